From an optimization exercise on the open Yosys and OpenROAD flow, aimed at small area; shortcuts taken in it are not production practice.
RTL that was checked went through simulation tests only; none was proved equivalent to the original.
Order is by start time. A run may have started before the one above it ended, and the first run may already hold edits.
The series may have gaps, and a smaller design here may also do less where the tests do not look.
For runs 3 to 6, only the layout was checked, not whether the RTL still works.
No driver is modelled on the clock port, so clocking that relies on it looks cheaper here than on a real chip.
Power figures rest on the tool's default switching activity, not on a simulated workload.

<file path="flow/run.sh">
#!/bin/bash
# synth_recipe.tcl (not shown) runs the flow's synth.tcl, then flattens the netlist and writes it again
# the make line also repeats each setting of config.mk as NAME=value (left out here)
make -C /OpenROAD-flow-scripts/flow DESIGN_CONFIG=/design/flow/config.mk WORK_HOME=/design/flow/orfs CLKGATE_MAP_FILE= SYNTH_SCRIPT=/design/flow/synth_recipe.tcl finish
</file>
<file path="flow/config.mk">
export PLATFORM = sky130hd
export DESIGN_NAME = udma_i2c_control
export DESIGN_NICKNAME = udma_i2c_control
export VERILOG_FILES = /design/flow/design.v
export SDC_FILE = /design/flow/constraint.sdc
export NUM_CORES = 4
export LEC_CHECK = 0
export CAP_MARGIN = 20
export CORE_MARGIN = 2
export CORE_UTILIZATION = 40
export SLEW_MARGIN = 20
</file>
<file path="flow/constraint.sdc">
create_clock -name core_clock -period 5.0 [get_ports {clk_i}]
set_input_delay 1.0000 -clock core_clock [delete_from_list [all_inputs] [get_ports {clk_i}]]
set_output_delay 1.0000 -clock core_clock [all_outputs]
set_load 0.01 [all_outputs]
</file>
<file path="flow/design.v">
module udma_i2c_bus_ctrl
(
    input  logic            clk_i,       
    input  logic            rstn_i,      
    input  logic            ena_i,       
    input  logic            sw_rst_i,    
    input  logic     [15:0] clk_cnt_i,   
    input  logic     [ 2:0] cmd_i,       
    input  logic            cmd_valid_i, 
    output logic            cmd_ack_o,   
    output logic            busy_o,      
    output logic            al_o,        
    input  logic            din_i,
    output logic            dout_o,
    input  logic            scl_i,       
    output logic            scl_o,       
    output logic            scl_oen,      
    input  logic            sda_i,       
    output logic            sda_o,       
    output logic            sda_oen       
);
    typedef logic [13:0] logic_14;
    logic [ 1:0] r_sync_scl;       
    logic [ 1:0] r_sync_sda;       
    logic [ 2:0] r_filter_scl, r_filter_sda;       
    logic        sSCL, sSDA;       
    logic        dSCL, dSDA;       
    logic        dscl_oen;         
    logic        sda_chk;          
    logic        clk_en;           
    logic        slave_wait;       
    logic [15:0] cnt;              
    logic [13:0] r_filter_cnt;     
    logic        scl_sync;
    logic r_start;
    logic r_stop;
    logic r_cmd_stop;
    enum logic [4:0] {S_IDLE,
                      S_START_PHASE1,
                      S_START_PHASE2,
                      S_START_PHASE3,
                      S_START_PHASE4,
                      S_STOP_PHASE1,
                      S_STOP_PHASE2,
                      S_STOP_PHASE3,
                      S_STOP_PHASE4,
                      S_RD_PHASE1,
                      S_RD_PHASE2,
                      S_RD_PHASE3,
                      S_RD_PHASE4,
                      S_WAIT_PHASE1,
                      S_WAIT_PHASE2,
                      S_WAIT_PHASE3,
                      S_WAIT_PHASE4,
                      S_WR_PHASE1,
                      S_WR_PHASE2,
                      S_WR_PHASE3,
                      S_WR_PHASE4} CS;
    assign scl_o = 1'b0;
    assign sda_o = 1'b0;
    always @(posedge clk_i, negedge rstn_i)
    begin
      if(rstn_i == 1'b0)
        dscl_oen <= 1'b1;   
      else
        dscl_oen <= scl_oen;
    end
    always @(posedge clk_i or negedge rstn_i)
      if (!rstn_i)
        slave_wait <= 1'b0;
      else
        if (sw_rst_i)
          slave_wait <= 1'b0;
        else
          slave_wait <= (scl_oen & ~dscl_oen & ~sSCL) | (slave_wait & ~sSCL);
    assign scl_sync   = dSCL & ~sSCL & scl_oen;
    always @(posedge clk_i or negedge rstn_i)
      if (~rstn_i)
      begin
          cnt    <= 16'h0;
          clk_en <= 1'b1;
      end
        else if (sw_rst_i)
        begin
            cnt    <= 16'h0;
            clk_en <= 1'b1;
        end
        else if (~|cnt || !ena_i || scl_sync)
        begin
            cnt    <= clk_cnt_i;
            clk_en <= 1'b1;
        end
        else if (slave_wait)
        begin
            cnt    <= cnt;
            clk_en <= 1'b0;
        end
        else
        begin
            cnt    <= cnt - 16'h1;
            clk_en <= 1'b0;
        end
    always @(posedge clk_i or negedge rstn_i)
      if (!rstn_i)
      begin
          r_sync_scl <= 2'b00;
          r_sync_sda <= 2'b00;
      end
      else
      begin
        if (sw_rst_i)
        begin
          r_sync_scl <= 2'b00;
          r_sync_sda <= 2'b00;
        end
        else
        begin
          r_sync_scl <= {r_sync_scl[0],scl_i};
          r_sync_sda <= {r_sync_sda[0],sda_i};
        end
      end
    always @(posedge clk_i or negedge rstn_i)
      if (!rstn_i)
        r_filter_cnt <= 'h0;
      else if (!ena_i || sw_rst_i)
        r_filter_cnt <= 'h0;
      else if (r_filter_cnt == 'h0)
        r_filter_cnt <= logic_14'(clk_cnt_i >> 2);  
      else
        r_filter_cnt <= r_filter_cnt -1;
    always @(posedge clk_i or negedge rstn_i)
      if (!rstn_i)
      begin
          r_filter_scl <= 3'b111;
          r_filter_sda <= 3'b111;
      end
      else
      if (sw_rst_i)
      begin
          r_filter_scl <= 3'b111;
          r_filter_sda <= 3'b111;
      end
      else if (r_filter_cnt == 'h0)
      begin
          r_filter_scl <= {r_filter_scl[1:0],r_sync_scl[1]};
          r_filter_sda <= {r_filter_sda[1:0],r_sync_sda[1]};
      end
    always @(posedge clk_i or negedge rstn_i)
      if (~rstn_i)
      begin
          sSCL <= 1'b1;
          sSDA <= 1'b1;
          dSCL <= 1'b1;
          dSDA <= 1'b1;
      end
      else
      begin
        if (sw_rst_i)
        begin
          sSCL <= 1'b1;
          sSDA <= 1'b1;
          dSCL <= 1'b1;
          dSDA <= 1'b1;
        end
        else
        begin
          sSCL <= &r_filter_scl[2:1] | &r_filter_scl[1:0] | (r_filter_scl[2] & r_filter_scl[0]);
          sSDA <= &r_filter_sda[2:1] | &r_filter_sda[1:0] | (r_filter_sda[2] & r_filter_sda[0]);
          dSCL <= sSCL;
          dSDA <= sSDA;
        end
      end
    always @(posedge clk_i or negedge rstn_i)
      if (~rstn_i)
      begin
        r_start <= 1'b0;
        r_stop  <= 1'b0;
      end
      else
      begin
        if (sw_rst_i)
        begin
          r_start <= 1'b0;
          r_stop  <= 1'b0;
        end
        else
        begin
          r_start <= ~sSDA &  dSDA & sSCL;  
          r_stop  <=  sSDA & ~dSDA & sSCL;  
        end
      end
    always @(posedge clk_i or negedge rstn_i)
      if      (!rstn_i)
        busy_o <= 1'b0;
      else
        if (sw_rst_i)
          busy_o <= 1'b0;
        else
          busy_o <= (r_start | busy_o) & ~r_stop;
    always @(posedge clk_i or negedge rstn_i)
      if (~rstn_i)
          r_cmd_stop <= 1'b0;
      else
      begin
        if (sw_rst_i)
          r_cmd_stop <= 1'b0;
        else if (cmd_valid_i)
          r_cmd_stop <= cmd_i == 3'b010;
      end
    always @(posedge clk_i or negedge rstn_i)
      if (~rstn_i)
          al_o <= 1'b0;
      else
      begin
        if (sw_rst_i)
          al_o <= 1'b0;
        else
          al_o <= (sda_chk & ~sSDA & sda_oen) | ((CS != S_IDLE) & r_stop & ~r_cmd_stop);
      end
    always @(posedge clk_i, negedge rstn_i)
    begin
      if(rstn_i == 1'b0)
      begin
        dout_o <= 1'b1;
      end
      else
      begin
        if (sSCL & ~dSCL)
          dout_o <= sSDA;
      end
    end
    always @(posedge clk_i or negedge rstn_i)
      if (!rstn_i)
      begin
          CS <= S_IDLE;
          cmd_ack_o <= 1'b0;
          scl_oen   <= 1'b1;
          sda_oen   <= 1'b1;
          sda_chk   <= 1'b0;
      end
      else if (al_o || sw_rst_i)
      begin
          CS <= S_IDLE;
          cmd_ack_o <= 1'b0;
          scl_oen   <= 1'b1;
          sda_oen   <= 1'b1;
          sda_chk   <= 1'b0;
      end
      else
      begin
              case (CS)
                    S_IDLE:
                    begin
                      if (cmd_valid_i)
                      begin
                        case (cmd_i)
                             3'b001: CS <= S_START_PHASE1;
                             3'b010:  CS <= S_STOP_PHASE1;
                             3'b011: CS <= S_WR_PHASE1;
                             3'b100:  CS <= S_RD_PHASE1;
                             3'b101:  CS <= S_WAIT_PHASE1;
                             default:        CS <= S_IDLE;
                        endcase
                      end
                      scl_oen <= scl_oen;  
                      sda_oen <= sda_oen;  
                      sda_chk <= 1'b0;     
                      cmd_ack_o <= 1'b0;     
                    end
                    S_WAIT_PHASE1:
                    begin
                      if (clk_en)
                        CS <= S_WAIT_PHASE2;
                      scl_oen <= 1'b1;     
                      sda_oen <= 1'b1;     
                      sda_chk <= 1'b0;     
                      cmd_ack_o <= 1'b0;   
                    end
                    S_WAIT_PHASE2:
                    begin
                      if (clk_en)
                        CS <= S_WAIT_PHASE3;
                      scl_oen <= 1'b1;     
                      sda_oen <= 1'b1;     
                      sda_chk <= 1'b0;     
                      cmd_ack_o <= 1'b0;   
                    end
                    S_WAIT_PHASE3:
                    begin
                      if (clk_en)
                        CS <= S_WAIT_PHASE4;
                      scl_oen <= 1'b1;     
                      sda_oen <= 1'b1;     
                      sda_chk <= 1'b0;     
                      cmd_ack_o <= 1'b0;   
                    end
                    S_WAIT_PHASE4:
                    begin
                      if (clk_en)
                      begin
                        CS <= S_IDLE;
                        cmd_ack_o <= 1'b1;
                      end
                      else
                        cmd_ack_o <= 1'b0;     
                      scl_oen <= 1'b1;     
                      sda_oen <= 1'b1;     
                      sda_chk <= 1'b0;     
                    end
                    S_START_PHASE1:
                    begin
                      if (clk_en)
                        CS <= S_START_PHASE2;
                      scl_oen <= scl_oen;  
                      sda_oen <= 1'b1;     
                      sda_chk <= 1'b0;     
                      cmd_ack_o <= 1'b0;     
                    end
                    S_START_PHASE2:
                    begin
                      if (clk_en)
                        CS <= S_START_PHASE3;
                      scl_oen <= 1'b1;  
                      sda_oen <= 1'b1;  
                      sda_chk <= 1'b0;  
                      cmd_ack_o <= 1'b0;     
                    end
                    S_START_PHASE3:
                    begin
                      if (clk_en)
                        CS <= S_START_PHASE4;
                      scl_oen <= 1'b1;  
                      sda_oen <= 1'b0;  
                      sda_chk <= 1'b0;  
                      cmd_ack_o <= 1'b0;     
                    end
                    S_START_PHASE4:
                    begin
                      if (clk_en)
                      begin
                        CS <= S_IDLE;
                        cmd_ack_o <= 1'b1;
                      end
                      else
                        cmd_ack_o <= 1'b0;     
                      scl_oen <= 1'b0;  
                      sda_oen <= 1'b0;  
                      sda_chk <= 1'b0;  
                    end
                    S_STOP_PHASE1:
                    begin
                      if (clk_en)
                        CS <= S_STOP_PHASE2;
                      scl_oen <= 1'b0;  
                      sda_oen <= 1'b0;  
                      sda_chk <= 1'b0;  
                      cmd_ack_o <= 1'b0;     
                    end
                    S_STOP_PHASE2:
                    begin
                      if (clk_en)
                        CS <= S_STOP_PHASE3;
                      scl_oen <= 1'b1;  
                      sda_oen <= 1'b0;  
                      sda_chk <= 1'b0;  
                      cmd_ack_o <= 1'b0;     
                    end
                    S_STOP_PHASE3:
                    begin
                      if (clk_en)
                        CS <= S_STOP_PHASE4;
                      scl_oen <= 1'b1;  
                      sda_oen <= 1'b0;  
                      sda_chk <= 1'b0;  
                      cmd_ack_o <= 1'b0;     
                    end
                    S_STOP_PHASE4:
                    begin
                      if (clk_en)
                      begin
                        CS <= S_IDLE;
                        cmd_ack_o <= 1'b1;
                      end
                      else
                        cmd_ack_o <= 1'b0;     
                      scl_oen <= 1'b1;  
                      sda_oen <= 1'b1;  
                      sda_chk <= 1'b0;  
                    end
                    S_RD_PHASE1:
                    begin
                      if (clk_en)
                        CS <= S_RD_PHASE2;
                      scl_oen <= 1'b0;  
                      sda_oen <= 1'b1;  
                      sda_chk <= 1'b0;  
                      cmd_ack_o <= 1'b0;     
                    end
                    S_RD_PHASE2:
                    begin
                      if (clk_en)
                        CS <= S_RD_PHASE3;
                        scl_oen <= 1'b1;  
                        sda_oen <= 1'b1;  
                        sda_chk <= 1'b0;  
                      cmd_ack_o <= 1'b0;     
                    end
                    S_RD_PHASE3:
                    begin
                      if (clk_en)
                        CS <= S_RD_PHASE4;
                      scl_oen <= 1'b1;  
                      sda_oen <= 1'b1;  
                      sda_chk <= 1'b0;  
                      cmd_ack_o <= 1'b0;     
                    end
                    S_RD_PHASE4:
                    begin
                      if (clk_en)
                      begin
                        CS <= S_IDLE;
                        cmd_ack_o <= 1'b1;
                      end
                      else
                        cmd_ack_o <= 1'b0;
                      scl_oen <= 1'b0;  
                      sda_oen <= 1'b1;  
                      sda_chk <= 1'b0;  
                    end
                    S_WR_PHASE1:
                    begin
                      if (clk_en)
                        CS <= S_WR_PHASE2;
                      scl_oen <= 1'b0;  
                      sda_oen <= din_i;   
                      sda_chk <= 1'b0;  
                      cmd_ack_o <= 1'b0;
                    end
                    S_WR_PHASE2:
                    begin
                      if (clk_en)
                        CS <= S_WR_PHASE3;
                      scl_oen <= 1'b1;  
                      sda_oen <= din_i;   
                      sda_chk <= 1'b0;  
                      cmd_ack_o <= 1'b0;
                    end
                    S_WR_PHASE3:
                    begin
                      if (clk_en)
                        CS <= S_WR_PHASE4;
                      scl_oen <= 1'b1;  
                      sda_oen <= din_i;
                      sda_chk <= 1'b1;  
                      cmd_ack_o <= 1'b0;
                    end
                    S_WR_PHASE4:
                    begin
                      if (clk_en)
                      begin
                        CS <= S_IDLE;
                        cmd_ack_o <= 1'b1;
                      end
                      else
                        cmd_ack_o <= 1'b0;
                      scl_oen <= 1'b0;  
                      sda_oen <= din_i;
                      sda_chk <= 1'b0;  
                    end
                    default:
                    begin
                      CS <= S_IDLE;
                      cmd_ack_o <= 1'b0;
                      scl_oen   <= 1'b1;  
                      sda_oen   <= 1'b1;
                      sda_chk   <= 1'b0;  
                    end
              endcase
      end
endmodule
module udma_i2c_control
(
	input  logic                      clk_i,           
	input  logic                      rstn_i,          
	input  logic                [3:0] ext_events_i,
	input  logic                [7:0] data_tx_i,
	input  logic                      data_tx_valid_i,
	output logic                      data_tx_ready_o,
	output logic                [7:0] data_rx_o,
	output logic                      data_rx_valid_o,
	input  logic                      data_rx_ready_i,
	input  logic                      sw_rst_i,
	output logic                      busy_o,
	output logic                      al_o,
	output logic                      eot_o,
	output logic                      ack_no,
	output logic                      err_o,
	input  logic                      scl_i,
	output logic                      scl_o,
	output logic                      scl_oe,
	input  logic                      sda_i,
	output logic                      sda_o,
	output logic                      sda_oe,
    input  logic [31:0] udma_cmd_i,
    input  logic udma_cmd_valid_i,
    output logic udma_cmd_ready_o
);
    enum logic [3:0]    {
                            ST_WAIT_IN_CMD,
                            ST_WAIT_EV,
                            ST_CMD_DONE,
                            ST_READ,
                            ST_WRITE,
                            ST_WRITE_BYTE,
                            ST_STORE_DATA,
                            ST_SKIP_CMD,
                            ST_GET_DATA,
                            ST_GET_WAIT,
                            ST_GET_WAIT_EV,
                            ST_GET_RPT,
                            ST_GET_CFG
                        } CS,NS;
    logic s_cmd_start;
    logic s_cmd_stop;
    logic s_cmd_rd_ack;
    logic s_cmd_rd_nack;
    logic s_cmd_wr;
    logic s_cmd_wait;
    logic s_cmd_wait_ev;
    logic s_cmd_rpt;
    logic s_cmd_cfg;
    logic s_cmd_wrb;
    logic s_cmd_eot;
    logic s_en_decode;
    logic s_sample_div;
    logic s_sample_rpt;
    logic s_sample_ev;
    logic [24:0] s_cmd_arg;
    logic [24:0] r_cmd_arg;
    logic [15:0] s_div_num;
    logic [15:0] r_div_num;
    logic [15:0] s_rpt_num;
    logic [15:0] r_rpt_num;
    logic [7:0] s_data;
    logic [7:0] r_data;
    logic [7:0] s_bits;
    logic [7:0] r_bits;
    logic s_core_txd;
    logic s_core_rxd;
    logic r_sample_wd;
    logic s_sample_wd;
	logic s_sample_arg;
	logic s_ack_valid;
    logic r_rd_ack;
    logic s_rd_ack;
    logic [2:0] s_bus_if_cmd;
    logic       s_bus_if_cmd_valid;
    logic s_en_bus_ctrl;
	logic s_scl_oen;
	logic s_sda_oen;
	logic s_cmd_done;
	logic s_busy;
	logic s_busy_rise;
	logic r_busy;
	logic s_al;
	logic s_al_rise;
	logic r_al;
	logic s_do_rst;
	logic s_data_tx_ready;
	logic s_data_rx_valid;
	logic [1:0] s_ev_sel;
	logic [1:0] r_ev_sel;
	logic       s_event;
	assign s_busy_rise = ~r_busy & s_busy;
	assign s_al_rise   = ~r_al   & s_al;
        assign busy_o = s_busy_rise;
        assign al_o = s_al_rise;
	assign err_o       = s_busy_rise | s_al_rise;
	assign ack_no      = s_ack_valid & s_core_rxd;
	assign s_do_rst    = sw_rst_i;
    assign s_cmd_start   = s_en_decode ? (udma_cmd_i[31:28] == 4'b0000)   : 1'b0;
    assign s_cmd_stop    = s_en_decode ? (udma_cmd_i[31:28] == 4'b0010)    : 1'b0;
    assign s_cmd_rd_ack  = s_en_decode ? (udma_cmd_i[31:28] == 4'b0100)  : 1'b0;
    assign s_cmd_rd_nack = s_en_decode ? (udma_cmd_i[31:28] == 4'b0110) : 1'b0;
    assign s_cmd_wr      = s_en_decode ? (udma_cmd_i[31:28] == 4'b1000)      : 1'b0;
    assign s_cmd_wait    = s_en_decode ? (udma_cmd_i[31:28] == 4'b1010)    : 1'b0;
    assign s_cmd_wait_ev = s_en_decode ? (udma_cmd_i[31:28] == 4'b0001) : 1'b0;
    assign s_cmd_rpt     = s_en_decode ? (udma_cmd_i[31:28] == 4'b1100)     : 1'b0;
    assign s_cmd_cfg     = s_en_decode ? (udma_cmd_i[31:28] == 4'b1110)     : 1'b0;
    assign s_cmd_wrb     = s_en_decode ? (udma_cmd_i[31:28] == 4'b0111)     : 1'b0;
    assign s_cmd_eot     = s_en_decode ? (udma_cmd_i[31:28] == 4'b1001)     : 1'b0;
    assign s_cmd_arg     = s_en_decode ? udma_cmd_i[24:0]                        : 'h0;
    assign s_ev_sel      = udma_cmd_i[25:24];
    assign s_core_txd = (CS == ST_READ) ? r_rd_ack : s_data[7];
    assign data_rx_o       = r_data;
    assign data_rx_valid_o = s_do_rst ? 1'b1 : s_data_rx_valid;
    assign data_tx_ready_o = s_do_rst ? 1'b1 : s_data_tx_ready;
	assign scl_oe = ~s_scl_oen;
	assign sda_oe = ~s_sda_oen;
    always_comb begin : proc_s_event
        s_event = 1'b0;
        for(int i=0;i<4;i++)
            if(r_ev_sel == i)
                s_event = ext_events_i[i];
    end
	udma_i2c_bus_ctrl bus_controller (
		.clk_i      ( clk_i              ),
		.rstn_i     ( rstn_i             ),
		.sw_rst_i   ( s_do_rst           ),
		.ena_i      ( s_en_bus_ctrl      ),
		.clk_cnt_i  ( r_div_num          ),
		.cmd_i      ( s_bus_if_cmd       ),
		.cmd_valid_i( s_bus_if_cmd_valid ),
		.cmd_ack_o  ( s_cmd_done         ),
		.busy_o     ( s_busy             ),
		.al_o       ( s_al               ),
		.din_i      ( s_core_txd         ),
		.dout_o     ( s_core_rxd         ),
		.scl_i      ( scl_i              ),
		.scl_o      ( scl_o              ),
		.scl_oen    ( s_scl_oen          ),
		.sda_i      ( sda_i              ),
		.sda_o      ( sda_o              ),
		.sda_oen    ( s_sda_oen          )
	);
	always_comb
	begin
		NS  = CS;
		s_data_tx_ready     = 1'b0;
		s_data_rx_valid     = 1'b0;
		udma_cmd_ready_o    = 1'b0;
		s_bus_if_cmd        = 3'b000;
		s_bus_if_cmd_valid  = 1'b0;
		s_rd_ack            = r_rd_ack;
		s_sample_wd         = r_sample_wd;
		s_rpt_num           = r_rpt_num;
		s_bits              = r_bits;
		s_data              = r_data;
		s_en_bus_ctrl       = 1'b1;
		s_en_decode         = 1'b0;
		s_div_num           = r_div_num;
		s_sample_div        = 1'b0;
		s_sample_rpt        = 1'b0;
		s_sample_ev         = 1'b0;
		s_sample_arg        = 1'b0;
		s_ack_valid         = 1'b0;
                eot_o               = 1'b0;
		case(CS)
			ST_WAIT_IN_CMD:
			begin
				s_en_bus_ctrl   = 1'b0;
				s_data_tx_ready	= 1'b0;
				s_en_bus_ctrl   = 1'b1;
                udma_cmd_ready_o    = 1'b1;
				if (udma_cmd_valid_i)
				begin
					s_en_decode     = 1'b1;
					s_sample_arg    = 1'b1;
					if(s_cmd_start)
					begin
						s_bus_if_cmd       = 3'b001;
						s_bus_if_cmd_valid = 1'b1;
						NS = ST_CMD_DONE;
					end
					else if(s_cmd_stop)
					begin
						s_bus_if_cmd       = 3'b010;
						s_bus_if_cmd_valid = 1'b1;
						NS = ST_CMD_DONE;
					end
					else if(s_cmd_wait)
					begin
						NS = ST_GET_WAIT;
					end
					else if(s_cmd_wait_ev)
					begin
						s_sample_ev = 1'b1;
						NS = ST_WAIT_EV;
					end
					else if(s_cmd_rd_ack)
					begin
                        s_bus_if_cmd       = 3'b100;
						s_bus_if_cmd_valid = 1'b1;
						s_rd_ack = 1'b0;
						s_bits = 8'h8;
						NS = ST_READ;
					end
					else if(s_cmd_rd_nack)
					begin
                        s_bus_if_cmd       = 3'b100;
						s_bus_if_cmd_valid = 1'b1;
						s_rd_ack = 1'b1;
						s_bits = 8'h8;
						NS = ST_READ;
					end
					else if(s_cmd_wr)
					begin
						NS = ST_GET_DATA;
					end
					else if(s_cmd_wrb)
					begin
                        NS = ST_WRITE_BYTE;
					end
					else if(s_cmd_eot)
					begin
                        eot_o = 1'b1;
					end
					else if(s_cmd_rpt)
					begin
						NS = ST_GET_RPT;
					end
					else if(s_cmd_cfg)
					begin
						NS = ST_GET_CFG;
					end
				end
			end
			ST_CMD_DONE:
			begin
				if (s_cmd_done && (r_bits == 'h0))
					NS = ST_WAIT_IN_CMD;
				else if (s_cmd_done && !(r_bits == 'h0))
				begin
                    s_bus_if_cmd       = 3'b101;
					s_bus_if_cmd_valid = 1'b1;
					s_bits             = r_bits - 1;
					NS = ST_CMD_DONE;
				end
			end
			ST_WAIT_EV:
			begin
				if (s_event && (r_bits == 'h0))
					NS = ST_WAIT_IN_CMD;
				else if (s_event && !(r_bits == 'h0))
				begin
					s_bits             = r_bits - 1;
					NS = ST_WAIT_EV;
				end
			end
			ST_READ:
				if (s_cmd_done && (r_bits == 'h1))
				begin
                    s_bus_if_cmd       = 3'b011;
					s_bus_if_cmd_valid = 1'b1;
					s_bits = r_bits - 1;
					s_data = {r_data[6:0],s_core_rxd};
					NS = ST_READ;
				end
				else if (s_cmd_done && !(r_bits == 'h0))
				begin
                    s_bus_if_cmd       = 3'b100;
					s_bus_if_cmd_valid = 1'b1;
					s_bits = r_bits - 1;
					s_data = {r_data[6:0],s_core_rxd};
					NS = ST_READ;
				end
				else if(s_cmd_done && (r_bits == 'h0))
				begin
					NS = ST_STORE_DATA;
				end
			ST_STORE_DATA:
			begin
                s_data_rx_valid = 1'b1;
				if (data_rx_ready_i)
				begin
					if(r_rpt_num == 'h0)
						NS = ST_WAIT_IN_CMD;
					else
					begin
                        s_bus_if_cmd       = 3'b100;
						s_bus_if_cmd_valid = 1'b1;
						s_bits = 'h8;
						s_sample_rpt = 1'b1;
						s_rpt_num = r_rpt_num - 1;
						NS = ST_READ;
					end
				end
			end
			ST_GET_DATA:
			begin
                s_data_tx_ready	= 1'b1;
                if (data_tx_valid_i)
                begin
                    s_bus_if_cmd       = 3'b011;
                    s_bus_if_cmd_valid = 1'b1;
                    s_data = data_tx_i;
                    s_bits = 8'h8;
                    NS = ST_WRITE;
                end
			end
			ST_SKIP_CMD:
			begin
				s_data_tx_ready	= 1'b1;
				begin
					NS = ST_WAIT_IN_CMD;
				end
			end
            ST_GET_RPT:
            begin
                s_sample_rpt    = 1'b1;
                if (r_cmd_arg[7:0] == 'h0)
                begin
                    s_rpt_num = 'h0;
                    NS = ST_SKIP_CMD;
                end
                else
                begin
                    s_rpt_num = r_cmd_arg[15:0] - 1;
                    NS = ST_WAIT_IN_CMD;
                end
            end
			ST_GET_CFG:
            begin
                s_sample_div = 1'b1;
                s_div_num[15:0] = r_cmd_arg[15:0];
                NS = ST_WAIT_IN_CMD;
            end
			ST_GET_WAIT:
            begin
                s_bus_if_cmd       = 3'b101;
                s_bus_if_cmd_valid = 1'b1;
                s_bits = r_cmd_arg[7:0];
                NS = ST_CMD_DONE;
            end
			ST_WRITE:
            begin
				if (s_cmd_done && (r_bits == 'h1))
				begin
                    s_bus_if_cmd       = 3'b100;
					s_bus_if_cmd_valid = 1'b1;
					s_data = {r_data[6:0],1'b0};
					s_bits = r_bits - 1;
					NS = ST_WRITE;
				end
				else if (s_cmd_done && !(r_bits == 'h0))
				begin
                    s_bus_if_cmd       = 3'b011;
					s_bus_if_cmd_valid = 1'b1;
					s_data = {r_data[6:0],1'b0};
					s_bits = r_bits - 1;
					NS = ST_WRITE;
				end
				else if(s_cmd_done && (r_bits == 'h0) && !(r_rpt_num == 'h0))
				begin
					s_bits = 'h8;
					s_sample_rpt = 1'b1;
					s_rpt_num = r_rpt_num - 1;
				        s_ack_valid = 1'b1;
                                        NS = ST_GET_DATA;
				end
				else if (s_cmd_done && (r_bits == 'h0) && (r_rpt_num == 'h0))
				begin
				        s_ack_valid = 1'b1;
                                        NS = ST_WAIT_IN_CMD;
				end
            end
            ST_WRITE_BYTE:
            begin
                s_bus_if_cmd       = 3'b011;
                s_bus_if_cmd_valid = 1'b1;
                s_data = r_cmd_arg[7:0];
                s_bits = 8'h8;
                NS = ST_WRITE;
            end
			default:
			begin
				NS  = ST_WAIT_IN_CMD;
				s_en_bus_ctrl       = 1'b0;
				s_data_tx_ready     = 1'b0;
				s_bus_if_cmd        = 3'b000;
				s_bus_if_cmd_valid  = 1'b0;
				s_rd_ack            = r_rd_ack;
				s_sample_wd         = r_sample_wd;
				s_rpt_num           = r_rpt_num;
				s_bits              = r_bits;
				s_data              = r_data;
			end
		endcase  
	end
	always @(posedge clk_i or negedge rstn_i)
      if (!rstn_i)
	  begin
	    CS          <= ST_WAIT_IN_CMD;
        r_cmd_arg   <= 'h0;
	    r_sample_wd <= 1'b0;
	    r_rpt_num   <= 'h0;
	    r_data      <= 'h0;
	    r_bits      <= 'h0;
	    r_rd_ack    <= 1'b0;
	    r_div_num   <= 16'h100;
	    r_busy      <= 1'b0;
	    r_al        <= 1'b0;
	    r_ev_sel    <=  'h0;
	  end
	  else
	  begin
	  	if (s_do_rst)
	  	begin
		    CS          <= ST_WAIT_IN_CMD;
            r_cmd_arg   <= 'h0;
		    r_sample_wd <= 1'b0;
		    r_rpt_num   <= 'h0;
	    	r_data      <= 'h0;
		    r_bits      <= 'h0;
	    	r_rd_ack    <= 1'b0;
		    r_div_num   <= 16'h100;
	    	r_busy      <= 1'b0;
	    	r_al        <= 1'b0;
     	    r_ev_sel    <=  'h0;
	  	end
	  	else
	  	begin
		  	CS  <= NS;
		  	if (s_sample_arg)
            	r_cmd_arg   <= s_cmd_arg;
		  	r_sample_wd <= s_sample_wd;
	  		r_data      <= s_data;
		  	r_bits      <= s_bits;
		    r_rd_ack    <= s_rd_ack;
		    r_busy      <= s_busy;
		    r_al        <= s_al;
            if (s_sample_rpt)
		  		r_rpt_num <= s_rpt_num;
		    if (s_sample_div)
	    		r_div_num <= s_div_num;
	    	if (s_sample_ev)
	    		r_ev_sel  <= s_ev_sel;
	  	end
	  end
endmodule
</file>
==> summary.md, run 1 <==
| Metric | Value |
|---|---|
| Die width | `~150 um` |
| DR iter-0 viols | `706` |
| Most frequent cell after synthesis | `nand2_1` |
| Pre-CTS setup slack | `approximately 1.3 ns` |
| Comb pwr share | `0.405` |
| Synth area leader | `dfrtp_1` |
| Crit path DAT | `between 2 and 3 ns` |
| Fin worst setup slack | `1.02 ns` |
| R2R Path Start | `r_bits[0]` |
| Placed inst area | `between 8000 and 9000 um2` |
| Worst Path Required | `approximately 4.0 ns` |
| CTS tree | `built` |
| # diodes | `0` |
| Mux cell area share after synthesis | `0.0180` |
| Initial antenna violation count | `0` |
| Adder-cell share of the synthesized area | `0.0156` |
| Buffers plus inverters on the worst setup path | `1` |
| Psw | `around 1.9 mW` |
| Synth Area in Compound Gates | `0.214` |
| Clock Path Buffers | `2` |
| Hold Slack | `between 0.3 and 0.4 ns` |
| Mapped Cells | `938` |
| Largest net degree at the start of global routing | `56` |
| Post-placement cell count | `~1,200` |
| Unrepaired setup endpoints after global routing | `no` |
| Final Critical Period | `approximately 4.0 ns` |
| CTS Buf Count | `17` |
| Synthesized area | `between 8000 and 9000 um2` |
| CP Capture Type | `output port` |
| Met3 usage in global routing | `0.0411` |
| Row cnt | `51` |
| Vias per inst | `approximately 5.7` |
| Max_slew headroom | `0.326` |
| Wirelength per Cell | `17.6 um` |
| Final nets | `1,038` |
| Slew @ Worst Pin | `approximately 1.0 ns` |
| Max Clk Rate | `about 0.25 GHz` |
| Global-route wire length before repair | `~36,000 um` |
| Top Usage Layer GRT | `met2` |
| DP Wirelength | `approximately 15,000 um` |
| Clock latency (worst-skew pair) | `roughly 0.43 ns` |
| WL final | `roughly 22,000 um` |
| Cts repair resizes | `0` |
| CP top delay family | `simple AND/OR/NAND/NOR gates` |
| Routability cong. | `between 0.9 and 1` |
| Met2 Use GR | `0.329` |
| Crit-path max FO | `30` |
| Finished Cell Area | `between 9000 and 10,000 um2` |
| Worst IR Drop VDD | `275 uV` |
| Io pins | `between 70 and 80` |
| Vias | `7,204` |
| Setup Viol. Count Final | `0` |
| Port-buffer cells | `59` |
| Fill cells | `about 2,000` |
| Reg clk slew, reported paths | `~0.06 ns` |
| CTS Root Cell | `clkbuf_16` |
| Synth top area share | `0.372` |
| DRC | `0` |
| Fin crit share | `0.796` |
| Yosys warns | `2` |
| Asr flop ratio synth | `1.00` |
| GRT Residual Overflow | `0` |
| Area of the multi-input gates | `roughly 4300 um2` |
| P_leak | `around 3.9 nW` |
| Reg area | `approximately 3400 um2` |
| Postcts setup bufs | `0` |
| Synth Register Bits | `approximately 140` |
| Largest family of logic cells by synthesized area | `simple AND/OR/NAND/NOR gates` |
| CTS HTree Levels | `4` |
| CTS hold repair buffers | `0` |
| Final Util | `0.479` |
| Die H | `roughly 150 um` |
| Clock Skew | `approximately 0.011 ns` |
| CTS sink cnt | `~140` |
| Ys flop type | `dfrtp_1` |
| Initial Util | `0.410` |
| Syn avg cell area | `around 8.5 um2` |
| ANT nets after route | `0` |
| Clock network power share | `0.261` |
| Synthesis-to-layout area growth | `16.9%` |
| Post-route insts no fill | `approximately 1,300` |
| Worst Setup Start Kind | `register` |
| Pre-Repair DR Iteration Count | `7` |
| Hold Crit Class | `reg -> reg` |
| Post-synth EDFFs | `0` |
| Hold Vio Cnt, Final | `0` |
| Synth top area cells | `dfrtp_1, nand2_1, dfstp_2` |
| Max-Cap Viols | `0` |
| Switching portion of total power | `0.409` |
| Hold path start | `bus_controller.scl_oen` |
| Simple-gate portion of the synthesized area | `0.241` |
| Total GRT Usage | `0.211` |
| Core Area | `just under 20,000 um2` |
| Outcome | `timing/DRC/antenna clean` |
| Internal power | `between 2 and 3 mW` |
| Crit-path slowest cell | `dfrtp_1` |
| Crit. Startpoint | `CS[2]` |
| CP cell instances | `or4b_2 -> nor2_1 -> and3_1 -> clkdlybuf4s50_1` |
| Seq pwr share | `0.334` |
| Synth Area in XOR/XNOR | `0.0427` |
| Slew Limit Fails | `0` |
| Die ar. | `roughly 21,000 um2` |
| Sequential fraction of the synthesis area | `0.425` |
| Synth unique cells | `77` |
| Power per cell area | `501 nW/um2` |
| Vias in the first global route | `about 7,000` |
| Setup TNS | `0 ns` |
| Synth cell count leaders | `nand2_1, dfrtp_1, nor2_1` |
| Final total power | `4.69 mW` |
| Routing usage on met1 | `0.298` |
| Crit Path Class | `reg -> out` |
| Share of post-route cells with drive strength above 1 | `0.0839` |
| Delay of the slowest cell on the worst path | `0.88 ns` |
-- flip-flops by register name (all words and copies together) (netlist names), 2 cells and up --
| signal | cells |
|---|---|
| bus_controller.CS | 5 |
| bus_controller.r_sync_sda | 2 |
| bus_controller.r_filter_scl | 3 |
| r_ev_sel | 2 |
| r_bits | 8 |
| bus_controller.r_sync_scl | 2 |
| r_div_num | 16 |
| r_cmd_arg | 16 |
| bus_controller.cnt | 16 |
| r_rpt_num | 16 |
| bus_controller.r_filter_sda | 3 |
| CS | 4 |
| bus_controller.r_filter_cnt | 14 |
| r_data | 8 |
-- power groups by stage --
stage	Sequential (mW)	Combinational (mW)	Clock, mW
finish	1.57	1.90	1.22
global route	1.60	2.13	1.28
CTS	1.56	1.89	1.23
detailed placement	1.58	1.87	0
global placement	1.58	1.85	0
floorplan	1.44	1.49	0
-- per-layer routing --
layer  wire [um]  vias to the layer above
met2       10100                      230
met3        1270                       40
met4         490                        0
met1       10200                     3451
li1            -                     3483
met5           0                        -
-- layout make-up --
type / instances / share of cell area
tap: 265 / 0.0354
multi-input combinational: 721 / 0.456
sequential: 135 / 0.363
clock buffer: 18 / 0.0469
timing repair buffer: 73 / 0.0737
inverter: 28 / 0.0112
clock inverter: 14 / 0.0135
-- cell usage in the layout, fill, tap and decap left out, drive strengths merged, types with 18 or more instances in the layout --
cell type      count
clkdlybuf4s50     57
nand2            140
o21ai             59
a211oi            24
a21oi             75
nand3             18
inv               31
clkbuf            18
xnor2             29
dfrtp            119
nor2              96
nor4              20
nor3              29
-- cell families (layout without fill, tap and decap cells) --
| family | Yosys count | after routing |
|---|---|---|
| simple gates | 396 | 396 |
| compound gates | 261 | 261 |
| flops | 135 | 135 |
| buf+inv | 83 | 133 |
| xor+xnor | 39 | 39 |
| mux | 13 | 13 |
| fa+ha+maj | 10 | 10 |
| other cells | 1 | 2 |
-- path summary, 6_finish.rpt --
path                       cells past startpoint  slack [ns]                       to
max in group asynchronous                      2        3.49   bus_controller.cnt[12]
max                                            4        1.02                   ack_no
max reg2reg                                   10        1.58   bus_controller.sda_oen
min                                            0        0.40  bus_controller.dscl_oen
min in group asynchronous                      1        0.50              r_ev_sel[0]
min reg2reg                                    0        0.40  bus_controller.dscl_oen
==> run 2: changes to the inputs <==
==> flow/design.v (replaced) <==
module udma_i2c_bus_ctrl
(
    input  logic            clk_i,
    input  logic            rstn_i,
    input  logic            sw_rst_i,
    input  logic     [15:0] clk_cnt_i,
    input  logic     [ 2:0] cmd_i,
    input  logic            cmd_valid_i,
    output logic            cmd_ack_o,
    output logic            busy_o,
    output logic            al_o,
    input  logic            din_i,
    output logic            dout_o,
    input  logic            scl_i,
    output logic            scl_oe,
    input  logic            sda_i,
    output logic            sda_oe
);
    logic [ 1:0] r_sync_scl;
    logic [ 1:0] r_sync_sda;
    logic [ 2:0] r_filter_scl, r_filter_sda;
    logic        sSCL, sSDA;
    logic        dSCL, dSDA;
    logic        dscl_oe;
    logic        sda_chk;
    logic        clk_en;
    logic        slave_wait;
    logic [15:0] cnt;
    logic [13:0] r_filter_cnt;
    logic        scl_sync;
    logic        r_start;
    logic        r_stop;
    logic [ 2:0] r_type;
    logic [ 1:0] r_phase;
    logic        s_idle;
    logic        s_fz;
    assign s_idle    = (r_type == 3'd0);
    assign cmd_ack_o = s_idle & (r_phase == 2'd1);
    always_ff @(posedge clk_i, negedge rstn_i)
      if (!rstn_i)
        dscl_oe <= 1'b0;
      else
        dscl_oe <= scl_oe;
    always_ff @(posedge clk_i or negedge rstn_i)
      if (!rstn_i)
        slave_wait <= 1'b0;
      else if (sw_rst_i)
        slave_wait <= 1'b0;
      else
        slave_wait <= (~scl_oe & dscl_oe & ~sSCL) | (slave_wait & ~sSCL);
    assign scl_sync = dSCL & ~sSCL & ~scl_oe;
    always_ff @(posedge clk_i or negedge rstn_i)
      if (!rstn_i)
      begin
          cnt    <= 16'h0;
          clk_en <= 1'b1;
      end
      else if (sw_rst_i)
      begin
          cnt    <= 16'h0;
          clk_en <= 1'b1;
      end
      else if (~|cnt || scl_sync)
      begin
          cnt    <= clk_cnt_i;
          clk_en <= 1'b1;
      end
      else
      begin
          if (!slave_wait)
            cnt  <= cnt - 16'h1;
          clk_en <= 1'b0;
      end
    always_ff @(posedge clk_i or negedge rstn_i)
      if (!rstn_i)
      begin
          r_sync_scl <= 2'b00;
          r_sync_sda <= 2'b00;
      end
      else if (sw_rst_i)
      begin
          r_sync_scl <= 2'b00;
          r_sync_sda <= 2'b00;
      end
      else
      begin
          r_sync_scl <= {r_sync_scl[0],scl_i};
          r_sync_sda <= {r_sync_sda[0],sda_i};
      end
    assign s_fz = ~|r_filter_cnt;
    always_ff @(posedge clk_i or negedge rstn_i)
      if (!rstn_i)
        r_filter_cnt <= 14'h0;
      else if (sw_rst_i)
        r_filter_cnt <= 14'h0;
      else if (s_fz)
        r_filter_cnt <= clk_cnt_i[15:2];
      else
        r_filter_cnt <= r_filter_cnt - 14'h1;
    always_ff @(posedge clk_i or negedge rstn_i)
      if (!rstn_i)
      begin
          r_filter_scl <= 3'b111;
          r_filter_sda <= 3'b111;
      end
      else if (sw_rst_i)
      begin
          r_filter_scl <= 3'b111;
          r_filter_sda <= 3'b111;
      end
      else if (s_fz)
      begin
          r_filter_scl <= {r_filter_scl[1:0],r_sync_scl[1]};
          r_filter_sda <= {r_filter_sda[1:0],r_sync_sda[1]};
      end
    always_ff @(posedge clk_i or negedge rstn_i)
      if (!rstn_i)
      begin
          sSCL <= 1'b1;
          sSDA <= 1'b1;
          dSCL <= 1'b1;
          dSDA <= 1'b1;
      end
      else if (sw_rst_i)
      begin
          sSCL <= 1'b1;
          sSDA <= 1'b1;
          dSCL <= 1'b1;
          dSDA <= 1'b1;
      end
      else
      begin
          sSCL <= (r_filter_scl[2] & r_filter_scl[1]) | (r_filter_scl[1] & r_filter_scl[0]) | (r_filter_scl[2] & r_filter_scl[0]);
          sSDA <= (r_filter_sda[2] & r_filter_sda[1]) | (r_filter_sda[1] & r_filter_sda[0]) | (r_filter_sda[2] & r_filter_sda[0]);
          dSCL <= sSCL;
          dSDA <= sSDA;
      end
    always_ff @(posedge clk_i or negedge rstn_i)
      if (!rstn_i)
      begin
        r_start <= 1'b0;
        r_stop  <= 1'b0;
      end
      else if (sw_rst_i)
      begin
        r_start <= 1'b0;
        r_stop  <= 1'b0;
      end
      else
      begin
        r_start <= ~sSDA &  dSDA & sSCL;
        r_stop  <=  sSDA & ~dSDA & sSCL;
      end
    always_ff @(posedge clk_i or negedge rstn_i)
      if (!rstn_i)
        busy_o <= 1'b0;
      else if (sw_rst_i)
        busy_o <= 1'b0;
      else
        busy_o <= (r_start | busy_o) & ~r_stop;
    always_ff @(posedge clk_i or negedge rstn_i)
      if (!rstn_i)
        al_o <= 1'b0;
      else if (sw_rst_i)
        al_o <= 1'b0;
      else
        al_o <= (sda_chk & ~sSDA & ~sda_oe) |
                (~s_idle & (r_type != 3'b010) & r_stop);
    always_ff @(posedge clk_i, negedge rstn_i)
      if (!rstn_i)
        dout_o <= 1'b1;
      else if (sSCL & ~dSCL)
        dout_o <= sSDA;
    always_ff @(posedge clk_i or negedge rstn_i)
      if (!rstn_i)
      begin
          r_type  <= 3'd0;
          r_phase <= 2'd0;
          scl_oe  <= 1'b0;
          sda_oe  <= 1'b0;
          sda_chk <= 1'b0;
      end
      else if (al_o || sw_rst_i)
      begin
          r_type  <= 3'd0;
          r_phase <= 2'd0;
          scl_oe  <= 1'b0;
          sda_oe  <= 1'b0;
          sda_chk <= 1'b0;
      end
      else if (s_idle)
      begin
          if (cmd_valid_i)
            r_type <= cmd_i;
          r_phase <= 2'd0;
          sda_chk <= 1'b0;
      end
      else
      begin
          if (clk_en)
          begin
            if (r_phase == 2'd3)
            begin
              r_type  <= 3'd0;
              r_phase <= 2'd1;
            end
            else
              r_phase <= r_phase + 2'd1;
          end
          sda_chk <= 1'b0;
          case (r_type)
            3'b001:
            begin
              if (r_phase != 2'd0)
                scl_oe <= (r_phase == 2'd3);
              sda_oe <= r_phase[1];
            end
            3'b010:
            begin
              scl_oe <= (r_phase == 2'd0);
              sda_oe <= (r_phase != 2'd3);
            end
            3'b011:
            begin
              scl_oe  <= (r_phase == 2'd0) || (r_phase == 2'd3);
              sda_oe  <= ~din_i;
              sda_chk <= (r_phase == 2'd2);
            end
            3'b100:
            begin
              scl_oe <= (r_phase == 2'd0) || (r_phase == 2'd3);
              sda_oe <= 1'b0;
            end
            default:
            begin
              scl_oe <= 1'b0;
              sda_oe <= 1'b0;
            end
          endcase
      end
endmodule
module udma_i2c_control
(
	input  logic                      clk_i,
	input  logic                      rstn_i,
	input  logic                [3:0] ext_events_i,
	input  logic                [7:0] data_tx_i,
	input  logic                      data_tx_valid_i,
	output logic                      data_tx_ready_o,
	output logic                [7:0] data_rx_o,
	output logic                      data_rx_valid_o,
	input  logic                      data_rx_ready_i,
	input  logic                      sw_rst_i,
	output logic                      busy_o,
	output logic                      al_o,
	output logic                      eot_o,
	output logic                      ack_no,
	output logic                      err_o,
	input  logic                      scl_i,
	output logic                      scl_o,
	output logic                      scl_oe,
	input  logic                      sda_i,
	output logic                      sda_o,
	output logic                      sda_oe,
    input  logic [31:0] udma_cmd_i,
    input  logic udma_cmd_valid_i,
    output logic udma_cmd_ready_o
);
    typedef enum logic [3:0] {
        ST_WAIT_IN_CMD = 4'd0,
        ST_WAIT_EV     = 4'd1,
        ST_DONE_SS     = 4'd2,
        ST_DONE_WAIT   = 4'd3,
        ST_READ        = 4'd4,
        ST_WRITE       = 4'd5,
        ST_WRITE_BYTE  = 4'd6,
        ST_STORE_DATA  = 4'd7,
        ST_SKIP_CMD    = 4'd8,
        ST_GET_DATA    = 4'd9,
        ST_GET_WAIT    = 4'd10,
        ST_GET_RPT     = 4'd11,
        ST_GET_CFG     = 4'd12
    } state_t;
    state_t CS, NS;
    logic [15:0] r_arg;
    logic [15:0] r_rpt_num;
    logic [15:0] r_div_num;
    logic  [7:0] r_data;
    logic        r_busy;
    logic        r_al;
    logic        s_busy;
    logic        s_al;
    logic        s_done;
    logic        s_dout;
    logic        s_din;
    logic  [2:0] s_bus_cmd;
    logic        s_bus_cmd_valid;
    logic  [3:0] s_op;
    logic        s_take;
    logic        s_is_rd;
    logic        s_arg_load;
    logic        s_arg_dec;
    logic        s_arg_bits;
    logic        s_shift;
    logic        s_data_tx;
    logic        s_data_wrb;
    logic        s_rpt_load;
    logic        s_rpt_dec;
    logic        s_rpt_clr;
    logic        s_div_load;
    logic        s_bits_z;
    logic        s_bits_one;
    logic        s_wait_z;
    logic        s_rpt_z;
    logic        s_rpt_lo_z;
    logic        s_event;
    assign s_op    = udma_cmd_i[31:28];
    assign s_take  = udma_cmd_valid_i & (CS == ST_WAIT_IN_CMD);
    assign s_is_rd = (s_op == 4'b0100) | (s_op == 4'b0110);
    assign s_bits_z   = (r_arg[3:0] == 4'd0);
    assign s_bits_one = (r_arg[3:0] == 4'd1);
    assign s_wait_z   = s_bits_z & (r_arg[7:4] == 4'd0);
    assign s_rpt_lo_z = (r_rpt_num[7:0] == 8'd0);
    assign s_rpt_z    = s_rpt_lo_z & (r_rpt_num[15:8] == 8'd0);
    assign s_event = ext_events_i[r_arg[1:0]];
    assign busy_o = ~r_busy & s_busy;
    assign al_o   = ~r_al & s_al;
    assign err_o  = busy_o | al_o;
    assign ack_no = (CS == ST_WRITE) & s_done & s_bits_z & s_dout;
    assign data_rx_o       = r_data;
    assign data_rx_valid_o = sw_rst_i | (CS == ST_STORE_DATA);
    assign data_tx_ready_o = sw_rst_i | (CS == ST_GET_DATA) | (CS == ST_SKIP_CMD);
    assign udma_cmd_ready_o = (CS == ST_WAIT_IN_CMD);
    assign eot_o = s_take & (s_op == 4'b1001);
    assign scl_o = 1'b0;
    assign sda_o = 1'b0;
    assign s_din = (CS == ST_READ) ? r_arg[4] : r_data[7];
    udma_i2c_bus_ctrl bus_controller (
        .clk_i      ( clk_i           ),
        .rstn_i     ( rstn_i          ),
        .sw_rst_i   ( sw_rst_i        ),
        .clk_cnt_i  ( r_div_num       ),
        .cmd_i      ( s_bus_cmd       ),
        .cmd_valid_i( s_bus_cmd_valid ),
        .cmd_ack_o  ( s_done          ),
        .busy_o     ( s_busy          ),
        .al_o       ( s_al            ),
        .din_i      ( s_din           ),
        .dout_o     ( s_dout          ),
        .scl_i      ( scl_i           ),
        .scl_oe     ( scl_oe          ),
        .sda_i      ( sda_i           ),
        .sda_oe     ( sda_oe          )
    );
    always_comb
    begin
        NS              = CS;
        s_bus_cmd       = 3'b011;
        s_bus_cmd_valid = 1'b0;
        s_arg_load      = 1'b0;
        s_arg_dec       = 1'b0;
        s_arg_bits      = 1'b0;
        s_shift         = 1'b0;
        s_data_tx       = 1'b0;
        s_data_wrb      = 1'b0;
        s_rpt_load      = 1'b0;
        s_rpt_dec       = 1'b0;
        s_rpt_clr       = 1'b0;
        s_div_load      = 1'b0;
        case (CS)
            ST_WAIT_IN_CMD:
            begin
                if (udma_cmd_valid_i)
                begin
                    s_arg_load = 1'b1;
                    case (s_op)
                        4'b0000:
                        begin
                            s_bus_cmd       = 3'b001;
                            s_bus_cmd_valid = 1'b1;
                            NS = ST_DONE_SS;
                        end
                        4'b0010:
                        begin
                            s_bus_cmd       = 3'b010;
                            s_bus_cmd_valid = 1'b1;
                            NS = ST_DONE_SS;
                        end
                        4'b1010:    NS = ST_GET_WAIT;
                        4'b0001: NS = ST_WAIT_EV;
                        4'b0100, 4'b0110:
                        begin
                            s_bus_cmd       = 3'b100;
                            s_bus_cmd_valid = 1'b1;
                            NS = ST_READ;
                        end
                        4'b1000:      NS = ST_GET_DATA;
                        4'b0111:     NS = ST_WRITE_BYTE;
                        4'b1100:
                        begin
                            s_rpt_load = 1'b1;
                            NS = ST_GET_RPT;
                        end
                        4'b1110:     NS = ST_GET_CFG;
                        default:          ;
                    endcase
                end
            end
            ST_DONE_SS:
            begin
                if (s_done)
                    NS = ST_WAIT_IN_CMD;
            end
            ST_DONE_WAIT:
            begin
                if (s_done)
                begin
                    if (s_wait_z)
                        NS = ST_WAIT_IN_CMD;
                    else
                    begin
                        s_bus_cmd       = 3'b101;
                        s_bus_cmd_valid = 1'b1;
                        s_arg_dec       = 1'b1;
                    end
                end
            end
            ST_WAIT_EV:
            begin
                if (s_event)
                    NS = ST_WAIT_IN_CMD;
            end
            ST_READ:
            begin
                if (s_done)
                begin
                    if (s_bits_z)
                        NS = ST_STORE_DATA;
                    else
                    begin
                        s_bus_cmd       = s_bits_one ? 3'b011 : 3'b100;
                        s_bus_cmd_valid = 1'b1;
                        s_arg_dec       = 1'b1;
                        s_shift         = 1'b1;
                    end
                end
            end
            ST_STORE_DATA:
            begin
                if (data_rx_ready_i)
                begin
                    if (s_rpt_z)
                        NS = ST_WAIT_IN_CMD;
                    else
                    begin
                        s_bus_cmd       = 3'b100;
                        s_bus_cmd_valid = 1'b1;
                        s_arg_bits      = 1'b1;
                        s_rpt_dec       = 1'b1;
                        NS = ST_READ;
                    end
                end
            end
            ST_GET_DATA:
            begin
                if (data_tx_valid_i)
                begin
                    s_bus_cmd       = 3'b011;
                    s_bus_cmd_valid = 1'b1;
                    s_data_tx       = 1'b1;
                    s_arg_bits      = 1'b1;
                    NS = ST_WRITE;
                end
            end
            ST_SKIP_CMD:
            begin
                NS = ST_WAIT_IN_CMD;
            end
            ST_GET_RPT:
            begin
                if (s_rpt_lo_z)
                begin
                    s_rpt_clr = 1'b1;
                    NS = ST_SKIP_CMD;
                end
                else
                begin
                    s_rpt_dec = 1'b1;
                    NS = ST_WAIT_IN_CMD;
                end
            end
            ST_GET_CFG:
            begin
                s_div_load = 1'b1;
                NS = ST_WAIT_IN_CMD;
            end
            ST_GET_WAIT:
            begin
                s_bus_cmd       = 3'b101;
                s_bus_cmd_valid = 1'b1;
                NS = ST_DONE_WAIT;
            end
            ST_WRITE:
            begin
                if (s_done)
                begin
                    if (s_bits_z)
                    begin
                        if (s_rpt_z)
                            NS = ST_WAIT_IN_CMD;
                        else
                        begin
                            s_rpt_dec = 1'b1;
                            NS = ST_GET_DATA;
                        end
                    end
                    else
                    begin
                        s_bus_cmd       = s_bits_one ? 3'b100 : 3'b011;
                        s_bus_cmd_valid = 1'b1;
                        s_arg_dec       = 1'b1;
                        s_shift         = 1'b1;
                    end
                end
            end
            ST_WRITE_BYTE:
            begin
                s_bus_cmd       = 3'b011;
                s_bus_cmd_valid = 1'b1;
                s_data_wrb      = 1'b1;
                s_arg_bits      = 1'b1;
                NS = ST_WRITE;
            end
            default:
            begin
                NS = ST_WAIT_IN_CMD;
            end
        endcase
    end
    always_ff @(posedge clk_i)
    begin
        if (s_arg_load)
        begin
            r_arg[15:5] <= udma_cmd_i[15:5];
            r_arg[4]    <= s_is_rd ? udma_cmd_i[29] : udma_cmd_i[4];
            r_arg[3]    <= s_is_rd | udma_cmd_i[3];
            r_arg[2]    <= ~s_is_rd & udma_cmd_i[2];
            r_arg[1:0]  <= s_is_rd ? 2'b00 :
                           (s_op == 4'b0001) ? udma_cmd_i[25:24] : udma_cmd_i[1:0];
        end
        else if (s_arg_bits)
            r_arg[3:0] <= 4'd8;
        else if (s_arg_dec)
            r_arg[7:0] <= r_arg[7:0] - 8'd1;
    end
    always_ff @(posedge clk_i or negedge rstn_i)
    begin
        if (!rstn_i)
        begin
            CS        <= ST_WAIT_IN_CMD;
            r_rpt_num <= 16'h0;
            r_data    <= 8'h0;
            r_div_num <= 16'h100;
            r_busy    <= 1'b0;
            r_al      <= 1'b0;
        end
        else if (sw_rst_i)
        begin
            CS        <= ST_WAIT_IN_CMD;
            r_rpt_num <= 16'h0;
            r_data    <= 8'h0;
            r_div_num <= 16'h100;
            r_busy    <= 1'b0;
            r_al      <= 1'b0;
        end
        else
        begin
            CS     <= NS;
            r_busy <= s_busy;
            r_al   <= s_al;
            if (s_rpt_clr)
                r_rpt_num <= 16'h0;
            else if (s_rpt_load)
                r_rpt_num <= udma_cmd_i[15:0];
            else if (s_rpt_dec)
                r_rpt_num <= r_rpt_num - 16'h1;
            if (s_data_tx)
                r_data <= data_tx_i;
            else if (s_data_wrb)
                r_data <= r_arg[7:0];
            else if (s_shift)
                r_data <= {r_data[6:0], s_dout & (CS == ST_READ)};
            if (s_div_load)
                r_div_num <= r_arg;
        end
    end
endmodule
==> summary.md, run 2 <==
| Metric | Value |
|---|---|
| Outcome | `timing/DRC/antenna clean` |
| CTS tree | `built` |
| Fin crit share | `0.795` |
| GRT Residual Overflow | `0` |
| Global-route wire length before repair | `between 20,000 and 30,000 um` |
| Crit-path max FO | `20` |
| CTS Buf Count | `17` |
| Reg area | `3150 um2` |
| Final total power | `4.36 mW` |
| Buffers plus inverters on the worst setup path | `2` |
| Vias in the first global route | `5,665` |
| Crit. Startpoint | `CS[0]` |
| Max Clk Rate | `between 0.2 and 0.3 GHz` |
| DP Wirelength | `roughly 12,000 um` |
| Worst Setup Start Kind | `register` |
| Pre-Repair DR Iteration Count | `6` |
| DR iter-0 viols | `between 400 and 500` |
| Setup TNS | `0 ns` |
| CP Capture Type | `output port` |
| DRC | `0` |
| Synth top area share | `0.333` |
| Slew Limit Fails | `0` |
| Die ar. | `18,500 um2` |
| Postcts setup bufs | `0` |
| Largest net degree at the start of global routing | `between 50 and 60` |
| Syn avg cell area | `9.22 um2` |
| Vias per inst | `between 5 and 6` |
| Unrepaired setup endpoints after global routing | `no` |
| WL final | `~17,000 um` |
| Io pins | `72` |
| Initial antenna violation count | `0` |
| Ys flop type | `dfrtp_1` |
| Sequential fraction of the synthesis area | `0.451` |
| CP top delay family | `simple AND/OR/NAND/NOR gates` |
| R2R Path Start | `CS[0]` |
| CP cell instances | `nor2_1 -> nand2_2 -> inv_1 -> nand2_1 -> nor4_1 -> clkdlybuf4s50_1` |
| Vias | `between 5,000 and 6,000` |
| Most frequent cell after synthesis | `nor2_1` |
| Worst Path Required | `approximately 4.0 ns` |
| Final Critical Period | `just under 4 ns` |
| Synth top area cells | `dfrtp_1, edfxtp_1, nor2_1` |
| Crit path DAT | `2.97 ns` |
| Synthesis-to-layout area growth | `18.2%` |
| CTS Root Cell | `clkbuf_16` |
| Hold Vio Cnt, Final | `0` |
| Row cnt | `48` |
| Post-synth EDFFs | `16` |
| Reg clk slew, reported paths | `0.06 ns` |
| Core Area | `between 15,000 and 20,000 um2` |
| Cts repair resizes | `0` |
| Final Util | `0.480` |
| Mapped Cells | `roughly 760` |
| Asr flop ratio synth | `0.869` |
| CTS HTree Levels | `4` |
| Synth cell count leaders | `nor2_1, dfrtp_1, nand2_1` |
| Synth unique cells | `80` |
| Initial Util | `0.406` |
| CTS hold repair buffers | `0` |
| Worst IR Drop VDD | `roughly 260 uV` |
| Share of post-route cells with drive strength above 1 | `0.0902` |
| Area of the multi-input gates | `~3500 um2` |
| Fill cells | `between 1,500 and 2,000` |
| # diodes | `0` |
| Clock latency (worst-skew pair) | `around 0.42 ns` |
| Wirelength per Cell | `roughly 17 um` |
| Routability cong. | `0.891` |
| Port-buffer cells | `a little under 60` |
| Clock Path Buffers | `2` |
| Yosys warns | `2` |
| Crit Path Class | `reg -> out` |
| Synth area leader | `dfrtp_1` |
| Commonest non-fill, non-tap cell in the layout | `nor2_1` |
| Total GRT Usage | `0.200` |
| ANT nets after route | `0` |
| Max-Cap Viols | `0` |
| Power per cell area | `between 500 and 600 nW/um2` |
| CTS sink cnt | `~120` |
| Setup Viol. Count Final | `0` |
| Commonest non-fill, non-tap cells in the layout | `nor2_1, dfrtp_1, nand2_1` |
| Clock Skew | `approximately 0.01 ns` |
| P_leak | `about 3.3 nW` |
| Final nets | `860` |
| Synthesized area | `between 6000 and 7000 um2` |
| Die H | `around 140 um` |
| Delay of the slowest cell on the worst path | `slightly above 0.6 ns` |
| Slew @ Worst Pin | `between 0.8 and 0.9 ns` |
| Die width | `around 140 um` |
| Crit-path slowest cell | `dfrtp_1` |
| Max_slew headroom | `0.417` |
| Hold Crit Class | `in -> async` |
| Synth Register Bits | `approximately 120` |
## run 2: cell count changes after synthesis, sizes merged, moves of 14 or more
cell / before / now
o21ai: 59 / 26
nand2: 140 / 84
edfxtp: 0 / 16
nor2: 96 / 111
a21oi: 75 / 61
dfrtp: 119 / 93
## run 2: path summary, 6_finish.rpt
| check | endpoint | slack (ns) | cells past startpoint |
|---|---|---|---|
| worst max-delay path | eot_o | 1.03 | 6 |
| worst min-delay path | bus_controller.r_filter_cnt[6] | 0.40 | 1 |
| worst max register to register | r_rpt_num[5] | 1.90 | 10 |
| worst min register to register | bus_controller.busy_o | 0.43 | 1 |
| max in group asynchronous | bus_controller.r_sync_scl[1] | 3.67 | 2 |
| min in group core_clock | bus_controller.busy_o | 0.43 | 1 |
## run 2: worst reg2reg max path, stage by stage (launching register included)
cell and delay (ns):
dfrtp_1 0.61, nor2_1 0.50, nand2_2 0.12, inv_1 0.23
nand2_1 0.23, inv_1 0.53, nand4b_1 0.19, buf_4 0.27
inv_1 0.12, a22oi_1 0.09, a21oi_1 0.13
## run 2: area by class of cell
| cell class | instances | area share |
|---|---|---|
| Multi-Input combinational cell | 565 | 0.423 |
| Sequential cell | 122 | 0.382 |
| Timing Repair Buffer | 65 | 0.0766 |
| Clock buffer | 25 | 0.0564 |
| Tap cell | 225 | 0.0341 |
| Clock inverter | 7 | 0.0171 |
| Inverter | 25 | 0.0114 |
## run 2: layer usage
layer	vias up	part of all wire	global-route usage
met5	-	0	0
met4	0	0.027	0.0828
met3	36	0.043	0.0347
met2	176	0.48	0.322
met1	2734	0.45	0.267
li1	2771	-	-
## run 2: power breakdown
part | internal [mW] | leakage, nW | switching [mW]
Clock | 0.847 | 0.290 | 0.427
Combinational | 0.663 | 1.49 | 0.890
Sequential | 1.26 | 1.56 | 0.270
## run 2: cells by family after synthesis
kind of cell,count (synthesis),synth area share
compound gates,167,0.161
xor+xnor,43,0.0539
fa+ha+maj,12,0.0215
buf+inv,71,0.0522
flops,122,0.451
mux,13,0.0229
other cells,1,0.000537
simple gates,328,0.237
## run 2: metrics by stage
step | worst slack [ns] | hold slack [ns] | area, um2 | cells
after floorplan | 2.37 | 0.402 | 6990 | 758
after global placement | 1.38 | 0.434 | 7630 | 1001
after detailed placement | 1.38 | 0.432 | 7630 | 1001
after CTS | 1.05 | 0.386 | 8240 | 1033
after global routing | 0.838 | 0.392 | 8250 | 1034
final | 1.03 | 0.396 | 8250 | 1034
==> run 3: changes to the inputs <==
--- a/flow/design.v
+++ b/flow/design.v
@@ -10,4 +10,5 @@
     output logic            busy_o,
     output logic            al_o,
+    output logic            al_rise_o,
     input  logic            din_i,
     output logic            dout_o,
@@ -29,4 +30,5 @@
     logic [13:0] r_filter_cnt;
     logic        scl_sync;
+    logic        ddSDA;
     logic        r_start;
     logic        r_stop;
@@ -37,4 +39,5 @@
     assign s_idle    = (r_type == 3'd0);
     assign cmd_ack_o = s_idle & (r_phase == 2'd1);
+    assign al_rise_o = al_o & ~(s_idle & (r_phase == 2'd0));
     always_ff @(posedge clk_i, negedge rstn_i)
       if (!rstn_i)
@@ -68,6 +71,5 @@
       else
       begin
-          if (!slave_wait)
-            cnt  <= cnt - 16'h1;
+          cnt    <= cnt - {15'h0, ~slave_wait};
           clk_en <= 1'b0;
       end
@@ -117,15 +119,17 @@
       if (!rstn_i)
       begin
-          sSCL <= 1'b1;
-          sSDA <= 1'b1;
-          dSCL <= 1'b1;
-          dSDA <= 1'b1;
+          sSCL  <= 1'b1;
+          sSDA  <= 1'b1;
+          dSCL  <= 1'b1;
+          dSDA  <= 1'b1;
+          ddSDA <= 1'b1;
       end
       else if (sw_rst_i)
       begin
-          sSCL <= 1'b1;
-          sSDA <= 1'b1;
-          dSCL <= 1'b1;
-          dSDA <= 1'b1;
+          sSCL  <= 1'b1;
+          sSDA  <= 1'b1;
+          dSCL  <= 1'b1;
+          dSDA  <= 1'b1;
+          ddSDA <= 1'b1;
       end
       else
@@ -135,21 +139,8 @@
           dSCL <= sSCL;
           dSDA <= sSDA;
+          ddSDA <= dSDA;
       end
-    always_ff @(posedge clk_i or negedge rstn_i)
-      if (!rstn_i)
-      begin
-        r_start <= 1'b0;
-        r_stop  <= 1'b0;
-      end
-      else if (sw_rst_i)
-      begin
-        r_start <= 1'b0;
-        r_stop  <= 1'b0;
-      end
-      else
-      begin
-        r_start <= ~sSDA &  dSDA & sSCL;
-        r_stop  <=  sSDA & ~dSDA & sSCL;
-      end
+    assign r_start = ~dSDA &  ddSDA & dSCL;
+    assign r_stop  =  dSDA & ~ddSDA & dSCL;
     always_ff @(posedge clk_i or negedge rstn_i)
       if (!rstn_i)
@@ -288,7 +279,7 @@
     logic  [7:0] r_data;
     logic        r_busy;
-    logic        r_al;
     logic        s_busy;
     logic        s_al;
+    logic        s_al_rise;
     logic        s_done;
     logic        s_dout;
@@ -325,5 +316,5 @@
     assign s_event = ext_events_i[r_arg[1:0]];
     assign busy_o = ~r_busy & s_busy;
-    assign al_o   = ~r_al & s_al;
+    assign al_o   = s_al_rise;
     assign err_o  = busy_o | al_o;
     assign ack_no = (CS == ST_WRITE) & s_done & s_bits_z & s_dout;
@@ -346,4 +337,5 @@
         .busy_o     ( s_busy          ),
         .al_o       ( s_al            ),
+        .al_rise_o  ( s_al_rise       ),
         .din_i      ( s_din           ),
         .dout_o     ( s_dout          ),
@@ -551,6 +543,6 @@
         else if (s_arg_bits)
             r_arg[3:0] <= 4'd8;
-        else if (s_arg_dec)
-            r_arg[7:0] <= r_arg[7:0] - 8'd1;
+        else
+            r_arg[7:0] <= r_arg[7:0] - {7'd0, s_arg_dec};
     end
     always_ff @(posedge clk_i or negedge rstn_i)
@@ -563,5 +555,4 @@
             r_div_num <= 16'h100;
             r_busy    <= 1'b0;
-            r_al      <= 1'b0;
         end
         else if (sw_rst_i)
@@ -572,5 +563,4 @@
             r_div_num <= 16'h100;
             r_busy    <= 1'b0;
-            r_al      <= 1'b0;
         end
         else
@@ -578,11 +568,10 @@
             CS     <= NS;
             r_busy <= s_busy;
-            r_al   <= s_al;
             if (s_rpt_clr)
                 r_rpt_num <= 16'h0;
             else if (s_rpt_load)
                 r_rpt_num <= udma_cmd_i[15:0];
-            else if (s_rpt_dec)
-                r_rpt_num <= r_rpt_num - 16'h1;
+            else
+                r_rpt_num <= r_rpt_num - {15'h0, s_rpt_dec};
             if (s_data_tx)
                 r_data <= data_tx_i;
==> flow/flow/run.sh (new file) <==
#!/bin/bash
# Layout flow: the standard ORFS flow (standard.sh), with
#  - port buffers of the smallest buffer cell instead of clkdlybuf4s50_1,
#  - clock tree synthesis without dummy loads and with small clock buffers.
# Each tool's output goes to the ORFS logs under orfs/logs; make's own output
# goes to flow_make.log in this folder.
set -euo pipefail
export BUFFER_PORTS_ARGS="-buffer_cell sky130_fd_sc_hd__buf_1"
export CTS_ARGS="-sink_clustering_enable -repair_clock_nets -dont_use_dummy_load -buf_list sky130_fd_sc_hd__clkbuf_8"
bash standard.sh > flow_make.log 2>&1
==> flow/standard.sh (new file) <==
#!/bin/bash
# synth_recipe.tcl (not shown) runs the flow's synth.tcl, then flattens the netlist and writes it again
# the make line also repeats each setting of config.mk as NAME=value (left out here)
make -C /OpenROAD-flow-scripts/flow DESIGN_CONFIG=/design/flow/config.mk WORK_HOME=/design/flow/orfs CLKGATE_MAP_FILE= SYNTH_SCRIPT=/design/flow/synth_recipe.tcl "${@:-finish}"
removed: flow/run.sh
==> summary.md, run 3 <==
| Metric | Value |
|---|---|
| Die ar. | `about 18,000 um2` |
| Synthesized area | `approximately 6600 um2` |
| Global-route wire length before repair | `around 26,000 um` |
| CTS HTree Levels | `4` |
| Commonest non-fill, non-tap cell in the layout | `nor2_1` |
| CTS tree | `built` |
| Met2 Use GR | `0.304` |
| Synth unique cells | `69` |
| Top Usage Layer GRT | `met2` |
| Worst Path Required | `4.00 ns` |
| Reg area | `between 3000 and 4000 um2` |
| Synth top area cells | `dfrtp_1, nor2_1, dfstp_2` |
| Synth area leader | `dfrtp_1` |
| Routability cong. | `~0.86` |
| Syn avg cell area | `9.13 um2` |
| Vias per inst | `roughly 5.4` |
| Initial Util | `0.412` |
| Post-synth EDFFs | `12` |
| Fin worst setup slack | `between 1 and 1.5 ns` |
| Postcts setup bufs | `0` |
| Setup TNS | `0 ns` |
| Synth Register Bits | `120` |
| Initial antenna violation count | `0` |
| R2R Setup Slk | `roughly 1.6 ns` |
| Final Util | `0.448` |
| Io pins | `72` |
| Power per cell area | `approximately 460 nW/um2` |
| Wirelength per Cell | `~16 um` |
| Finished Cell Area | `around 7200 um2` |
| Cts repair resizes | `0` |
| Hold endpoint | `bus_controller.dscl_oe` |
| Area of the multi-input gates | `roughly 3300 um2` |
| Setup Viol. Count Final | `0` |
| Mapped Cells | `around 720` |
| Yosys warns | `2` |
| Pre-Repair DR Iteration Count | `4` |
| Worst Setup Start Kind | `register` |
| Max Clk Rate | `approximately 0.27 GHz` |
| WL final | `~16,000 um` |
| # diodes | `0` |
| Vias | `5,294` |
| Clock Skew | `about 0.019 ns` |
| Commonest non-fill, non-tap cells in the layout | `nor2_1, nand2_1, dfrtp_1` |
| Crit Path Class | `reg -> out` |
| Hold path depth | `0` |
| Crit path DAT | `2.65 ns` |
| DP Wirelength | `around 11,000 um` |
| Reg2Reg Depth | `11` |
| Final nets | `a little over 800` |
| Hold Slack | `0.448 ns` |
| ANT nets after route | `0` |
| CTS hold repair buffers | `0` |
| Hold Crit Class | `reg -> reg` |
| Sequential fraction of the synthesis area | `0.464` |
| Clock Path Buffers | `2` |
| Synth cell count leaders | `nor2_1, nand2_1, dfrtp_1` |
| Clock latency (worst-skew pair) | `between 0.4 and 0.5 ns` |
| CP Capture Type | `output port` |
| Placed inst area | `6930 um2` |
| Ys flop type | `dfrtp_1` |
| Row cnt | `46` |
| Core Area | `16,000 um2` |
| Routing usage on met1 | `0.248` |
| Terminus of the critical flop-to-flop path | `r_rpt_num[10]` |
| Port-buffer cells | `between 50 and 60` |
| DRC | `0` |
| Outcome | `timing/DRC/antenna clean` |
| Die width | `about 130 um` |
| Share of post-route cells with drive strength above 1 | `0.0923` |
| Synthesis-to-layout area growth | `8.65%` |
| Fin crit share | `0.731` |
| Unrepaired setup endpoints after global routing | `no` |
| Final total power | `approximately 3.3 mW` |
| Reg clk slew, reported paths | `roughly 0.060 ns` |
| CTS sink cnt | `120` |
| Max_slew headroom | `0.318` |
| CTS Root Cell | `clkbuf_8` |
| Synth top area share | `0.341` |
| Most frequent cell after synthesis | `nor2_1` |
| Slew @ Worst Pin | `between 1 and 1.5 ns` |
| R2R Path Start | `CS[3]` |
| Hold Vio Cnt, Final | `0` |
| Post-placement cell count | `between 900 and 1,000` |
| Crit-path max FO | `26` |
| Worst IR Drop VDD | `about 210 uV` |
| Asr flop ratio synth | `0.867` |
| Hold path start | `bus_controller.scl_oe` |
| Met3 usage in global routing | `0.0475` |
| Vias in the first global route | `between 5,000 and 6,000` |
| GRT Residual Overflow | `0` |
| Fill cells | `1,611` |
| P_leak | `2.99 nW` |
| Largest net degree at the start of global routing | `71` |
| Die H | `between 100 and 150 um` |
| Final Critical Period | `3.65 ns` |
| Total GRT Usage | `0.188` |
| Max-Cap Viols | `0` |
| Pre-CTS setup slack | `approximately 1.6 ns` |
| Slew Limit Fails | `0` |
| CTS Buf Count | `17` |
| Post-route insts no fill | `974` |
| DR iter-0 viols | `just over 300` |
run 3: kinds of logic (layout without fill, tap and decap cells):
logic type / Yosys count / in the layout / share of synthesized area
AO/OA/AOI/OAI: 142 / 142 / 0.145
XOR/XNOR: 41 / 41 / 0.0544
adder cells (fa/ha/maj): 13 / 13 / 0.0247
buffers and inverters: 70 / 104 / 0.0444
flip-flops: 120 / 120 / 0.464
multiplexers: 27 / 27 / 0.0432
other: 1 / 2 / 0.000568
AND/OR/NAND/NOR: 309 / 309 / 0.224
run 3: layout make-up:
| class | count | area share |
|---|---|---|
| inverter | 25 | 0.0131 |
| timing repair buffer | 62 | 0.0347 |
| clock buffer | 17 | 0.0326 |
| multi-input combinational | 534 | 0.455 |
| sequential | 120 | 0.427 |
| tap | 216 | 0.0377 |
run 3: metal layers:
| metal | share of wire | wire length [um] | vias up |
|---|---|---|---|
| li1 | - | - | 2585 |
| met1 | 0.46 | 7190 | 2590 |
| met2 | 0.48 | 7530 | 100 |
| met3 | 0.039 | 605 | 19 |
| met4 | 0.015 | 230 | 0 |
| met5 | 0 | 0 | - |
run 3: worst max-delay path by stage:
stage / from / slack, ns / cells past startpoint / end
after global placement: CS[3] / 1.66 / 11 / r_rpt_num[10]
final: CS[0] / 1.35 / 6 / eot_o
after global routing: CS[0] / 1.12 / 6 / eot_o
after detailed placement: CS[3] / 1.58 / 11 / r_rpt_num[10]
after CTS: CS[0] / 1.34 / 6 / eot_o
after floorplan: r_rpt_num[9] / 2.21 / 11 / r_rpt_num[10]
run 3: critical path, stage by stage, from the launching register on:
cell	delay, ns
dfrtp_1	0.66
nor2_2	0.45
nand2_1	0.16
inv_1	0.10
nand2_1	0.31
nor4_1	0.35
buf_1	0.18
run 3: power breakdown:
| group | total [mW] | leakage [nW] | switching, mW | internal, mW |
|---|---|---|---|---|
| clock network | 0.623 | 0.122 | 0.325 | 0.298 |
| logic | 1.22 | 1.34 | 0.697 | 0.525 |
| registers | 1.47 | 1.53 | 0.256 | 1.22 |
==> run 4: changes to the inputs <==
--- a/flow/flow/run.sh
+++ b/flow/flow/run.sh
@@ -7,4 +7,4 @@
 set -euo pipefail
 export BUFFER_PORTS_ARGS="-buffer_cell sky130_fd_sc_hd__buf_1"
-export CTS_ARGS="-sink_clustering_enable -repair_clock_nets -dont_use_dummy_load -buf_list sky130_fd_sc_hd__clkbuf_8"
+export CTS_ARGS="-sink_clustering_enable -repair_clock_nets -dont_use_dummy_load -buf_list {sky130_fd_sc_hd__clkbuf_4 sky130_fd_sc_hd__clkbuf_8}"
 bash standard.sh > flow_make.log 2>&1
==> summary.md, run 4 <==
| Metric | Value |
|---|---|
| Unrepaired setup endpoints after global routing | `no` |
| Worst Setup Start Kind | `register` |
| Cts repair resizes | `0` |
| R2R Path Start | `CS[3]` |
| Slew @ Worst Pin | `~1.0 ns` |
| Buffers plus inverters on the worst setup path | `2` |
| Total stage count of the critical path | `6` |
| Worst IR Drop VDD | `208 uV` |
| GRT Residual Overflow | `0` |
| CTS HTree Levels | `4` |
| Total GRT Usage | `0.188` |
| Crit Path Class | `reg -> out` |
| Max Clk Rate | `about 0.27 GHz` |
| Clock Path Buffers | `2` |
| Ys flop type | `dfrtp_1` |
| Synthesized area | `about 6600 um2` |
| CP Capture Type | `output port` |
| Synth cell count leaders | `nor2_1, nand2_1, dfrtp_1` |
| Final total power | `3.32 mW` |
| Synth top area cells | `dfrtp_1, nor2_1, dfstp_2` |
| Clock latency (worst-skew pair) | `~0.44 ns` |
| Reg clk slew, reported paths | `0.06 ns` |
| Commonest non-fill, non-tap cell in the layout | `nor2_1` |
| Hold Crit Class | `reg -> reg` |
| Wirelength per Cell | `approximately 16 um` |
| Max-Cap Viols | `0` |
| DRC | `0` |
| Fin crit share | `0.731` |
| Slew Limit Fails | `0` |
| Die H | `~130 um` |
| Crit-path slowest cell | `dfrtp_1` |
| Worst Path Required | `about 4.0 ns` |
| Mapped Cells | `723` |
| Finished Cell Area | `between 7000 and 8000 um2` |
| Placed inst area | `6930 um2` |
| Synth area leader | `dfrtp_1` |
| Hold endpoint | `bus_controller.dscl_oe` |
| CP dominant cell by count | `nand2_1` |
| Synth unique cells | `69` |
| Vias in the first global route | `5,281` |
| Global-route wire length before repair | `~26,000 um` |
| Postcts setup bufs | `0` |
| Commonest non-fill, non-tap cells in the layout | `nor2_1, nand2_1, dfrtp_1` |
| CTS hold repair buffers | `0` |
| Share of post-route cells with drive strength above 1 | `0.0923` |
| Top Usage Layer GRT | `met2` |
| WL final | `between 15,000 and 20,000 um` |
| Row cnt | `46` |
| Routing usage on met1 | `0.248` |
| Most frequent cell after synthesis | `nor2_1` |
| Syn avg cell area | `approximately 9 um2` |
| CTS Root Cell | `clkbuf_8` |
| Vias per inst | `5.44` |
| Synth Register Bits | `120` |
| Core Area | `16,000 um2` |
| Reg2Reg Depth | `11` |
| Synthesis-to-layout area growth | `8.65%` |
| Yosys warns | `2` |
| Met2 Use GR | `0.304` |
| Initial antenna violation count | `0` |
| Hold path depth | `0` |
| Synth top area share | `0.341` |
| Crit-path max FO | `26` |
| Routability cong. | `~0.86` |
| Setup TNS | `0 ns` |
| CP top delay family | `simple AND/OR/NAND/NOR gates` |
| Setup Viol. Count Final | `0` |
| CTS Buf Count | `17` |
| Final nets | `between 800 and 900` |
| Max_slew headroom | `0.318` |
| Hold Vio Cnt, Final | `0` |
| CTS sink cnt | `between 100 and 150` |
| Crit path DAT | `2.65 ns` |
| CTS tree | `built` |
| Vias | `5,294` |
| Outcome | `timing/DRC/antenna clean` |
| Initial Util | `0.412` |
| Die width | `132 um` |
| Pre-Repair DR Iteration Count | `4` |
| Clock Skew | `0.0188 ns` |
| Hold path start | `bus_controller.scl_oe` |
| Port-buffer cells | `59` |
| Largest net degree at the start of global routing | `71` |
| DP Wirelength | `around 11,000 um` |
| Delay of the slowest cell on the worst path | `0.66 ns` |
| Power per cell area | `around 460 nW/um2` |
| # diodes | `0` |
| R2R Setup Slk | `approximately 1.6 ns` |
| Terminus of the critical flop-to-flop path | `r_rpt_num[10]` |
| CP cell instances | `nor2_2 -> nand2_1 -> inv_1 -> nand2_1 -> nor4_1 -> buf_1` |
| Post-synth EDFFs | `12` |
| Asr flop ratio synth | `0.867` |
| Sequential fraction of the synthesis area | `0.464` |
| P_leak | `2.99 nW` |
| Met3 usage in global routing | `0.0475` |
| Die ar. | `17,500 um2` |
| Io pins | `between 70 and 80` |
| ANT nets after route | `0` |
| Final Critical Period | `approximately 3.7 ns` |
| DR iter-0 viols | `310` |
[run 4: per-stage QoR]
step / util / hold slack (ns) / cells / setup slack (ns)
5_1_grt: 0.448 / 0.468 / 974 / 1.12
6_report: 0.448 / 0.448 / 974 / 1.35
2_1_floorplan: - / 0.439 / 724 / 2.21
4_1_cts: 0.448 / 0.459 / 974 / 1.34
3_5_place_dp: 0.433 / 0.454 / 957 / 1.58
3_3_place_gp: 0.433 / 0.451 / 957 / 1.66
[run 4: how the worst max path moves through the flow]
stage                            start             to
after floorplan           r_rpt_num[9]  r_rpt_num[10]
after global placement           CS[3]  r_rpt_num[10]
after detailed placement         CS[3]  r_rpt_num[10]
after CTS                        CS[0]          eot_o
after global routing             CS[0]          eot_o
final                            CS[0]          eot_o
[run 4: kinds of logic after synthesis]
family	Yosys count	share of synthesized area
DFF	120	0.464
other	1	0.000568
buffers and inverters	70	0.0444
AOI/OAI and AO/OA	142	0.145
adders and majority gates	13	0.0247
and+or+nand+nor	309	0.224
muxes	27	0.0432
xor gates and xnor gates	41	0.0544
[run 4: per-layer routing]
layer  part of all wire  wire length [um]
met1               0.46              7190
met2               0.48              7530
met3              0.039               605
met4              0.015               230
met5                  0                 0
[run 4: area by class of cell]
type	count	area, um2
Clock buffer	17	234
Sequential cell	120	3060
Tap cell	216	270
Timing Repair Buffer	62	249
Multi-Input combinational cell	534	3260
Fill cell	1611	8830
Inverter	25	93.8
[run 4: power breakdown]
| group | switching, mW | internal, mW |
|---|---|---|
| Sequential | 0.256 | 1.22 |
| Combinational | 0.697 | 0.525 |
| Clock | 0.325 | 0.298 |
| Total | 1.28 | 2.04 |
==> run 5: changes to the inputs <==
--- a/flow/flow/run.sh
+++ b/flow/flow/run.sh
@@ -7,4 +7,4 @@
 set -euo pipefail
 export BUFFER_PORTS_ARGS="-buffer_cell sky130_fd_sc_hd__buf_1"
-export CTS_ARGS="-sink_clustering_enable -repair_clock_nets -dont_use_dummy_load -buf_list {sky130_fd_sc_hd__clkbuf_4 sky130_fd_sc_hd__clkbuf_8}"
+export CTS_ARGS="-sink_clustering_enable -repair_clock_nets -dont_use_dummy_load -buf_list sky130_fd_sc_hd__clkbuf_8 -sink_clustering_size 40 -sink_clustering_max_diameter 300"
 bash standard.sh > flow_make.log 2>&1
==> summary.md, run 5 <==
| Metric | Value |
|---|---|
| Internal power | `2.04 mW` |
| Vias in the first global route | `roughly 5,300` |
| Reg2Reg Depth | `11` |
| Final nets | `between 800 and 900` |
| Wirelength per Cell | `about 16 um` |
| DRC | `0` |
| Initial Util | `0.412` |
| Setup Viol. Count Final | `0` |
| Hold path depth | `0` |
| Worst Setup Start Kind | `register` |
| Outcome | `timing/DRC/antenna clean` |
| DR iter-0 viols | `310` |
| # diodes | `0` |
| Most frequent cell after synthesis | `nor2_1` |
| P_leak | `between 2 and 3 nW` |
| Yosys warns | `2` |
| Row cnt | `46` |
| Unrepaired setup endpoints after global routing | `no` |
| Mapped Cells | `approximately 720` |
| Synthesized area | `between 6000 and 7000 um2` |
| Largest net degree at the start of global routing | `between 70 and 80` |
| Post-synth EDFFs | `12` |
| CTS Buf Count | `17` |
| WL final | `15,600 um` |
| Synth Register Bits | `120` |
| CP top delay family | `simple AND/OR/NAND/NOR gates` |
| CTS tree | `built` |
| Setup TNS | `0 ns` |
| Max Clk Rate | `0.274 GHz` |
| Worst Path Required | `around 4.0 ns` |
| Seq pwr share | `0.444` |
| Sequential fraction of the synthesis area | `0.464` |
| Slew @ Worst Pin | `around 1.0 ns` |
| Synth area leader | `dfrtp_1` |
| Clock network power share | `0.188` |
| Hold Vio Cnt, Final | `0` |
| CTS HTree Levels | `4` |
| Final Critical Period | `3.65 ns` |
| Initial antenna violation count | `0` |
| CTS hold repair buffers | `0` |
| Synth cell count leaders | `nor2_1, nand2_1, dfrtp_1` |
| Post-placement cell count | `about 960` |
| Max_slew headroom | `0.318` |
| Comb pwr share | `0.368` |
| Commonest non-fill, non-tap cell in the layout | `nor2_1` |
| Crit-path slowest cell | `dfrtp_1` |
| Placed inst area | `roughly 6900 um2` |
| Global-route wire length before repair | `roughly 26,000 um` |
| Vias | `between 5,000 and 6,000` |
| Clock Skew | `roughly 0.019 ns` |
| CP Capture Type | `output port` |
| Die ar. | `between 15,000 and 20,000 um2` |
| Share of post-route cells with drive strength above 1 | `0.0923` |
| DP Wirelength | `approximately 11,000 um` |
| Reg clk slew, reported paths | `0.06 ns` |
| Clock Path Buffers | `2` |
| Crit Path Class | `reg -> out` |
| Fill cells | `1,611` |
| Buffers plus inverters on the worst setup path | `2` |
| Switching portion of total power | `0.385` |
| Crit-path max FO | `26` |
| Crit path DAT | `~2.7 ns` |
| Vias per inst | `between 5 and 6` |
| Hold Crit Class | `reg -> reg` |
| Routability cong. | `approximately 0.86` |
| Commonest non-fill, non-tap cells in the layout | `nor2_1, nand2_1, dfrtp_1` |
| Total stage count of the critical path | `6` |
| Die H | `between 100 and 150 um` |
| CTS Root Cell | `clkbuf_8` |
| Port-buffer cells | `between 50 and 60` |
| Delay of the slowest cell on the worst path | `between 0.6 and 0.7 ns` |
| Synth top area cells | `dfrtp_1, nor2_1, dfstp_2` |
| Core Area | `around 16,000 um2` |
| Synthesis-to-layout area growth | `8.65%` |
| Ys flop type | `dfrtp_1` |
| GRT Residual Overflow | `0` |
| Synth top area share | `0.341` |
| Asr flop ratio synth | `0.867` |
| Finished Cell Area | `7170 um2` |
| CP cell instances | `nor2_2 -> nand2_1 -> inv_1 -> nand2_1 -> nor4_1 -> buf_1` |
| Psw | `between 1 and 1.5 mW` |
| Clock latency (worst-skew pair) | `0.44 ns` |
| ANT nets after route | `0` |
| CTS sink cnt | `120` |
| Fin crit share | `0.731` |
| Slew Limit Fails | `0` |
| Power per cell area | `around 460 nW/um2` |
| CP dominant cell by count | `nand2_1` |
| Synth unique cells | `about 70` |
| Pre-Repair DR Iteration Count | `4` |
| Max-Cap Viols | `0` |
| Post-route insts no fill | `a little under 1,000` |
| Worst IR Drop VDD | `roughly 210 uV` |
| Postcts setup bufs | `0` |
| Io pins | `~70` |
| Total GRT Usage | `0.188` |
| Die width | `around 130 um` |
| Cts repair resizes | `0` |
| Syn avg cell area | `9.13 um2` |
run 5: cell counts in the layout (fill, tap and decap cells not counted):
Identical to the previous run, type by type.
run 5: final cells by class:
cell class	count	area, um2	area share
Tap cell	216	270	0.0377
Clock buffer	17	234	0.0326
Multi-Input combinational cell	534	3260	0.455
Sequential cell	120	3060	0.427
Inverter	25	93.8	0.0131
Timing Repair Buffer	62	249	0.0347
run 5: kinds of logic (layout without fill, tap and decap cells):
group           Yosys count  in the layout  synth area share
compound gates          142            142             0.145
buf+inv                  70            104            0.0444
flops                   120            120             0.464
mux                      27             27            0.0432
fa+ha+maj                13             13            0.0247
other cells               1              2          0.000568
xor+xnor                 41             41            0.0544
simple gates            309            309             0.224
run 5: power by group through the flow:
stage | Clock (mW) | Combinational, mW | Sequential [mW]
5_1_grt | 0.690 | 1.37 | 1.51
6_report | 0.623 | 1.22 | 1.47
3_5_place_dp | 0 | 1.21 | 1.49
3_3_place_gp | 0 | 1.18 | 1.48
4_1_cts | 0.644 | 1.23 | 1.47
2_1_floorplan | 0 | 1.06 | 1.37
run 5: metal layers:
metal / part of all wire / wire length (um) / vias to the layer above / GRT usage
met4: 0.015 / 230 / 0 / 0.0591
li1: - / - / 2585 / -
met5: 0 / 0 / - / 0
met1: 0.46 / 7190 / 2590 / 0.248
met2: 0.48 / 7530 / 100 / 0.304
met3: 0.039 / 605 / 19 / 0.0475
run 5: worst register-to-register path: cells and delay by family (launching register included):
| kind | cells | cell delay [ns] |
|---|---|---|
| AO/OA/AOI/OAI | 3 | 0.66 |
| XOR/XNOR | 1 | 0.15 |
| adder cells (fa/ha/maj) | 2 | 0.44 |
| flip-flops | 1 | 0.59 |
| AND/OR/NAND/NOR | 5 | 1.50 |
run 5: worst paths after layout:
path,slack (ns),start,end
max in group asynchronous,3.19,rstn_i,bus_controller.clk_en
min reg2reg,0.45,bus_controller.scl_oe,bus_controller.dscl_oe
max reg2reg,1.55,CS[3],r_rpt_num[10]
min,0.45,bus_controller.scl_oe,bus_controller.dscl_oe
max,1.35,CS[0],eot_o
min in group asynchronous,0.74,rstn_i,bus_controller.r_sync_scl[0]
run 5: through the flow:
step	hold slack [ns]	util	setup WS [ns]	total power, mW
finish	0.448	0.448	1.35	3.32
global route	0.468	0.448	1.12	3.58
CTS	0.459	0.448	1.34	3.34
detailed placement	0.454	0.433	1.58	2.70
global placement	0.451	0.433	1.66	2.66
floorplan	0.439	-	2.21	2.42
==> run 6: changes to the inputs <==
--- a/flow/flow/run.sh
+++ b/flow/flow/run.sh
@@ -7,4 +7,4 @@
 set -euo pipefail
 export BUFFER_PORTS_ARGS="-buffer_cell sky130_fd_sc_hd__buf_1"
-export CTS_ARGS="-sink_clustering_enable -repair_clock_nets -dont_use_dummy_load -buf_list sky130_fd_sc_hd__clkbuf_8 -sink_clustering_size 40 -sink_clustering_max_diameter 300"
+export CTS_ARGS="-sink_clustering_enable -repair_clock_nets -dont_use_dummy_load -buf_list sky130_fd_sc_hd__clkbuf_4 -root_buf sky130_fd_sc_hd__clkbuf_8 -sink_clustering_size 20 -sink_clustering_max_diameter 300"
 bash standard.sh > flow_make.log 2>&1
==> summary.md, run 6 <==
| Metric | Value |
|---|---|
| Vias in the first global route | `between 5,000 and 6,000` |
| WL final | `15,600 um` |
| Cts repair resizes | `0` |
| Vias per inst | `between 5 and 6` |
| Finished Cell Area | `7070 um2` |
| Row cnt | `46` |
| CTS HTree Levels | `4` |
| Io pins | `slightly above 70` |
| Share of post-route cells with drive strength above 1 | `0.0923` |
| Fin crit share | `0.726` |
| Wirelength per Cell | `16.0 um` |
| Placed inst area | `between 6000 and 7000 um2` |
| Initial Util | `0.412` |
| Hold path depth | `0` |
| Syn avg cell area | `approximately 9.1 um2` |
| Post-route insts no fill | `around 970` |
| CTS sink cnt | `120` |
| GRT Residual Overflow | `0` |
| CTS Buf Count | `17` |
| Hold path start | `bus_controller.scl_oe` |
| Synth Register Bits | `120` |
| DP Wirelength | `about 11,000 um` |
| Total GRT Usage | `0.185` |
| Delay of the slowest cell on the worst path | `just under 0.7 ns` |
| Reg2Reg Depth | `11` |
| Ys flop type | `dfrtp_1` |
| Slew @ Worst Pin | `about 1.0 ns` |
| Commonest non-fill, non-tap cell in the layout | `nor2_1` |
| Max_slew headroom | `0.310` |
| Unrepaired setup endpoints after global routing | `no` |
| DR iter-0 viols | `roughly 280` |
| CP cell instances | `nor2_2 -> nand2_1 -> inv_1 -> nand2_1 -> nor4_1 -> buf_1` |
| Largest net degree at the start of global routing | `a little over 70` |
| Clock Skew | `approximately 0.030 ns` |
| ANT nets after route | `0` |
| R2R Setup Slk | `about 1.5 ns` |
| Yosys warns | `2` |
| Crit-path slowest cell | `dfrtp_1` |
| Synth unique cells | `69` |
| Synth Area in XOR/XNOR | `0.0544` |
| Post-placement cell count | `about 960` |
| Vias | `~5,300` |
| Adder-cell share of the synthesized area | `0.0247` |
| Final nets | `825` |
| Synth top area share | `0.341` |
| CP dominant cell by count | `nand2_1` |
| Asr flop ratio synth | `0.867` |
| Hold Crit Class | `reg -> reg` |
| P_leak | `between 2 and 3 nW` |
| CTS tree | `built` |
| Crit Path Class | `reg -> out` |
| Crit path DAT | `2.63 ns` |
| CTS hold repair buffers | `0` |
| Routability cong. | `0.861` |
| Sequential fraction of the synthesis area | `0.464` |
| Synth top area cells | `dfrtp_1, nor2_1, dfstp_2` |
| Initial antenna violation count | `0` |
| Most frequent cell after synthesis | `nor2_1` |
| Slew Limit Fails | `0` |
| Mapped Cells | `723` |
| Max Clk Rate | `around 0.28 GHz` |
| Synthesis-to-layout area growth | `7.13%` |
| Synth Area in Compound Gates | `0.145` |
| Max-Cap Viols | `0` |
| Die ar. | `roughly 18,000 um2` |
| Die width | `approximately 130 um` |
| # diodes | `0` |
| Terminus of the critical flop-to-flop path | `r_rpt_num[10]` |
| Synthesized area | `approximately 6600 um2` |
| Postcts setup bufs | `0` |
| Hold Vio Cnt, Final | `0` |
| Crit-path max FO | `26` |
| Hold Slack | `around 0.46 ns` |
| Hold endpoint | `bus_controller.dscl_oe` |
| Outcome | `timing/DRC/antenna clean` |
| Synth area leader | `dfrtp_1` |
| DRC | `0` |
| Global-route wire length before repair | `roughly 26,000 um` |
| Setup TNS | `0 ns` |
| Die H | `approximately 130 um` |
| Clock Path Buffers | `2` |
| Synth cell count leaders | `nor2_1, nand2_1, dfrtp_1` |
| Largest family of logic cells by synthesized area | `simple AND/OR/NAND/NOR gates` |
| Worst Setup Start Kind | `register` |
| Setup Viol. Count Final | `0` |
| Worst IR Drop VDD | `about 200 uV` |
| Buffers plus inverters on the worst setup path | `2` |
| Pre-Repair DR Iteration Count | `5` |
| Reg clk slew, reported paths | `0.08 ns` |
| R2R Path Start | `CS[3]` |
| Power per cell area | `roughly 450 nW/um2` |
| Simple-gate portion of the synthesized area | `0.224` |
| Mux cell area share after synthesis | `0.0432` |
| Final Critical Period | `approximately 3.6 ns` |
| Port-buffer cells | `around 60` |
| CP top delay family | `simple AND/OR/NAND/NOR gates` |
| CTS Root Cell | `clkbuf_8` |
| Commonest non-fill, non-tap cells in the layout | `nor2_1, nand2_1, dfrtp_1` |
| Fill cells | `1,618` |
| Clock latency (worst-skew pair) | `between 0.4 and 0.5 ns` |
| CP Capture Type | `output port` |
| Core Area | `roughly 16,000 um2` |
| Post-synth EDFFs | `12` |
| Worst Path Required | `4.00 ns` |
run 6: cell counts after synthesis:
Identical to the previous run, type by type.
run 6: worst max path at each step:
stage,start,end,slack [ns],cells after the start
detailed placement,CS[3],r_rpt_num[10],1.58,11
global placement,CS[3],r_rpt_num[10],1.66,11
global route,CS[0],eot_o,1.14,6
floorplan,r_rpt_num[9],r_rpt_num[10],2.21,11
finish,CS[0],eot_o,1.37,6
CTS,CS[0],eot_o,1.37,6
run 6: stage by stage:
stage / total power [mW] / utilization / setup WS (ns)
floorplan: 2.42 / - / 2.21
global placement: 2.66 / 0.433 / 1.66
detailed placement: 2.70 / 0.433 / 1.58
CTS: 3.18 / 0.442 / 1.37
global route: 3.41 / 0.442 / 1.14
finish: 3.16 / 0.442 / 1.37
run 6: power by group:
group / switching, mW / internal (mW) / total, mW
clock: 0.304 / 0.166 / 0.470
combinational: 0.696 / 0.525 / 1.22
sequential: 0.256 / 1.22 / 1.47
run 6: cell families after synthesis:
group / Yosys count
AOI/OAI and AO/OA: 142
xor gates and xnor gates: 41
adders and majority gates: 13
buffers and inverters: 70
DFF: 120
muxes: 27
other: 1
and+or+nand+nor: 309
run 6: metal layers:
metal	share of wire	wire length, um	global-route usage
met1	0.46	7210	0.246
met2	0.48	7530	0.307
met3	0.044	688	0.0398
met4	0.011	179	0.0514
met5	0	0	0
run 6: layout make-up:
class	count	area, um2	area share
multi-input combinational	534	3260	0.461
sequential	120	3060	0.433
tap	216	270	0.0382
timing repair buffer	62	249	0.0352
clock buffer	17	134	0.0189
inverter	25	93.8	0.0133
run 6: worst register-to-register path, delay by kind of cell (launching register included):
kind / cells / cell delay, ns
AND/OR/NAND/NOR: 5 / 1.52
AO/OA/AOI/OAI: 3 / 0.65
flip-flops: 1 / 0.61
adder cells (fa/ha/maj): 2 / 0.44
XOR/XNOR: 1 / 0.15
==> run 7: changes to the inputs <==
--- a/flow/design.v
+++ b/flow/design.v
@@ -290,5 +290,4 @@
     logic        s_take;
     logic        s_is_rd;
-    logic        s_arg_load;
     logic        s_arg_dec;
     logic        s_arg_bits;
@@ -350,5 +349,4 @@
         s_bus_cmd       = 3'b011;
         s_bus_cmd_valid = 1'b0;
-        s_arg_load      = 1'b0;
         s_arg_dec       = 1'b0;
         s_arg_bits      = 1'b0;
@@ -365,5 +363,4 @@
                 if (udma_cmd_valid_i)
                 begin
-                    s_arg_load = 1'b1;
                     case (s_op)
                         4'b0000:
@@ -531,8 +528,10 @@
     end
     always_ff @(posedge clk_i)
+        r_arg[15:8] <= udma_cmd_i[15:8];
+    always_ff @(posedge clk_i)
     begin
-        if (s_arg_load)
+        if (CS == ST_WAIT_IN_CMD)
         begin
-            r_arg[15:5] <= udma_cmd_i[15:5];
+            r_arg[7:5]  <= udma_cmd_i[7:5];
             r_arg[4]    <= s_is_rd ? udma_cmd_i[29] : udma_cmd_i[4];
             r_arg[3]    <= s_is_rd | udma_cmd_i[3];
==> summary.md, run 7 <==
| Metric | Value |
|---|---|
| Outcome | `timing/DRC/antenna clean` |
| Max-Cap Viols | `0` |
| Clock network power share | `0.155` |
| Crit. Startpoint | `r_rpt_num[9]` |
| Max Clk Rate | `around 0.28 GHz` |
| Clock Skew | `~0.045 ns` |
| Final nets | `~830` |
| Syn avg cell area | `9.07 um2` |
| Sequential fraction of the synthesis area | `0.457` |
| Mapped Cells | `roughly 700` |
| P_leak | `just under 3 nW` |
| Share of post-route cells with drive strength above 1 | `0.0856` |
| Seq pwr share | `0.447` |
| Io pins | `between 70 and 80` |
| Vias | `approximately 5,400` |
| Synth area leader | `dfrtp_1` |
| Hold Crit Class | `reg -> reg` |
| Vias in the first global route | `between 5,000 and 6,000` |
| Largest net degree at the start of global routing | `78` |
| Clock latency (worst-skew pair) | `about 0.43 ns` |
| Pre-CTS setup slack | `about 1.6 ns` |
| Wirelength per Cell | `between 15 and 20 um` |
| Total GRT Usage | `0.189` |
| Asr flop ratio synth | `0.867` |
| DP Wirelength | `11,400 um` |
| Setup Viol. Count Final | `0` |
| Max_slew headroom | `0.317` |
| # diodes | `0` |
| Setup TNS | `0 ns` |
| Synth Register Bits | `120` |
| Synth Area in Compound Gates | `0.156` |
| CP Capture Point | `r_rpt_num[10]` |
| CTS tree | `built` |
| Ys flop type | `dfrtp_1` |
| Die ar. | `around 17,000 um2` |
| Die width | `approximately 130 um` |
| Synth top area cells | `dfrtp_1, dfstp_2, nor2_1` |
| Fin crit share | `0.707` |
| Hold Vio Cnt, Final | `0` |
| Synthesized area | `~6500 um2` |
| CP Capture Type | `register` |
| Reg2Reg Depth | `12` |
| Clock Path Buffers | `2` |
| Worst Path Required | `5.31 ns` |
| Final Critical Period | `approximately 3.5 ns` |
| CTS Root Cell | `clkbuf_8` |
| CTS Buf Count | `17` |
| CTS sink cnt | `120` |
| Routability cong. | `0.879` |
| Vias per inst | `about 5.5` |
| Simple-gate portion of the synthesized area | `0.226` |
| Die H | `~130 um` |
| Switching portion of total power | `0.402` |
| Initial antenna violation count | `0` |
| CTS hold repair buffers | `0` |
| Synthesis-to-layout area growth | `8.12%` |
| Unrepaired setup endpoints after global routing | `no` |
| Crit path DAT | `just under 4 ns` |
| R2R Path Start | `r_rpt_num[9]` |
| Slew Limit Fails | `0` |
| Pre-Repair DR Iteration Count | `5` |
| Crit Path Class | `reg -> reg` |
| Reg clk slew, reported paths | `around 0.12 ns` |
| Post-synth EDFFs | `4` |
| Postcts setup bufs | `0` |
| Commonest non-fill, non-tap cells in the layout | `nor2_1, dfrtp_1, nand2_1` |
| Crit-path max FO | `4` |
| ANT nets after route | `0` |
| Fin worst setup slack | `between 1 and 1.5 ns` |
| Commonest non-fill, non-tap cell in the layout | `nor2_1` |
| WL final | `between 15,000 and 20,000 um` |
| Comb pwr share | `0.398` |
| Worst Setup Start Kind | `register` |
| Mux cell area share after synthesis | `0.0422` |
| Global-route wire length before repair | `26,600 um` |
| Synth Area in XOR/XNOR | `0.0551` |
| Psw | `1.24 mW` |
| Worst IR Drop VDD | `around 190 uV` |
| Cts repair resizes | `0` |
| Most frequent cell after synthesis | `nor2_1` |
| Yosys warns | `2` |
| Power per cell area | `roughly 440 nW/um2` |
| CTS HTree Levels | `4` |
| Initial Util | `0.410` |
| R2R Setup Slk | `approximately 1.5 ns` |
| DRC | `0` |
| Internal power | `between 1.5 and 2 mW` |
| Port-buffer cells | `~60` |
| GRT Residual Overflow | `0` |
| Slew @ Worst Pin | `between 1 and 1.5 ns` |
| Synth cell count leaders | `nor2_1, dfrtp_1, nand2_1` |
| Terminus of the critical flop-to-flop path | `r_rpt_num[10]` |
| Synth unique cells | `61` |
| DR iter-0 viols | `326` |
| Row cnt | `46` |
| Largest family of logic cells by synthesized area | `simple AND/OR/NAND/NOR gates` |
| Adder-cell share of the synthesized area | `0.0249` |
| Synth top area share | `0.345` |
| Core Area | `~16,000 um2` |
## run 7: cell count changes after synthesis, moves of 5 or more
cell and delta:
nand2_1 -13, dfxtp_1 +8, nor3_1 +6, a211oi_1 +10, nor2_1 -9, a211oi_2 -7, nand2b_1 +14, clkbuf_1 +10
edfxtp_1 -8, buf_2 -6, o21ai_0 -10, o211ai_1 +5
## run 7: logic make-up (layout without fill, tap and decap cells)
kind of cell | count (synthesis) | in the layout
compound gates | 146 | 146
simple gates | 307 | 307
mux | 26 | 26
xor+xnor | 41 | 41
other cells | 1 | 2
fa+ha+maj | 13 | 13
buf+inv | 65 | 104
flops | 120 | 120
## run 7: per-stage QoR
stage | cell area [um2] | util | power [mW] | cells | hold WS [ns]
2_1_floorplan | 6520 | - | 2.29 | 720 | 0.399
3_3_place_gp | 6920 | 0.435 | 2.58 | 958 | 0.421
3_5_place_dp | 6920 | 0.435 | 2.61 | 958 | 0.417
4_1_cts | 7050 | 0.444 | 3.10 | 975 | 0.434
5_1_grt | 7050 | 0.444 | 3.32 | 975 | 0.448
6_report | 7050 | 0.444 | 3.09 | 975 | 0.429
## run 7: final cells by class
type	count	area (um2)
clock buffers	17	134
multi-input cells	535	3310
inverters	21	78.8
well taps	216	270
fillers	1613	8840
flip-flops and latches	120	2980
repair buffers	66	279
## run 7: worst min-delay path by stage
stage,startpoint,endpoint,slack (ns),depth (start not counted)
5_1_grt,r_arg[15],r_div_num[15],0.45,2
3_3_place_gp,r_arg[15],r_div_num[15],0.42,2
3_5_place_dp,r_arg[8],r_div_num[8],0.42,2
6_report,r_arg[8],r_div_num[8],0.43,2
4_1_cts,r_arg[8],r_div_num[8],0.43,2
2_1_floorplan,r_arg[8],r_div_num[8],0.40,2
## run 7: power by group through the flow
stage / clock (mW) / combinational (mW) / sequential [mW]
2_1_floorplan: 0 / 0.992 / 1.30
3_3_place_gp: 0 / 1.20 / 1.39
3_5_place_dp: 0 / 1.22 / 1.39
4_1_cts: 0.494 / 1.23 / 1.38
5_1_grt: 0.533 / 1.38 / 1.41
6_report: 0.478 / 1.23 / 1.38
## run 7: critical path: stages (launching register included)
cell and delay (ns):
dfrtp_1 0.45, or4_4 0.57, or4_4 0.46, nor3_1 0.54, nor3_1 0.19, nand2_1 0.11, nand2_1 0.07, ha_1 0.24
ha_1 0.22, nand2_1 0.12, or3_2 0.14, xor2_1 0.05, a211oi_1 0.25
## run 7: routing by layer
| layer | up-vias | global-route usage | routed length, um |
|---|---|---|---|
| met3 | 24 | 0.0436 | 699 |
| met2 | 125 | 0.315 | 7740 |
| met1 | 2603 | 0.244 | 7460 |
| li1 | 2609 | - | - |
| met5 | - | 0 | 0 |
| met4 | 0 | 0.0628 | 270 |
==> run 8: changes to the inputs <==
--- a/flow/config.mk
+++ b/flow/config.mk
@@ -8,4 +8,4 @@
 export CAP_MARGIN = 20
 export CORE_MARGIN = 2
-export CORE_UTILIZATION = 40
+export CORE_UTILIZATION = 65
 export SLEW_MARGIN = 20
==> summary.md, run 8 <==
| Metric | Value |
|---|---|
| Final Critical Period | `between 3 and 4 ns` |
| Pre-Repair DR Iteration Count | `5` |
| Mux cell area share after synthesis | `0.0422` |
| Die width | `between 100 and 150 um` |
| Max_slew headroom | `0.336` |
| Max-Cap Viols | `0` |
| Outcome | `timing/DRC/antenna clean` |
| Synthesized area | `6520 um2` |
| Ys flop type | `dfrtp_1` |
| Initial antenna violation count | `0` |
| Most frequent cell after synthesis | `nor2_1` |
| Hold Crit Class | `reg -> reg` |
| Setup TNS | `0 ns` |
| Routability cong. | `between 0.9 and 1` |
| R2R Setup Slk | `roughly 1.6 ns` |
| Asr flop ratio synth | `0.867` |
| Post-placement cell count | `~900` |
| Total GRT Usage | `0.290` |
| Wirelength per Cell | `approximately 17 um` |
| Unrepaired setup endpoints after global routing | `no` |
| Post-synth EDFFs | `4` |
| Worst Path Required | `5.28 ns` |
| WL final | `around 15,000 um` |
| Vias | `approximately 5,400` |
| Terminus of the critical flop-to-flop path | `r_rpt_num[10]` |
| Clock latency (worst-skew pair) | `approximately 0.42 ns` |
| DRC | `0` |
| Vias per inst | `6.06` |
| Clock Path Buffers | `2` |
| Synthesis-to-layout area growth | `6.45%` |
| Max Clk Rate | `between 0.2 and 0.3 GHz` |
| Global-route wire length before repair | `about 25,000 um` |
| Clock Skew | `about 0.035 ns` |
| Die H | `approximately 100 um` |
| Hold Vio Cnt, Final | `0` |
| Io pins | `approximately 70` |
| Setup Viol. Count Final | `0` |
| CTS Root Cell | `clkbuf_8` |
| Reg clk slew, reported paths | `roughly 0.090 ns` |
| R2R Path Start | `CS[2]` |
| Sequential fraction of the synthesis area | `0.457` |
| Cts repair resizes | `0` |
| Core Area | `roughly 9800 um2` |
| Crit Path Class | `reg -> reg` |
| CTS Buf Count | `17` |
| CTS hold repair buffers | `0` |
| Synth Area in XOR/XNOR | `0.0551` |
| CTS sink cnt | `120` |
| Hold endpoint | `r_div_num[8]` |
| Crit path DAT | `between 3 and 4 ns` |
| DR iter-0 viols | `381` |
| Synth Register Bits | `120` |
| Synth unique cells | `61` |
| Largest family of logic cells by synthesized area | `simple AND/OR/NAND/NOR gates` |
| DP Wirelength | `between 10,000 and 15,000 um` |
| CP Capture Type | `register` |
| GRT Residual Overflow | `0` |
| Fin crit share | `0.684` |
| Synth top area share | `0.345` |
| Mapped Cells | `719` |
| Commonest non-fill, non-tap cell in the layout | `nor2_1` |
| Synth Area in Compound Gates | `0.156` |
| Simple-gate portion of the synthesized area | `0.226` |
| Slew Limit Fails | `0` |
| Initial Util | `0.667` |
| Worst Setup Start Kind | `register` |
| Synth cell count leaders | `nor2_1, dfrtp_1, nand2_1` |
| CTS HTree Levels | `4` |
| ANT nets after route | `0` |
| Postcts setup bufs | `0` |
| Synth top area cells | `dfrtp_1, dfstp_2, nor2_1` |
| Post-route insts no fill | `892` |
| Die ar. | `approximately 11,000 um2` |
| Hold path depth | `2` |
| Commonest non-fill, non-tap cells in the layout | `nor2_1, dfrtp_1, nand2_1` |
| # diodes | `0` |
| Vias in the first global route | `~5,200` |
| Synth area leader | `dfrtp_1` |
| Slew @ Worst Pin | `0.997 ns` |
| Largest net degree at the start of global routing | `slightly above 70` |
| Crit-path max FO | `21` |
| Share of post-route cells with drive strength above 1 | `0.0843` |
| Syn avg cell area | `~9.1 um2` |
| CTS tree | `built` |
| Adder-cell share of the synthesized area | `0.0249` |
| Hold path start | `r_arg[8]` |
| Reg2Reg Depth | `11` |
| Worst IR Drop VDD | `between 200 and 300 uV` |
| Power per cell area | `between 400 and 500 nW/um2` |
| Port-buffer cells | `59` |
| Yosys warns | `2` |
| Row cnt | `36` |
| Final nets | `a little over 800` |
| P_leak | `~3 nW` |
run 8: cell count changes in the layout (fill, tap and decap cells not counted), sizes merged:
cell,previous run,this run
clkbuf,18,19
buf,65,64
run 8: power breakdown:
part	switching (mW)	internal [mW]	total [mW]
clock	0.294	0.166	0.461
sequential	0.250	1.16	1.41
combinational	0.674	0.514	1.19
total	1.22	1.84	3.06
run 8: worst max path at each step:
stage	to	from	slack, ns	cells past startpoint
floorplan	r_rpt_num[10]	r_rpt_num[9]	2.13	11
global placement	r_rpt_num[10]	CS[2]	1.72	11
detailed placement	r_rpt_num[10]	CS[2]	1.64	11
CTS	r_rpt_num[10]	CS[2]	1.62	11
global route	r_rpt_num[10]	CS[2]	1.38	11
finish	r_rpt_num[10]	CS[2]	1.58	11
run 8: worst max-delay path, stage by stage, from the launching register on:
cell and delay [ns]:
dfrtp_1 0.80, nand2b_1 0.34, nor2_1 0.32, o311a_4 0.29, a31oi_1 0.04, nand2_1 0.10
ha_1 0.24, ha_1 0.20, nand2_1 0.10, or3_2 0.44, xor2_1 0.16, a211oi_1 0.28
run 8: kinds of logic after synthesis:
group | Yosys count
DFF | 120
other | 1
and+or+nand+nor | 307
AOI/OAI and AO/OA | 146
buffers and inverters | 65
adders and majority gates | 13
xor gates and xnor gates | 41
muxes | 26
run 8: metal layers:
layer | routed length, um | vias up | track usage
met1 | 6600 | 2588 | 0.388
met3 | 926 | 31 | 0.0739
met2 | 7040 | 179 | 0.457
li1 | - | 2608 | -
met4 | 367 | 0 | 0.113
met5 | 0 | - | 0
run 8: stage by stage:
stage | setup slack, ns | hold slack [ns] | util | total power [mW] | cell area [um2]
3_3_place_gp | 1.72 | 0.413 | 0.696 | 2.55 | 6810
5_1_grt | 1.38 | 0.445 | 0.710 | 3.29 | 6940
3_5_place_dp | 1.64 | 0.425 | 0.696 | 2.60 | 6810
6_report | 1.58 | 0.423 | 0.710 | 3.06 | 6940
4_1_cts | 1.62 | 0.432 | 0.710 | 3.06 | 6940
2_1_floorplan | 2.13 | 0.399 | - | 2.29 | 6520
run 8: cell type report:
class / count / area [um2]
clock buffers: 17 / 134
inverters: 21 / 78.8
flip-flops and latches: 120 / 2980
fillers: 771 / 2830
well taps: 133 / 166
multi-input cells: 535 / 3300
repair buffers: 66 / 279
==> run 9: changes to the inputs <==
--- a/flow/design.v
+++ b/flow/design.v
@@ -5,6 +5,9 @@
     input  logic            sw_rst_i,
     input  logic     [15:0] clk_cnt_i,
-    input  logic     [ 2:0] cmd_i,
     input  logic            cmd_valid_i,
+    input  logic            bt_start_i,
+    input  logic            bt_stop_i,
+    input  logic            bt_write_i,
+    input  logic            bt_read_i,
     output logic            cmd_ack_o,
     output logic            busy_o,
@@ -33,9 +36,9 @@
     logic        r_start;
     logic        r_stop;
-    logic [ 2:0] r_type;
+    logic        r_act;
     logic [ 1:0] r_phase;
     logic        s_idle;
     logic        s_fz;
-    assign s_idle    = (r_type == 3'd0);
+    assign s_idle    = ~r_act;
     assign cmd_ack_o = s_idle & (r_phase == 2'd1);
     assign al_rise_o = al_o & ~(s_idle & (r_phase == 2'd0));
@@ -157,5 +160,5 @@
       else
         al_o <= (sda_chk & ~sSDA & ~sda_oe) |
-                (~s_idle & (r_type != 3'b010) & r_stop);
+                (r_act & ~bt_stop_i & r_stop);
     always_ff @(posedge clk_i, negedge rstn_i)
       if (!rstn_i)
@@ -166,5 +169,5 @@
       if (!rstn_i)
       begin
-          r_type  <= 3'd0;
+          r_act   <= 1'b0;
           r_phase <= 2'd0;
           scl_oe  <= 1'b0;
@@ -174,5 +177,5 @@
       else if (al_o || sw_rst_i)
       begin
-          r_type  <= 3'd0;
+          r_act   <= 1'b0;
           r_phase <= 2'd0;
           scl_oe  <= 1'b0;
@@ -182,6 +185,5 @@
       else if (s_idle)
       begin
-          if (cmd_valid_i)
-            r_type <= cmd_i;
+          r_act   <= cmd_valid_i;
           r_phase <= 2'd0;
           sda_chk <= 1'b0;
@@ -193,5 +195,5 @@
             if (r_phase == 2'd3)
             begin
-              r_type  <= 3'd0;
+              r_act   <= 1'b0;
               r_phase <= 2'd1;
             end
@@ -199,34 +201,26 @@
               r_phase <= r_phase + 2'd1;
           end
-          sda_chk <= 1'b0;
-          case (r_type)
-            3'b001:
-            begin
-              if (r_phase != 2'd0)
-                scl_oe <= (r_phase == 2'd3);
-              sda_oe <= r_phase[1];
-            end
-            3'b010:
-            begin
-              scl_oe <= (r_phase == 2'd0);
-              sda_oe <= (r_phase != 2'd3);
-            end
-            3'b011:
-            begin
-              scl_oe  <= (r_phase == 2'd0) || (r_phase == 2'd3);
-              sda_oe  <= ~din_i;
-              sda_chk <= (r_phase == 2'd2);
-            end
-            3'b100:
-            begin
-              scl_oe <= (r_phase == 2'd0) || (r_phase == 2'd3);
-              sda_oe <= 1'b0;
-            end
-            default:
-            begin
-              scl_oe <= 1'b0;
-              sda_oe <= 1'b0;
-            end
-          endcase
+          sda_chk <= bt_write_i & (r_phase == 2'd2);
+          if (bt_start_i)
+          begin
+            if (r_phase != 2'd0)
+              scl_oe <= (r_phase == 2'd3);
+            sda_oe <= r_phase[1];
+          end
+          else if (bt_stop_i)
+          begin
+            scl_oe <= (r_phase == 2'd0);
+            sda_oe <= (r_phase != 2'd3);
+          end
+          else if (bt_write_i | bt_read_i)
+          begin
+            scl_oe <= (r_phase == 2'd0) || (r_phase == 2'd3);
+            sda_oe <= bt_write_i & ~din_i;
+          end
+          else
+          begin
+            scl_oe <= 1'b0;
+            sda_oe <= 1'b0;
+          end
       end
 endmodule
@@ -285,9 +279,13 @@
     logic        s_dout;
     logic        s_din;
-    logic  [2:0] s_bus_cmd;
     logic        s_bus_cmd_valid;
     logic  [3:0] s_op;
     logic        s_take;
     logic        s_is_rd;
+    logic        s_is_rd_ss;
+    logic        s_bt_start;
+    logic        s_bt_stop;
+    logic        s_bt_write;
+    logic        s_bt_read;
     logic        s_arg_dec;
     logic        s_arg_bits;
@@ -308,4 +306,9 @@
     assign s_take  = udma_cmd_valid_i & (CS == ST_WAIT_IN_CMD);
     assign s_is_rd = (s_op == 4'b0100) | (s_op == 4'b0110);
+    assign s_is_rd_ss = ~udma_cmd_i[31] & ~udma_cmd_i[28];
+    assign s_bt_start = (CS == ST_DONE_SS) & ~r_arg[4];
+    assign s_bt_stop  = (CS == ST_DONE_SS) &  r_arg[4];
+    assign s_bt_write = ((CS == ST_READ) & s_bits_z) | ((CS == ST_WRITE) & ~s_bits_z);
+    assign s_bt_read  = ((CS == ST_WRITE) & s_bits_z) | ((CS == ST_READ) & ~s_bits_z);
     assign s_bits_z   = (r_arg[3:0] == 4'd0);
     assign s_bits_one = (r_arg[3:0] == 4'd1);
@@ -331,6 +334,9 @@
         .sw_rst_i   ( sw_rst_i        ),
         .clk_cnt_i  ( r_div_num       ),
-        .cmd_i      ( s_bus_cmd       ),
         .cmd_valid_i( s_bus_cmd_valid ),
+        .bt_start_i ( s_bt_start      ),
+        .bt_stop_i  ( s_bt_stop       ),
+        .bt_write_i ( s_bt_write      ),
+        .bt_read_i  ( s_bt_read       ),
         .cmd_ack_o  ( s_done          ),
         .busy_o     ( s_busy          ),
@@ -347,5 +353,4 @@
     begin
         NS              = CS;
-        s_bus_cmd       = 3'b011;
         s_bus_cmd_valid = 1'b0;
         s_arg_dec       = 1'b0;
@@ -366,5 +371,4 @@
                         4'b0000:
                         begin
-                            s_bus_cmd       = 3'b001;
                             s_bus_cmd_valid = 1'b1;
                             NS = ST_DONE_SS;
@@ -372,5 +376,4 @@
                         4'b0010:
                         begin
-                            s_bus_cmd       = 3'b010;
                             s_bus_cmd_valid = 1'b1;
                             NS = ST_DONE_SS;
@@ -380,5 +383,4 @@
                         4'b0100, 4'b0110:
                         begin
-                            s_bus_cmd       = 3'b100;
                             s_bus_cmd_valid = 1'b1;
                             NS = ST_READ;
@@ -409,5 +411,4 @@
                     else
                     begin
-                        s_bus_cmd       = 3'b101;
                         s_bus_cmd_valid = 1'b1;
                         s_arg_dec       = 1'b1;
@@ -428,5 +429,4 @@
                     else
                     begin
-                        s_bus_cmd       = s_bits_one ? 3'b011 : 3'b100;
                         s_bus_cmd_valid = 1'b1;
                         s_arg_dec       = 1'b1;
@@ -443,5 +443,4 @@
                     else
                     begin
-                        s_bus_cmd       = 3'b100;
                         s_bus_cmd_valid = 1'b1;
                         s_arg_bits      = 1'b1;
@@ -455,5 +454,4 @@
                 if (data_tx_valid_i)
                 begin
-                    s_bus_cmd       = 3'b011;
                     s_bus_cmd_valid = 1'b1;
                     s_data_tx       = 1'b1;
@@ -486,5 +484,4 @@
             ST_GET_WAIT:
             begin
-                s_bus_cmd       = 3'b101;
                 s_bus_cmd_valid = 1'b1;
                 NS = ST_DONE_WAIT;
@@ -506,5 +503,4 @@
                     else
                     begin
-                        s_bus_cmd       = s_bits_one ? 3'b100 : 3'b011;
                         s_bus_cmd_valid = 1'b1;
                         s_arg_dec       = 1'b1;
@@ -515,5 +511,4 @@
             ST_WRITE_BYTE:
             begin
-                s_bus_cmd       = 3'b011;
                 s_bus_cmd_valid = 1'b1;
                 s_data_wrb      = 1'b1;
@@ -534,5 +529,5 @@
         begin
             r_arg[7:5]  <= udma_cmd_i[7:5];
-            r_arg[4]    <= s_is_rd ? udma_cmd_i[29] : udma_cmd_i[4];
+            r_arg[4]    <= s_is_rd_ss ? udma_cmd_i[29] : udma_cmd_i[4];
             r_arg[3]    <= s_is_rd | udma_cmd_i[3];
             r_arg[2]    <= ~s_is_rd & udma_cmd_i[2];
==> flow/flow/run.sh (replaced) <==
#!/bin/bash
# Layout flow: the standard ORFS flow (standard.sh) with three changes.
#  1. Synthesis: the same synthesis script (synth_recipe.tcl -> ORFS synth.tcl),
#     except that ABC maps the combinational logic with flow/area.abc (an
#     area-oriented script) instead of ORFS's delay-oriented abc_speed script.
#     Flip-flops are mapped before ABC runs, so registers, their names and
#     cell types are those of the standard synthesis.
#  2. Port buffers use the smallest buffer cell (buf_1).
#  3. Clock tree synthesis without dummy loads, with clkbuf_4 leaf buffers
#     and a clkbuf_8 root.
# The tools' logs are ORFS's own, under orfs/logs; make's output goes to
# flow_make.log, and the generated scripts stay in this folder.
set -euo pipefail
here=$(pwd)

# ORFS synth.tcl with the ABC script replaced
sed 's|^\(\s*\)log_cmd abc {\*}\$abc_args$|\1log_cmd abc -script $::env(MY_ABC_SCRIPT) {*}[lrange $abc_args 2 end]|' \
    "$FLOW_HOME/scripts/synth.tcl" > "$here/my_synth_core.tcl"
grep -q 'MY_ABC_SCRIPT' "$here/my_synth_core.tcl"

# The standard flow's synthesis wrapper, sourcing the script above
sed "s|source \$::env(SCRIPTS_DIR)/synth.tcl|source $here/my_synth_core.tcl|" \
    "$here/synth_recipe.tcl" > "$here/my_synth.tcl"
grep -q 'my_synth_core.tcl' "$here/my_synth.tcl"

# standard.sh, with the synthesis script above
sed "s|SYNTH_SCRIPT=[^ ]*|SYNTH_SCRIPT=$here/my_synth.tcl|" "$here/standard.sh" > "$here/my_standard.sh"
grep -q 'my_synth.tcl' "$here/my_standard.sh"

export MY_ABC_SCRIPT="$here/flow/area.abc"
export BUFFER_PORTS_ARGS="-buffer_cell sky130_fd_sc_hd__buf_1"
export CTS_ARGS="-sink_clustering_enable -repair_clock_nets -dont_use_dummy_load -buf_list sky130_fd_sc_hd__clkbuf_4 -root_buf sky130_fd_sc_hd__clkbuf_8 -sink_clustering_size 20 -sink_clustering_max_diameter 300"
bash "$here/my_standard.sh" > "$here/flow_make.log" 2>&1
==> flow/flow/area.abc (new file) <==
strash
&get -n
&deepsyn -T 20
&put
dc2
&get -n
&st
&dch -f
&nf -a -R 1000
&put
--- a/flow/config.mk
+++ b/flow/config.mk
@@ -8,4 +8,4 @@
 export CAP_MARGIN = 20
 export CORE_MARGIN = 2
-export CORE_UTILIZATION = 65
+export CORE_UTILIZATION = 40
 export SLEW_MARGIN = 20
==> summary.md, run 9 <==
| Metric | Value |
|---|---|
| P_leak | `about 2.6 nW` |
| Die ar. | `15,000 um2` |
| Mux cell area share after synthesis | `0.00735` |
| Setup Viol. Count Final | `0` |
| DR iter-0 viols | `roughly 360` |
| Synth cell count leaders | `nand2_1, dfrtp_1, o21ai_0` |
| R2R Path Start | `CS[3]` |
| Synthesized area | `~5600 um2` |
| Hold endpoint | `r_div_num[8]` |
| Reg2Reg Depth | `11` |
| Crit path DAT | `around 3.9 ns` |
| CTS hold repair buffers | `0` |
| Synth Area in XOR/XNOR | `0.0530` |
| Most frequent cell after synthesis | `nand2_1` |
| Simple-gate portion of the synthesized area | `0.214` |
| Clock Skew | `roughly 0.043 ns` |
| CTS Buf Count | `17` |
| Port-buffer cells | `between 50 and 60` |
| Total GRT Usage | `0.199` |
| Yosys warns | `2` |
| Ys flop type | `dfrtp_1` |
| Commonest non-fill, non-tap cells in the layout | `nand2_1, dfrtp_1, buf_1` |
| CTS HTree Levels | `4` |
| Postcts setup bufs | `0` |
| Sequential fraction of the synthesis area | `0.522` |
| Hold Slack | `between 0.3 and 0.4 ns` |
| CTS tree | `built` |
| Share of post-route cells with drive strength above 1 | `0.0586` |
| Worst Path Required | `between 5 and 6 ns` |
| Setup TNS | `0 ns` |
| Finished Cell Area | `about 6200 um2` |
| CTS Root Cell | `clkbuf_8` |
| DRC | `0` |
| Worst Setup Start Kind | `register` |
| Pre-Repair DR Iteration Count | `7` |
| Row cnt | `43` |
| Wirelength per Cell | `about 16 um` |
| Reg clk slew, reported paths | `~0.11 ns` |
| Synth top area cells | `dfrtp_1, nand2_1, dfstp_2` |
| R2R Setup Slk | `around 1.4 ns` |
| CP Capture Type | `register` |
| Io pins | `around 70` |
| Hold Crit Class | `reg -> reg` |
| CTS sink cnt | `roughly 120` |
| Synth area leader | `dfrtp_1` |
| Synth Register Bits | `118` |
| Die H | `123 um` |
| Final Critical Period | `3.63 ns` |
| Max Clk Rate | `0.276 GHz` |
| Vias | `approximately 4,700` |
| Largest family of logic cells by synthesized area | `simple AND/OR/NAND/NOR gates` |
| Crit Path Class | `reg -> reg` |
| Synth unique cells | `47` |
| Synthesis-to-layout area growth | `10.9%` |
| # diodes | `0` |
| Slew Limit Fails | `0` |
| Power per cell area | `between 400 and 500 nW/um2` |
| Vias in the first global route | `around 4,600` |
| Mapped Cells | `between 500 and 600` |
| GRT Residual Overflow | `0` |
| Routability cong. | `about 0.94` |
| Hold path start | `r_arg[8]` |
| Clock latency (worst-skew pair) | `around 0.43 ns` |
| Crit-path max FO | `10` |
| Commonest non-fill, non-tap cell in the layout | `nand2_1` |
| Max-Cap Viols | `0` |
| Cts repair resizes | `0` |
| Hold path depth | `2` |
| DP Wirelength | `approximately 10,000 um` |
| Pre-CTS setup slack | `1.46 ns` |
| Largest net degree at the start of global routing | `67` |
| Placed inst area | `between 6000 and 7000 um2` |
| Slew @ Worst Pin | `between 1 and 1.5 ns` |
| Die width | `123 um` |
| Terminus of the critical flop-to-flop path | `r_rpt_num[13]` |
| Worst IR Drop VDD | `~270 uV` |
| Hold Vio Cnt, Final | `0` |
| WL final | `13,800 um` |
| Unrepaired setup endpoints after global routing | `no` |
| Initial Util | `0.408` |
| Post-synth EDFFs | `4` |
| Final total power | `between 2 and 3 mW` |
| Global-route wire length before repair | `roughly 23,000 um` |
| Asr flop ratio synth | `0.864` |
| Final nets | `between 700 and 800` |
| Crit. Startpoint | `CS[3]` |
| Outcome | `timing/DRC/antenna clean` |
| Vias per inst | `between 5 and 6` |
| Fin worst setup slack | `about 1.4 ns` |
| Core Area | `~14,000 um2` |
| Clock Path Buffers | `2` |
| Adder-cell share of the synthesized area | `0.0290` |
| ANT nets after route | `0` |
| Initial antenna violation count | `0` |
| Fin crit share | `0.725` |
| Syn avg cell area | `~9.6 um2` |
| Synth Area in Compound Gates | `0.158` |
| Synth top area share | `0.392` |
| Max_slew headroom | `0.310` |
## run 9: how the worst max path moves through the flow
stage / endpoint / slack (ns) / cells after the start
floorplan: eot_o / 1.71 / 3
global placement: r_rpt_num[13] / 1.55 / 11
detailed placement: r_rpt_num[13] / 1.46 / 11
CTS: r_rpt_num[13] / 1.45 / 11
global route: r_rpt_num[13] / 1.13 / 11
finish: r_rpt_num[13] / 1.37 / 11
## run 9: cells by family (layout without fill, tap and decap cells)
group | count (synthesis) | after routing
DFF | 118 | 118
adders and majority gates | 13 | 13
muxes | 4 | 4
AOI/OAI and AO/OA | 137 | 137
and+or+nand+nor | 258 | 258
xor gates and xnor gates | 34 | 34
buffers and inverters | 22 | 100
other | 1 | 2
## run 9: final cells by class
type	instances	area, um2
Fill cell	1412	7540
Inverter	20	75.1
Clock buffer	17	134
Tap cell	180	225
Multi-Input combinational cell	448	2610
Timing Repair Buffer	63	255
Sequential cell	118	2930
## run 9: power breakdown
group	total [mW]	switching [mW]	internal, mW	leakage, nW
clock network	0.457	0.291	0.166	0.0808
logic	1.09	0.629	0.456	1.04
registers	1.45	0.266	1.19	1.49
total	3.00	1.19	1.81	2.61
## run 9: worst max-delay path, stage by stage (launching register included)
cell	delay, ns
dfrtp_1	0.51
nand2b_1	0.33
nor3b_1	0.47
nand2_1	0.16
o211ai_1	0.23
ha_1	0.25
nand2_1	0.13
or3_1	0.41
or4_1	0.47
or3_1	0.32
a21oi_1	0.14
o21ai_0	0.08
## run 9: layer usage
layer  routed length (um)  GRT usage  vias up
li1                     -          -     2245
met1                 6260      0.267     2249
met2                 6310      0.297      152
met3                  882     0.0613       27
met4                  386     0.0862        0
met5                    0          0        -
## run 9: through the flow
stage / util / std cells
global placement: 0.442 / 829
CTS: 0.452 / 846
global route: 0.452 / 846
detailed placement: 0.442 / 829
floorplan: - / 588
finish: 0.452 / 846
==> run 10: changes to the inputs <==
--- a/flow/design.v
+++ b/flow/design.v
@@ -43,8 +43,5 @@
     assign cmd_ack_o = s_idle & (r_phase == 2'd1);
     assign al_rise_o = al_o & ~(s_idle & (r_phase == 2'd0));
-    always_ff @(posedge clk_i, negedge rstn_i)
-      if (!rstn_i)
-        dscl_oe <= 1'b0;
-      else
+    always_ff @(posedge clk_i)
         dscl_oe <= scl_oe;
     always_ff @(posedge clk_i or negedge rstn_i)
@@ -58,23 +55,13 @@
     always_ff @(posedge clk_i or negedge rstn_i)
       if (!rstn_i)
-      begin
-          cnt    <= 16'h0;
-          clk_en <= 1'b1;
-      end
+          cnt <= 16'h0;
       else if (sw_rst_i)
-      begin
-          cnt    <= 16'h0;
-          clk_en <= 1'b1;
-      end
+          cnt <= 16'h0;
       else if (~|cnt || scl_sync)
-      begin
-          cnt    <= clk_cnt_i;
-          clk_en <= 1'b1;
-      end
+          cnt <= clk_cnt_i;
       else
-      begin
-          cnt    <= cnt - {15'h0, ~slave_wait};
-          clk_en <= 1'b0;
-      end
+          cnt <= cnt - {15'h0, ~slave_wait};
+    always_ff @(posedge clk_i)
+        clk_en <= ~|cnt || scl_sync;
     always_ff @(posedge clk_i or negedge rstn_i)
       if (!rstn_i)
@@ -124,5 +111,4 @@
           sSCL  <= 1'b1;
           sSDA  <= 1'b1;
-          dSCL  <= 1'b1;
           dSDA  <= 1'b1;
           ddSDA <= 1'b1;
@@ -132,5 +118,4 @@
           sSCL  <= 1'b1;
           sSDA  <= 1'b1;
-          dSCL  <= 1'b1;
           dSDA  <= 1'b1;
           ddSDA <= 1'b1;
@@ -140,8 +125,12 @@
           sSCL <= (r_filter_scl[2] & r_filter_scl[1]) | (r_filter_scl[1] & r_filter_scl[0]) | (r_filter_scl[2] & r_filter_scl[0]);
           sSDA <= (r_filter_sda[2] & r_filter_sda[1]) | (r_filter_sda[1] & r_filter_sda[0]) | (r_filter_sda[2] & r_filter_sda[0]);
-          dSCL <= sSCL;
           dSDA <= sSDA;
           ddSDA <= dSDA;
       end
+    always_ff @(posedge clk_i)
+      if (sw_rst_i)
+        dSCL <= 1'b1;
+      else
+        dSCL <= sSCL;
     assign r_start = ~dSDA &  ddSDA & dSCL;
     assign r_stop  =  dSDA & ~ddSDA & dSCL;
@@ -523,4 +512,6 @@
     end
     always_ff @(posedge clk_i)
+        r_busy <= s_busy;
+    always_ff @(posedge clk_i)
         r_arg[15:8] <= udma_cmd_i[15:8];
     always_ff @(posedge clk_i)
@@ -548,5 +539,4 @@
             r_data    <= 8'h0;
             r_div_num <= 16'h100;
-            r_busy    <= 1'b0;
         end
         else if (sw_rst_i)
@@ -556,10 +546,8 @@
             r_data    <= 8'h0;
             r_div_num <= 16'h100;
-            r_busy    <= 1'b0;
         end
         else
         begin
             CS     <= NS;
-            r_busy <= s_busy;
             if (s_rpt_clr)
                 r_rpt_num <= 16'h0;
--- a/flow/flow/run.sh
+++ b/flow/flow/run.sh
@@ -4,5 +4,6 @@
 #     except that ABC maps the combinational logic with flow/area.abc (an
 #     area-oriented script) instead of ORFS's delay-oriented abc_speed script.
-#     Flip-flops are mapped before ABC runs, so registers, their names and
+#     Adders are left to ABC too (no extract_fa / adder techmap step).
+#     Flip-flops are mapped apart from both, so registers, their names and
 #     cell types are those of the standard synthesis.
 #  2. Port buffers use the smallest buffer cell (buf_1).
@@ -15,7 +16,9 @@
 
 # ORFS synth.tcl with the ABC script replaced
-sed 's|^\(\s*\)log_cmd abc {\*}\$abc_args$|\1log_cmd abc -script $::env(MY_ABC_SCRIPT) {*}[lrange $abc_args 2 end]|' \
+sed -e 's|^\(\s*\)log_cmd abc {\*}\$abc_args$|\1log_cmd abc -script $::env(MY_ABC_SCRIPT) {*}[lrange $abc_args 2 end]|' \
+    -e 's|^\(\s*\)\[env_var_exists_and_non_empty ADDER_MAP_FILE\] &&$|\10 \&\&|' \
     "$FLOW_HOME/scripts/synth.tcl" > "$here/my_synth_core.tcl"
 grep -q 'MY_ABC_SCRIPT' "$here/my_synth_core.tcl"
+grep -q '^\s*0 &&$' "$here/my_synth_core.tcl"
 
 # The standard flow's synthesis wrapper, sourcing the script above
==> flow/flow/area.abc (replaced) <==
strash
&get -n
&deepsyn -T 20
&put
&get -n
&st
&dch -f
&nf -a -R 1000
&put
==> summary.md, run 10 <==
| Metric | Value |
|---|---|
| Outcome | `timing/DRC/antenna clean` |
| DRC | `0` |
| Total stage count of the critical path | `8` |
| Initial antenna violation count | `0` |
| Share of post-route cells with drive strength above 1 | `0.0571` |
| Mapped Cells | `between 500 and 600` |
| Postcts setup bufs | `0` |
| Hold Crit Class | `reg -> reg` |
| Synthesized area | `between 5000 and 6000 um2` |
| Pre-Repair DR Iteration Count | `5` |
| Crit-path slowest cell | `or4_1` |
| Crit Path Class | `reg -> reg` |
| Post-synth EDFFs | `4` |
| Delay of the slowest cell on the worst path | `about 0.61 ns` |
| Vias in the first global route | `about 4,300` |
| Die width | `roughly 120 um` |
| CTS Buf Count | `17` |
| Pre-CTS setup slack | `1.54 ns` |
| Max Clk Rate | `about 0.29 GHz` |
| Reg clk slew, reported paths | `about 0.10 ns` |
| Asr flop ratio synth | `0.831` |
| Commonest non-fill, non-tap cells in the layout | `dfrtp_1, nor2_1, nand2_1` |
| Synth unique cells | `52` |
| CTS tree | `built` |
| CTS Root Cell | `clkbuf_8` |
| Total GRT Usage | `0.188` |
| Commonest non-fill, non-tap cell in the layout | `dfrtp_1` |
| CTS sink cnt | `118` |
| Clock latency (worst-skew pair) | `0.41 ns` |
| Hold Slack | `0.376 ns` |
| Synth top area cells | `dfrtp_1, dfxtp_1, dfstp_2` |
| Final nets | `~680` |
| Fill cells | `about 1,300` |
| Terminus of the critical flop-to-flop path | `bus_controller.r_filter_sda[0]` |
| Crit path DAT | `approximately 3.8 ns` |
| Setup Viol. Count Final | `0` |
| Core Area | `roughly 13,000 um2` |
| Wirelength per Cell | `approximately 16 um` |
| Synth cell count leaders | `dfrtp_1, nor2_1, nand2_1` |
| Largest net degree at the start of global routing | `76` |
| Synth area leader | `dfrtp_1` |
| Crit-path max FO | `14` |
| Buffers plus inverters on the worst setup path | `0` |
| CP top delay family | `simple AND/OR/NAND/NOR gates` |
| Slew Limit Fails | `0` |
| Die H | `about 120 um` |
| Ys flop type | `dfrtp_1` |
| DR iter-0 viols | `368` |
| Reg2Reg Depth | `8` |
| Port-buffer cells | `between 50 and 60` |
| DP Wirelength | `roughly 9000 um` |
| Setup TNS | `0 ns` |
| R2R Path Start | `bus_controller.r_filter_cnt[2]` |
| Worst IR Drop VDD | `170 uV` |
| Syn avg cell area | `~9.8 um2` |
| Max_slew headroom | `0.367` |
| Crit. Startpoint | `bus_controller.r_filter_cnt[2]` |
| Max-Cap Viols | `0` |
| Fin crit share | `0.699` |
| Row cnt | `42` |
| CP Capture Point | `bus_controller.r_filter_sda[0]` |
| Synth top area share | `0.400` |
| Worst Path Required | `about 5.3 ns` |
| R2R Setup Slk | `1.51 ns` |
| CTS HTree Levels | `4` |
| CP Capture Type | `register` |
| ANT nets after route | `0` |
| Vias | `approximately 4,400` |
| CTS hold repair buffers | `0` |
| Slew @ Worst Pin | `about 0.95 ns` |
| Final Critical Period | `about 3.5 ns` |
| Sequential fraction of the synthesis area | `0.540` |
| # diodes | `0` |
| CP cell instances | `or4_1 -> nor4_1 -> nand2b_1 -> nor4_1 -> nand2b_1 -> or3_1 -> or2_0 -> o22a_1` |
| Most frequent cell after synthesis | `dfrtp_1` |
| Die ar. | `approximately 14,000 um2` |
| Clock Skew | `just over 0.03 ns` |
| Worst Setup Start Kind | `register` |
| Fin worst setup slack | `1.51 ns` |
| Cts repair resizes | `0` |
| Synth Register Bits | `118` |
| P_leak | `between 2 and 2.5 nW` |
| Vias per inst | `roughly 5.4` |
| Unrepaired setup endpoints after global routing | `no` |
| Power per cell area | `between 400 and 500 nW/um2` |
| Initial Util | `0.408` |
| Clock Path Buffers | `2` |
| WL final | `12,500 um` |
| Synthesis-to-layout area growth | `11.0%` |
| Io pins | `72` |
| Global-route wire length before repair | `between 20,000 and 25,000 um` |
| Hold Vio Cnt, Final | `0` |
| Yosys warns | `2` |
| GRT Residual Overflow | `0` |
| Routability cong. | `0.868` |
run 10: cell count changes after synthesis, sizes merged, moves of 5 or more:
| cell | delta |
|---|---|
| a222oi | -7 |
| ha | -13 |
| o21a | +6 |
| o21ai | -12 |
| o22ai | +5 |
| a22o | -5 |
| clkinv | -7 |
| nand2 | -39 |
| a21o | +5 |
| nor2 | +21 |
| o31ai | +12 |
| nor3 | +5 |
| xnor2 | -7 |
| xor2 | +5 |
run 10: report_power, final:
| group | internal (mW) | total [mW] | switching [mW] |
|---|---|---|---|
| Combinational | 0.342 | 0.851 | 0.509 |
| Sequential | 1.14 | 1.36 | 0.218 |
| Clock | 0.167 | 0.461 | 0.294 |
| Total | 1.65 | 2.67 | 1.02 |
run 10: layout make-up:
cell class | count | area (um2) | area share
Clock buffer | 17 | 134 | 0.0224
Inverter | 13 | 48.8 | 0.00816
Multi-Input combinational cell | 420 | 2420 | 0.404
Sequential cell | 118 | 2910 | 0.486
Tap cell | 176 | 220 | 0.0368
Timing Repair Buffer | 62 | 249 | 0.0417
run 10: how the worst min path moves through the flow:
stage	from	to	slack (ns)	depth (start not counted)
after floorplan	bus_controller.busy_o	r_busy	0.36	0
after global placement	r_arg[8]	r_div_num[8]	0.38	2
after detailed placement	bus_controller.busy_o	r_busy	0.38	0
after CTS	r_arg[8]	r_div_num[8]	0.38	2
after global routing	r_arg[8]	r_div_num[8]	0.39	2
final	r_arg[8]	r_div_num[8]	0.38	2
run 10: cells by family after synthesis:
group,share of synthesized area
mux,0.0102
simple gates,0.206
compound gates,0.179
xor+xnor,0.0521
other cells,0.000697
flops,0.540
buf+inv,0.0119
run 10: per-layer routing:
metal / vias to the layer above / GRT usage / wire length [um] / share of wire
met3: 16 / 0.0513 / 522 / 0.042
li1: 2146 / - / - / -
met1: 2104 / 0.259 / 5900 / 0.47
met5: - / 0 / 0 / 0
met2: 84 / 0.292 / 5970 / 0.48
met4: 0 / 0.0500 / 151 / 0.012
run 10: stage by stage:
step                std cells  utilization  instance area, um2  total power, mW
floorplan                 553            -                5390             1.96
global placement          788        0.442                5830             2.20
CTS                       805        0.452                5970             2.70
global route              806        0.453                5980             2.88
finish                    806        0.453                5980             2.67
detailed placement        788        0.442                5830             2.23
run 10: worst register-to-register path: cells and delay by family, from the launching register on:
family / cells / cell delay [ns]
AND/OR/NAND/NOR: 7 / 2.73
flip-flops: 1 / 0.41
AO/OA/AOI/OAI: 1 / 0.27
==> run 11: changes to the inputs <==
--- a/flow/flow/run.sh
+++ b/flow/flow/run.sh
@@ -33,4 +33,4 @@
 export MY_ABC_SCRIPT="$here/flow/area.abc"
 export BUFFER_PORTS_ARGS="-buffer_cell sky130_fd_sc_hd__buf_1"
-export CTS_ARGS="-sink_clustering_enable -repair_clock_nets -dont_use_dummy_load -buf_list sky130_fd_sc_hd__clkbuf_4 -root_buf sky130_fd_sc_hd__clkbuf_8 -sink_clustering_size 20 -sink_clustering_max_diameter 300"
+export CTS_ARGS="-repair_clock_nets -dont_use_dummy_load -buf_list sky130_fd_sc_hd__clkbuf_4 -root_buf sky130_fd_sc_hd__clkbuf_8"
 bash "$here/my_standard.sh" > "$here/flow_make.log" 2>&1
==> summary.md, run 11 <==
| Metric | Value |
|---|---|
| Syn avg cell area | `9.75 um2` |
| CP Capture Type | `register` |
| Comb pwr share | `0.318` |
| Vias | `around 4,400` |
| WL final | `around 13,000 um` |
| Asr flop ratio synth | `0.831` |
| Final Critical Period | `3.49 ns` |
| Synth top area share | `0.400` |
| Initial Util | `0.408` |
| # diodes | `0` |
| Worst Path Required | `between 5 and 6 ns` |
| Unrepaired setup endpoints after global routing | `no` |
| Synth Register Bits | `118` |
| CTS HTree Levels | `4` |
| Outcome | `timing/DRC/antenna clean` |
| Seq pwr share | `0.509` |
| CTS sink cnt | `around 120` |
| Final nets | `684` |
| Crit path DAT | `~3.8 ns` |
| CTS Buf Count | `17` |
| Post-synth EDFFs | `4` |
| Most frequent cell after synthesis | `dfrtp_1` |
| Mapped Cells | `about 550` |
| Yosys warns | `2` |
| Max_slew headroom | `0.367` |
| Pre-CTS setup slack | `1.54 ns` |
| Cts repair resizes | `0` |
| Clock latency (worst-skew pair) | `just over 0.4 ns` |
| Io pins | `72` |
| Initial antenna violation count | `0` |
| Max-Cap Viols | `0` |
| Wirelength per Cell | `between 15 and 20 um` |
| Crit-path max FO | `14` |
| GRT Residual Overflow | `0` |
| DP Wirelength | `between 8000 and 9000 um` |
| Ys flop type | `dfrtp_1` |
| CTS hold repair buffers | `0` |
| Vias per inst | `5.40` |
| Clock Skew | `just over 0.03 ns` |
| CTS Root Cell | `clkbuf_8` |
| Setup Viol. Count Final | `0` |
| Delay of the slowest cell on the worst path | `between 0.6 and 0.7 ns` |
| Vias in the first global route | `between 4,000 and 5,000` |
| P_leak | `roughly 2.5 nW` |
| CP cell instances | `or4_1 -> nor4_1 -> nand2b_1 -> nor4_1 -> nand2b_1 -> or3_1 -> or2_0 -> o22a_1` |
| Worst IR Drop VDD | `approximately 170 uV` |
| Synth cell count leaders | `dfrtp_1, nor2_1, nand2_1` |
| Synth top area cells | `dfrtp_1, dfxtp_1, dfstp_2` |
| Post-placement cell count | `just under 800` |
| Setup TNS | `0 ns` |
| CTS tree | `built` |
| Final Util | `0.453` |
| Commonest non-fill, non-tap cells in the layout | `dfrtp_1, nor2_1, nand2_1` |
| Routability cong. | `0.868` |
| Max Clk Rate | `0.286 GHz` |
| Area of the multi-input gates | `2420 um2` |
| Reg area | `approximately 2900 um2` |
| Post-route insts no fill | `approximately 810` |
| Synth unique cells | `52` |
| ANT nets after route | `0` |
| Total GRT Usage | `0.188` |
| Postcts setup bufs | `0` |
| Synthesis-to-layout area growth | `11.0%` |
| Global-route wire length before repair | `between 20,000 and 25,000 um` |
| Clock Path Buffers | `2` |
| Psw | `between 1 and 1.5 mW` |
| Largest net degree at the start of global routing | `76` |
| Worst Setup Start Kind | `register` |
| Die width | `120 um` |
| Core Area | `13,200 um2` |
| Commonest non-fill, non-tap cell in the layout | `dfrtp_1` |
| Internal power | `1.65 mW` |
| Row cnt | `42` |
| Slew Limit Fails | `0` |
| Crit Path Class | `reg -> reg` |
| Switching portion of total power | `0.382` |
| Die ar. | `between 10,000 and 15,000 um2` |
| Synth area leader | `dfrtp_1` |
| DRC | `0` |
| Synthesized area | `between 5000 and 6000 um2` |
| Fin worst setup slack | `between 1.5 and 2 ns` |
| Fin crit share | `0.699` |
| Fill cells | `~1,300` |
| Hold Crit Class | `reg -> reg` |
| Port-buffer cells | `59` |
| Power per cell area | `~450 nW/um2` |
| Pre-Repair DR Iteration Count | `5` |
| Hold Vio Cnt, Final | `0` |
| DR iter-0 viols | `~370` |
| Reg clk slew, reported paths | `0.10 ns` |
| Die H | `between 100 and 150 um` |
| Sequential fraction of the synthesis area | `0.540` |
| Crit-path slowest cell | `or4_1` |
| Clock network power share | `0.172` |
| Share of post-route cells with drive strength above 1 | `0.0571` |
| Hold Slack | `approximately 0.38 ns` |
| Slew @ Worst Pin | `0.949 ns` |
run 11: worst paths after layout:
| check | slack [ns] | cells past startpoint | startpoint | to |
|---|---|---|---|---|
| worst max register to register | 1.51 | 8 | bus_controller.r_filter_cnt[2] | bus_controller.r_filter_sda[0] |
| worst max-delay path | 1.51 | 8 | bus_controller.r_filter_cnt[2] | bus_controller.r_filter_sda[0] |
| worst min register to register | 0.38 | 2 | r_arg[8] | r_div_num[8] |
| min in group asynchronous | 0.73 | 1 | rstn_i | bus_controller.r_sync_sda[1] |
| worst min-delay path | 0.38 | 2 | r_arg[8] | r_div_num[8] |
| max in group asynchronous | 3.27 | 2 | rstn_i | bus_controller.ddSDA |
run 11: critical path: cells and delay by family, from the launching register on:
family	cells	cell delay (ns)
and+or+nand+nor	7	2.73
DFF	1	0.41
AOI/OAI and AO/OA	1	0.27
run 11: stage by stage:
stage	cell area, um2	power, mW
2_1_floorplan	5390	1.96
3_3_place_gp	5830	2.20
3_5_place_dp	5830	2.23
4_1_cts	5970	2.70
5_1_grt	5980	2.88
6_report	5980	2.67
run 11: final cells by class:
type | instances | area share
Sequential cell | 118 | 0.486
Multi-Input combinational cell | 420 | 0.404
Timing Repair Buffer | 62 | 0.0417
Tap cell | 176 | 0.0368
Clock buffer | 17 | 0.0224
Inverter | 13 | 0.00816
run 11: cells by family (layout without fill, tap and decap cells):
family,Yosys count,after routing,share of synthesized area
mux,4,4,0.0102
flops,118,118,0.540
xor+xnor,32,32,0.0521
simple gates,235,235,0.206
compound gates,147,147,0.179
other cells,1,2,0.000697
buf+inv,15,92,0.0119
run 11: per-layer routing:
metal	global-route usage	wire length [um]	vias to the layer above
met3	0.0513	522	16
met2	0.292	5970	84
met5	0	0	-
li1	-	-	2146
met1	0.259	5900	2104
met4	0.0500	151	0
run 11: power by group through the flow:
stage | combinational, mW | sequential (mW) | clock [mW]
final | 0.851 | 1.36 | 0.461
after global routing | 0.966 | 1.39 | 0.526
after CTS | 0.854 | 1.36 | 0.482
after detailed placement | 0.848 | 1.38 | 0
after global placement | 0.829 | 1.37 | 0
after floorplan | 0.654 | 1.30 | 0
==> run 12: changes to the inputs <==
--- a/flow/design.v
+++ b/flow/design.v
@@ -23,5 +23,6 @@
     logic [ 1:0] r_sync_scl;
     logic [ 1:0] r_sync_sda;
-    logic [ 2:0] r_filter_scl, r_filter_sda;
+    logic [ 2:0] r_nfilter_scl, r_nfilter_sda;
+    logic        nsSCL, nsSDA, ndSDA, nddSDA;
     logic        sSCL, sSDA;
     logic        dSCL, dSDA;
@@ -34,4 +35,5 @@
     logic        scl_sync;
     logic        ddSDA;
+    logic        r_ndout;
     logic        r_start;
     logic        r_stop;
@@ -93,39 +95,43 @@
       if (!rstn_i)
       begin
-          r_filter_scl <= 3'b111;
-          r_filter_sda <= 3'b111;
+          r_nfilter_scl <= 3'b000;
+          r_nfilter_sda <= 3'b000;
       end
       else if (sw_rst_i)
       begin
-          r_filter_scl <= 3'b111;
-          r_filter_sda <= 3'b111;
+          r_nfilter_scl <= 3'b000;
+          r_nfilter_sda <= 3'b000;
       end
       else if (s_fz)
       begin
-          r_filter_scl <= {r_filter_scl[1:0],r_sync_scl[1]};
-          r_filter_sda <= {r_filter_sda[1:0],r_sync_sda[1]};
+          r_nfilter_scl <= {r_nfilter_scl[1:0],~r_sync_scl[1]};
+          r_nfilter_sda <= {r_nfilter_sda[1:0],~r_sync_sda[1]};
       end
     always_ff @(posedge clk_i or negedge rstn_i)
-      if (!rstn_i)
+      if (~rstn_i)
       begin
-          sSCL  <= 1'b1;
-          sSDA  <= 1'b1;
-          dSDA  <= 1'b1;
-          ddSDA <= 1'b1;
+          nsSCL  <= 1'b0;
+          nsSDA  <= 1'b0;
+          ndSDA  <= 1'b0;
+          nddSDA <= 1'b0;
       end
       else if (sw_rst_i)
       begin
-          sSCL  <= 1'b1;
-          sSDA  <= 1'b1;
-          dSDA  <= 1'b1;
-          ddSDA <= 1'b1;
+          nsSCL  <= 1'b0;
+          nsSDA  <= 1'b0;
+          ndSDA  <= 1'b0;
+          nddSDA <= 1'b0;
       end
       else
       begin
-          sSCL <= (r_filter_scl[2] & r_filter_scl[1]) | (r_filter_scl[1] & r_filter_scl[0]) | (r_filter_scl[2] & r_filter_scl[0]);
-          sSDA <= (r_filter_sda[2] & r_filter_sda[1]) | (r_filter_sda[1] & r_filter_sda[0]) | (r_filter_sda[2] & r_filter_sda[0]);
-          dSDA <= sSDA;
-          ddSDA <= dSDA;
-      end
+          nsSCL  <= (r_nfilter_scl[2] & r_nfilter_scl[1]) | (r_nfilter_scl[1] & r_nfilter_scl[0]) | (r_nfilter_scl[2] & r_nfilter_scl[0]);
+          nsSDA  <= (r_nfilter_sda[2] & r_nfilter_sda[1]) | (r_nfilter_sda[1] & r_nfilter_sda[0]) | (r_nfilter_sda[2] & r_nfilter_sda[0]);
+          ndSDA  <= nsSDA;
+          nddSDA <= ndSDA;
+      end
+    assign sSCL  = ~nsSCL;
+    assign sSDA  = ~nsSDA;
+    assign dSDA  = ~ndSDA;
+    assign ddSDA = ~nddSDA;
     always_ff @(posedge clk_i)
       if (sw_rst_i)
@@ -152,7 +158,8 @@
     always_ff @(posedge clk_i, negedge rstn_i)
       if (!rstn_i)
-        dout_o <= 1'b1;
+        r_ndout <= 1'b0;
       else if (sSCL & ~dSCL)
-        dout_o <= sSDA;
+        r_ndout <= nsSDA;
+    assign dout_o = ~r_ndout;
     always_ff @(posedge clk_i or negedge rstn_i)
       if (!rstn_i)
@@ -260,4 +267,5 @@
     logic [15:0] r_rpt_num;
     logic [15:0] r_div_num;
+    logic [15:0] r_div_x;    
     logic  [7:0] r_data;
     logic        r_busy;
@@ -292,4 +300,5 @@
     logic        s_rpt_lo_z;
     logic        s_event;
+    assign r_div_num = r_div_x ^ 16'h100;
     assign s_op    = udma_cmd_i[31:28];
     assign s_take  = udma_cmd_valid_i & (CS == ST_WAIT_IN_CMD);
@@ -538,5 +547,5 @@
             r_rpt_num <= 16'h0;
             r_data    <= 8'h0;
-            r_div_num <= 16'h100;
+            r_div_x   <= 16'h0;
         end
         else if (sw_rst_i)
@@ -545,5 +554,5 @@
             r_rpt_num <= 16'h0;
             r_data    <= 8'h0;
-            r_div_num <= 16'h100;
+            r_div_x   <= 16'h0;
         end
         else
@@ -563,5 +572,5 @@
                 r_data <= {r_data[6:0], s_dout & (CS == ST_READ)};
             if (s_div_load)
-                r_div_num <= r_arg;
+                r_div_x   <= r_arg ^ 16'h100;
         end
     end
--- a/flow/flow/run.sh
+++ b/flow/flow/run.sh
@@ -8,6 +8,11 @@
 #     cell types are those of the standard synthesis.
 #  2. Port buffers use the smallest buffer cell (buf_1).
-#  3. Clock tree synthesis without dummy loads, with clkbuf_4 leaf buffers
-#     and a clkbuf_8 root.
+#  3. The clock tree is built by flow/manual_cts.tcl, run by ORFS's CTS step
+#     (PRE_CTS_TCL hook) on the placed design: the clock port drives one
+#     root buffer (buf_6), which drives four leaf buffers (buf_12), each
+#     placed at the centre of the quarter of the flip-flops it drives (the
+#     quarters come from recursive bisection of their locations). TritonCTS
+#     is told to skip these nets; the rest of the CTS step (placement
+#     legalisation, timing repair) runs as usual.
 # The tools' logs are ORFS's own, under orfs/logs; make's output goes to
 # flow_make.log, and the generated scripts stay in this folder.
@@ -33,4 +38,8 @@
 export MY_ABC_SCRIPT="$here/flow/area.abc"
 export BUFFER_PORTS_ARGS="-buffer_cell sky130_fd_sc_hd__buf_1"
-export CTS_ARGS="-repair_clock_nets -dont_use_dummy_load -buf_list sky130_fd_sc_hd__clkbuf_4 -root_buf sky130_fd_sc_hd__clkbuf_8"
+export PRE_CTS_TCL="$here/flow/manual_cts.tcl"
+export MCTS_LEVELS=2
+export MCTS_LEAF=sky130_fd_sc_hd__buf_12
+export MCTS_ROOT=sky130_fd_sc_hd__buf_6
+export CTS_ARGS="-sink_clustering_enable -repair_clock_nets -dont_use_dummy_load"
 bash "$here/my_standard.sh" > "$here/flow_make.log" 2>&1
==> flow/flow/manual_cts.tcl (new file) <==
# Clock tree built by hand before TritonCTS runs (PRE_CTS_TCL hook):
# the clock port drives one root buffer, which drives MCTS_NLEAF leaf buffers;
# each leaf buffer drives the flip-flops of one region, the regions coming
# from recursive bisection of the flip-flop locations (equal sizes).
# The nets built here are then skipped by TritonCTS.
proc mcts_split {items depth} {
  # items: list of {x y iterm}; returns a list of groups
  if {$depth == 0} { return [list $items] }
  set xs [lmap i $items {lindex $i 0}]
  set ys [lmap i $items {lindex $i 1}]
  set wx [expr {[tcl::mathfunc::max {*}$xs] - [tcl::mathfunc::min {*}$xs]}]
  set wy [expr {[tcl::mathfunc::max {*}$ys] - [tcl::mathfunc::min {*}$ys]}]
  set k [expr {$wx >= $wy ? 0 : 1}]
  set s [lsort -real -index $k $items]
  set h [expr {[llength $s] / 2}]
  return [concat [mcts_split [lrange $s 0 [expr {$h - 1}]] [expr {$depth - 1}]] \
                 [mcts_split [lrange $s $h end] [expr {$depth - 1}]]]
}

proc mcts_centroid {items} {
  set sx 0; set sy 0
  foreach i $items { set sx [expr {$sx + [lindex $i 0]}]; set sy [expr {$sy + [lindex $i 1]}] }
  set n [llength $items]
  return [list [expr {int($sx / $n)}] [expr {int($sy / $n)}]]
}

proc mcts_pin {inst dir} {
  foreach it [$inst getITerms] {
    if {[$it getSigType] != "SIGNAL"} { continue }
    if {$dir == "in" && [$it isInputSignal]} { return $it }
    if {$dir == "out" && [$it isOutputSignal]} { return $it }
  }
  error "no $dir pin on [$inst getName]"
}

proc mcts_build {clk_port levels leaf_master root_master} {
  set db [ord::get_db]
  set block [ord::get_db_block]
  set clk_net [[$block findBTerm $clk_port] getNet]
  set lm [$db findMaster $leaf_master]
  set rm [$db findMaster $root_master]
  set items {}
  foreach it [$clk_net getITerms] {
    set inst [$it getInst]
    set bb [$inst getBBox]
    lappend items [list [expr {([$bb xMin] + [$bb xMax]) / 2}] [expr {([$bb yMin] + [$bb yMax]) / 2}] $it]
  }
  puts "manual CTS: [llength $items] clock sinks on [$clk_net getName]"
  set groups [mcts_split $items $levels]
  # root buffer
  set root [odb::dbInst_create $block $rm mcts_root]
  set root_net [odb::dbNet_create $block mcts_root_net]
  $root_net setSigType CLOCK
  [mcts_pin $root in] connect $clk_net
  [mcts_pin $root out] connect $root_net
  set leaves {}
  set n 0
  set skip [list [$clk_net getName] mcts_root_net]
  foreach g $groups {
    set c [mcts_centroid $g]
    set leaf [odb::dbInst_create $block $lm mcts_leaf_$n]
    set lnet [odb::dbNet_create $block mcts_leaf_net_$n]
    $lnet setSigType CLOCK
    foreach i $g {
      set it [lindex $i 2]
      $it disconnect
      $it connect $lnet
    }
    [mcts_pin $leaf in] connect $root_net
    [mcts_pin $leaf out] connect $lnet
    $leaf setLocation [lindex $c 0] [lindex $c 1]
    $leaf setPlacementStatus PLACED
    lappend leaves [list [lindex $c 0] [lindex $c 1]]
    lappend skip mcts_leaf_net_$n
    puts "manual CTS: leaf $n drives [llength $g] sinks at $c"
    incr n
  }
  set rc [mcts_centroid $leaves]
  $root setLocation [lindex $rc 0] [lindex $rc 1]
  $root setPlacementStatus PLACED
  return $skip
}

set mcts_skip [mcts_build clk_i $::env(MCTS_LEVELS) $::env(MCTS_LEAF) $::env(MCTS_ROOT)]
set_cts_config -skip_nets $mcts_skip
==> summary.md, run 12 <==
| Metric | Value |
|---|---|
| Hold Crit Class | `reg -> reg` |
| DRC | `0` |
| Crit Path Class | `reg -> reg` |
| Clock latency (worst-skew pair) | `0.34 ns` |
| Wirelength per Cell | `roughly 16 um` |
| Global-route wire length before repair | `around 21,000 um` |
| Unrepaired setup endpoints after global routing | `no` |
| Final total power | `roughly 2.8 mW` |
| Outcome | `timing/DRC/antenna clean` |
| Slew @ Worst Pin | `about 0.9 ns` |
| Synth top area share | `0.457` |
| GRT Residual Overflow | `0` |
| Worst Setup Start Kind | `register` |
| Worst Path Required | `between 5 and 6 ns` |
| Crit path DAT | `about 3.9 ns` |
| Sequential fraction of the synthesis area | `0.540` |
| Die ar. | `about 14,000 um2` |
| Delay of the slowest cell on the worst path | `between 0.7 and 0.8 ns` |
| Largest net degree at the start of global routing | `66` |
| Final Critical Period | `roughly 3.7 ns` |
| Worst IR Drop VDD | `around 200 uV` |
| Yosys warns | `2` |
| Core Area | `roughly 13,000 um2` |
| Vias per inst | `about 5.5` |
| Fin crit share | `0.730` |
| Commonest non-fill, non-tap cells in the layout | `dfrtp_1, nand2_1, nor2_1` |
| Vias in the first global route | `~4,200` |
| Power per cell area | `474 nW/um2` |
| Final nets | `about 670` |
| Synthesized area | `between 5000 and 6000 um2` |
| Max Clk Rate | `0.274 GHz` |
| P_leak | `approximately 2.5 nW` |
| Slew Limit Fails | `0` |
| Asr flop ratio synth | `0.831` |
| Max_slew headroom | `0.400` |
| Synth area leader | `dfrtp_1` |
| DP Wirelength | `around 9400 um` |
| Clock Skew | `between 0.009 and 0.01 ns` |
| Fill cells | `1,255` |
| Crit-path slowest cell | `nor4_1` |
| Total GRT Usage | `0.180` |
| CTS hold repair buffers | `0` |
| Synth unique cells | `53` |
| Most frequent cell after synthesis | `dfrtp_1` |
| Post-synth EDFFs | `4` |
| Die H | `about 120 um` |
| Synth Register Bits | `~120` |
| Hold Vio Cnt, Final | `0` |
| Pre-Repair DR Iteration Count | `7` |
| Initial antenna violation count | `0` |
| Postcts setup bufs | `0` |
| ANT nets after route | `0` |
| Commonest non-fill, non-tap cell in the layout | `dfrtp_1` |
| Setup Viol. Count Final | `0` |
| Setup TNS | `0 ns` |
| Max-Cap Viols | `0` |
| Initial Util | `0.406` |
| Hold Slack | `just under 0.4 ns` |
| CP Capture Type | `register` |
| Die width | `approximately 120 um` |
| Ys flop type | `dfrtp_1` |
| Vias | `about 4,400` |
| WL final | `approximately 13,000 um` |
| Routability cong. | `about 0.88` |
| Synthesis-to-layout area growth | `10.9%` |
| Port-buffer cells | `a little under 60` |
| Mapped Cells | `550` |
| Io pins | `72` |
| Synth cell count leaders | `dfrtp_1, nand2_1, nor2_1` |
| Reg clk slew, reported paths | `0.12 ns` |
| Syn avg cell area | `around 10 um2` |
| Share of post-route cells with drive strength above 1 | `0.0275` |
| Synth top area cells | `dfrtp_1, dfxtp_1, nand2_1` |
| CP cell instances | `nor4_1 -> and2_0 -> nand3_1 -> o211ai_1 -> and2_0 -> nand2_1 -> or3_1 -> or4_1 -> or3_1 -> a21oi_1 -> a21o_1` |
| Cts repair resizes | `0` |
| # diodes | `0` |
| Crit-path max FO | `7` |
| DR iter-0 viols | `between 200 and 300` |
| Row cnt | `42` |
==> run 12: cell count changes in the layout (fill, tap and decap cells not counted), sizes merged, moves of 7 or more <==
cell    change
nand2      +17
clkbuf     -16
a222oi      +7
dfrtp      +12
o31ai       -7
dfstp      -12
nor2        -9
==> run 12: final timing paths <==
| check | endpoint | slack, ns | cells past startpoint | start |
|---|---|---|---|---|
| worst max-delay path | r_rpt_num[14] | 1.35 | 11 | r_arg[1] |
| worst min register to register | r_busy | 0.39 | 0 | bus_controller.busy_o |
| max in group asynchronous | bus_controller.r_sync_scl[1] | 3.22 | 2 | rstn_i |
| worst min-delay path | r_busy | 0.39 | 0 | bus_controller.busy_o |
| worst max register to register | r_rpt_num[14] | 1.35 | 11 | r_arg[1] |
| min in group asynchronous | bus_controller.cnt[14] | 0.80 | 1 | rstn_i |
==> run 12: critical path: cells and delay by family, from the launching register on <==
family / cells / cell delay [ns]
compound gates: 3 / 0.41
flops: 1 / 0.41
simple gates: 8 / 2.79
==> run 12: cell families after synthesis <==
group	after synthesis	synth area share
buffers and inverters	17	0.0133
xor gates and xnor gates	32	0.0523
DFF	118	0.540
muxes	5	0.0119
and+or+nand+nor	238	0.204
AOI/OAI and AO/OA	139	0.178
other	1	0.000699
==> run 12: final cells by class <==
type,instances,area [um2],area share
Multi-Input combinational cell,416,2420,0.407
Inverter,15,56.3,0.00947
Timing Repair Buffer,64,264,0.0444
Buffer,5,91.3,0.0154
Tap cell,176,220,0.0370
Sequential cell,118,2890,0.487
==> run 12: power breakdown <==
| group | switching (mW) | internal, mW | total [mW] |
|---|---|---|---|
| combinational | 0.631 | 0.393 | 1.02 |
| clock | 0.281 | 0.143 | 0.423 |
| sequential | 0.221 | 1.15 | 1.37 |
| total | 1.13 | 1.68 | 2.82 |
==> run 12: metrics by stage <==
stage	util	setup WS, ns	area [um2]	std cells
floorplan	-	1.78	5370	551
global route	0.451	1.09	5950	794
finish	0.451	1.35	5950	794
CTS	0.450	1.39	5930	794
detailed placement	0.443	1.41	5840	789
global placement	0.443	1.40	5840	789
==> run 12: layer usage <==
| layer | share of wire | global-route usage | up-vias |
|---|---|---|---|
| li1 | - | - | 2128 |
| met1 | 0.46 | 0.259 | 2114 |
| met2 | 0.48 | 0.304 | 97 |
| met3 | 0.036 | 0.0124 | 19 |
| met4 | 0.020 | 0.0316 | 0 |
| met5 | 0 | 0 | - |
==> run 13: changes to the inputs <==
==> flow/flow/area.abc (replaced) <==
strash
&get -n
&deepsyn -T 20
&st
&dch -f
&nf -a -R 1000
&st
&dch -f
&nf -a -R 1000
&st
&dch -f
&nf -a -R 1000
&put
==> summary.md, run 13 <==
| Metric | Value |
|---|---|
| Worst Path Required | `approximately 5.3 ns` |
| Synth Register Bits | `118` |
| Largest net degree at the start of global routing | `just under 70` |
| Core Area | `about 13,000 um2` |
| Die width | `about 120 um` |
| Crit Path Class | `reg -> reg` |
| Slew @ Worst Pin | `approximately 0.94 ns` |
| Row cnt | `42` |
| Synth cell count leaders | `dfrtp_1, nand2_1, nor2_1` |
| Synth top area share | `0.459` |
| Post-route insts no fill | `roughly 800` |
| Global-route wire length before repair | `~22,000 um` |
| Met2 Use GR | `0.321` |
| DRC | `0` |
| Synthesized area | `5340 um2` |
| Routability cong. | `0.857` |
| Mapped Cells | `roughly 550` |
| Worst Setup Start Kind | `register` |
| Max-Cap Viols | `0` |
| Cts repair resizes | `0` |
| Post-placement cell count | `roughly 790` |
| Placed inst area | `5820 um2` |
| DR iter-0 viols | `226` |
| Hold Vio Cnt, Final | `0` |
| Synth area leader | `dfrtp_1` |
| Worst IR Drop VDD | `292 uV` |
| Sequential fraction of the synthesis area | `0.542` |
| Slew Limit Fails | `0` |
| Most frequent cell after synthesis | `dfrtp_1` |
| Port-buffer cells | `59` |
| CTS hold repair buffers | `0` |
| Vias | `between 4,000 and 5,000` |
| Fin crit share | `0.689` |
| Vias in the first global route | `4,329` |
| Initial antenna violation count | `0` |
| CP Capture Type | `register` |
| Final Critical Period | `roughly 3.4 ns` |
| Synth unique cells | `53` |
| Top Usage Layer GRT | `met2` |
| Hold path depth | `0` |
| Reg clk slew, reported paths | `~0.12 ns` |
| Crit-path max FO | `14` |
| Commonest non-fill, non-tap cells in the layout | `dfrtp_1, nand2_1, nor2_1` |
| Pre-CTS setup slack | `roughly 1.5 ns` |
| Total GRT Usage | `0.184` |
| ANT nets after route | `0` |
| Max_slew headroom | `0.375` |
| Crit path DAT | `3.72 ns` |
| Setup Viol. Count Final | `0` |
| GRT Residual Overflow | `0` |
| Met3 usage in global routing | `0.0162` |
| Unrepaired setup endpoints after global routing | `no` |
| # diodes | `0` |
| Final total power | `roughly 2.7 mW` |
| Final nets | `670` |
| Power per cell area | `453 nW/um2` |
| Die H | `approximately 120 um` |
| Max Clk Rate | `roughly 0.29 GHz` |
| Setup TNS | `0 ns` |
| Initial Util | `0.406` |
| Fin worst setup slack | `about 1.6 ns` |
| Postcts setup bufs | `0` |
| Share of post-route cells with drive strength above 1 | `0.0244` |
| Yosys warns | `2` |
| Ys flop type | `dfrtp_1` |
| Wirelength per Cell | `roughly 17 um` |
| Syn avg cell area | `9.76 um2` |
| Commonest non-fill, non-tap cell in the layout | `dfrtp_1` |
| Reg2Reg Depth | `8` |
| DP Wirelength | `roughly 9600 um` |
| Clock Skew | `about 0.013 ns` |
| P_leak | `2.51 nW` |
| Die ar. | `14,300 um2` |
| Synthesis-to-layout area growth | `10.8%` |
| WL final | `roughly 13,000 um` |
| Finished Cell Area | `between 5000 and 6000 um2` |
| Synth top area cells | `dfrtp_1, dfxtp_1, nand2_1` |
| Vias per inst | `between 5 and 6` |
| Pre-Repair DR Iteration Count | `6` |
| Io pins | `72` |
| Hold Crit Class | `reg -> reg` |
| Clock latency (worst-skew pair) | `roughly 0.34 ns` |
| Outcome | `timing/DRC/antenna clean` |
| Post-synth EDFFs | `4` |
| Routing usage on met1 | `0.257` |
| Asr flop ratio synth | `0.831` |
-- run 13: worst max-delay path, stage by stage, from the launching register on --
cell and delay, ns:
dfrtp_1 0.43, or4_1 0.62, nor4_1 0.42, nand2b_1 0.21
nor4_1 0.37, nand2b_1 0.19, or3_1 0.60, nor2_1 0.32
a22o_1 0.20
-- run 13: where the power goes --
part           leakage, nW  internal [mW]  total (mW)  switching [mW]
registers             1.52           1.13        1.33           0.203
logic                0.950          0.356       0.929           0.573
clock network       0.0436          0.142       0.417           0.274
-- run 13: layer usage --
layer / part of all wire / routed length [um] / up-vias
met1: 0.44 / 5820 / 2150
met2: 0.50 / 6530 / 97
met3: 0.042 / 545 / 19
met5: 0 / 0 / -
li1: - / - / 2116
met4: 0.017 / 227 / 0
-- run 13: cells by family after synthesis --
family,Yosys count,synth area share
xor gates and xnor gates,30,0.0492
DFF,118,0.542
muxes,5,0.0120
and+or+nand+nor,231,0.197
other,1,0.000703
buffers and inverters,20,0.0155
AOI/OAI and AO/OA,142,0.184
-- run 13: final timing paths --
path / startpoint / endpoint / slack (ns)
max reg2reg: bus_controller.r_filter_cnt[1] / bus_controller.r_nfilter_scl[1] / 1.56
min: bus_controller.busy_o / r_busy / 0.39
min in group asynchronous: rstn_i / bus_controller.r_filter_cnt[11] / 0.81
max: bus_controller.r_filter_cnt[1] / bus_controller.r_nfilter_scl[1] / 1.56
max in group asynchronous: rstn_i / bus_controller.cnt[13] / 3.23
min reg2reg: bus_controller.busy_o / r_busy / 0.39
-- run 13: cell type report --
cell class | count | area [um2]
sequential | 118 | 2890
buffer | 5 | 91.3
inverter | 18 | 67.6
fill | 1324 | 7220
timing repair buffer | 65 | 272
tap | 176 | 220
multi-input combinational | 410 | 2370
-- run 13: per-stage QoR --
step / utilization / hold WS, ns
4_1_cts: 0.450 / 0.374
5_1_grt: 0.450 / 0.415
3_3_place_gp: 0.443 / 0.366
2_1_floorplan: - / 0.354
6_report: 0.450 / 0.394
3_5_place_dp: 0.443 / 0.367
==> run 14: changes to the inputs <==
--- a/flow/config.mk
+++ b/flow/config.mk
@@ -6,6 +6,6 @@
 export NUM_CORES = 4
 export LEC_CHECK = 0
-export CAP_MARGIN = 20
+export CAP_MARGIN = 0
 export CORE_MARGIN = 2
 export CORE_UTILIZATION = 40
-export SLEW_MARGIN = 20
+export SLEW_MARGIN = 0
==> summary.md, run 14 <==
| Metric | Value |
|---|---|
| P_leak | `between 2 and 3 nW` |
| Die width | `around 120 um` |
| Wirelength per Cell | `about 17 um` |
| DP Wirelength | `9640 um` |
| Syn avg cell area | `roughly 9.8 um2` |
| Ys flop type | `dfrtp_1` |
| CTS hold repair buffers | `0` |
| Routability cong. | `approximately 0.86` |
| WL final | `between 10,000 and 15,000 um` |
| Unrepaired setup endpoints after global routing | `no` |
| Global-route wire length before repair | `approximately 22,000 um` |
| Post-placement cell count | `between 700 and 800` |
| Vias in the first global route | `about 4,300` |
| Synth top area cells | `dfrtp_1, dfxtp_1, nand2_1` |
| Max-Cap Viols | `0` |
| Crit path DAT | `around 3.7 ns` |
| Yosys warns | `2` |
| Asr flop ratio synth | `0.831` |
| Mapped Cells | `around 550` |
| # diodes | `0` |
| Share of post-route cells with drive strength above 1 | `0.0228` |
| Reg clk slew, reported paths | `about 0.12 ns` |
| Row cnt | `42` |
| Die H | `between 100 and 150 um` |
| Vias per inst | `around 5.5` |
| Outcome | `timing/DRC/antenna clean` |
| Most frequent cell after synthesis | `dfrtp_1` |
| Slew Limit Fails | `0` |
| CP top delay family | `simple AND/OR/NAND/NOR gates` |
| Synth area leader | `dfrtp_1` |
| Crit-path slowest cell | `or4_1` |
| Synth cell count leaders | `dfrtp_1, nand2_1, nor2_1` |
| Initial antenna violation count | `0` |
| Reg area | `2890 um2` |
| Final nets | `669` |
| DRC | `0` |
| Total GRT Usage | `0.184` |
| Final Critical Period | `approximately 3.4 ns` |
| Die ar. | `14,300 um2` |
| Clock latency (worst-skew pair) | `0.34 ns` |
| Postcts setup bufs | `0` |
| Synthesized area | `between 5000 and 6000 um2` |
| CP Capture Type | `register` |
| Sequential fraction of the synthesis area | `0.542` |
| Setup Viol. Count Final | `0` |
| Largest net degree at the start of global routing | `a little under 70` |
| Pre-Repair DR Iteration Count | `5` |
| Max Clk Rate | `roughly 0.29 GHz` |
| Worst Setup Start Kind | `register` |
| Port-buffer cells | `59` |
| Synthesis-to-layout area growth | `10.7%` |
| Io pins | `72` |
| Hold Crit Class | `reg -> reg` |
| Crit Path Class | `reg -> reg` |
| Area of the multi-input gates | `between 2000 and 2500 um2` |
| Post-synth EDFFs | `4` |
| Fill cells | `about 1,300` |
| Clock Skew | `between 0.01 and 0.015 ns` |
| Buffers plus inverters on the worst setup path | `0` |
| DR iter-0 viols | `between 200 and 250` |
| Hold Slack | `a little under 0.4 ns` |
| Slew @ Worst Pin | `roughly 1.0 ns` |
| Core Area | `between 10,000 and 15,000 um2` |
| Vias | `~4,400` |
| Initial Util | `0.406` |
| Max_slew headroom | `0.299` |
| Crit-path max FO | `14` |
| Setup TNS | `0 ns` |
| GRT Residual Overflow | `0` |
| Power per cell area | `453 nW/um2` |
| Cts repair resizes | `0` |
| CP cell instances | `or4_1 -> nor4_1 -> nand2b_1 -> nor4_1 -> nand2b_1 -> or3_1 -> nor2_1 -> a22o_1` |
| Worst IR Drop VDD | `about 300 uV` |
| Synth Register Bits | `~120` |
| Commonest non-fill, non-tap cells in the layout | `dfrtp_1, nand2_1, nor2_1` |
| Delay of the slowest cell on the worst path | `just over 0.6 ns` |
| ANT nets after route | `0` |
| Worst Path Required | `around 5.3 ns` |
| Post-route insts no fill | `a little under 800` |
| Hold Vio Cnt, Final | `0` |
| Synth top area share | `0.459` |
| Final total power | `about 2.7 mW` |
| Commonest non-fill, non-tap cell in the layout | `dfrtp_1` |
| Synth unique cells | `between 50 and 60` |
| Fin crit share | `0.689` |
[run 14: cell type report]
type | count | area share
inverter | 18 | 0.0114
sequential | 118 | 0.490
tap | 176 | 0.0373
buffer | 5 | 0.0155
multi-input combinational | 410 | 0.402
timing repair buffer | 64 | 0.0447
[run 14: worst paths after layout]
check / start / slack [ns] / end / cells after the start
max in group asynchronous: rstn_i / 3.24 / bus_controller.cnt[13] / 2
setup / recovery: bus_controller.r_filter_cnt[1] / 1.56 / bus_controller.r_nfilter_scl[1] / 8
hold reg to reg: bus_controller.busy_o / 0.39 / r_busy / 0
hold / removal: bus_controller.busy_o / 0.39 / r_busy / 0
min in group asynchronous: rstn_i / 0.81 / bus_controller.r_filter_cnt[11] / 1
setup reg to reg: bus_controller.r_filter_cnt[1] / 1.56 / bus_controller.r_nfilter_scl[1] / 8
[run 14: cells by family (layout without fill, tap and decap cells)]
logic type,after synthesis,count (layout),share of synthesized area
buffers and inverters,20,87,0.0155
multiplexers,5,5,0.0120
flip-flops,118,118,0.542
AND/OR/NAND/NOR,231,231,0.197
AO/OA/AOI/OAI,142,142,0.184
XOR/XNOR,30,30,0.0492
other,1,2,0.000703
[run 14: power by group]
group	switching, mW	total [mW]	internal [mW]
sequential	0.202	1.33	1.13
clock	0.276	0.418	0.142
combinational	0.573	0.927	0.355
[run 14: through the flow]
step                      cell area (um2)   util  setup slack, ns
after global placement               5820  0.443             1.67
final                                5910  0.450             1.56
after global routing                 5910  0.450             1.17
after floorplan                      5340      -             1.95
after detailed placement             5820  0.443             1.55
after CTS                            5910  0.450             1.53
[run 14: layer usage]
layer  up-vias  wire (um)  track usage
li1       2115          -            -
met1      2140       5770        0.257
met2       104       6490        0.321
met3        24        576       0.0162
met4         0        256       0.0279
met5         -          0            0
==> run 15: changes to the inputs <==
--- a/flow/design.v
+++ b/flow/design.v
@@ -47,10 +47,5 @@
     always_ff @(posedge clk_i)
         dscl_oe <= scl_oe;
-    always_ff @(posedge clk_i or negedge rstn_i)
-      if (!rstn_i)
-        slave_wait <= 1'b0;
-      else if (sw_rst_i)
-        slave_wait <= 1'b0;
-      else
+    always_ff @(posedge clk_i)
         slave_wait <= (~scl_oe & dscl_oe & ~sSCL) | (slave_wait & ~sSCL);
     assign scl_sync = dSCL & ~sSCL & ~scl_oe;
@@ -162,4 +157,6 @@
         r_ndout <= nsSDA;
     assign dout_o = ~r_ndout;
+    always_ff @(posedge clk_i)
+        sda_chk <= ~al_o & r_act & bt_write_i & (r_phase == 2'd2);
     always_ff @(posedge clk_i or negedge rstn_i)
       if (!rstn_i)
@@ -169,5 +166,4 @@
           scl_oe  <= 1'b0;
           sda_oe  <= 1'b0;
-          sda_chk <= 1'b0;
       end
       else if (al_o || sw_rst_i)
@@ -177,5 +173,4 @@
           scl_oe  <= 1'b0;
           sda_oe  <= 1'b0;
-          sda_chk <= 1'b0;
       end
       else if (s_idle)
@@ -183,5 +178,4 @@
           r_act   <= cmd_valid_i;
           r_phase <= 2'd0;
-          sda_chk <= 1'b0;
       end
       else
@@ -197,5 +191,4 @@
               r_phase <= r_phase + 2'd1;
           end
-          sda_chk <= bt_write_i & (r_phase == 2'd2);
           if (bt_start_i)
           begin
--- a/flow/config.mk
+++ b/flow/config.mk
@@ -6,6 +6,6 @@
 export NUM_CORES = 4
 export LEC_CHECK = 0
-export CAP_MARGIN = 0
+export CAP_MARGIN = 20
 export CORE_MARGIN = 2
 export CORE_UTILIZATION = 40
-export SLEW_MARGIN = 0
+export SLEW_MARGIN = 20
==> summary.md, run 15 <==
| Metric | Value |
|---|---|
| CP top delay family | `simple AND/OR/NAND/NOR gates` |
| Reg area | `around 2900 um2` |
| Clock Skew | `roughly 0.014 ns` |
| Hold Vio Cnt, Final | `0` |
| Die width | `~120 um` |
| Synthesized area | `approximately 5300 um2` |
| Crit-path max FO | `17` |
| Largest net degree at the start of global routing | `56` |
| Wirelength per Cell | `about 16 um` |
| Adder-cell share of the synthesized area | `0` |
| Vias in the first global route | `between 4,000 and 5,000` |
| Delay of the slowest cell on the worst path | `approximately 0.58 ns` |
| # diodes | `0` |
| Row cnt | `between 40 and 50` |
| Post-placement cell count | `between 700 and 800` |
| Core Area | `around 13,000 um2` |
| Commonest non-fill, non-tap cell in the layout | `dfrtp_1` |
| Slew @ Worst Pin | `roughly 1.1 ns` |
| ANT nets after route | `0` |
| Port-buffer cells | `just under 60` |
| Crit path DAT | `2.37 ns` |
| DR iter-0 viols | `between 200 and 250` |
| Setup TNS | `0 ns` |
| Io pins | `72` |
| Synthesis-to-layout area growth | `10.6%` |
| Synth area leader | `dfrtp_1` |
| CTS hold repair buffers | `0` |
| DP Wirelength | `~9000 um` |
| Reg clk slew, reported paths | `between 0.1 and 0.15 ns` |
| Area of the multi-input gates | `approximately 2400 um2` |
| Post-synth EDFFs | `4` |
| Initial antenna violation count | `0` |
| Routability cong. | `0.875` |
| Share of post-route cells with drive strength above 1 | `0.0214` |
| Buffers plus inverters on the worst setup path | `2` |
| Reg2Reg Depth | `8` |
| Synth unique cells | `51` |
| Synth Area in XOR/XNOR | `0.0510` |
| Postcts setup bufs | `0` |
| Synth Area in Compound Gates | `0.177` |
| GRT Residual Overflow | `0` |
| Total stage count of the critical path | `6` |
| Final total power | `about 2.7 mW` |
| Worst IR Drop VDD | `217 uV` |
| Hold Crit Class | `reg -> reg` |
| Max Clk Rate | `between 0.2 and 0.3 GHz` |
| Vias | `approximately 4,300` |
| Slew Limit Fails | `0` |
| Mux cell area share after synthesis | `0.0101` |
| Most frequent cell after synthesis | `dfrtp_1` |
| Die H | `between 100 and 150 um` |
| Synth cell count leaders | `dfrtp_1, nand2_1, nor2_1` |
| Hold path depth | `0` |
| Cts repair resizes | `0` |
| Total GRT Usage | `0.172` |
| Synth top area share | `0.452` |
| Sequential fraction of the synthesis area | `0.542` |
| Mapped Cells | `roughly 540` |
| Pre-Repair DR Iteration Count | `6` |
| Max-Cap Viols | `0` |
| Max_slew headroom | `0.288` |
| Vias per inst | `5.43` |
| Fin crit share | `0.673` |
| Crit-path slowest cell | `dfrtp_1` |
| Largest family of logic cells by synthesized area | `simple AND/OR/NAND/NOR gates` |
| Worst Setup Start Kind | `register` |
| Commonest non-fill, non-tap cells in the layout | `dfrtp_1, nand2_1, buf_1` |
| Synth top area cells | `dfrtp_1, dfxtp_1, nand2_1` |
| Syn avg cell area | `between 9 and 10 um2` |
| Global-route wire length before repair | `20,500 um` |
| Ys flop type | `dfrtp_1` |
| WL final | `between 10,000 and 15,000 um` |
| CP cell instances | `nor3_1 -> nand2b_1 -> clkinv_1 -> nand3_1 -> nor3b_1 -> buf_1` |
| Outcome | `timing/DRC/antenna clean` |
| Clock latency (worst-skew pair) | `0.34 ns` |
| Final nets | `between 600 and 700` |
| Final Critical Period | `roughly 3.4 ns` |
| P_leak | `2.48 nW` |
| Initial Util | `0.405` |
| Yosys warns | `2` |
| Die ar. | `14,200 um2` |
| Synth Register Bits | `118` |
| Worst Path Required | `4.00 ns` |
| CP Capture Type | `output port` |
| Asr flop ratio synth | `0.814` |
| Power per cell area | `between 400 and 500 nW/um2` |
| Simple-gate portion of the synthesized area | `0.211` |
| Post-route insts no fill | `slightly below 800` |
| Unrepaired setup endpoints after global routing | `no` |
| Hold Slack | `roughly 0.39 ns` |
| Setup Viol. Count Final | `0` |
| Crit Path Class | `reg -> out` |
| Fill cells | `~1,300` |
| DRC | `0` |
run 15: cell count changes in the layout (fill, tap and decap cells not counted), sizes merged, moves of 7 or more:
cell	delta
clkinv	-10
nor3	+7
nor2	-8
nand2	-10
o21ai	+10
run 15: worst reg2reg max path: cells and delay by family (launching register included):
family,cells,cell delay (ns)
simple gates,7,2.59
flops,1,0.43
compound gates,1,0.19
run 15: kinds of logic after synthesis:
| kind of cell | Yosys count |
|---|---|
| AOI/OAI and AO/OA | 142 |
| xor gates and xnor gates | 31 |
| buffers and inverters | 10 |
| DFF | 118 |
| muxes | 4 |
| other | 1 |
| and+or+nand+nor | 235 |
run 15: stage by stage:
| step | area, um2 | util | setup slack [ns] |
|---|---|---|---|
| floorplan | 5320 | - | 2.03 |
| detailed placement | 5790 | 0.441 | 1.72 |
| global placement | 5790 | 0.441 | 1.78 |
| CTS | 5880 | 0.448 | 1.72 |
| global route | 5880 | 0.448 | 1.41 |
| finish | 5880 | 0.448 | 1.63 |
run 15: final timing paths:
kind                                                start  slack (ns)                              end
min in group asynchronous                          rstn_i        0.77                     r_rpt_num[1]
setup / recovery                                    CS[0]        1.63                            eot_o
hold reg to reg                     bus_controller.busy_o        0.39                           r_busy
hold / removal                      bus_controller.busy_o        0.39                           r_busy
setup reg to reg           bus_controller.r_filter_cnt[1]        1.72  bus_controller.r_nfilter_scl[1]
max in group asynchronous                          rstn_i        3.20            bus_controller.cnt[1]
run 15: area by class of cell:
type                    count  share of cell area
plain buffers               5              0.0155
repair buffers             63              0.0436
multi-input cells         414               0.408
inverters                   8             0.00510
well taps                 176              0.0374
flip-flops and latches    118               0.490
run 15: layer usage:
| metal | share of wire | global-route usage | routed length [um] |
|---|---|---|---|
| met1 | 0.48 | 0.251 | 5940 |
| met2 | 0.48 | 0.292 | 5890 |
| met3 | 0.026 | 0.0110 | 323 |
| met4 | 0.013 | 0.0191 | 165 |
| met5 | 0 | 0 | 0 |
run 15: where the power goes:
part | internal [mW] | switching (mW) | leakage [nW]
combinational | 0.387 | 0.557 | 0.927
clock | 0.143 | 0.275 | 0.0436
sequential | 1.15 | 0.223 | 1.51
==> run 16: changes to the inputs <==
--- a/flow/config.mk
+++ b/flow/config.mk
@@ -6,6 +6,6 @@
 export NUM_CORES = 4
 export LEC_CHECK = 0
-export CAP_MARGIN = 20
+export CAP_MARGIN = 0
 export CORE_MARGIN = 2
 export CORE_UTILIZATION = 40
-export SLEW_MARGIN = 20
+export SLEW_MARGIN = 0
==> summary.md, run 16 <==
| Metric | Value |
|---|---|
| Hold Vio Cnt, Final | `0` |
| Die width | `between 100 and 150 um` |
| Crit-path max FO | `17` |
| Initial antenna violation count | `0` |
| Post-synth EDFFs | `4` |
| DR iter-0 viols | `around 250` |
| Power per cell area | `465 nW/um2` |
| Sequential fraction of the synthesis area | `0.542` |
| Most frequent cell after synthesis | `dfrtp_1` |
| Setup TNS | `0 ns` |
| Vias per inst | `5.43` |
| Unrepaired setup endpoints after global routing | `no` |
| Core Area | `13,100 um2` |
| CP Capture Type | `output port` |
| Slew @ Worst Pin | `1.07 ns` |
| Mapped Cells | `approximately 540` |
| Share of post-route cells with drive strength above 1 | `0.0214` |
| Asr flop ratio synth | `0.814` |
| CP top delay family | `simple AND/OR/NAND/NOR gates` |
| Hold path depth | `0` |
| Commonest non-fill, non-tap cell in the layout | `dfrtp_1` |
| Total GRT Usage | `0.172` |
| Port-buffer cells | `59` |
| Ys flop type | `dfrtp_1` |
| Vias | `around 4,300` |
| Final total power | `about 2.7 mW` |
| Io pins | `between 70 and 80` |
| Crit path DAT | `between 2 and 2.5 ns` |
| Post-route insts no fill | `slightly below 800` |
| Synthesis-to-layout area growth | `10.6%` |
| Crit-path slowest cell | `dfrtp_1` |
| Fin crit share | `0.673` |
| ANT nets after route | `0` |
| Max-Cap Viols | `0` |
| Syn avg cell area | `9.83 um2` |
| Synth unique cells | `slightly above 50` |
| Delay of the slowest cell on the worst path | `0.58 ns` |
| R2R Path Start | `bus_controller.r_filter_cnt[1]` |
| Hold path start | `bus_controller.busy_o` |
| Clock latency (worst-skew pair) | `~0.34 ns` |
| Crit Path Class | `reg -> out` |
| Yosys warns | `2` |
| Hold endpoint | `r_busy` |
| Worst IR Drop VDD | `~220 uV` |
| Buffers plus inverters on the worst setup path | `2` |
| Reg2Reg Depth | `8` |
| Wirelength per Cell | `between 15 and 20 um` |
| WL final | `around 12,000 um` |
| GRT Residual Overflow | `0` |
| Worst Path Required | `4.00 ns` |
| Synth cell count leaders | `dfrtp_1, nand2_1, nor2_1` |
| Outcome | `timing/DRC/antenna clean` |
| Final nets | `approximately 660` |
| CTS hold repair buffers | `0` |
| Die ar. | `approximately 14,000 um2` |
| Slew Limit Fails | `0` |
| Post-placement cell count | `around 780` |
| DP Wirelength | `9030 um` |
| Synth top area cells | `dfrtp_1, dfxtp_1, nand2_1` |
| DRC | `0` |
| Routability cong. | `0.875` |
| Worst Setup Start Kind | `register` |
| Die H | `between 100 and 150 um` |
| Commonest non-fill, non-tap cells in the layout | `dfrtp_1, nand2_1, buf_1` |
| Setup Viol. Count Final | `0` |
| Terminus of the critical flop-to-flop path | `bus_controller.r_nfilter_scl[1]` |
| Largest net degree at the start of global routing | `56` |
| Reg clk slew, reported paths | `approximately 0.12 ns` |
| Hold Crit Class | `reg -> reg` |
| Postcts setup bufs | `0` |
| P_leak | `~2.5 nW` |
| CP cell instances | `nor3_1 -> nand2b_1 -> clkinv_1 -> nand3_1 -> nor3b_1 -> buf_1` |
| Synth Register Bits | `approximately 120` |
| Vias in the first global route | `about 4,100` |
| Synth top area share | `0.452` |
| Global-route wire length before repair | `20,500 um` |
| # diodes | `0` |
| Clock Skew | `roughly 0.014 ns` |
| Final Critical Period | `roughly 3.4 ns` |
| Row cnt | `42` |
| Cts repair resizes | `0` |
| Max Clk Rate | `approximately 0.30 GHz` |
| Synth area leader | `dfrtp_1` |
| Pre-Repair DR Iteration Count | `6` |
| Initial Util | `0.405` |
| Max_slew headroom | `0.288` |
| R2R Setup Slk | `approximately 1.7 ns` |
| Synthesized area | `~5300 um2` |
==> run 16: cells by family after synthesis <==
logic type	synth area share
simple gates	0.211
compound gates	0.177
buf+inv	0.00847
other cells	0.000705
flops	0.542
xor+xnor	0.0510
mux	0.0101
==> run 16: metrics by stage <==
stage	hold WS [ns]	instance area, um2	utilization	setup slack (ns)
floorplan	0.354	5320	-	2.03
global placement	0.366	5790	0.441	1.78
detailed placement	0.368	5790	0.441	1.72
CTS	0.368	5880	0.448	1.72
global route	0.415	5880	0.448	1.41
finish	0.391	5880	0.448	1.63
==> run 16: area by class of cell <==
type	instances	area [um2]
Buffer	5	91.3
Timing Repair Buffer	63	256
Tap cell	176	220
Sequential cell	118	2880
Inverter	8	30.0
Multi-Input combinational cell	414	2400
Fill cell	1316	7250
==> run 16: worst max-delay path by stage <==
| stage | from | to | slack (ns) | cells after the start |
|---|---|---|---|---|
| after floorplan | udma_cmd_i[31] | r_rpt_num[11] | 2.03 | 4 |
| after CTS | bus_controller.r_filter_cnt[1] | bus_controller.r_nfilter_scl[1] | 1.72 | 8 |
| after detailed placement | bus_controller.r_filter_cnt[1] | bus_controller.r_nfilter_scl[1] | 1.72 | 8 |
| final | CS[0] | eot_o | 1.63 | 6 |
| after global placement | bus_controller.r_filter_cnt[1] | bus_controller.r_nfilter_sda[1] | 1.78 | 8 |
| after global routing | CS[0] | eot_o | 1.41 | 6 |
==> run 16: report_power, final <==
part	internal [mW]	switching [mW]	leakage, nW
logic	0.387	0.557	0.927
clock network	0.143	0.275	0.0436
registers	1.15	0.223	1.51
total	1.68	1.06	2.48
==> run 16: metal layers <==
layer | part of all wire | global-route usage | vias to the layer above | wire, um
met5 | 0 | 0 | - | 0
met4 | 0.013 | 0.0191 | 0 | 165
met3 | 0.026 | 0.0110 | 12 | 323
met2 | 0.48 | 0.292 | 60 | 5890
met1 | 0.48 | 0.251 | 2089 | 5940
li1 | - | - | 2093 | -
==> run 16: worst reg2reg max path, cell delays in order, from the launching register on <==
cell,delay [ns]
dfrtp_1,0.43
or4_1,0.61
nor4_1,0.37
nand2b_1,0.19
nor4_1,0.36
nand2b_1,0.18
or3_1,0.57
nor2_1,0.31
a22o_1,0.19
==> run 17: changes to the inputs <==
==> flow/flow/area.abc (replaced) <==
strash
&get -n
&deepsyn -J 100 -T 120
&st
&dch -f
&nf -a -R 1000
&st
&dch -f
&nf -a -R 1000
&st
&dch -f
&nf -a -R 1000
&put
--- a/flow/flow/manual_cts.tcl
+++ b/flow/flow/manual_cts.tcl
@@ -1,7 +1,9 @@
-# Clock tree built by hand before TritonCTS runs (PRE_CTS_TCL hook):
-# the clock port drives one root buffer, which drives MCTS_NLEAF leaf buffers;
-# each leaf buffer drives the flip-flops of one region, the regions coming
-# from recursive bisection of the flip-flop locations (equal sizes).
-# The nets built here are then skipped by TritonCTS.
+# Clock tree built by hand before TritonCTS runs (ORFS PRE_CTS_TCL hook):
+# the clock port drives one root buffer (MCTS_ROOT), which drives 2^MCTS_LEVELS
+# leaf buffers (MCTS_LEAF); each leaf buffer drives the flip-flops of one
+# region, the regions coming from recursive bisection of the flip-flop
+# locations (equal sizes), and sits at the centre of its flip-flops.
+# The nets built here are then skipped by TritonCTS (set_cts_config -skip_nets);
+# the CTS step's placement legalisation and timing repair run as usual.
 proc mcts_split {items depth} {
   # items: list of {x y iterm}; returns a list of groups
--- a/flow/config.mk
+++ b/flow/config.mk
@@ -6,6 +6,6 @@
 export NUM_CORES = 4
 export LEC_CHECK = 0
-export CAP_MARGIN = 0
+export CAP_MARGIN = 20
 export CORE_MARGIN = 2
 export CORE_UTILIZATION = 40
-export SLEW_MARGIN = 0
+export SLEW_MARGIN = 20
==> summary.md, run 17 <==
| Metric | Value |
|---|---|
| Outcome | `timing/DRC/antenna clean` |
| Setup Viol. Count Final | `0` |
| Synthesized area | `5320 um2` |
| Largest net degree at the start of global routing | `between 50 and 60` |
| Die ar. | `approximately 14,000 um2` |
| Global-route wire length before repair | `approximately 20,000 um` |
| Crit Path Class | `reg -> out` |
| Synth Register Bits | `~120` |
| Yosys warns | `2` |
| Placed inst area | `between 5000 and 6000 um2` |
| Clock latency (worst-skew pair) | `between 0.3 and 0.4 ns` |
| Synth top area share | `0.452` |
| Core Area | `13,100 um2` |
| Hold Crit Class | `reg -> reg` |
| Final nets | `around 660` |
| Commonest non-fill, non-tap cells in the layout | `dfrtp_1, nand2_1, buf_1` |
| Slew Limit Fails | `0` |
| Synth top area cells | `dfrtp_1, dfxtp_1, nand2_1` |
| Total GRT Usage | `0.172` |
| Max_slew headroom | `0.288` |
| DP Wirelength | `9030 um` |
| Final Critical Period | `approximately 3.4 ns` |
| Max-Cap Viols | `0` |
| Mapped Cells | `541` |
| Port-buffer cells | `around 60` |
| Initial antenna violation count | `0` |
| WL final | `roughly 12,000 um` |
| Post-synth EDFFs | `4` |
| Die width | `around 120 um` |
| ANT nets after route | `0` |
| Hold path depth | `0` |
| Synth cell count leaders | `dfrtp_1, nand2_1, nor2_1` |
| Setup TNS | `0 ns` |
| Worst IR Drop VDD | `217 uV` |
| Power per cell area | `roughly 460 nW/um2` |
| Postcts setup bufs | `0` |
| Sequential fraction of the synthesis area | `0.542` |
| Io pins | `72` |
| DR iter-0 viols | `between 200 and 250` |
| Fill cells | `1,316` |
| Clock Skew | `0.0144 ns` |
| Synth unique cells | `between 50 and 60` |
| Wirelength per Cell | `around 16 um` |
| Hold Vio Cnt, Final | `0` |
| Reg clk slew, reported paths | `0.12 ns` |
| Unrepaired setup endpoints after global routing | `no` |
| Vias | `about 4,300` |
| Pre-Repair DR Iteration Count | `6` |
| Share of post-route cells with drive strength above 1 | `0.0214` |
| Cts repair resizes | `0` |
| Most frequent cell after synthesis | `dfrtp_1` |
| Vias per inst | `between 5 and 6` |
| Synthesis-to-layout area growth | `10.6%` |
| Worst Path Required | `~4.0 ns` |
| Reg2Reg Depth | `8` |
| Commonest non-fill, non-tap cell in the layout | `dfrtp_1` |
| Ys flop type | `dfrtp_1` |
| Worst Setup Start Kind | `register` |
| Die H | `between 100 and 150 um` |
| Max Clk Rate | `between 0.2 and 0.3 GHz` |
| Finished Cell Area | `5880 um2` |
| Slew @ Worst Pin | `approximately 1.1 ns` |
| Crit-path max FO | `17` |
| Initial Util | `0.405` |
| Vias in the first global route | `between 4,000 and 5,000` |
| Row cnt | `42` |
| GRT Residual Overflow | `0` |
| Hold Slack | `around 0.4 ns` |
| CP Capture Type | `output port` |
| DRC | `0` |
| Asr flop ratio synth | `0.814` |
| Crit path DAT | `~2.4 ns` |
| Routability cong. | `between 0.8 and 0.9` |
| Fin crit share | `0.673` |
| P_leak | `approximately 2.5 nW` |
| CTS hold repair buffers | `0` |
| Synth area leader | `dfrtp_1` |
| # diodes | `0` |
| Syn avg cell area | `9.83 um2` |
==> run 17: kinds of logic after synthesis <==
logic type	after synthesis	synth area share
flip-flops	118	0.542
XOR/XNOR	31	0.0510
AO/OA/AOI/OAI	142	0.177
AND/OR/NAND/NOR	235	0.211
other	1	0.000705
multiplexers	4	0.0101
buffers and inverters	10	0.00847
==> run 17: worst max-delay path, cell delays in order, from the launching register on <==
cell,delay [ns]
dfrtp_1,0.58
nor3_1,0.39
nand2b_1,0.27
clkinv_1,0.26
nand3_1,0.16
nor3b_1,0.19
buf_1,0.17
==> run 17: cell type report <==
class                   instances  area [um2]  area share
flip-flops and latches        118        2880       0.490
multi-input cells             414        2400       0.408
repair buffers                 63         256      0.0436
well taps                     176         220      0.0374
plain buffers                   5        91.3      0.0155
inverters                       8        30.0     0.00510
==> run 17: worst paths after layout <==
| check | from | slack (ns) | to |
|---|---|---|---|
| worst max register to register | bus_controller.r_filter_cnt[1] | 1.72 | bus_controller.r_nfilter_scl[1] |
| worst min-delay path | bus_controller.busy_o | 0.39 | r_busy |
| min in group asynchronous | rstn_i | 0.77 | r_rpt_num[1] |
| worst min register to register | bus_controller.busy_o | 0.39 | r_busy |
| max in group asynchronous | rstn_i | 3.20 | bus_controller.cnt[1] |
| worst max-delay path | CS[0] | 1.63 | eot_o |
==> run 17: power breakdown <==
group | total, mW | switching (mW) | internal (mW) | leakage (nW)
Combinational | 0.944 | 0.557 | 0.387 | 0.927
Sequential | 1.37 | 0.223 | 1.15 | 1.51
Clock | 0.418 | 0.275 | 0.143 | 0.0436
==> run 17: metal layers <==
metal | vias to the layer above | wire length (um) | track usage | share of wire
li1 | 2093 | - | - | -
met1 | 2089 | 5940 | 0.251 | 0.48
met2 | 60 | 5890 | 0.292 | 0.48
met3 | 12 | 323 | 0.0110 | 0.026
met4 | 0 | 165 | 0.0191 | 0.013
met5 | - | 0 | 0 | 0
==> run 17: stage by stage <==
stage / instances / utilization / worst slack, ns / total power, mW
final: 784 / 0.448 / 1.63 / 2.73
after global routing: 784 / 0.448 / 1.41 / 2.94
after detailed placement: 779 / 0.441 / 1.72 / 2.33
after floorplan: 542 / - / 2.03 / 2.04
after CTS: 784 / 0.448 / 1.72 / 2.65
after global placement: 779 / 0.441 / 1.78 / 2.30
==> run 18: changes to the inputs <==
--- a/flow/flow/run.sh
+++ b/flow/flow/run.sh
@@ -3,5 +3,7 @@
 #  1. Synthesis: the same synthesis script (synth_recipe.tcl -> ORFS synth.tcl),
 #     except that ABC maps the combinational logic with flow/area.abc (an
-#     area-oriented script) instead of ORFS's delay-oriented abc_speed script.
+#     area-oriented script) instead of ORFS's delay-oriented abc_speed script,
+#     once for each of three seeds of its &deepsyn step, keeping the smallest
+#     result (flow/abc_best.tcl).
 #     Adders are left to ABC too (no extract_fa / adder techmap step).
 #     Flip-flops are mapped apart from both, so registers, their names and
@@ -21,12 +23,12 @@
 
 # ORFS synth.tcl with the ABC script replaced
-sed -e 's|^\(\s*\)log_cmd abc {\*}\$abc_args$|\1log_cmd abc -script $::env(MY_ABC_SCRIPT) {*}[lrange $abc_args 2 end]|' \
+sed -e 's|^\(\s*\)log_cmd abc {\*}\$abc_args$|\1my_abc_best $abc_args $lib_args|' \
     -e 's|^\(\s*\)\[env_var_exists_and_non_empty ADDER_MAP_FILE\] &&$|\10 \&\&|' \
     "$FLOW_HOME/scripts/synth.tcl" > "$here/my_synth_core.tcl"
-grep -q 'MY_ABC_SCRIPT' "$here/my_synth_core.tcl"
+grep -q 'my_abc_best' "$here/my_synth_core.tcl"
 grep -q '^\s*0 &&$' "$here/my_synth_core.tcl"
 
 # The standard flow's synthesis wrapper, sourcing the script above
-sed "s|source \$::env(SCRIPTS_DIR)/synth.tcl|source $here/my_synth_core.tcl|" \
+sed "s|source \$::env(SCRIPTS_DIR)/synth.tcl|source $here/flow/abc_best.tcl; source $here/my_synth_core.tcl|" \
     "$here/synth_recipe.tcl" > "$here/my_synth.tcl"
 grep -q 'my_synth_core.tcl' "$here/my_synth.tcl"
@@ -36,5 +38,11 @@
 grep -q 'my_synth.tcl' "$here/my_standard.sh"
 
-export MY_ABC_SCRIPT="$here/flow/area.abc"
+# one ABC script per &deepsyn seed
+export MY_ABC_SEEDS="0 1 2"
+export MY_ABC_DIR="$here"
+for seed in $MY_ABC_SEEDS; do
+  sed "s|^&deepsyn \(.*\)$|\&deepsyn \1 -S $seed|" "$here/flow/area.abc" > "$here/area_s$seed.abc"
+  grep -q -- "-S $seed" "$here/area_s$seed.abc"
+done
 export BUFFER_PORTS_ARGS="-buffer_cell sky130_fd_sc_hd__buf_1"
 export PRE_CTS_TCL="$here/flow/manual_cts.tcl"
==> flow/flow/abc_best.tcl (new file) <==
# ABC with the area script run once per seed of its &deepsyn step
# (MY_ABC_SEEDS, scripts MY_ABC_DIR/area_s<seed>.abc); the smallest result
# is kept. Only combinational logic is mapped here: flip-flops are already
# mapped, so every run has the same registers.
proc my_abc_best {abc_args lib_args} {
  set rest [lrange $abc_args 2 end]
  design -save my_pre_abc
  set best ""
  set best_area 0
  foreach s $::env(MY_ABC_SEEDS) {
    design -load my_pre_abc
    abc -script $::env(MY_ABC_DIR)/area_s$s.abc {*}$rest
    tee -q -o $::env(MY_ABC_DIR)/stat_s$s.txt stat {*}$lib_args
    set fh [open $::env(MY_ABC_DIR)/stat_s$s.txt r]
    set txt [read $fh]
    close $fh
    if {![regexp {Chip area for module '[^']*': ([0-9.]+)} $txt -> area]} {
      error "no area in stat output for ABC seed $s"
    }
    puts "ABC seed $s: area $area"
    if {$best eq "" || $area < $best_area} {
      set best $s
      set best_area $area
      design -save my_best_abc
    }
  }
  design -load my_best_abc
  puts "ABC: kept seed $best (area $best_area)"
}
==> summary.md, run 18 <==
| Metric | Value |
|---|---|
| Buffers plus inverters on the worst setup path | `2` |
| Vias in the first global route | `a little over 4,000` |
| Total stage count of the critical path | `6` |
| Final Critical Period | `~3.4 ns` |
| Sequential fraction of the synthesis area | `0.542` |
| Fin worst setup slack | `between 1.5 and 2 ns` |
| Global-route wire length before repair | `about 20,000 um` |
| Synth area leader | `dfrtp_1` |
| Ys flop type | `dfrtp_1` |
| Synthesis-to-layout area growth | `10.6%` |
| Routability cong. | `~0.9` |
| Synth cell count leaders | `dfrtp_1, nand2_1, nor2_1` |
| Slew @ Worst Pin | `1.07 ns` |
| CP Capture Type | `output port` |
| Postcts setup bufs | `0` |
| CP cell instances | `nor3_1 -> nand2b_1 -> clkinv_1 -> nand3_1 -> nor3b_1 -> buf_1` |
| Crit path DAT | `2.37 ns` |
| Die width | `around 120 um` |
| Hold Crit Class | `reg -> reg` |
| Share of post-route cells with drive strength above 1 | `0.0214` |
| Worst Setup Start Kind | `register` |
| Setup Viol. Count Final | `0` |
| Total GRT Usage | `0.172` |
| Fin crit share | `0.673` |
| Finished Cell Area | `5880 um2` |
| Final nets | `roughly 660` |
| Worst IR Drop VDD | `around 220 uV` |
| CP top delay family | `simple AND/OR/NAND/NOR gates` |
| R2R Setup Slk | `around 1.7 ns` |
| Wirelength per Cell | `between 15 and 20 um` |
| Clock Skew | `between 0.01 and 0.015 ns` |
| Syn avg cell area | `just under 10 um2` |
| Slew Limit Fails | `0` |
| Synth Register Bits | `roughly 120` |
| Worst Path Required | `4.00 ns` |
| Most frequent cell after synthesis | `dfrtp_1` |
| GRT Residual Overflow | `0` |
| Io pins | `between 70 and 80` |
| Crit. Startpoint | `CS[0]` |
| Port-buffer cells | `a little under 60` |
| Vias per inst | `about 5.4` |
| ANT nets after route | `0` |
| Synthesized area | `roughly 5300 um2` |
| Commonest non-fill, non-tap cells in the layout | `dfrtp_1, nand2_1, buf_1` |
| Pre-CTS setup slack | `about 1.7 ns` |
| Yosys warns | `2` |
| # diodes | `0` |
| Reg2Reg Depth | `8` |
| Initial Util | `0.405` |
| CTS hold repair buffers | `0` |
| Unrepaired setup endpoints after global routing | `no` |
| R2R Path Start | `bus_controller.r_filter_cnt[1]` |
| Max-Cap Viols | `0` |
| Die H | `around 120 um` |
| DR iter-0 viols | `about 250` |
| Row cnt | `42` |
| Final Util | `0.448` |
| WL final | `about 12,000 um` |
| Crit-path max FO | `17` |
| Asr flop ratio synth | `0.814` |
| Setup TNS | `0 ns` |
| Vias | `about 4,300` |
| CP Capture Point | `eot_o` |
| Largest net degree at the start of global routing | `56` |
| Initial antenna violation count | `0` |
| Max_slew headroom | `0.288` |
| Die ar. | `roughly 14,000 um2` |
| DP Wirelength | `between 9000 and 10,000 um` |
| Crit-path slowest cell | `dfrtp_1` |
| Placed inst area | `a little under 6000 um2` |
| Outcome | `timing/DRC/antenna clean` |
| Crit Path Class | `reg -> out` |
| Hold Vio Cnt, Final | `0` |
| Synth top area share | `0.452` |
| Synth top area cells | `dfrtp_1, dfxtp_1, nand2_1` |
| Terminus of the critical flop-to-flop path | `bus_controller.r_nfilter_scl[1]` |
| Fill cells | `around 1,300` |
| Commonest non-fill, non-tap cell in the layout | `dfrtp_1` |
| Power per cell area | `approximately 460 nW/um2` |
| P_leak | `approximately 2.5 nW` |
| Reg clk slew, reported paths | `about 0.12 ns` |
| Synth unique cells | `51` |
| Pre-Repair DR Iteration Count | `6` |
| Max Clk Rate | `between 0.2 and 0.3 GHz` |
| Cts repair resizes | `0` |
| Core Area | `13,100 um2` |
| Mapped Cells | `about 540` |
| Final total power | `roughly 2.7 mW` |
| Clock latency (worst-skew pair) | `0.34 ns` |
| DRC | `0` |
| Post-synth EDFFs | `4` |
| Delay of the slowest cell on the worst path | `0.58 ns` |
run 18: where the power goes:
part / internal [mW] / switching, mW / leakage [nW] / total [mW]
Combinational: 0.387 / 0.557 / 0.927 / 0.944
Sequential: 1.15 / 0.223 / 1.51 / 1.37
Clock: 0.143 / 0.275 / 0.0436 / 0.418
run 18: how the worst min path moves through the flow:
stage / startpoint / endpoint / slack [ns] / depth (start not counted)
final: bus_controller.busy_o / r_busy / 0.39 / 0
after global routing: bus_controller.busy_o / r_busy / 0.41 / 0
after CTS: bus_controller.busy_o / r_busy / 0.37 / 0
after detailed placement: bus_controller.busy_o / r_busy / 0.37 / 0
after global placement: bus_controller.busy_o / r_busy / 0.37 / 0
after floorplan: bus_controller.busy_o / r_busy / 0.35 / 0
run 18: layout make-up:
| cell class | count | area (um2) | share of cell area |
|---|---|---|---|
| repair buffers | 63 | 256 | 0.0436 |
| plain buffers | 5 | 91.3 | 0.0155 |
| flip-flops and latches | 118 | 2880 | 0.490 |
| inverters | 8 | 30.0 | 0.00510 |
| well taps | 176 | 220 | 0.0374 |
| multi-input cells | 414 | 2400 | 0.408 |
run 18: cell families (layout without fill, tap and decap cells):
group                  count (synthesis)  after routing  synth area share
buffers and inverters                 10             76           0.00847
AO/OA/AOI/OAI                        142            142             0.177
multiplexers                           4              4            0.0101
flip-flops                           118            118             0.542
XOR/XNOR                              31             31            0.0510
AND/OR/NAND/NOR                      235            235             0.211
other                                  1              2          0.000705
run 18: metal layers:
| layer | up-vias | wire length (um) | global-route usage | share of wire |
|---|---|---|---|---|
| met5 | - | 0 | 0 | 0 |
| met4 | 0 | 165 | 0.0191 | 0.013 |
| met3 | 12 | 323 | 0.0110 | 0.026 |
| met2 | 60 | 5890 | 0.292 | 0.48 |
| met1 | 2089 | 5940 | 0.251 | 0.48 |
| li1 | 2093 | - | - | - |
run 18: stage by stage:
stage	std cells	hold WS [ns]
final	784	0.391
after global routing	784	0.415
after CTS	784	0.368
after detailed placement	779	0.368
after global placement	779	0.366
after floorplan	542	0.354

afterwards: timing with drivers on the ports:
The results above use ideal ports. As a check the final layouts listed here were re-extracted and re-timed, cells and wires unchanged.
Step 1: set_driving_cell puts a clkbuf_16 on clk_i and a buf_2 on each other input, an assumption about the parent block.
Step 2 times the ports against the registers' clock, not the clock port: input delays grow and output delays shrink by t, the midpoint of the rising clock arrivals with the driver on.
a / b / c = ideal ports / drivers / drivers and shift; a / b = the first two.
run | t (ns) | setup slack, ns | worst setup path at the end | clock arrival spread, ns | slew at the worst register clock pin (ns)
run 1 | 0.473 | 1.018 / 0.972 / 1.172 | input to register | 0.013 / 0.013 | 0.07 / 0.07
run 2 | 0.456 | 1.025 / 0.985 / 1.336 | input to output | 0.011 / 0.011 | 0.06 / 0.06
run 3 | 0.471 | 1.346 / 1.309 / 1.548 | register to register | 0.019 / 0.019 | 0.07 / 0.07
run 4 | 0.471 | 1.346 / 1.309 / 1.548 | register to register | 0.019 / 0.019 | 0.07 / 0.07
run 5 | 0.471 | 1.346 / 1.309 / 1.548 | register to register | 0.019 / 0.019 | 0.07 / 0.07
run 6 | 0.436 | 1.368 / 1.332 / 1.530 | register to register | 0.030 / 0.030 | 0.10 / 0.10
run 7 | 0.446 | 1.466 / 1.466 / 1.466 | register to register | 0.046 / 0.046 | 0.12 / 0.12
run 8 | 0.441 | 1.580 / 1.580 / 1.580 | register to register | 0.036 / 0.036 | 0.11 / 0.11
run 9 | 0.444 | 1.374 / 1.374 / 1.374 | register to register | 0.043 / 0.043 | 0.11 / 0.11
run 10 | 0.431 | 1.507 / 1.507 / 1.507 | register to register | 0.030 / 0.030 | 0.10 / 0.10
run 11 | 0.431 | 1.507 / 1.507 / 1.507 | register to register | 0.030 / 0.030 | 0.10 / 0.10
run 12 | 0.366 | 1.349 / 1.349 / 1.349 | register to register | 0.012 / 0.012 | 0.12 / 0.12
run 13 | 0.368 | 1.556 / 1.556 / 1.556 | register to register | 0.013 / 0.012 | 0.12 / 0.12
run 14 | 0.368 | 1.556 / 1.556 / 1.556 | register to register | 0.014 / 0.014 | 0.12 / 0.12
run 15 | 0.365 | 1.634 / 1.600 / 1.718 | register to register | 0.015 / 0.016 | 0.12 / 0.12
run 16 | 0.365 | 1.634 / 1.600 / 1.718 | register to register | 0.015 / 0.016 | 0.12 / 0.12
run 17 | 0.365 | 1.634 / 1.600 / 1.718 | register to register | 0.015 / 0.016 | 0.12 / 0.12
run 18 | 0.365 | 1.634 / 1.600 / 1.718 | register to register | 0.015 / 0.016 | 0.12 / 0.12
After both steps setup and hold are still met in every run listed.
